Source: an optimization exercise on an open RTL-to-GDS flow (aim: small area). Production flows keep margins and buffers that such runs may drop.
RTL that was checked went through simulation tests only; none was proved equivalent to the original.
Runs are listed by start time; runs that overlapped did not see each other's results, and the first one shown may already differ from the original design.
The series may have gaps, and a smaller design here may also do less where the tests do not look.
No functional check of the RTL was part of runs 1, 6 to 8, 10 and 11.

==> flow/design.v <==
module spi_slave_interface #(
    parameter integer WIDTH = 16
)(
    input  logic clk,                
    input  logic rst,                
    input  logic sclk,              
    input  logic cs_n,              
    input  logic mosi,              
    output logic miso,              
    output logic wr_en,                             
    output logic [15:0] addr,                       
    output logic signed [WIDTH-1:0] wr_data,        
    input  logic signed [WIDTH-1:0] rd_data         
);
    typedef enum logic [1:0] {
        IDLE,
        SHIFT_IN,
        SHIFT_OUT
    } spi_state_t;
    spi_state_t state, next_state;
    logic [5:0] bit_count;
    logic [31:0] shift_reg;          
    logic [WIDTH-1:0] read_buffer;   
    logic [1:0] sclk_sync;
    logic sclk_rising, sclk_falling;
    always_ff @(posedge clk or posedge rst) begin
        if (rst) begin
            sclk_sync <= 2'b00;
        end else begin
            sclk_sync <= {sclk_sync[0], sclk};
        end
    end
    assign sclk_rising  = (sclk_sync == 2'b01);
    assign sclk_falling = (sclk_sync == 2'b10);
    always_ff @(posedge clk or posedge rst) begin
        if (rst) begin
            state <= IDLE;
        end else begin
            state <= next_state;
        end
    end
    always_comb begin
        next_state = state;
        case (state)
            IDLE: begin
                if (!cs_n) begin
                    next_state = SHIFT_IN;
                end
            end
            SHIFT_IN: begin
                if (bit_count == 6'd32) begin
                    next_state = SHIFT_OUT;
                end
            end
            SHIFT_OUT: begin
                if (cs_n) begin
                    next_state = IDLE;
                end
            end
            default: begin
                next_state = IDLE;
            end
        endcase
    end
    always_ff @(posedge clk or posedge rst) begin
        if (rst) begin
            shift_reg <= 32'd0;
            bit_count <= 6'd0;
        end else if (cs_n) begin
            shift_reg <= 32'd0;
            bit_count <= 6'd0;
        end else if (state == SHIFT_IN) begin
            if (sclk_rising) begin
                shift_reg <= {shift_reg[30:0], mosi};
                bit_count <= bit_count + 1;
            end
        end else if (state != SHIFT_IN) begin
            bit_count <= 6'd0;
        end
    end
    always_ff @(posedge clk or posedge rst) begin
        if (rst) begin
            wr_en   <= 1'b0;
            addr    <= 16'd0;
            wr_data <= '0;
        end else begin
            wr_en <= 1'b0;  
            if (state == SHIFT_IN && bit_count == 6'd32) begin
                addr    <= shift_reg[30:16];
                wr_data <= shift_reg[15:0];
                if (!shift_reg[31]) begin  
                    wr_en <= 1'b1;
                end
            end
        end
    end
    logic rd_pending;
    always_ff @(posedge clk or posedge rst) begin
        if (rst) begin
            rd_pending <= 1'b0;
        end else begin
            rd_pending <= (state == SHIFT_IN && bit_count == 6'd32 && shift_reg[31]);
        end
    end
    always_ff @(posedge clk or posedge rst) begin
        if (rst) begin
            read_buffer <= '0;
        end else begin
            if (rd_pending) begin
                read_buffer <= rd_data;
            end else if (state == SHIFT_OUT && sclk_falling) begin
                read_buffer <= {read_buffer[WIDTH-2:0], 1'b0};
            end
        end
    end
    always_ff @(posedge clk or posedge rst) begin
        if (rst) begin
            miso <= 1'b0;
        end else begin
            if (state == SHIFT_OUT && shift_reg[31]) begin
                miso <= read_buffer[WIDTH-1];
            end else begin
                miso <= 1'b0;
            end
        end
    end
endmodule
module parameter_register_file #(
    parameter integer WIDTH = 16,
    parameter integer NUM_NEURONS_LAYER_1 = 4,
    parameter integer NUM_NEURONS_LAYER_2 = 3
)(
    input  logic clk,
    input  logic rst,
    input  logic wr_en,
    input  logic [15:0] addr,
    input  logic signed [WIDTH-1:0] wr_data,
    output logic signed [WIDTH-1:0] rd_data,
    output logic signed [WIDTH-1:0] threshold,
    output logic signed [WIDTH-1:0] leak,
    output logic signed [WIDTH-1:0] reset_potential,
    output logic signed [WIDTH-1:0] refractory_cycles,
    output logic [NUM_NEURONS_LAYER_1-1:0][NUM_NEURONS_LAYER_2-1:0][WIDTH-1:0] synaptic_weights
);
    logic signed [WIDTH-1:0] threshold_reg, leak_reg, reset_reg, refractory_reg;
    logic [NUM_NEURONS_LAYER_1-1:0][NUM_NEURONS_LAYER_2-1:0][WIDTH-1:0] weight_mem;
    int w_idx, w_i, w_j;
    assign w_idx = addr - 16'h1000;
    assign w_i   = w_idx / NUM_NEURONS_LAYER_2;
    assign w_j   = w_idx % NUM_NEURONS_LAYER_2;
    always_ff @(posedge clk or posedge rst) begin
        if (rst) begin
            threshold_reg   <= 16'd1000;
            leak_reg        <= 16'd10;
            reset_reg       <= 16'd0;
            refractory_reg  <= 16'd10;
            for (int m = 0; m < NUM_NEURONS_LAYER_1; m++) begin
                for (int n = 0; n < NUM_NEURONS_LAYER_2; n++) begin
                    weight_mem[m][n] <= '0;
                end
            end
        end else if (wr_en) begin
            case (addr)
                16'h0000: threshold_reg  <= wr_data;
                16'h0001: leak_reg       <= wr_data;
                16'h0002: reset_reg      <= wr_data;
                16'h0003: refractory_reg <= wr_data;
                default: begin
                    if (addr >= 16'h1000 && addr < 16'h1000 + NUM_NEURONS_LAYER_1 * NUM_NEURONS_LAYER_2) begin
                        weight_mem[w_i][w_j] <= wr_data;
                    end
                end
            endcase
        end
    end
    always_comb begin
        case (addr)
            16'h0000: rd_data = threshold_reg;
            16'h0001: rd_data = leak_reg;
            16'h0002: rd_data = reset_reg;
            16'h0003: rd_data = refractory_reg;
            default: begin
                if (addr >= 16'h1000 && addr < 16'h1000 + NUM_NEURONS_LAYER_1 * NUM_NEURONS_LAYER_2) begin
                    rd_data = weight_mem[w_i][w_j];
                end else begin
                    rd_data = '0;
                end
            end
        endcase
    end
    assign threshold          = threshold_reg;
    assign leak               = leak_reg;
    assign reset_potential    = reset_reg;
    assign refractory_cycles  = refractory_reg;
    assign synaptic_weights   = weight_mem;
endmodule
module lif_neuron #(
    parameter integer WIDTH = 16
)(
    input  logic                      clk,
    input  logic                      rst,
    input  logic signed [WIDTH-1:0]   input_current,
    input  logic signed [WIDTH-1:0]   threshold,
    input  logic signed [WIDTH-1:0]   leak,
    input  logic signed [WIDTH-1:0]   reset_potential,
    input  logic signed [WIDTH-1:0]   refractory_cycles,
    output reg                        spike
);
    localparam signed [WIDTH-1:0] MAX_POTENTIAL = 2**(WIDTH-1) - 1;
    localparam signed [WIDTH-1:0] MIN_POTENTIAL = -(2**(WIDTH-1));
    logic signed [WIDTH-1:0] membrane_potential;
    logic [WIDTH-1:0] refractory_counter;
    logic in_refractory;
    logic signed [WIDTH:0] extended_sum;   
    logic signed [WIDTH-1:0] next_potential;
    logic spike_next;
    always_comb begin
        extended_sum = $signed(membrane_potential) + $signed(input_current) - $signed(leak);
        if (extended_sum > MAX_POTENTIAL)
            next_potential = MAX_POTENTIAL;
        else if (extended_sum < MIN_POTENTIAL)
            next_potential = MIN_POTENTIAL;
        else
            next_potential = extended_sum[WIDTH-1:0];
        spike_next = (!in_refractory && next_potential >= threshold);
    end
    always_ff @(posedge clk or posedge rst) begin
        if (rst) begin
            membrane_potential <= 0;
            spike <= 0;
            refractory_counter <= 0;
            in_refractory <= 0;
        end else begin
            spike <= 0;
            if (in_refractory) begin
                if (refractory_counter == 0)
                    in_refractory <= 0;
                else
                    refractory_counter <= refractory_counter - 1;
            end else begin
                if (spike_next) begin
                    spike <= 1;
                    membrane_potential <= reset_potential;
                    in_refractory <= 1;
                    refractory_counter <= refractory_cycles - 1;
                end else begin
                    membrane_potential <= next_potential;
                end
            end
        end
    end
endmodule
module fully_connected_neural_network #(
    parameter integer WIDTH = 16,
    parameter integer NUM_NEURONS_LAYER_1 = 4,
    parameter integer NUM_NEURONS_LAYER_2 = 3
)(
    input  logic clk,
    input  logic rst,
    input  logic signed [WIDTH-1:0] input_current,
    input  logic signed [WIDTH-1:0] threshold,
    input  logic signed [WIDTH-1:0] leak,
    input  logic signed [WIDTH-1:0] reset_potential,
    input  logic signed [WIDTH-1:0] refractory_cycles,
    input  logic [NUM_NEURONS_LAYER_1-1:0][NUM_NEURONS_LAYER_2-1:0][WIDTH-1:0] synaptic_weights,
    output logic [NUM_NEURONS_LAYER_2-1:0] spikes_layer_2
);
    logic spike_layer_1 [NUM_NEURONS_LAYER_1-1:0];
    logic signed [WIDTH-1:0] input_current_layer_2 [NUM_NEURONS_LAYER_2-1:0];
    logic spike_layer_2_int [NUM_NEURONS_LAYER_2-1:0];
    genvar i;
    generate
        for (i = 0; i < NUM_NEURONS_LAYER_1; i++) begin : layer_1_neurons
            lif_neuron #(
                .WIDTH(WIDTH)
            ) neuron_layer_1 (
                .clk(clk),
                .rst(rst),
                .input_current(input_current),
                .threshold(threshold),
                .leak(leak),
                .reset_potential(reset_potential),
                .refractory_cycles(refractory_cycles),
                .spike(spike_layer_1[i])
            );
        end
    endgenerate
    always_comb begin
        integer j, k;
        for (j = 0; j < NUM_NEURONS_LAYER_2; j++) begin
            input_current_layer_2[j] = 0;
            for (k = 0; k < NUM_NEURONS_LAYER_1; k++) begin
                if (spike_layer_1[k]) begin
                    input_current_layer_2[j] += synaptic_weights[k][j];
                end
            end
        end
    end
    generate
        for (i = 0; i < NUM_NEURONS_LAYER_2; i++) begin : layer_2_neurons
            lif_neuron #(
                .WIDTH(WIDTH)
            ) neuron_layer_2 (
                .clk(clk),
                .rst(rst),
                .input_current(input_current_layer_2[i]),
                .threshold(threshold),
                .leak(leak),
                .reset_potential(reset_potential),
                .refractory_cycles(refractory_cycles),
                .spike(spike_layer_2_int[i])
            );
        end
    endgenerate
    always_ff @(posedge clk or posedge rst) begin
        if (rst) begin
            spikes_layer_2 <= '0;
        end else begin
            for (int s = 0; s < NUM_NEURONS_LAYER_2; s++) begin
                spikes_layer_2[s] <= spike_layer_2_int[s];
            end
        end
    end
endmodule
module top #(
    parameter integer WIDTH = 16,
    parameter integer NUM_NEURONS_LAYER_1 = 4,
    parameter integer NUM_NEURONS_LAYER_2 = 3
)(
    input  logic clk,
    input  logic rst,
    input  logic sclk,
    input  logic cs_n,
    input  logic mosi,
    output logic miso,
    input  logic signed [WIDTH-1:0] input_current,
    output logic [NUM_NEURONS_LAYER_2-1:0] spikes
);
    logic wr_en;
    logic [15:0] addr;
    logic signed [WIDTH-1:0] wr_data;
    logic signed [WIDTH-1:0] rd_data;
    logic signed [WIDTH-1:0] threshold;
    logic signed [WIDTH-1:0] leak;
    logic signed [WIDTH-1:0] reset_potential;
    logic signed [WIDTH-1:0] refractory_cycles;
    logic [NUM_NEURONS_LAYER_1-1:0][NUM_NEURONS_LAYER_2-1:0][WIDTH-1:0] synaptic_weights;
    spi_slave_interface #(
        .WIDTH(WIDTH)
    ) spi_inst (
        .clk(clk),
        .rst(rst),
        .sclk(sclk),
        .cs_n(cs_n),
        .mosi(mosi),
        .miso(miso),
        .wr_en(wr_en),
        .addr(addr),
        .wr_data(wr_data),
        .rd_data(rd_data)
    );
    parameter_register_file #(
        .WIDTH(WIDTH),
        .NUM_NEURONS_LAYER_1(NUM_NEURONS_LAYER_1),
        .NUM_NEURONS_LAYER_2(NUM_NEURONS_LAYER_2)
    ) reg_file (
        .clk(clk),
        .rst(rst),
        .wr_en(wr_en),
        .addr(addr),
        .wr_data(wr_data),
        .rd_data(rd_data),
        .threshold(threshold),
        .leak(leak),
        .reset_potential(reset_potential),
        .refractory_cycles(refractory_cycles),
        .synaptic_weights(synaptic_weights)
    );
    fully_connected_neural_network #(
        .WIDTH(WIDTH),
        .NUM_NEURONS_LAYER_1(NUM_NEURONS_LAYER_1),
        .NUM_NEURONS_LAYER_2(NUM_NEURONS_LAYER_2)
    ) nn_inst (
        .clk(clk),
        .rst(rst),
        .input_current(input_current),
        .threshold(threshold),
        .leak(leak),
        .reset_potential(reset_potential),
        .refractory_cycles(refractory_cycles),
        .synaptic_weights(synaptic_weights),
        .spikes_layer_2(spikes)
    );
endmodule
==> flow/run.sh <==
#!/bin/bash
# synth_recipe.tcl (not shown) runs the flow's synth.tcl, then flattens the netlist and writes it again
# the make line also repeats each setting of config.mk as NAME=value (left out here)
make -C /OpenROAD-flow-scripts/flow DESIGN_CONFIG=/design/flow/config.mk WORK_HOME=/design/flow/orfs CLKGATE_MAP_FILE= SYNTH_SCRIPT=/design/flow/synth_recipe.tcl finish
==> flow/config.mk <==
export PLATFORM = sky130hd
export DESIGN_NAME = top
export DESIGN_NICKNAME = top
export VERILOG_FILES = /design/flow/design.v
export SDC_FILE = /design/flow/constraint.sdc
export NUM_CORES = 4
export LEC_CHECK = 0
export CAP_MARGIN = 20
export CORE_MARGIN = 2
export CORE_UTILIZATION = 40
export SLEW_MARGIN = 20
==> flow/constraint.sdc <==
create_clock -name core_clock -period 14.0 [get_ports {clk}]
set_input_delay 2.8000 -clock core_clock [delete_from_list [all_inputs] [get_ports {clk}]]
set_output_delay 2.8000 -clock core_clock [all_outputs]
set_load 0.01 [all_outputs]
==> results of run 1 <==
-- worst max-delay path, delay by kind of cell, from the launching register on --
family,cells,cell delay [ps]
simple gates,13,3210
compound gates,35,6240
buf+inv,6,880
mux,1,220
xor+xnor,3,480
flops,1,430
fa+ha+maj,6,1640
-- cell families after synthesis --
group	count (synthesis)	synth area share [%]
adder cells (fa/ha/maj)	590	15.9
AO/OA/AOI/OAI	1612	18.9
XOR/XNOR	374	6.34
flip-flops	589	28.3
buffers and inverters	874	6.51
AND/OR/NAND/NOR	1286	12.3
multiplexers	494	11.7
-- through the flow --
| stage | util, % | hold slack (ps) | instance area (sq um) |
|---|---|---|---|
| after floorplan | - | 331 | 52200 |
| after global placement | 42.7 | 335 | 55400 |
| after detailed placement | 42.8 | 343 | 55400 |
| after CTS | 44.7 | 359 | 57900 |
| after global routing | 45.0 | 361 | 58300 |
| final | 45.0 | 354 | 58300 |
-- timing repair --
item | in CTS | in global routing
setup endpoints to repair | 93 | 192
buffers inserted | 0 | 3
pin swaps | 0 | 17
gates cloned | 0 | 1
resized for setup | 3 | 73
-- how the worst min path moves through the flow --
stage | start | end | slack [ps] | depth (start not counted)
after CTS | nn_inst.layer_2_neurons[2].neuron_layer_2.spike | nn_inst.spikes_layer_2[2] | 360 | 0
final | nn_inst.layer_2_neurons[2].neuron_layer_2.spike | nn_inst.spikes_layer_2[2] | 350 | 0
after floorplan | nn_inst.layer_2_neurons[0].neuron_layer_2.spike | nn_inst.spikes_layer_2[0] | 330 | 0
after global routing | nn_inst.layer_2_neurons[2].neuron_layer_2.spike | nn_inst.spikes_layer_2[2] | 360 | 0
after detailed placement | nn_inst.layer_2_neurons[0].neuron_layer_2.spike | nn_inst.spikes_layer_2[0] | 340 | 0
after global placement | nn_inst.layer_2_neurons[2].neuron_layer_2.spike | nn_inst.spikes_layer_2[2] | 340 | 0
-- layer usage --
metal  wire (um)  GRT usage [%]  up-vias
li1            -              -    20628
met1       74300           33.8    20986
met2       66700           35.0     1166
met3        8680           2.81      186
met4        3470           5.95        0
met5           0              0        -
-- cell usage after synthesis (13+ instances only) --
library cell	instances	area share (%)
o21bai_1	138	2.0
a221oi_1	31	0.52
nor4_1	17	0.20
and2_1	72	0.86
xnor2_1	294	4.9
o31ai_1	14	0.20
a21o_1	55	0.79
buf_1	28	0.20
o21ai_0	456	4.4
a21boi_0	23	0.33
xor2_1	78	1.3
and3_1	15	0.18
buf_2	13	0.12
mux4_2	48	2.1
a31oi_1	42	0.50
mux2_4	50	1.4
o22ai_1	87	1.0
nand4_1	35	0.42
mux2_2	218	4.7
or3_1	17	0.20
nor3_1	54	0.52
a32o_1	49	0.94
nor4_4	14	0.57
a21oi_1	522	5.0
nor2b_1	52	0.62
ha_1	467	11
o21a_1	35	0.50
a211oi_1	26	0.37
fa_1	123	4.7
dfrtp_1	579	28
or4_1	13	0.19
nor3b_1	61	0.88
nand3_1	121	1.2
a22o_1	15	0.25
inv_1	582	4.2
o211ai_1	16	0.23
nor2_1	241	1.7
mux2i_1	165	3.2
or2_2	20	0.24
clkbuf_1	232	1.7
nand2_1	475	3.4
nand2b_1	40	0.48
-- area by class of cell --
cell class,count,area (sq um)
fill,12534,71200
multi-input combinational,4357,34500
sequential,589,14800
inverter,586,2200
tap,1742,2180
timing repair buffer,240,2130
clock buffer,106,2130
clock inverter,27,409
==> Flow_metrics.wiki, run 1 <==
{| class="wikitable"
! Metric !! Value
|-
| Number of cells in the design after placement || 7508
|-
| Maximum cell stage delay along the critical path || 650 ps
|-
| Maximum achievable frequency || 75.6 MHz
|-
| Global-route wire length before repair || 240000 um
|-
| Tightest Hold Check Type || register to register
|-
| Top FF cell, synth || dfrtp_1
|-
| Vertical die dimension || between 300 and 400 um
|-
| Count of TritonRoute iterations in the first routing pass || 6
|-
| Reg2reg start || spi_inst.addr[2]
|-
| Signed area change from the synthesized netlist to the final layout || 11.8%
|-
| Setup WS pre-CTS || 26.5 ps
|-
| Largest net degree at the start of global routing || 163
|-
| Most common cell after layout, fill and taps aside || inv_1
|-
| Antenna violations before repair || 2
|-
| Gate count of the mapped netlist || 5819
|-
| PortBufs || 24
|-
| Required time worst endpoint || roughly 15000 ps
|-
| CTS tree || built
|-
| Vias || about 43000
|-
| Global-route usage over all layers || 22.8%
|-
| Startpoint-to-endpoint class of the critical path || register to register
|-
| Post-route clock period utilization || 94.5%
|-
| Worst Setup SP || spi_inst.addr[2]
|-
| R2R Path End || reg_file.weight_mem[30]
|-
| Worst-case clock buffer depth || 3
|-
| Final hold violation count || 0
|-
| Flip-flop count of the largest register after layout || between 150 and 200
|-
| Layout cells sized above 1 || 13.6%
|-
| Number of hold buffers added after CTS || 0
|-
| Post-Synthesis Net Count || 6430
|-
| Avg Cell Area, Syn || 8.96 sq um
|-
| Via count of the first global-routing pass || 41343
|-
| Count of routing violations after the opening detailed-route iteration || 3565
|-
| Crit path capture type || register
|-
| Final weighted congestion in routability-driven placement || 0.898
|-
| Mean routed wirelength per cell || 20.0 um
|-
| Shortest period the worst path allows || 13230 ps
|-
| Total number of yosys warnings || 8
|-
| Count of pins over their slew limit || 0
|-
| Cell Area, Synth || 0.0521 sq mm
|-
| Global-route congestion overflow total || 0
|-
| Status || complete, no violations
|-
| Clock net sink count || between 500 and 600
|-
| Number of inserted diodes || 0
|-
| Worst clock skew on the final layout || between 40 and 50 ps
|-
| Slew at the pin closest to its max-slew limit || approximately 1100 ps
|-
| Detailed-route DRC error count || 0
|-
| Reg with most FFs || reg_file.weight_mem
|-
| Dpl hpwl || around 120000 um
|-
| Die ar. || 0.133 sq mm
|-
| Proportion of synthesized chip area in sequential cells || around 28%
|-
| Sum of routed wire length over all layers || 153000 um
|-
| Number of flops mapped to enable cells by yosys || 0
|-
| Post-route non-filler standard cell count || 7647
|-
| Final setup margin || 774 ps
|-
| Termination of the worst setup path || reg_file.weight_mem[30]
|-
| Later-pin clock latency in the skew report || 660 ps
|-
| Peak fanout along the critical path || 16
|-
| Launching element type of the critical path || register
|-
| Largest registers || reg_file.weight_mem (192), nn_inst.layer_1_neurons.neuron_layer_1.membrane_potential (64), nn_inst.layer_1_neurons.neuron_layer_1.refractory_counter (64)
|-
| Cell Rows || roughly 130
|-
| I/O Pins || 25
|-
| Core region area || 0.129 sq mm
|-
| Number of cells traversed by the worst register-to-register path || 64
|-
| Maximum capacitance violations || 0
|-
| Slowest stage cell on the critical path || or4_4
|-
| Clock-pin slew on the worst setup and hold paths || 50 ps
|-
| Total clock buffers created by CTS || 75
|-
| Number of nets in the layout || 6460
|-
| Die width || 365 um
|-
| Count of state elements after synthesis || 589
|-
| CP Data Arrival Time || 13740 ps
|-
| Clock tree root driver cell || clkbuf_16
|-
| Most Frequent Cell on Critical Path || a21oi_1
|-
| Fraction of registers with async set or reset after synthesis || 100%
|-
| Worst slew slack as a fraction of its limit || 24.5%
|-
| Top library cells by usage in the layout, fill and taps aside || 581 x inv_1, 571 x dfrtp_1, 514 x a21oi_1, 474 x nand2_1, 466 x ha_1
|-
| Htree depth || 3
|-
| Number of antenna-violating nets in the routed design || 0
|-
| Final sum of negative setup slack || 0 ps
|-
| Effective utilization at floorplan || 40.3%
|-
| Count of unique library cells instantiated by Yosys || between 100 and 150
|-
| Setup slack of the most critical reg-to-reg path || 770 ps
|-
| Ratio of routed vias to standard cells || 5.62
|-
| Setup violators final || 0
|}
Power of run 1 is not shown: the default activity estimate is doubtful for this run.
==> run 2, diff against run 1 <==
==> flow/design.v (replaced) <==
module spi_slave_interface (
    input  logic        clk,
    input  logic        rst,
    input  logic        sclk,
    input  logic        cs_n,
    input  logic        mosi,
    output logic        miso,
    output logic        wr_en,
    output logic        rd_pending,
    output logic        addr_valid,    
    output logic [31:0] frame,
    input  logic [15:0] rd_data
);
    localparam logic [1:0] IDLE = 2'd0, SHIFT_IN = 2'd1, SHIFT_OUT = 2'd2;
    logic [1:0]  state;
    logic [5:0]  bit_count;
    logic [31:0] shift_reg;
    logic [15:0] read_buffer;
    logic [1:0]  sclk_sync;
    wire sclk_rising  = (sclk_sync == 2'b01);
    wire sclk_falling = (sclk_sync == 2'b10);
    wire in_shift     = (state == SHIFT_IN);
    wire in_out       = (state == SHIFT_OUT);
    wire decode       = in_shift && bit_count[5];
    assign frame = shift_reg;
    assign addr_valid = in_shift && (bit_count == 6'd16);
    always_ff @(posedge clk or posedge rst) begin
        if (rst) begin
            sclk_sync     <= 2'b00;
            state         <= IDLE;
            bit_count     <= 6'd0;
            shift_reg[31] <= 1'b0;
            wr_en         <= 1'b0;
            rd_pending    <= 1'b0;
            read_buffer   <= 16'd0;
            miso          <= 1'b0;
        end else begin
            sclk_sync <= {sclk_sync[0], sclk};
            case (state)
                IDLE:      if (!cs_n) state <= SHIFT_IN;
                SHIFT_IN:  if (bit_count[5]) state <= SHIFT_OUT;
                SHIFT_OUT: if (cs_n) state <= IDLE;
                default:   state <= IDLE;
            endcase
            if (cs_n || !in_shift)
                bit_count <= 6'd0;
            else if (sclk_rising)
                bit_count <= bit_count + 6'd1;
            if (cs_n)
                shift_reg[31] <= 1'b0;
            else if (in_shift && sclk_rising)
                shift_reg[31] <= shift_reg[30];
            wr_en      <= decode && !shift_reg[31];
            rd_pending <= decode && shift_reg[31];
            if (rd_pending)
                read_buffer <= rd_data;
            else if (in_out && sclk_falling)
                read_buffer <= {read_buffer[14:0], 1'b0};
            miso <= in_out && shift_reg[31] && read_buffer[15];
        end
    end
    always_ff @(posedge clk) begin
        if (!cs_n && in_shift && sclk_rising)
            shift_reg[30:0] <= {shift_reg[29:0], mosi};
    end
endmodule
module parameter_register_file (
    input  logic        clk,
    input  logic        rst,
    input  logic        wr_en,
    input  logic        rd_pending,
    input  logic        addr_valid,
    input  logic [31:0] frame,
    output logic [15:0] rd_data,
    output logic [15:0] threshold,
    output logic [15:0] leak,
    output logic [15:0] reset_potential,
    output logic [15:0] refractory_cycles,
    output logic [2:0][15:0] weight_sum
);
    logic [14:0] a;
    assign a = frame[14:0];
    logic       sel_par, sel_w;
    logic [1:0] sel_i, sel_j;        
    always_ff @(posedge clk)
        if (addr_valid) begin
            sel_par <= (a[14:2] == 13'd0);
            sel_w   <= (a[14:4] == 11'h100) && (a[3:0] < 4'd12);
            sel_i   <= (a[3:0] < 4'd3) ? 2'd0 : (a[3:0] < 4'd6) ? 2'd1 : (a[3:0] < 4'd9) ? 2'd2 : 2'd3;
            sel_j   <= (a[14:2] == 13'd0) ? a[1:0] :
                       (a[3:0] == 4'd0 || a[3:0] == 4'd3 || a[3:0] == 4'd6 || a[3:0] == 4'd9) ? 2'd0 :
                       (a[3:0] == 4'd1 || a[3:0] == 4'd4 || a[3:0] == 4'd7 || a[3:0] == 4'd10) ? 2'd1 : 2'd2;
        end
    wire [15:0] wr_data = frame[15:0];
    always_ff @(posedge clk or posedge rst) begin
        if (rst) begin
            threshold         <= 16'd1000;
            leak              <= 16'd10;
            reset_potential   <= 16'd0;
            refractory_cycles <= 16'd10;
        end else if (wr_en && sel_par) begin
            case (sel_j)
                2'd0: threshold         <= wr_data;
                2'd1: leak              <= wr_data;
                2'd2: reset_potential   <= wr_data;
                2'd3: refractory_cycles <= wr_data;
            endcase
        end
    end
    logic [11:0][15:0] ring;
    logic [1:0] pi, pj;
    logic clearing, pending;
    logic [15:0] hold;
    wire at_sel = (pi == sel_i) && (pj == sel_j);
    wire put = pending && at_sel;
    always_ff @(posedge clk) begin
        for (int k = 0; k < 11; k++) ring[k] <= ring[k+1];
        ring[11] <= clearing ? 16'd0 : put ? hold : ring[0];
        if (wr_en && sel_w)
            hold <= wr_data;
        else if (!pending && at_sel)
            hold <= ring[0];
    end
    always_ff @(posedge clk or posedge rst) begin
        if (rst) begin
            pi <= 2'd0;
            pj <= 2'd0;
            clearing <= 1'b1;
            pending <= 1'b0;
        end else begin
            if (pj == 2'd2) begin
                pj <= 2'd0;
                pi <= pi + 2'd1;
                if (pi == 2'd3) clearing <= 1'b0;
            end else begin
                pj <= pj + 2'd1;
            end
            if (wr_en && sel_w)
                pending <= 1'b1;
            else if (put)
                pending <= 1'b0;
        end
    end
    wire [15:0] wsum_sel = weight_sum[sel_j];
    wire [15:0] wsum_new = wsum_sel + wr_data - hold;
    always_ff @(posedge clk or posedge rst) begin
        if (rst)
            weight_sum <= '0;
        else if (wr_en && sel_w)
            weight_sum[sel_j] <= wsum_new;
    end
    always_comb begin
        rd_data = 16'd0;
        if (sel_w)
            rd_data = hold;
        else if (sel_par)
            case (sel_j)
                2'd0: rd_data = threshold;
                2'd1: rd_data = leak;
                2'd2: rd_data = reset_potential;
                2'd3: rd_data = refractory_cycles;
            endcase
    end
endmodule
module lif_neuron (
    input  logic        clk,
    input  logic        rst,
    input  logic [15:0] input_current,
    input  logic [15:0] nleak,         
    input  logic [15:0] threshold,
    input  logic        tmin,          
    input  logic [15:0] reset_potential,
    input  logic [16:0] refractory_load,
    output logic        spike
);
    logic [15:0] p;
    logic [16:0] count;
    wire inr = |count;
    wire [15:0] s = p ^ input_current ^ nleak;
    wire [16:0] k = {(p & input_current) | (p & nleak) | (input_current & nleak), 1'b0};
    wire [16:0] se = {s[15], s};
    logic [17:0] c;
    logic [16:0] v;
    logic [17:0] g;
    wire [16:0] nt = {threshold[15], ~threshold};
    always_comb begin
        c[0] = 1'b1;
        g[0] = 1'b1;
        for (int b = 0; b < 17; b++) begin
            v[b] = se[b] ^ k[b] ^ c[b];
            c[b+1] = (se[b] & k[b]) | (se[b] & c[b]) | (k[b] & c[b]);
        end
        for (int b = 0; b < 17; b++) begin
            logic vb;
            vb = (b == 16) ? ~v[16] : v[b];
            g[b+1] = (vb & nt[b]) | (vb & g[b]) | (nt[b] & g[b]);
        end
    end
    wire under = v[16] & ~v[15];
    wire over  = ~v[16] & v[15];
    wire fire = g[17] | (under & tmin);
    wire [15:0] np = (under | over) ? {v[16], {15{~v[16]}}} : v[15:0];
    always_ff @(posedge clk or posedge rst) begin
        if (rst) begin
            p     <= 16'd0;
            count <= 17'd0;
            spike <= 1'b0;
        end else begin
            spike <= !inr && fire;
            if (!inr)
                p <= fire ? reset_potential : np;
            count <= ({17{!inr && fire}} & refractory_load) | (count - {16'd0, inr});
        end
    end
endmodule
module fully_connected_neural_network (
    input  logic        clk,
    input  logic        rst,
    input  logic [15:0] input_current,
    input  logic [15:0] threshold,
    input  logic [15:0] leak,
    input  logic [15:0] reset_potential,
    input  logic [15:0] refractory_cycles,
    input  logic [2:0][15:0] weight_sum,
    output logic [2:0]  spikes_layer_2
);
    logic s1;
    logic [2:0] s2;
    wire [16:0] rload = {refractory_cycles == 16'd0, refractory_cycles};
    wire [15:0] nleak = ~leak;
    wire        tmin  = (threshold == 16'h8000);
    lif_neuron n1 (
        .clk(clk), .rst(rst), .input_current(input_current),
        .threshold(threshold), .tmin(tmin), .nleak(nleak), .reset_potential(reset_potential),
        .refractory_load(rload), .spike(s1)
    );
    genvar j;
    generate
        for (j = 0; j < 3; j++) begin : l2
            lif_neuron n2 (
                .clk(clk), .rst(rst), .input_current(weight_sum[j] & {16{s1}}),
                .threshold(threshold), .tmin(tmin), .nleak(nleak), .reset_potential(reset_potential),
                .refractory_load(rload), .spike(s2[j])
            );
        end
    endgenerate
    always_ff @(posedge clk or posedge rst)
        if (rst) spikes_layer_2 <= 3'b0;
        else     spikes_layer_2 <= s2;
endmodule
module top (
    input  logic clk,
    input  logic rst,
    input  logic sclk,
    input  logic cs_n,
    input  logic mosi,
    output logic miso,
    input  logic signed [15:0] input_current,
    output logic [2:0] spikes
);
    logic wr_en, rd_pending, addr_valid;
    logic [31:0] frame;
    logic [15:0] rd_data, threshold, leak, reset_potential, refractory_cycles;
    logic [2:0][15:0] weight_sum;
    spi_slave_interface spi_inst (
        .clk(clk), .rst(rst), .sclk(sclk), .cs_n(cs_n), .mosi(mosi), .miso(miso),
        .wr_en(wr_en), .rd_pending(rd_pending), .addr_valid(addr_valid),
        .frame(frame), .rd_data(rd_data)
    );
    parameter_register_file reg_file (
        .clk(clk), .rst(rst), .wr_en(wr_en), .rd_pending(rd_pending),
        .addr_valid(addr_valid), .frame(frame), .rd_data(rd_data),
        .threshold(threshold), .leak(leak), .reset_potential(reset_potential),
        .refractory_cycles(refractory_cycles), .weight_sum(weight_sum)
    );
    fully_connected_neural_network nn_inst (
        .clk(clk), .rst(rst), .input_current(input_current), .threshold(threshold),
        .leak(leak), .reset_potential(reset_potential), .refractory_cycles(refractory_cycles),
        .weight_sum(weight_sum), .spikes_layer_2(spikes)
    );
endmodule
==> run 2 against run 1 <==
  * Global-route usage decreased by 1.9 points
  * Area after synthesis shrank 52%
  * First-iteration DRC count decreased by 58%
  * Non-clock buffer count fell by 190
  * Cell area is 52% lower
  * Synthesized cell count shrank 60%
  * Count of clock-buffer cells in the layout shrank 27
  * Cell count is 58% lower
  * Hold slack got worse by 32 ps
  * Die area shrank 52%
  * Still clean
  * Critical path depth decreased by 40
==> Flow_metrics.wiki, run 2 <==
{| class="wikitable"
! Metric !! Value
|-
| Worst slew slack as a fraction of its limit || 21.0%
|-
| Top-count cell post-synth || inv_1
|-
| Later-pin clock latency in the skew report || 620 ps
|-
| Reg with most FFs || reg_file.ring
|-
| Flip-flop count of the largest register after layout || about 190
|-
| Largest registers || reg_file.ring (192), nn_inst.l2.n2.count (51)
|-
| Count of pins over their slew limit || 0
|-
| Largest net degree at the start of global routing || 80
|-
| Number of hold buffers added after CTS || 0
|-
| Detailed-route DRC error count || 0
|-
| Global-route congestion overflow total || 0
|-
| Top FF cell, synth || dfrtp_1
|-
| I/O Pins || 25
|-
| CTS tree || built
|-
| Worst-case clock buffer depth || 3
|-
| Htree depth || 2
|-
| Number of nets in the layout || 2548
|-
| Dpl hpwl || 47900 um
|-
| Crit path capture type || register
|-
| Area contributors post-synth || dfrtp_1 28%, dfxtp_1 15%, fa_1 11%, edfxtp_1 6.4%, inv_1 4.5%
|-
| Proportion of synthesized chip area in sequential cells || 50.6%
|-
| Sum of routed wire length over all layers || ~66000 um
|-
| Setup repair after global routing missed its margin || false
|-
| Clock net sink count || ~530
|-
| Number of cells traversed by the worst register-to-register path || 24
|-
| Launching element type of the critical path || input pin
|-
| Total clock buffers created by CTS || 54
|-
| Startpoint-to-endpoint class of the critical path || input pin to register
|-
| Die ar. || between 0.06 and 0.07 sq mm
|-
| Slew at the pin closest to its max-slew limit || 1180 ps
|-
| Antenna violations before repair || 1
|-
| Avg Cell Area, Syn || 10.7 sq um
|-
| Post-cts resize count || 0
|-
| Vertical die dimension || 254 um
|-
| Layout cells sized above 1 || just under 8%
|-
| Worst clock skew on the final layout || 15.9 ps
|-
| Hold path cells || 0
|-
| Status || complete, no violations
|-
| Number of setup buffers added after CTS || 0
|-
| Core region area || between 0.06 and 0.07 sq mm
|-
| Required time worst endpoint || 14490 ps
|-
| Peak fanout along the critical path || 16
|-
| Fraction of registers with async set or reset after synthesis || around 54%
|-
| Count of state elements after synthesis || roughly 530
|-
| Number of flops mapped to enable cells by yosys || 53
|-
| Area occupied by multi-input gates || approximately 0.011 sq mm
|-
| Area occupied by registers || 0.0126 sq mm
|-
| Mean routed wirelength per cell || 20.4 um
|-
| Area leader, netlist || dfrtp_1
|-
| Maximum capacitance violations || 0
|-
| Cell Area, Synth || around 0.025 sq mm
|-
| Number of inserted diodes || 0
|-
| Number of antenna-violating nets in the routed design || 0
|-
| Via count of the first global-routing pass || 17775
|-
| Cell Rows || 91
|-
| Vias || 17316
|-
| Final sum of negative setup slack || 0 ps
|-
| Count of unique library cells instantiated by Yosys || 74
|-
| Signed area change from the synthesized netlist to the final layout || 12.2%
|-
| Shortest period the worst path allows || between 10000 and 15000 ps
|-
| Global-route usage over all layers || 21.0%
|-
| Tightest Hold Check Type || register to register
|-
| Setup violators final || 0
|-
| PortBufs || 24
|-
| Clock tree root driver cell || clkbuf_16
|-
| Post-Synthesis Net Count || 2538
|-
| List of most frequent post-synthesis cells || 301 x inv_1, 276 x dfrtp_1, 234 x nand2_1, 192 x dfxtp_1, 191 x o21ai_0
|-
| Most common cell after layout, fill and taps aside || inv_1
|-
| Top library cells by usage in the layout, fill and taps aside || 300 x inv_1, 276 x dfrtp_1, 234 x nand2_1, 192 x dfxtp_1, 190 x o21ai_0
|-
| Maximum achievable frequency || 83.2 MHz
|-
| Count of routing violations after the opening detailed-route iteration || 1508
|-
| Final weighted congestion in routability-driven placement || ~0.9
|-
| Clock-pin slew on the worst setup and hold paths || roughly 60 ps
|-
| Post-route clock period utilization || 85.8%
|-
| Layout filler cell count || 5747
|-
| Die width || 254 um
|-
| Total number of yosys warnings || 4
|-
| Ratio of routed vias to standard cells || 5.35
|-
| Global-route wire length before repair || 103000 um
|-
| Gate count of the mapped netlist || 2343
|-
| CP Data Arrival Time || 12500 ps
|-
| Final hold violation count || 0
|-
| Count of TritonRoute iterations in the first routing pass || 6
|-
| Effective utilization at floorplan || about two fifths
|-
| Synth top area share || 27.7%
|}
==> run 2: cell count changes after synthesis, moves of 241 or more <==
cell,change
ha_1,-432
a21oi_1,-411
dfrtp_1,-303
inv_1,-281
o21ai_0,-265
nand2_1,-241
==> run 2: kinds of logic (layout without fill, tap and decap cells) <==
family          count (synthesis)  in the layout  synth area share, %
simple gates                  550            550                 10.4
compound gates                532            532                 14.3
flops                         532            532                 50.6
buf+inv                       403            457                 6.17
fa+ha+maj                     176            176                 13.0
xor+xnor                       90             90                 3.16
mux                            60             60                 2.47
==> run 2: final timing paths <==
| kind | start | end | slack (ps) |
|---|---|---|---|
| setup / recovery | input_current[0] | nn_inst.n1.p[12] | 1980 |
| hold / removal | reg_file.ring[56] | reg_file.ring[40] | 320 |
| setup reg to reg | reg_file.leak[1] | nn_inst.n1.p[12] | 3990 |
| hold reg to reg | reg_file.ring[56] | reg_file.ring[40] | 320 |
| max in group asynchronous | rst | nn_inst.l2[0].n2.count[4] | 9580 |
| min in group asynchronous | rst | reg_file.weight_sum[4] | 2650 |
==> run 2: stage by stage <==
step           util, %  instances  setup WS (ps)  hold slack [ps]  cell area (sq um)
2_1_floorplan        -       2343           2750              310              25000
3_3_place_gp      42.3       3130           1290              310              26100
3_5_place_dp      42.3       3133           1190              312              26100
4_1_cts           45.3       3233           1810              324              28000
5_1_grt           45.4       3234           1630              328              28000
6_report          45.4       3234           1980              323              28000
==> run 2: final cells by class <==
class	instances	share of cell area, %
clock buffer	79	5.63
clock inverter	21	0.956
inverter	307	4.14
multi-input combinational	1408	38.8
sequential	532	45.1
tap	837	3.74
timing repair buffer	50	1.70
==> run 2: worst max-delay path, stage by stage <==
cell and delay (ps):
clkdlybuf4s50_1 460, inv_1 50, fa_1 610, fa_1 190, inv_1 60, fa_1 440
fa_1 480, fa_1 470, fa_1 470, fa_1 470, fa_1 460, fa_1 480
fa_1 470, fa_1 490, fa_1 470, fa_1 470, fa_1 420, inv_1 90
fa_1 200, fa_1 450, ha_1 570, nor2_1 990, a21oi_1 80, o311ai_0 360
==> run 2: routing by layer <==
layer | up-vias | global-route usage (%) | share of wire, %
met5 | - | 0 | 0
met4 | 0 | 7.16 | 2.8
met3 | 111 | 3.27 | 6.0
met2 | 542 | 33.3 | 46
met1 | 8748 | 29.3 | 45
li1 | 7915 | - | -
Power of run 2 is not shown: the default activity estimate is doubtful for this run.
==> run 3, diff against run 2 <==
--- a/flow/config.mk
+++ b/flow/config.mk
@@ -8,4 +8,6 @@
 export CAP_MARGIN = 20
 export CORE_MARGIN = 2
-export CORE_UTILIZATION = 40
+export CORE_UTILIZATION = 65
+export CTS_BUF_LIST = sky130_fd_sc_hd__clkbuf_2 sky130_fd_sc_hd__clkbuf_4 sky130_fd_sc_hd__clkbuf_8
+export CTS_CLUSTER_SIZE = 30
 export SLEW_MARGIN = 20
==> run 3 against run 2 <==
  * Still clean
  * Via count increased by 3.2%
  * Core utilization increased by 27 points
  * Hold slack worse by 23 ps
  * Synthesized cell count is the same
  * Cell count is 8.8% lower
  * Count of clock-buffer cells in the layout rose by 53
  * Clock skew grew 39 ps
  * Die area is 38% lower
  * Cell area decreased by 1.9%
  * Maximum frequency grew 1.8%
  * Area after synthesis stayed put
==> Flow_metrics.wiki, run 3 <==
{| class="wikitable"
! Metric !! Value
|-
| Status || complete, no violations
|-
| Most Frequent Cell on Critical Path || fa_1
|-
| Largest net degree at the start of global routing || between 100 and 150
|-
| Clock tree root driver cell || clkbuf_8
|-
| Slowest stage cell on the critical path || o21ai_1
|-
| Clock-pin slew on the worst setup and hold paths || 70 ps
|-
| Number of inserted diodes || 0
|-
| Layout cells sized above 1 || 10.0%
|-
| Final sum of negative setup slack || 0 ps
|-
| Most common cell after layout, fill and taps aside || inv_1
|-
| Maximum cell stage delay along the critical path || 800 ps
|-
| Final weighted congestion in routability-driven placement || 0.952
|-
| Core region area || around 0.038 sq mm
|-
| Tightest Hold Check Type || register to register
|-
| Worst slew slack as a fraction of its limit || 22.2%
|-
| Dpl hpwl || 47100 um
|-
| Top-count cell post-synth || inv_1
|-
| Number of setup buffers added after CTS || 0
|-
| Area contributors post-synth || dfrtp_1 28%, dfxtp_1 15%, fa_1 11%, edfxtp_1 6.4%, inv_1 4.5%
|-
| Vias || 17864
|-
| Largest registers || reg_file.ring (192), nn_inst.l2.n2.count (51)
|-
| Avg Cell Area, Syn || between 10 and 15 sq um
|-
| Count of state elements after synthesis || 532
|-
| Post-Synthesis Net Count || 2538
|-
| Maximum capacitance violations || 0
|-
| Launching element type of the critical path || input pin
|-
| Shortest period the worst path allows || 11810 ps
|-
| Fraction of registers with async set or reset after synthesis || 53.9%
|-
| Area leader, netlist || dfrtp_1
|-
| Count of routing violations after the opening detailed-route iteration || between 1500 and 2000
|-
| Worst clock skew on the final layout || 55.3 ps
|-
| Worst-case clock buffer depth || 3
|-
| I/O Pins || 25
|-
| Number of antenna-violating nets in the routed design || 0
|-
| Flip-flop count of the largest register after layout || 192
|-
| Sum of routed wire length over all layers || ~67000 um
|-
| Peak fanout along the critical path || 18
|-
| Antenna violations before repair || 0
|-
| Final hold violation count || 0
|-
| Slew at the pin closest to its max-slew limit || between 1000 and 1500 ps
|-
| Clock net sink count || 532
|-
| Vertical die dimension || 200 um
|-
| Setup violators final || 0
|-
| Count of pins over their slew limit || 0
|-
| Proportion of synthesized chip area in sequential cells || 50.6%
|-
| Via count of the first global-routing pass || 17586
|-
| Count of TritonRoute iterations in the first routing pass || 8
|-
| Count of unique library cells instantiated by Yosys || 74
|-
| Total number of yosys warnings || 4
|-
| Startpoint-to-endpoint class of the critical path || input pin to register
|-
| Required time worst endpoint || ~14000 ps
|-
| Global-route wire length before repair || ~100000 um
|-
| List of most frequent post-synthesis cells || 301 x inv_1, 276 x dfrtp_1, 234 x nand2_1, 192 x dfxtp_1, 191 x o21ai_0
|-
| Die width || 200 um
|-
| Signed area change from the synthesized netlist to the final layout || 10.1%
|-
| Ratio of routed vias to standard cells || 6.06
|-
| Synth top area share || 27.7%
|-
| Gate count of the mapped netlist || 2343
|-
| Detailed-route DRC error count || 0
|-
| Htree depth || 3
|-
| Mean routed wirelength per cell || 22.6 um
|-
| Post-route clock period utilization || a little over four fifths
|-
| Later-pin clock latency in the skew report || 670 ps
|-
| Reg with most FFs || reg_file.ring
|-
| Top FF cell, synth || dfrtp_1
|-
| Number of hold buffers added after CTS || 0
|-
| Global-route usage over all layers || 34.7%
|-
| Post-cts resize count || 0
|-
| Top library cells by usage in the layout, fill and taps aside || 300 x inv_1, 276 x dfrtp_1, 234 x nand2_1, 192 x dfxtp_1, 190 x o21ai_0
|-
| Setup repair after global routing missed its margin || false
|-
| Number of nets in the layout || 2572
|-
| CP Data Arrival Time || between 10000 and 15000 ps
|-
| Crit path capture type || register
|-
| Die ar. || 0.0400 sq mm
|-
| CTS tree || built
|-
| Effective utilization at floorplan || 66.1%
|-
| Maximum achievable frequency || 84.7 MHz
|-
| PortBufs || 24
|-
| Cell Rows || between 70 and 80
|-
| Number of flops mapped to enable cells by yosys || 53
|-
| Total clock buffers created by CTS || 83
|-
| Cell Area, Synth || 0.0250 sq mm
|-
| Global-route congestion overflow total || 0
|}
## run 3: cell counts after synthesis
No cell type changed its count.
## run 3: cells by family (layout without fill, tap and decap cells)
| family | after synthesis | in the layout | share of synthesized area [%] |
|---|---|---|---|
| AND/OR/NAND/NOR | 550 | 550 | 10.4 |
| AO/OA/AOI/OAI | 532 | 532 | 14.3 |
| flip-flops | 532 | 532 | 50.6 |
| buffers and inverters | 403 | 499 | 6.17 |
| adder cells (fa/ha/maj) | 176 | 176 | 13.0 |
| XOR/XNOR | 90 | 90 | 3.16 |
| multiplexers | 60 | 60 | 2.47 |
## run 3: worst paths after layout
path | startpoint | endpoint | slack (ps) | cells past startpoint
worst min-delay path | reg_file.ring[41] | reg_file.ring[25] | 300 | 0
worst min register to register | reg_file.ring[41] | reg_file.ring[25] | 300 | 0
worst max-delay path | input_current[0] | nn_inst.n1.count[16] | 2190 | 27
worst max register to register | reg_file.leak[1] | nn_inst.n1.count[16] | 4080 | 27
max in group asynchronous | rst | reg_file.weight_sum[20] | 8830 | 4
min in group asynchronous | rst | spi_inst.state[0] | 2760 | 2
## run 3: per-layer routing
metal | track usage [%] | up-vias | wire length [um]
met1 | 48.8 | 8903 | 28000
met5 | 0 | - | 0
li1 | - | 7982 | -
met4 | 15.7 | 0 | 2870
met3 | 7.16 | 152 | 5880
met2 | 52.4 | 827 | 29800
## run 3: through the flow
stage	setup slack, ps	utilization, %	hold slack, ps	area [sq um]	cells
2_1_floorplan	2750	-	310	25000	2343
3_3_place_gp	1540	67.9	311	25700	2802
3_5_place_dp	1410	68.0	312	25700	2803
4_1_cts	2140	72.8	300	27500	2950
5_1_grt	1650	72.8	306	27500	2950
6_report	2190	72.8	299	27500	2950
## run 3: cell type report
class	instances	area, sq um
clock buffers	132	1660
clock inverters	15	143
fillers	2696	10300
inverters	307	1160
multi-input cells	1408	10900
flip-flops and latches	532	12600
well taps	511	639
repair buffers	45	402
## run 3: worst max-delay path: cells and delay by family
kind	cells	cell delay (ps)
adder cells (fa/ha/maj)	15	6510
buffers and inverters	5	840
AO/OA/AOI/OAI	6	2070
AND/OR/NAND/NOR	1	80
Power of run 3 is not shown: the default activity estimate is doubtful for this run.
==> run 4, diff against run 3 <==
==> flow/config.mk (replaced) <==
export PLATFORM = sky130hd
export DESIGN_NAME = top
export DESIGN_NICKNAME = top
export VERILOG_FILES = /design/flow/design.v
export SDC_FILE = /design/flow/constraint.sdc
export NUM_CORES = 4
export LEC_CHECK = 0
export CAP_MARGIN = 20
export CORE_MARGIN = 2
export CORE_UTILIZATION = 40
export CTS_BUF_LIST = sky130_fd_sc_hd__clkbuf_4
export CTS_CLUSTER_SIZE = 20
export SLEW_MARGIN = 20
==> run 4 against run 3 <==
  * Still clean on timing, DRC and antenna
  * Setup slack better by 210 ps
  * Global-route usage down 13 points
  * Core utilization down 27 points
  * Area after synthesis unchanged
  * Clock skew up 14 ps
  * Maximum frequency up 1.8%
  * Via count up 0.31%
  * Cell count up 15%
  * First-iteration DRC count down 8.9%
  * Non-clock buffer count up 4
  * Critical path type unchanged
==> Flow_metrics.wiki, run 4 <==
{| class="wikitable"
! Metric !! Value
|-
| Maximum achievable frequency || roughly 86 MHz
|-
| Antenna violations before repair || 3
|-
| Cell type group with the largest total delay on the critical path || adder cells
|-
| Via count of the first global-routing pass || 18507
|-
| Count of pins over their slew limit || 0
|-
| Number of antenna-violating nets in the routed design || 0
|-
| Post-Synthesis Net Count || 2538
|-
| Final hold violation count || 0
|-
| Worst clock skew on the final layout || 68.9 ps
|-
| Number of nets in the layout || 2633
|-
| Number of setup buffers added after CTS || 0
|-
| Worst path buffer plus inverter count || 4
|-
| Later-pin clock latency in the skew report || 990 ps
|-
| Final sum of negative setup slack || 0 ps
|-
| Count of routing violations after the opening detailed-route iteration || 1526
|-
| Core region area || 0.0617 sq mm
|-
| Gate count of the mapped netlist || 2343
|-
| Global-route usage over all layers || 21.6%
|-
| Setup repair after global routing missed its margin || false
|-
| Top FF cell, synth || dfrtp_1
|-
| Number of flops mapped to enable cells by yosys || 53
|-
| Synth top area share || 27.7%
|-
| Ratio of routed vias to standard cells || roughly 5.3
|-
| Post-cts resize count || 0
|-
| CTS tree || built
|-
| Count of state elements after synthesis || ~530
|-
| Total clock buffers created by CTS || 140
|-
| Effective utilization at floorplan || between 40% and 50%
|-
| Clock-pin slew on the worst setup and hold paths || ~60 ps
|-
| Worst path cell trace || clkdlybuf4s50_1 -> inv_1 -> fa_1 -> fa_1 -> inv_1 -> fa_1 -> fa_1 -> fa_1 -> fa_1 -> fa_1 -> fa_1 -> fa_1 -> fa_1 -> fa_1 -> fa_1 -> fa_1 -> fa_1 -> inv_1 -> fa_1 -> fa_1 -> ha_1 -> nor2_1 -> a21oi_1 -> o311ai_0
|-
| Global-route congestion overflow total || 0
|-
| Maximum cell stage delay along the critical path || ~940 ps
|-
| Clock net sink count || around 530
|-
| Count of unique library cells instantiated by Yosys || 74
|-
| List of most frequent post-synthesis cells || 301 x inv_1, 276 x dfrtp_1, 234 x nand2_1, 192 x dfxtp_1, 191 x o21ai_0
|-
| Layout cells sized above 1 || between 10 and 15%
|-
| Tightest Hold Check Type || register to register
|-
| Proportion of synthesized chip area in sequential cells || 50.6%
|-
| Sum of routed wire length over all layers || about 67000 um
|-
| Shortest period the worst path allows || 11600 ps
|-
| Setup violators final || 0
|-
| CP Data Arrival Time || between 10000 and 15000 ps
|-
| Cell Area, Synth || 0.0250 sq mm
|-
| PortBufs || 24
|-
| Cell Rows || 91
|-
| Slew at the pin closest to its max-slew limit || 1110 ps
|-
| Vertical die dimension || between 200 and 300 um
|-
| Largest registers || reg_file.ring (192), nn_inst.l2.n2.count (51)
|-
| Post-route clock period utilization || 82.9%
|-
| Largest net degree at the start of global routing || 80
|-
| Startpoint-to-endpoint class of the critical path || input pin to register
|-
| Slowest stage cell on the critical path || nor2_1
|-
| Area leader, netlist || dfrtp_1
|-
| Peak fanout along the critical path || 16
|-
| Final weighted congestion in routability-driven placement || 0.904
|-
| Count of TritonRoute iterations in the first routing pass || 6
|-
| Launching element type of the critical path || input pin
|-
| Signed area change from the synthesized netlist to the final layout || 12.0%
|-
| Most common cell after layout, fill and taps aside || inv_1
|-
| Clock tree root driver cell || clkbuf_4
|-
| Status || complete, no violations
|-
| Dpl hpwl || 47900 um
|-
| I/O Pins || 25
|-
| Area contributors post-synth || dfrtp_1 28%, dfxtp_1 15%, fa_1 11%, edfxtp_1 6.4%, inv_1 4.5%
|-
| Mean routed wirelength per cell || 19.8 um
|-
| Htree depth || 4
|-
| Top-count cell post-synth || inv_1
|-
| Fraction of registers with async set or reset after synthesis || 53.9%
|-
| Worst-case clock buffer depth || 3
|-
| Reg with most FFs || reg_file.ring
|-
| Number of hold buffers added after CTS || 0
|-
| Maximum capacitance violations || 0
|-
| Required time worst endpoint || about 15000 ps
|-
| Most Frequent Cell on Critical Path || fa_1
|-
| Vias || 17919
|-
| Flip-flop count of the largest register after layout || between 150 and 200
|-
| Die width || ~250 um
|-
| Crit path capture type || register
|-
| Worst slew slack as a fraction of its limit || 25.8%
|-
| Avg Cell Area, Syn || 10.7 sq um
|-
| Total number of yosys warnings || 4
|-
| Die ar. || 0.0644 sq mm
|-
| Top library cells by usage in the layout, fill and taps aside || 300 x inv_1, 276 x dfrtp_1, 234 x nand2_1, 206 x clkbuf_4, 192 x dfxtp_1
|-
| Global-route wire length before repair || 105000 um
|-
| Worst hold-check slack || 283 ps
|-
| Detailed-route DRC error count || 0
|}
==> run 4: cell types whose count changed in the layout (fill, tap and decap cells not counted), sizes merged <==
cell      change
clkinv       +27
bufinv        -1
clkbuf       +74
inv           +2
buf           +4
diode         +5
clkinvlp      +3
==> run 4: kinds of logic (layout without fill, tap and decap cells) <==
group	count (synthesis)	count (layout)	synth area share, %
multiplexers	60	60	2.47
flip-flops	532	532	50.6
other	0	5	0
XOR/XNOR	90	90	3.16
AND/OR/NAND/NOR	550	550	10.4
adder cells (fa/ha/maj)	176	176	13.0
buffers and inverters	403	608	6.17
AO/OA/AOI/OAI	532	532	14.3
==> run 4: cell type report <==
type                       instances  area, sq um
fill                            5876        33700
sequential                       532        12600
multi-input combinational       1408        10900
clock buffer                     206         1550
inverter                         307         1160
tap                              837         1050
timing repair buffer              49          455
clock inverter                    46          258
antenna                            5         12.5
==> run 4: path summary, 6_finish.rpt <==
kind	from	end	slack (ps)	cells past startpoint
max in group asynchronous	rst	nn_inst.n1.count[11]	9520	4
min in group asynchronous	rst	reg_file.weight_sum[19]	2290	2
hold / removal	reg_file.ring[16]	reg_file.ring[0]	280	0
hold reg to reg	reg_file.ring[16]	reg_file.ring[0]	280	0
setup reg to reg	reg_file.leak[1]	nn_inst.n1.p[13]	4100	24
setup / recovery	input_current[0]	nn_inst.n1.p[13]	2400	24
==> run 4: metrics by stage <==
step	area [sq um]	util [%]	cells	worst slack [ps]
2_1_floorplan	25000	-	2343	2750
3_3_place_gp	26100	42.3	3130	1290
3_5_place_dp	26100	42.3	3133	1190
4_1_cts	27900	45.3	3385	2240
5_1_grt	28000	45.3	3390	2010
6_report	28000	45.3	3390	2400
==> run 4: metal layers <==
layer	up-vias	global-route usage (%)	routed length (um)
li1	8175	-	-
met1	8941	29.1	29800
met2	673	33.4	30800
met3	130	4.75	4520
met4	0	9.51	1990
met5	-	0	0
==> run 4: worst reg2reg max path, cell delays in order (launching register included) <==
cell	delay, ps
dfstp_2	700
inv_1	110
fa_1	450
inv_1	70
fa_1	160
inv_1	60
fa_1	440
fa_1	470
fa_1	480
fa_1	470
fa_1	470
fa_1	460
fa_1	480
fa_1	470
fa_1	490
fa_1	470
fa_1	470
fa_1	420
inv_1	90
fa_1	200
fa_1	450
ha_1	570
nor2_1	940
a21oi_1	70
o311ai_0	330
Power of run 4 is not shown: the default activity estimate is doubtful for this run.
==> run 5, diff against run 4 <==
--- a/flow/config.mk
+++ b/flow/config.mk
@@ -8,6 +8,7 @@
 export CAP_MARGIN = 20
 export CORE_MARGIN = 2
-export CORE_UTILIZATION = 40
-export CTS_BUF_LIST = sky130_fd_sc_hd__clkbuf_4
-export CTS_CLUSTER_SIZE = 20
+export CORE_UTILIZATION = 65
+export CTS_BUF_LIST = sky130_fd_sc_hd__clkbuf_16
+export CTS_CLUSTER_DIAMETER = 120
+export CTS_CLUSTER_SIZE = 25
 export SLEW_MARGIN = 20
==> run 5 against run 4 <==
  * Cell count is 16% lower
  * Critical path depth is 3 higher
  * Die area is 38% lower
  * Non-clock buffer count is 3 lower
  * Global-route usage is 12 points higher
  * Maximum frequency is 2.0% lower
  * Synthesized cell count stayed put
  * Core utilization is 25 points higher
  * Critical path type unchanged
  * Critical endpoint is now nn_inst.n1.count[8]
  * Largest cell class unchanged
==> Flow_metrics.wiki, run 5 <==
{| class="wikitable"
! Metric !! Value
|-
| Layout filler cell count || 2800
|-
| Post-synthesis share of cell area spent on full adders, half adders and majority gates || 13.0%
|-
| Status || complete, no violations
|-
| Setup violators final || 0
|-
| Reg with most FFs || reg_file.ring
|-
| Fraction of registers with async set or reset after synthesis || 53.9%
|-
| Via count of the first global-routing pass || ~17000
|-
| Hold path cells || 0
|-
| Top-count cell post-synth || inv_1
|-
| Worst Hold Launch || reg_file.ring[28]
|-
| Count of pins over their slew limit || 0
|-
| Total number of yosys warnings || 4
|-
| Number of setup buffers added after CTS || 0
|-
| Vertical die dimension || 200 um
|-
| Tightest Hold Check Type || register to register
|-
| Count of unique library cells instantiated by Yosys || 74
|-
| Total length of routed met3 wires || 5780 um
|-
| Most common cell after layout, fill and taps aside || inv_1
|-
| CTS tree || built
|-
| Ratio of routed vias to standard cells || between 6 and 7
|-
| Reg2reg start || reg_file.leak[1]
|-
| Later-pin clock latency in the skew report || a little over 600 ps
|-
| Avg Cell Area, Syn || around 11 sq um
|-
| Layout cells sized above 1 || 5.39%
|-
| Dpl hpwl || 47100 um
|-
| Post-route clock period utilization || 84.6%
|-
| Final hold violation count || 0
|-
| Number of antenna-violating nets in the routed design || 0
|-
| Shortest period the worst path allows || 11840 ps
|-
| Top library cells by usage in the layout, fill and taps aside || 317 x inv_1, 276 x dfrtp_1, 234 x nand2_1, 192 x dfxtp_1, 190 x o21ai_0
|-
| List of most frequent post-synthesis cells || 301 x inv_1, 276 x dfrtp_1, 234 x nand2_1, 192 x dfxtp_1, 191 x o21ai_0
|-
| PortBufs || 24
|-
| Gate count of the mapped netlist || approximately 2300
|-
| Global-route congestion overflow total || 0
|-
| Peak fanout along the critical path || 18
|-
| Vias || 17439
|-
| Met2 routed wirelength || about 30000 um
|-
| Synth top area share || between 20% and 30%
|-
| Worst-case clock buffer depth || 3
|-
| Die width || 200 um
|-
| Proportion of synthesized chip area in sequential cells || 50.6%
|-
| Highest metal layer with signal wires || met4
|-
| Setup repair after global routing missed its margin || false
|-
| Signed area change from the synthesized netlist to the final layout || 5.80%
|-
| Htree depth || 1
|-
| Number of nets in the layout || 2515
|-
| CP Data Arrival Time || roughly 12000 ps
|-
| Worst hold path endpoint || reg_file.ring[12]
|-
| Area leader, netlist || dfrtp_1
|-
| Flip-flop count of the largest register after layout || 192
|-
| Number of inserted diodes || 0
|-
| Synthesized-area fraction occupied by xor and xnor cells || 3.16%
|-
| Clock-pin slew on the worst setup and hold paths || 100 ps
|-
| Count of state elements after synthesis || around 530
|-
| Global-route wire length before repair || 99900 um
|-
| Worst clock skew on the final layout || 30.0 ps
|-
| Mean routed wirelength per cell || 23.0 um
|-
| Worst slew slack as a fraction of its limit || around 24%
|-
| Largest registers || reg_file.ring (192), nn_inst.l2.n2.count (51)
|-
| Antenna violations before repair || 0
|-
| Global-route usage over all layers || 33.8%
|-
| Area contributors post-synth || dfrtp_1 28%, dfxtp_1 15%, fa_1 11%, edfxtp_1 6.4%, inv_1 4.5%
|-
| Top FF cell, synth || dfrtp_1
|-
| Launching element type of the critical path || input pin
|-
| Required time worst endpoint || 14440 ps
|-
| Clock net sink count || 532
|-
| Largest net degree at the start of global routing || roughly 140
|-
| Post-cts resize count || 0
|-
| Number of flops mapped to enable cells by yosys || 53
|-
| Count of TritonRoute iterations in the first routing pass || 9
|-
| Cell Rows || 71
|-
| Maximum capacitance violations || 0
|-
| Die ar. || roughly 0.04 sq mm
|-
| Final sum of negative setup slack || 0 ps
|-
| Effective utilization at floorplan || 66.1%
|-
| Final weighted congestion in routability-driven placement || 0.952
|-
| Crit path capture type || register
|-
| Post-Synthesis Net Count || about 2500
|-
| Clock tree root driver cell || clkbuf_16
|-
| Total clock buffers created by CTS || 25
|-
| I/O Pins || 25
|-
| Met1 Wirelength || 27500 um
|-
| Core region area || 0.0378 sq mm
|-
| Maximum achievable frequency || roughly 84 MHz
|-
| Setup slack of the most critical reg-to-reg path || 4070 ps
|-
| R2R Path End || nn_inst.n1.count[8]
|-
| Count of routing violations after the opening detailed-route iteration || 1675
|-
| Sum of routed wire length over all layers || 65500 um
|-
| Multiplexer area fraction after synthesis || under 10%
|-
| Number of cells traversed by the worst register-to-register path || 27
|-
| Cell Area, Synth || ~0.025 sq mm
|-
| Dominant combinational cell family by area after synthesis || compound AO/OA/AOI/OAI gates
|-
| Slew at the pin closest to its max-slew limit || approximately 1100 ps
|-
| Simple-gate share of the synthesized area || 10.4%
|-
| Synthesized-area fraction occupied by ao, oa, aoi and oai cells || between 10% and 20%
|-
| Detailed-route DRC error count || 0
|-
| Startpoint-to-endpoint class of the critical path || input pin to register
|-
| Number of hold buffers added after CTS || 0
|}
## run 5: logic make-up after synthesis
logic type,Yosys count
AND/OR/NAND/NOR,550
AO/OA/AOI/OAI,532
flip-flops,532
buffers and inverters,403
adder cells (fa/ha/maj),176
XOR/XNOR,90
multiplexers,60
## run 5: layout make-up
class,instances,area [sq um],share of cell area [%]
clock inverters,20,92.6,0.350
repair buffers,46,417,1.58
clock buffers,25,626,2.37
flip-flops and latches,532,12600,47.8
inverters,307,1160,4.39
well taps,511,639,2.42
multi-input cells,1408,10900,41.1
## run 5: critical path, stage by stage
cell,delay (ps)
clkdlybuf4s50_1,450
inv_1,50
fa_1,610
fa_1,200
inv_1,50
fa_1,440
fa_1,460
fa_1,460
fa_1,460
fa_1,460
fa_1,470
fa_1,460
fa_1,460
fa_1,460
fa_1,460
fa_1,460
fa_1,420
inv_1,90
fa_1,220
nor2_1,80
a221o_1,300
a211o_1,270
o32a_1,340
a21o_1,160
buf_4,190
o21ai_1,790
o21ai_0,200
## run 5: metal layers
| metal | global-route usage (%) | vias up |
|---|---|---|
| li1 | - | 7823 |
| met1 | 48.2 | 8736 |
| met2 | 52.3 | 744 |
| met3 | 6.15 | 136 |
| met4 | 12.9 | 0 |
| met5 | 0 | - |
## run 5: worst max path at each step
stage / slack [ps] / to / cells after the start / from
after detailed placement: 1410 / nn_inst.n1.p[12] / 24 / input_current[0]
after CTS: 2080 / nn_inst.n1.p[14] / 24 / input_current[0]
after global placement: 1540 / nn_inst.n1.count[16] / 27 / input_current[0]
after global routing: 1610 / nn_inst.n1.count[3] / 27 / input_current[0]
after floorplan: 2750 / nn_inst.n1.count[11] / 27 / input_current[0]
final: 2160 / nn_inst.n1.count[8] / 27 / input_current[0]
## run 5: stage by stage
step	instances	utilization, %	cell area, sq um	hold WS (ps)	setup slack (ps)
after detailed placement	2803	68.0	25700	312	1410
after global routing	2849	70.0	26400	329	1610
after global placement	2802	67.9	25700	311	1540
after CTS	2848	69.9	26400	320	2080
after floorplan	2343	-	25000	310	2750
final	2849	70.0	26400	316	2160
Power of run 5 is not shown: the default activity estimate is doubtful for this run.
==> run 6, diff against run 5 <==
--- a/flow/design.v
+++ b/flow/design.v
@@ -9,5 +9,5 @@
     output logic        rd_pending,
     output logic        addr_valid,    
-    output logic [31:0] frame,
+    output logic [15:0] frame,
     input  logic [15:0] rd_data
 );
@@ -15,5 +15,6 @@
     logic [1:0]  state;
     logic [5:0]  bit_count;
-    logic [31:0] shift_reg;
+    logic [15:0] shift_reg;
+    logic        rw;           
     logic [15:0] read_buffer;
     logic [1:0]  sclk_sync;
@@ -30,5 +31,5 @@
             state         <= IDLE;
             bit_count     <= 6'd0;
-            shift_reg[31] <= 1'b0;
+            rw          <= 1'b0;
             wr_en         <= 1'b0;
             rd_pending    <= 1'b0;
@@ -48,19 +49,19 @@
                 bit_count <= bit_count + 6'd1;
             if (cs_n)
-                shift_reg[31] <= 1'b0;
-            else if (in_shift && sclk_rising)
-                shift_reg[31] <= shift_reg[30];
-            wr_en      <= decode && !shift_reg[31];
-            rd_pending <= decode && shift_reg[31];
+                rw <= 1'b0;
+            else if (addr_valid)
+                rw <= shift_reg[15];
+            wr_en      <= decode && !rw;
+            rd_pending <= decode && rw;
             if (rd_pending)
                 read_buffer <= rd_data;
             else if (in_out && sclk_falling)
                 read_buffer <= {read_buffer[14:0], 1'b0};
-            miso <= in_out && shift_reg[31] && read_buffer[15];
+            miso <= in_out && rw && read_buffer[15];
         end
     end
     always_ff @(posedge clk) begin
         if (!cs_n && in_shift && sclk_rising)
-            shift_reg[30:0] <= {shift_reg[29:0], mosi};
+            shift_reg <= {shift_reg[14:0], mosi};
     end
 endmodule
@@ -71,5 +72,5 @@
     input  logic        rd_pending,
     input  logic        addr_valid,
-    input  logic [31:0] frame,
+    input  logic [15:0] frame,
     output logic [15:0] rd_data,
     output logic [15:0] threshold,
@@ -260,5 +261,5 @@
 );
     logic wr_en, rd_pending, addr_valid;
-    logic [31:0] frame;
+    logic [15:0] frame;
     logic [15:0] rd_data, threshold, leak, reset_potential, refractory_cycles;
     logic [2:0][15:0] weight_sum;
==> flow/flow/run.sh (new file) <==
#!/bin/bash
# Own flow: the standard ORFS flow, except that synthesis maps the
# combinational logic with an area-oriented ABC script (flow/abc_area.script
# in place of ORFS's abc_speed.script). Synthesis itself is the standard one
# (synth_recipe.tcl: -nofsm -noshare, flattened, renamed), so the registers,
# their names and cell types are unchanged; every step after synthesis is
# standard.sh's own.
set -euo pipefail
W=$(pwd)

# a copy of ORFS's scripts with the ABC script swapped
rm -rf "$W/scripts_area"
mkdir -p "$W/scripts_area"
cp -r "$FLOW_HOME/scripts/." "$W/scripts_area/"
cp "$W/flow/abc_area.script" "$W/scripts_area/abc_speed.script"

# synthesis (make reads SCRIPTS_DIR from the environment)
SCRIPTS_DIR="$W/scripts_area" bash "$W/standard.sh" synth > "$W/synth.log" 2>&1

# floorplan to final layout, the standard way, from that netlist
bash "$W/standard.sh" finish > "$W/layout.log" 2>&1

test -f "$W/out/final.def"
==> flow/flow/abc_area.script (new file) <==
&get -n
&st
&syn2
&dch -f
&nf -p -a -R 1000
&st
&syn2
&dch -f
&nf -p -a -R 1000
&st
&dch -f
&nf -p -a -R 1000
&put
topo
stime -c
==> flow/standard.sh (new file) <==
#!/bin/bash
# synth_recipe.tcl (not shown) runs the flow's synth.tcl, then flattens the netlist and writes it again
# the make line also repeats each setting of config.mk as NAME=value (left out here)
make -C /OpenROAD-flow-scripts/flow DESIGN_CONFIG=/design/flow/config.mk WORK_HOME=/design/flow/orfs CLKGATE_MAP_FILE= SYNTH_SCRIPT=/design/flow/synth_recipe.tcl "${@:-finish}"
--- a/flow/config.mk
+++ b/flow/config.mk
@@ -8,7 +8,4 @@
 export CAP_MARGIN = 20
 export CORE_MARGIN = 2
-export CORE_UTILIZATION = 65
-export CTS_BUF_LIST = sky130_fd_sc_hd__clkbuf_16
-export CTS_CLUSTER_DIAMETER = 120
-export CTS_CLUSTER_SIZE = 25
+export CORE_UTILIZATION = 40
 export SLEW_MARGIN = 20
removed: flow/run.sh
==> run 6 against run 5 <==
  * Still clean
  * Count of clock-buffer cells in the layout grew 48
  * Sequential cell count fell by 15
  * Hold slack about the same
  * Non-clock buffer count rose by 4
  * Core utilization decreased by 24 points
==> Flow_metrics.wiki, run 6 <==
{| class="wikitable"
! Metric !! Value
|-
| Post-route non-filler standard cell count || 3109
|-
| Via count of the first global-routing pass || 17390
|-
| Slew at the pin closest to its max-slew limit || 1120 ps
|-
| Reg2reg start || reg_file.leak[1]
|-
| Global-route usage over all layers || 21.5%
|-
| R2R Path End || nn_inst.n1.p[6]
|-
| Dpl hpwl || about 45000 um
|-
| Count of pins over their slew limit || 0
|-
| Tightest Hold Check Type || register to register
|-
| Most Frequent Cell on Critical Path || fa_1
|-
| Worst-case clock buffer depth || 3
|-
| Top library cells by usage in the layout, fill and taps aside || 331 x nand2_1, 282 x clkinv_1, 276 x dfrtp_1, 192 x dfxtp_1, 191 x o21ai_0
|-
| Number of flops mapped to enable cells by yosys || 38
|-
| Total number of yosys warnings || 4
|-
| Clock net sink count || 517
|-
| Number of hold buffers added after CTS || 0
|-
| Area leader, netlist || dfrtp_1
|-
| Top-count cell post-synth || nand2_1
|-
| Global-route congestion overflow total || 0
|-
| Setup repair after global routing missed its margin || false
|-
| CP Data Arrival Time || 12330 ps
|-
| Most common cell after layout, fill and taps aside || nand2_1
|-
| Setup slack of the most critical reg-to-reg path || 4220 ps
|-
| Detailed-route DRC error count || 0
|-
| Final hold violation count || 0
|-
| Count of unique library cells instantiated by Yosys || 53
|-
| Required time worst endpoint || 14440 ps
|-
| Core region area || 0.0576 sq mm
|-
| Number of cells traversed by the worst register-to-register path || 29
|-
| Die ar. || 0.0600 sq mm
|-
| Die width || 245 um
|-
| PortBufs || 24
|-
| Top FF cell, synth || dfrtp_1
|-
| Crit path capture type || register
|-
| List of most frequent post-synthesis cells || 331 x nand2_1, 283 x clkinv_1, 276 x dfrtp_1, 192 x dfxtp_1, 192 x o21ai_0
|-
| Worst clock skew on the final layout || 50.9 ps
|-
| Proportion of synthesized chip area in sequential cells || roughly 52%
|-
| Final weighted congestion in routability-driven placement || ~0.9
|-
| Global-route wire length before repair || 99300 um
|-
| Avg Cell Area, Syn || around 11 sq um
|-
| Hold path cells || 0
|-
| Mean routed wirelength per cell || 20.3 um
|-
| Fraction of registers with async set or reset after synthesis || 55.5%
|-
| Largest registers || reg_file.ring (192), nn_inst.l2.n2.count (51)
|-
| Number of antenna-violating nets in the routed design || 0
|-
| Number of setup buffers added after CTS || 0
|-
| Htree depth || 2
|-
| Number of nets in the layout || 2491
|-
| Reg with most FFs || reg_file.ring
|-
| Clock-pin slew on the worst setup and hold paths || ~60 ps
|-
| Maximum achievable frequency || 84.1 MHz
|-
| Worst slew slack as a fraction of its limit || 25.3%
|-
| Worst hold path endpoint || reg_file.ring[111]
|-
| Maximum capacitance violations || 0
|-
| Post-cts resize count || 0
|-
| Signed area change from the synthesized netlist to the final layout || 14.6%
|-
| CTS tree || built
|-
| Post-Synthesis Net Count || around 2400
|-
| Number of cells in the design after placement || between 3000 and 4000
|-
| Final sum of negative setup slack || 0 ps
|-
| Launching element type of the critical path || input pin
|-
| Count of TritonRoute iterations in the first routing pass || 5
|-
| Setup violators final || 0
|-
| Cell Rows || ~90
|-
| Flip-flop count of the largest register after layout || 192
|-
| Layout cells sized above 1 || between 6 and 7%
|-
| Vertical die dimension || 245 um
|-
| Area contributors post-synth || dfrtp_1 30%, dfxtp_1 17%, fa_1 12%, nand2_1 5.4%, edfxtp_1 4.9%
|-
| Ratio of routed vias to standard cells || roughly 5.4
|-
| Slowest stage cell on the critical path || fa_1
|-
| Largest net degree at the start of global routing || 79
|-
| Count of routing violations after the opening detailed-route iteration || 1385
|-
| Total clock buffers created by CTS || 54
|-
| Maximum cell stage delay along the critical path || about 620 ps
|-
| Status || complete, no violations
|-
| Startpoint-to-endpoint class of the critical path || input pin to register
|-
| Synth top area share || 29.7%
|-
| Gate count of the mapped netlist || 2190
|-
| Worst hold-check slack || around 320 ps
|-
| Cell Area, Synth || 0.0232 sq mm
|-
| Peak fanout along the critical path || 20
|-
| Sum of routed wire length over all layers || 63000 um
|-
| Worst Hold Launch || reg_file.ring[127]
|-
| Shortest period the worst path allows || 11890 ps
|-
| Vias || 16899
|-
| Clock tree root driver cell || clkbuf_16
|-
| Effective utilization at floorplan || 40.3%
|-
| I/O Pins || 25
|-
| Count of state elements after synthesis || 517
|-
| Antenna violations before repair || 0
|-
| Post-route clock period utilization || 84.9%
|-
| Later-pin clock latency in the skew report || 630 ps
|}
## run 6: cell count changes after synthesis, sizes merged, moves of 17 or more
| cell | before | now |
|---|---|---|
| nor2 | 132 | 69 |
| nand2 | 234 | 331 |
| clkinv | 1 | 283 |
| clkbuf | 83 | 0 |
| inv | 306 | 0 |
| a221oi | 36 | 7 |
| xor2 | 29 | 10 |
| mux2i | 48 | 17 |
| o22ai | 6 | 73 |
| a222oi | 18 | 1 |
| a21oi | 111 | 152 |
| a211oi | 24 | 5 |
| nor2b | 32 | 15 |
| o211ai | 27 | 5 |
## run 6: critical path, delay by kind of cell
kind            cells  cell delay [ps]
xor+xnor            2              410
compound gates      5             1030
buf+inv             6             1280
fa+ha+maj          16             6790
## run 6: routing by layer
| layer | vias up | track usage [%] | part of all wire [%] |
|---|---|---|---|
| met5 | - | 0 | 0 |
| met3 | 121 | 3.56 | 6.9 |
| met2 | 592 | 33.9 | 45 |
| met4 | 0 | 8.64 | 3.9 |
| li1 | 7722 | - | - |
| met1 | 8464 | 29.5 | 44 |
## run 6: cell type report
class / instances / area, sq um
fillers: 5339 / 31000
flip-flops and latches: 517 / 12200
multi-input cells: 1390 / 10000
clock buffers: 73 / 1620
inverters: 283 / 1070
well taps: 765 / 957
repair buffers: 50 / 439
clock inverters: 29 / 329
diodes: 2 / 5.00
## run 6: stage by stage
stage / setup slack [ps] / util (%) / instance area (sq um)
floorplan: 1670 / - / 23200
global placement: 1600 / 42.8 / 24700
detailed placement: 1410 / 42.8 / 24700
CTS: 2080 / 46.2 / 26600
global route: 1630 / 46.2 / 26600
finish: 2110 / 46.2 / 26600
## run 6: worst max path at each step
stage                                start             endpoint  slack (ps)  depth (start not counted)
after floorplan           input_current[0]      nn_inst.n1.p[0]        1670                         26
after global placement    input_current[0]  nn_inst.n1.count[5]        1600                         28
after detailed placement  input_current[0]  nn_inst.n1.count[7]        1410                         28
after CTS                 input_current[0]  nn_inst.n1.count[7]        2080                         28
after global routing      input_current[0]      nn_inst.n1.p[6]        1630                         29
final                     input_current[0]      nn_inst.n1.p[6]        2110                         29
## run 6: cells by family after synthesis
group | Yosys count | synth area share, %
AOI/OAI and AO/OA | 581 | 15.3
xor gates and xnor gates | 59 | 2.23
adders and majority gates | 179 | 14.1
buffers and inverters | 283 | 4.57
DFF | 517 | 52.5
muxes | 22 | 0.975
and+or+nand+nor | 549 | 10.4
Power of run 6 is not shown: the default activity estimate is doubtful for this run.
==> run 7, diff against run 6 <==
--- a/flow/config.mk
+++ b/flow/config.mk
@@ -8,4 +8,7 @@
 export CAP_MARGIN = 20
 export CORE_MARGIN = 2
-export CORE_UTILIZATION = 40
+export CORE_UTILIZATION = 65
+export CTS_BUF_LIST = sky130_fd_sc_hd__clkbuf_16
+export CTS_CLUSTER_DIAMETER = 120
+export CTS_CLUSTER_SIZE = 25
 export SLEW_MARGIN = 20
==> run 7 against run 6 <==
  * Still clean on timing, DRC and antenna
  * Global-route usage up 12 points
  * Critical path depth is 2 lower
  * Register-to-register slack improved by 70 ps
  * Count of clock-buffer cells in the layout is 48 lower
  * Hold slack better by 5.1 ps
  * Sequential cell count did not move
  * Critical path type unchanged
==> Flow_metrics.wiki, run 7 <==
{| class="wikitable"
! Metric !! Value
|-
| R2R Path End || nn_inst.n1.p[7]
|-
| Setup slack of the most critical reg-to-reg path || 4290 ps
|-
| Die width || slightly below 200 um
|-
| Via count of the first global-routing pass || 16837
|-
| Ratio of routed vias to standard cells || 6.19
|-
| Count of state elements after synthesis || ~520
|-
| Termination of the worst setup path || nn_inst.n1.p[7]
|-
| Top FF cell, synth || dfrtp_1
|-
| Number of setup buffers added after CTS || 0
|-
| Reg with most FFs || reg_file.ring
|-
| Cell Area, Synth || 0.0232 sq mm
|-
| Post-route non-filler standard cell count || 2742
|-
| Total clock buffers created by CTS || 24
|-
| Effective utilization at floorplan || roughly two thirds
|-
| Slew at the pin closest to its max-slew limit || about 1100 ps
|-
| Clock-pin slew on the worst setup and hold paths || 110 ps
|-
| Shortest period the worst path allows || around 12000 ps
|-
| Core region area || between 0.03 and 0.04 sq mm
|-
| Count of TritonRoute iterations in the first routing pass || 6
|-
| Worst hold-check slack || 322 ps
|-
| Fraction of registers with async set or reset after synthesis || 55.5%
|-
| Largest net degree at the start of global routing || 168
|-
| Htree depth || 1
|-
| CP Data Arrival Time || about 12000 ps
|-
| Vertical die dimension || 193 um
|-
| Startpoint-to-endpoint class of the critical path || input pin to register
|-
| Simple-gate share of the synthesized area || 10.4%
|-
| Top-count cell post-synth || nand2_1
|-
| Worst slew slack as a fraction of its limit || between 20% and 30%
|-
| Global-route wire length before repair || 94400 um
|-
| PortBufs || 24
|-
| List of most frequent post-synthesis cells || 331 x nand2_1, 283 x clkinv_1, 276 x dfrtp_1, 192 x dfxtp_1, 192 x o21ai_0
|-
| Reg2reg start || reg_file.leak[1]
|-
| Dominant combinational cell family by area after synthesis || compound AO/OA/AOI/OAI gates
|-
| Detailed-route DRC error count || 0
|-
| Required time worst endpoint || 14490 ps
|-
| Synthesized-area fraction occupied by xor and xnor cells || 2.23%
|-
| Launching element type of the critical path || input pin
|-
| Synthesized-area fraction occupied by ao, oa, aoi and oai cells || between 15 and 20%
|-
| Final setup margin || 2180 ps
|-
| CTS tree || built
|-
| Later-pin clock latency in the skew report || 570 ps
|-
| Maximum capacitance violations || 0
|-
| Global-route congestion overflow total || 0
|-
| Area leader, netlist || dfrtp_1
|-
| Number of nets in the layout || 2459
|-
| Mean routed wirelength per cell || 22.1 um
|-
| Die ar. || 0.0373 sq mm
|-
| Antenna violations before repair || 2
|-
| Clock net sink count || between 500 and 600
|-
| Final sum of negative setup slack || 0 ps
|-
| Sum of routed wire length over all layers || approximately 61000 um
|-
| Count of routing violations after the opening detailed-route iteration || roughly 1400
|-
| Final weighted congestion in routability-driven placement || 0.925
|-
| Worst Setup SP || input_current[0]
|-
| Area contributors post-synth || dfrtp_1 30%, dfxtp_1 17%, fa_1 12%, nand2_1 5.4%, edfxtp_1 4.9%
|-
| Number of cells traversed by the worst register-to-register path || 27
|-
| I/O Pins || 25
|-
| Count of unique library cells instantiated by Yosys || between 50 and 60
|-
| Synth top area share || 29.7%
|-
| Worst clock skew on the final layout || 21.1 ps
|-
| Post-Synthesis Net Count || 2385
|-
| Signed area change from the synthesized netlist to the final layout || 7.62%
|-
| Worst-case clock buffer depth || 3
|-
| Setup repair after global routing missed its margin || false
|-
| Final hold violation count || 0
|-
| Avg Cell Area, Syn || 10.6 sq um
|-
| Crit path capture type || register
|-
| Peak fanout along the critical path || 16
|-
| Number of antenna-violating nets in the routed design || 0
|-
| Top library cells by usage in the layout, fill and taps aside || 330 x nand2_1, 282 x clkinv_1, 276 x dfrtp_1, 192 x dfxtp_1, 191 x o21ai_0
|-
| Gate count of the mapped netlist || 2190
|-
| Vias || 16967
|-
| Dpl hpwl || 42400 um
|-
| Post-synthesis share of cell area spent on full adders, half adders and majority gates || between 10% and 20%
|-
| Status || complete, no violations
|-
| Number of cells in the design after placement || 2697
|-
| Number of flops mapped to enable cells by yosys || 38
|-
| Setup violators final || 0
|-
| Number of hold buffers added after CTS || 0
|-
| Tightest Hold Check Type || register to register
|-
| Total number of yosys warnings || 4
|-
| Proportion of synthesized chip area in sequential cells || between 50% and 60%
|-
| Post-cts resize count || 0
|-
| Multiplexer area fraction after synthesis || 0.975%
|-
| Clock tree root driver cell || clkbuf_16
|-
| Number of inserted diodes || 0
|-
| Global-route usage over all layers || 33.4%
|-
| Setup WS pre-CTS || roughly 1400 ps
|-
| Layout cells sized above 1 || 3.24%
|-
| Flip-flop count of the largest register after layout || around 190
|-
| Cell Rows || 69
|-
| Largest registers || reg_file.ring (192), nn_inst.l2.n2.count (51)
|-
| Most common cell after layout, fill and taps aside || nand2_1
|-
| Maximum achievable frequency || 84.6 MHz
|-
| Post-route clock period utilization || 84.4%
|-
| Count of pins over their slew limit || 0
|}
## run 7: cell count changes in the layout (fill, tap and decap cells not counted), sizes merged
cell and change:
buf -2, bufinv -4, clkbuf -48, clkinv -20
clkinvlp -1, diode -2, inv +14
## run 7: final cells by class
class | instances | area, sq um
well taps | 461 | 577
clock inverters | 18 | 72.6
multi-input cells | 1390 | 10000
flip-flops and latches | 517 | 12200
inverters | 283 | 1070
clock buffers | 25 | 626
fillers | 2626 | 10400
repair buffers | 48 | 433
## run 7: worst min path at each step
stage / cells past startpoint / end / from
global placement: 0 / reg_file.ring[13] / reg_file.ring[29]
detailed placement: 0 / reg_file.ring[161] / reg_file.ring[177]
global route: 0 / reg_file.ring[100] / reg_file.ring[116]
CTS: 0 / reg_file.ring[9] / reg_file.ring[25]
finish: 0 / reg_file.ring[100] / reg_file.ring[116]
floorplan: 0 / reg_file.ring[0] / reg_file.ring[16]
## run 7: cells by family (layout without fill, tap and decap cells)
family | Yosys count | after routing
compound gates | 581 | 581
xor+xnor | 59 | 59
fa+ha+maj | 179 | 179
buf+inv | 283 | 374
flops | 517 | 517
mux | 22 | 22
simple gates | 549 | 549
## run 7: critical path, cell delays in order
cell and delay, ps:
clkdlybuf4s50_1 490, clkinv_1 90, fa_1 620, fa_1 200, clkinv_1 90, fa_1 450, fa_1 470, fa_1 470
fa_1 480, fa_1 460, fa_1 460, fa_1 470, fa_1 460, fa_1 470, fa_1 470, fa_1 460
fa_1 430, clkinv_1 70, fa_1 190, fa_1 190, xor2_1 170, xnor2_1 220, ha_1 500, o21ai_0 610
buf_4 300, a21oi_1 60, o22ai_1 150
## run 7: through the flow
| stage | utilization [%] | cell area [sq um] |
|---|---|---|
| after detailed placement | 68.5 | 24300 |
| after floorplan | - | 23200 |
| final | 70.6 | 25000 |
| after global placement | 68.5 | 24300 |
| after global routing | 70.6 | 25000 |
| after CTS | 70.5 | 25000 |
## run 7: per-layer routing
layer	routed length [um]	GRT usage, %	part of all wire, %
met4	2230	11.6	3.7
met1	25100	46.8	41
met2	28400	53.7	47
met5	25	0	0.041
met3	4950	5.16	8.1
Power of run 7 is not shown: the default activity estimate is doubtful for this run.
==> run 8, diff against run 7 <==
--- a/flow/config.mk
+++ b/flow/config.mk
@@ -10,5 +10,5 @@
 export CORE_UTILIZATION = 65
 export CTS_BUF_LIST = sky130_fd_sc_hd__clkbuf_16
-export CTS_CLUSTER_DIAMETER = 120
-export CTS_CLUSTER_SIZE = 25
+export CTS_CLUSTER_DIAMETER = 100
+export CTS_CLUSTER_SIZE = 20
 export SLEW_MARGIN = 20
==> run 8 against run 7 <==
  * Still clean on timing, DRC and antenna
  * Via count shrank 0.18%
  * First-iteration DRC count grew 0.14%
  * Wire length grew 0.41%
  * Critical path depth is the same
  * Sequential share of layout area shrank 0.23 points
  * Synthesized cell count is the same
  * Non-clock buffer count is the same
  * Maximum frequency is essentially flat
  * Clock skew grew 10 ps
  * Critical path type unchanged
==> Flow_metrics.wiki, run 8 <==
{| class="wikitable"
! Metric !! Value
|-
| Number of inserted diodes || 0
|-
| Post-route clock period utilization || 84.3%
|-
| Area leader, netlist || dfrtp_1
|-
| Top library cells by usage in the layout, fill and taps aside || 330 x nand2_1, 282 x clkinv_1, 276 x dfrtp_1, 192 x dfxtp_1, 191 x o21ai_0
|-
| Worst slew slack as a fraction of its limit || approximately 29%
|-
| Count of TritonRoute iterations in the first routing pass || 8
|-
| Final hold violation count || 0
|-
| PortBufs || 24
|-
| Total clock buffers created by CTS || 29
|-
| Maximum achievable frequency || 84.7 MHz
|-
| Area contributors post-synth || dfrtp_1 30%, dfxtp_1 17%, fa_1 12%, nand2_1 5.4%, edfxtp_1 4.9%
|-
| Vertical die dimension || 193 um
|-
| List of most frequent post-synthesis cells || 331 x nand2_1, 283 x clkinv_1, 276 x dfrtp_1, 192 x dfxtp_1, 192 x o21ai_0
|-
| Slew at the pin closest to its max-slew limit || 1070 ps
|-
| Global-route wire length before repair || ~95000 um
|-
| Required time worst endpoint || around 15000 ps
|-
| Count of unique library cells instantiated by Yosys || 53
|-
| Worst-case clock buffer depth || 3
|-
| Worst clock skew on the final layout || 31.1 ps
|-
| Peak fanout along the critical path || 16
|-
| Launching element type of the critical path || input pin
|-
| Die width || 193 um
|-
| Setup repair after global routing missed its margin || false
|-
| Htree depth || 1
|-
| Effective utilization at floorplan || 65.6%
|-
| Most Frequent Cell on Critical Path || fa_1
|-
| Core region area || ~0.035 sq mm
|-
| Synth top area share || just under 30%
|-
| Flip-flop count of the largest register after layout || around 190
|-
| Antenna violations before repair || 2
|-
| Gate count of the mapped netlist || 2190
|-
| Startpoint-to-endpoint class of the critical path || input pin to register
|-
| Post-route non-filler standard cell count || 2751
|-
| Count of pins over their slew limit || 0
|-
| Number of nets in the layout || 2464
|-
| Cell Rows || 69
|-
| Reg with most FFs || reg_file.ring
|-
| Later-pin clock latency in the skew report || 600 ps
|-
| Fraction of registers with async set or reset after synthesis || 55.5%
|-
| Final sum of negative setup slack || 0 ps
|-
| I/O Pins || 25
|-
| Via count of the first global-routing pass || 16938
|-
| Maximum capacitance violations || 0
|-
| Count of routing violations after the opening detailed-route iteration || 1388
|-
| Largest net degree at the start of global routing || 168
|-
| Clock net sink count || 517
|-
| Post-Synthesis Net Count || 2385
|-
| Largest registers || reg_file.ring (192), nn_inst.l2.n2.count (51)
|-
| CP Data Arrival Time || 12310 ps
|-
| Number of flops mapped to enable cells by yosys || 38
|-
| Dpl hpwl || 42400 um
|-
| Sum of routed wire length over all layers || 61000 um
|-
| Count of state elements after synthesis || 517
|-
| Number of hold buffers added after CTS || 0
|-
| Number of antenna-violating nets in the routed design || 0
|-
| Cell Area, Synth || 0.0232 sq mm
|-
| Post-cts resize count || 0
|-
| Top-count cell post-synth || nand2_1
|-
| Area occupied by registers || 0.0122 sq mm
|-
| CTS tree || built
|-
| Number of cells in the design after placement || 2697
|-
| Total number of yosys warnings || 4
|-
| Clock tree root driver cell || clkbuf_16
|-
| Proportion of synthesized chip area in sequential cells || a little over half
|-
| Avg Cell Area, Syn || ~11 sq um
|-
| Global-route usage over all layers || around a third
|-
| Detailed-route DRC error count || 0
|-
| Clock-pin slew on the worst setup and hold paths || 100 ps
|-
| Tightest Hold Check Type || register to register
|-
| Final weighted congestion in routability-driven placement || between 0.9 and 1
|-
| Number of setup buffers added after CTS || 0
|-
| Ratio of routed vias to standard cells || 6.16
|-
| Signed area change from the synthesized netlist to the final layout || 8.14%
|-
| Area occupied by multi-input gates || 0.0100 sq mm
|-
| Layout cells sized above 1 || between 3 and 4%
|-
| Layout filler cell count || 2614
|-
| Setup violators final || 0
|-
| Top FF cell, synth || dfrtp_1
|-
| Mean routed wirelength per cell || 22.2 um
|-
| Global-route congestion overflow total || 0
|-
| Worst hold-check slack || 317 ps
|-
| Slowest stage cell on the critical path || fa_1
|-
| Shortest period the worst path allows || about 12000 ps
|-
| Crit path capture type || register
|-
| Status || complete, no violations
|-
| Vias || 16937
|-
| Die ar. || 0.0373 sq mm
|-
| Maximum cell stage delay along the critical path || 620 ps
|-
| Most common cell after layout, fill and taps aside || nand2_1
|}
[run 8: changes by cell type in the layout (fill, tap and decap cells not counted)]
cell and delta:
clkinv_2 +1, inv_1 +4, clkbuf_16 +4
[run 8: cells by family (layout without fill, tap and decap cells)]
logic type	Yosys count	after routing	share of synthesized area (%)
simple gates	549	549	10.4
fa+ha+maj	179	179	14.1
xor+xnor	59	59	2.23
mux	22	22	0.975
flops	517	517	52.5
buf+inv	283	383	4.57
compound gates	581	581	15.3
[run 8: path summary, 6_finish.rpt]
path / from / to / slack [ps] / cells past startpoint
worst min-delay path: reg_file.ring[142] / reg_file.ring[126] / 320 / 0
min in group asynchronous: rst / spi_inst.bit_count[4] / 2790 / 2
max in group asynchronous: rst / reg_file.leak[5] / 9760 / 3
worst min register to register: reg_file.ring[142] / reg_file.ring[126] / 320 / 0
worst max-delay path: input_current[0] / nn_inst.n1.p[7] / 2190 / 27
worst max register to register: reg_file.leak[1] / nn_inst.n1.p[7] / 4260 / 27
[run 8: critical path: cells and delay by family]
| kind | cells | cell delay (ps) |
|---|---|---|
| adders and majority gates | 17 | 7260 |
| buffers and inverters | 5 | 1030 |
| AOI/OAI and AO/OA | 3 | 820 |
| xor gates and xnor gates | 2 | 390 |
[run 8: through the flow]
stage               utilization, %  setup slack, ps  cell area, sq um
global route                  70.9             1800             25100
finish                        70.9             2190             25100
global placement              68.5             1600             24300
floorplan                        -             1670             23200
CTS                           70.9             2060             25100
detailed placement            68.5             1440             24300
[run 8: cell type report]
| type | count | area share (%) |
|---|---|---|
| clock buffer | 29 | 2.89 |
| clock inverter | 23 | 0.369 |
| inverter | 283 | 4.26 |
| multi-input combinational | 1390 | 40.0 |
| sequential | 517 | 48.5 |
| tap | 461 | 2.30 |
| timing repair buffer | 48 | 1.72 |
[run 8: layer usage]
layer	up-vias	share of wire [%]	wire length (um)	track usage, %
li1	7654	-	-	-
met1	8431	41	25100	46.9
met2	686	47	28800	54.4
met3	162	8.0	4850	5.48
met4	4	3.7	2250	11.4
met5	-	0.048	29	0
Power of run 8 is not shown: the default activity estimate is doubtful for this run.
==> run 9, diff against run 8 <==
--- a/flow/design.v
+++ b/flow/design.v
@@ -74,6 +74,6 @@
     input  logic [15:0] frame,
     output logic [15:0] rd_data,
-    output logic [15:0] threshold,
-    output logic [15:0] leak,
+    output logic [15:0] nthreshold,      
+    output logic [15:0] nleak,           
     output logic [15:0] reset_potential,
     output logic [15:0] refractory_cycles,
@@ -96,12 +96,12 @@
     always_ff @(posedge clk or posedge rst) begin
         if (rst) begin
-            threshold         <= 16'd1000;
-            leak              <= 16'd10;
+            nthreshold        <= 16'd1000 ^ 16'h7fff;
+            nleak             <= ~16'd10;
             reset_potential   <= 16'd0;
             refractory_cycles <= 16'd10;
         end else if (wr_en && sel_par) begin
             case (sel_j)
-                2'd0: threshold         <= wr_data;
-                2'd1: leak              <= wr_data;
+                2'd0: nthreshold        <= wr_data ^ 16'h7fff;
+                2'd1: nleak             <= ~wr_data;
                 2'd2: reset_potential   <= wr_data;
                 2'd3: refractory_cycles <= wr_data;
@@ -157,6 +157,6 @@
         else if (sel_par)
             case (sel_j)
-                2'd0: rd_data = threshold;
-                2'd1: rd_data = leak;
+                2'd0: rd_data = nthreshold ^ 16'h7fff;
+                2'd1: rd_data = ~nleak;
                 2'd2: rd_data = reset_potential;
                 2'd3: rd_data = refractory_cycles;
@@ -169,5 +169,5 @@
     input  logic [15:0] input_current,
     input  logic [15:0] nleak,         
-    input  logic [15:0] threshold,
+    input  logic [15:0] nthreshold,    
     input  logic        tmin,          
     input  logic [15:0] reset_potential,
@@ -184,5 +184,5 @@
     logic [16:0] v;
     logic [17:0] g;
-    wire [16:0] nt = {threshold[15], ~threshold};
+    wire [16:0] nt = {nthreshold[15], nthreshold[15] ^ 1'b1, nthreshold[14:0]};
     always_comb begin
         c[0] = 1'b1;
@@ -219,6 +219,6 @@
     input  logic        rst,
     input  logic [15:0] input_current,
-    input  logic [15:0] threshold,
-    input  logic [15:0] leak,
+    input  logic [15:0] nthreshold,
+    input  logic [15:0] nleak,
     input  logic [15:0] reset_potential,
     input  logic [15:0] refractory_cycles,
@@ -229,9 +229,8 @@
     logic [2:0] s2;
     wire [16:0] rload = {refractory_cycles == 16'd0, refractory_cycles};
-    wire [15:0] nleak = ~leak;
-    wire        tmin  = (threshold == 16'h8000);
+    wire        tmin  = &nthreshold;     
     lif_neuron n1 (
         .clk(clk), .rst(rst), .input_current(input_current),
-        .threshold(threshold), .tmin(tmin), .nleak(nleak), .reset_potential(reset_potential),
+        .nthreshold(nthreshold), .tmin(tmin), .nleak(nleak), .reset_potential(reset_potential),
         .refractory_load(rload), .spike(s1)
     );
@@ -241,5 +240,5 @@
             lif_neuron n2 (
                 .clk(clk), .rst(rst), .input_current(weight_sum[j] & {16{s1}}),
-                .threshold(threshold), .tmin(tmin), .nleak(nleak), .reset_potential(reset_potential),
+                .nthreshold(nthreshold), .tmin(tmin), .nleak(nleak), .reset_potential(reset_potential),
                 .refractory_load(rload), .spike(s2[j])
             );
@@ -262,5 +261,5 @@
     logic wr_en, rd_pending, addr_valid;
     logic [15:0] frame;
-    logic [15:0] rd_data, threshold, leak, reset_potential, refractory_cycles;
+    logic [15:0] rd_data, nthreshold, nleak, reset_potential, refractory_cycles;
     logic [2:0][15:0] weight_sum;
     spi_slave_interface spi_inst (
@@ -272,10 +271,10 @@
         .clk(clk), .rst(rst), .wr_en(wr_en), .rd_pending(rd_pending),
         .addr_valid(addr_valid), .frame(frame), .rd_data(rd_data),
-        .threshold(threshold), .leak(leak), .reset_potential(reset_potential),
+        .nthreshold(nthreshold), .nleak(nleak), .reset_potential(reset_potential),
         .refractory_cycles(refractory_cycles), .weight_sum(weight_sum)
     );
     fully_connected_neural_network nn_inst (
-        .clk(clk), .rst(rst), .input_current(input_current), .threshold(threshold),
-        .leak(leak), .reset_potential(reset_potential), .refractory_cycles(refractory_cycles),
+        .clk(clk), .rst(rst), .input_current(input_current), .nthreshold(nthreshold),
+        .nleak(nleak), .reset_potential(reset_potential), .refractory_cycles(refractory_cycles),
         .weight_sum(weight_sum), .spikes_layer_2(spikes)
     );
==> run 9 against run 8 <==
  * Still clean on timing, DRC and antenna
  * Cell area is 1.5% lower
  * Synthesized cell count is 4.8% lower
  * Sequential share of layout area is 0.80 points higher
  * Maximum frequency is 0.53% higher
  * Global-route usage is 1.9 points lower
  * Count of clock-buffer cells in the layout stayed put
  * Area after synthesis is 1.6% lower
  * Cell count is 4.0% lower
  * Via count is 3.8% lower
  * Critical path type unchanged
  * Critical endpoint is now nn_inst.n1.count[3]
==> Flow_metrics.wiki, run 9 <==
{| class="wikitable"
! Metric !! Value
|-
| Status || complete, no violations
|-
| Maximum achievable frequency || 85.1 MHz
|-
| Startpoint-to-endpoint class of the critical path || input pin to register
|-
| Count of state elements after synthesis || 517
|-
| Worst path buffer plus inverter count || 4
|-
| Largest net degree at the start of global routing || 165
|-
| Final cell utilization of the core || between 70 and 80%
|-
| Hold path cells || 0
|-
| Reg2reg start || reg_file.nleak[1]
|-
| I/O Pins || 25
|-
| Cell Area, Synth || roughly 0.023 sq mm
|-
| Final sum of negative setup slack || 0 ps
|-
| Synthesized-area fraction occupied by ao, oa, aoi and oai cells || between 15 and 20%
|-
| Post-cts resize count || 0
|-
| Core region area || 0.0345 sq mm
|-
| Die width || 192 um
|-
| Crit path capture type || register
|-
| Cell type group with the largest total delay on the critical path || adder cells
|-
| Vias || ~16000
|-
| Peak fanout along the critical path || 17
|-
| Multiplexer area fraction after synthesis || 0.942%
|-
| Maximum capacitance violations || 0
|-
| Signed area change from the synthesized netlist to the final layout || 8.28%
|-
| Effective utilization at floorplan || 66.2%
|-
| Worst slew slack as a fraction of its limit || 27.8%
|-
| Number of cells in the design after placement || 2589
|-
| Tightest Hold Check Type || register to register
|-
| Avg Cell Area, Syn || 11.0 sq um
|-
| Launching element type of the critical path || input pin
|-
| Number of setup buffers added after CTS || 0
|-
| Setup repair after global routing missed its margin || false
|-
| Clock-pin slew on the worst setup and hold paths || 90 ps
|-
| Area leader, netlist || dfrtp_1
|-
| Most common cell after layout, fill and taps aside || nand2_1
|-
| Largest registers || reg_file.ring (192), nn_inst.l2.n2.count (51)
|-
| List of most frequent post-synthesis cells || 332 x nand2_1, 261 x dfrtp_1, 229 x o21ai_0, 192 x dfxtp_1, 166 x a21oi_1
|-
| Post-Synthesis Net Count || 2280
|-
| Mean routed wirelength per cell || approximately 21 um
|-
| Reg with most FFs || reg_file.ring
|-
| CTS tree || built
|-
| Global-route congestion overflow total || 0
|-
| Worst Hold Launch || reg_file.ring[39]
|-
| Slew at the pin closest to its max-slew limit || 1080 ps
|-
| PortBufs || 24
|-
| Sum of routed wire length over all layers || 56300 um
|-
| Htree depth || 1
|-
| Count of routing violations after the opening detailed-route iteration || 1460
|-
| Top FF cell, synth || dfrtp_1
|-
| Total clock buffers created by CTS || 29
|-
| Worst clock skew on the final layout || 19.8 ps
|-
| Number of hold buffers added after CTS || 0
|-
| Number of cells traversed by the worst register-to-register path || 27
|-
| Final hold violation count || 0
|-
| Worst hold-check slack || 314 ps
|-
| Maximum cell stage delay along the critical path || 850 ps
|-
| Layout cells sized above 1 || 4.26%
|-
| Total number of yosys warnings || 4
|-
| Count of pins over their slew limit || 0
|-
| Die ar. || around 0.037 sq mm
|-
| Later-pin clock latency in the skew report || 590 ps
|-
| Worst Setup SP || input_current[1]
|-
| Number of nets in the layout || 2360
|-
| Antenna violations before repair || 0
|-
| Ratio of routed vias to standard cells || 6.17
|-
| Post-route non-filler standard cell count || 2640
|-
| Proportion of synthesized chip area in sequential cells || 53.4%
|-
| Global-route wire length before repair || about 89000 um
|-
| CP Data Arrival Time || 12260 ps
|-
| Via count of the first global-routing pass || 16217
|-
| Shortest period the worst path allows || between 10000 and 15000 ps
|-
| Number of flops mapped to enable cells by yosys || 38
|-
| Vertical die dimension || 192 um
|-
| Count of unique library cells instantiated by Yosys || approximately 50
|-
| Slowest stage cell on the critical path || nor2_1
|-
| Synthesized-area fraction occupied by xor and xnor cells || 2.34%
|-
| Final weighted congestion in routability-driven placement || ~0.9
|-
| Detailed-route DRC error count || 0
|-
| Flip-flop count of the largest register after layout || 192
|-
| Global-route usage over all layers || 31.7%
|-
| Post-synthesis share of cell area spent on full adders, half adders and majority gates || 14.1%
|-
| Most Frequent Cell on Critical Path || fa_1
|-
| Setup violators final || 0
|-
| Fraction of registers with async set or reset after synthesis || 55.5%
|-
| Clock tree root driver cell || clkbuf_16
|-
| Worst-case clock buffer depth || 3
|-
| Number of antenna-violating nets in the routed design || 0
|-
| Cell Rows || 68
|-
| Top-count cell post-synth || nand2_1
|-
| Top library cells by usage in the layout, fill and taps aside || 332 x nand2_1, 260 x dfrtp_1, 228 x o21ai_0, 192 x dfxtp_1, 166 x a21oi_1
|-
| Count of TritonRoute iterations in the first routing pass || 6
|-
| Area contributors post-synth || dfrtp_1 29%, dfxtp_1 17%, fa_1 12%, nand2_1 5.5%, o21ai_0 5.0%
|-
| Synth top area share || ~29%
|-
| Simple-gate share of the synthesized area || 11.5%
|-
| Dominant combinational cell family by area after synthesis || compound AO/OA/AOI/OAI gates
|-
| Instance count on the critical path || 28
|-
| Clock net sink count || 517
|-
| Gate count of the mapped netlist || 2085
|-
| Post-route clock period utilization || roughly 84%
|-
| Dpl hpwl || 40900 um
|-
| Required time worst endpoint || 14520 ps
|-
| Number of inserted diodes || 0
|}
-- run 9: cell count changes after synthesis, moves of 8 or more --
cell	previous run	this run
dfstp_2	11	26
o22ai_1	73	33
dfrtp_1	276	261
and2_0	12	43
o21ai_0	192	229
nor4_1	24	16
a21oi_1	152	166
clkinv_1	283	137
-- run 9: worst reg2reg max path, stage by stage (launching register included) --
cell      delay [ps]
dfrtp_1          540
clkinv_1         260
fa_1             580
fa_1             190
clkinv_1          90
fa_1             460
fa_1             470
fa_1             470
fa_1             470
fa_1             460
fa_1             460
fa_1             460
fa_1             460
fa_1             480
fa_1             460
fa_1             460
fa_1             430
clkinv_1          70
fa_1             200
fa_1             190
xor2_1           170
xnor2_1          220
ha_1             210
a21oi_1           50
a21boi_1         210
nor2_1           850
a22oi_1          210
nand2_1          110
-- run 9: final cells by class --
cell class | count | area (sq um)
Sequential cell | 517 | 12200
Multi-Input combinational cell | 1431 | 10200
Timing Repair Buffer | 49 | 438
Tap cell | 455 | 569
Fill cell | 2509 | 9800
Inverter | 137 | 522
Clock inverter | 22 | 88.8
Clock buffer | 29 | 726
-- run 9: path summary, 6_finish.rpt --
path	end	slack (ps)
hold / removal	reg_file.ring[23]	310
setup reg to reg	nn_inst.n1.count[3]	4210
min in group asynchronous	nn_inst.n1.p[15]	2740
max in group asynchronous	spi_inst.read_buffer[11]	9860
hold reg to reg	reg_file.ring[23]	310
setup / recovery	nn_inst.n1.count[3]	2260
-- run 9: metal layers --
| metal | global-route usage [%] | vias up | share of wire [%] |
|---|---|---|---|
| met2 | 49.5 | 654 | 46 |
| met4 | 7.51 | 0 | 2.1 |
| met1 | 46.6 | 8118 | 43 |
| li1 | - | 7440 | - |
| met3 | 5.75 | 81 | 9.3 |
| met5 | 0 | - | 0 |
-- run 9: metrics by stage --
step	area (sq um)	worst slack [ps]
5_1_grt	24700	1810
2_1_floorplan	22900	1820
3_3_place_gp	23900	1780
6_report	24700	2260
3_5_place_dp	23900	1640
4_1_cts	24700	2220
-- run 9: cell families (layout without fill, tap and decap cells) --
group                      count (synthesis)  after routing
DFF                                      517            517
AOI/OAI and AO/OA                        590            590
and+or+nand+nor                          585            585
muxes                                     21             21
buffers and inverters                    137            237
xor gates and xnor gates                  61             61
adders and majority gates                174            174
Power of run 9 is not shown: the default activity estimate is doubtful for this run.
==> run 10, diff against run 9 <==
--- a/flow/design.v
+++ b/flow/design.v
@@ -109,16 +109,30 @@
         end
     end
-    logic [11:0][15:0] ring;
+    wire [15:0] wsum_sel = weight_sum[sel_j];
+    logic [8:0][15:0] ring;
     logic [1:0] pi, pj;
     logic clearing, pending;
+    logic acc_go, acc_on, negate;
     logic [15:0] hold;
+    wire last   = (pi == 2'd2) && (pj == 2'd2);
+    wire i3     = (sel_i == 2'd3);
     wire at_sel = (pi == sel_i) && (pj == sel_j);
-    wire put = pending && at_sel;
+    wire put    = pending && at_sel;
+    wire upd    = wr_en && sel_w;
+    wire acc_start = acc_go && !acc_on && last;
+    wire acc_take  = acc_on && (pj == sel_j);
+    wire [15:0] f_a = (upd || acc_start) ? wsum_sel : 16'd0;
+    wire [15:0] f_b = upd ? wr_data : acc_take ? ring[0] : 16'd0;
+    wire [15:0] f_c = acc_start ? 16'd0 : hold;
+    wire [15:0] f   = f_a + f_b - f_c;
     always_ff @(posedge clk) begin
-        for (int k = 0; k < 11; k++) ring[k] <= ring[k+1];
-        ring[11] <= clearing ? 16'd0 : put ? hold : ring[0];
-        if (wr_en && sel_w)
+        for (int k = 0; k < 8; k++) ring[k] <= ring[k+1];
+        ring[8] <= clearing ? 16'd0 : put ? hold : ring[0];
+        if (upd && !i3)
             hold <= wr_data;
-        else if (!pending && at_sel)
+        else if (i3) begin
+            if (acc_start || acc_take || negate)
+                hold <= f;
+        end else if (!pending && at_sel)
             hold <= ring[0];
     end
@@ -129,25 +143,32 @@
             clearing <= 1'b1;
             pending <= 1'b0;
+            acc_go <= 1'b0;
+            acc_on <= 1'b0;
+            negate <= 1'b0;
         end else begin
             if (pj == 2'd2) begin
                 pj <= 2'd0;
-                pi <= pi + 2'd1;
-                if (pi == 2'd3) clearing <= 1'b0;
+                pi <= (pi == 2'd2) ? 2'd0 : pi + 2'd1;
+                if (pi == 2'd2) clearing <= 1'b0;
             end else begin
                 pj <= pj + 2'd1;
             end
-            if (wr_en && sel_w)
+            if (upd && !i3)
                 pending <= 1'b1;
             else if (put)
                 pending <= 1'b0;
-        end
-    end
-    wire [15:0] wsum_sel = weight_sum[sel_j];
-    wire [15:0] wsum_new = wsum_sel + wr_data - hold;
+            acc_go <= addr_valid || (acc_go && !acc_start);
+            if (acc_start)
+                acc_on <= 1'b1;
+            else if (last)
+                acc_on <= 1'b0;
+            negate <= acc_take;
+        end
+    end
     always_ff @(posedge clk or posedge rst) begin
         if (rst)
             weight_sum <= '0;
-        else if (wr_en && sel_w)
-            weight_sum[sel_j] <= wsum_new;
+        else if (upd)
+            weight_sum[sel_j] <= f;
     end
     always_comb begin
==> flow/flow/run.sh (replaced) <==
#!/bin/bash
# Own flow: the standard ORFS flow with three changes that only affect
# how the cells are chosen:
#  - synthesis maps the combinational logic with an area-oriented ABC script
#    (flow/abc_area.script in place of ORFS's abc_speed.script). Synthesis is
#    otherwise the standard one (synth_recipe.tcl: -nofsm -noshare, flattened,
#    renamed), so the registers, their names and cell types are unchanged;
#  - every input and output port still gets its own buffer, but a buf_1;
#  - clock tree: clkbuf_16 sink clusters of at most 20 flip-flops, without
#    dummy loads.
# Every step after synthesis is standard.sh's own.
set -euo pipefail
W=$(pwd)

# a copy of ORFS's scripts with the ABC script swapped
rm -rf "$W/scripts_area"
mkdir -p "$W/scripts_area"
cp -r "$FLOW_HOME/scripts/." "$W/scripts_area/"
cp "$W/flow/abc_area.script" "$W/scripts_area/abc_speed.script"

# synthesis (make reads SCRIPTS_DIR from the environment)
SCRIPTS_DIR="$W/scripts_area" bash "$W/standard.sh" synth > "$W/synth.log" 2>&1

# floorplan to final layout, the standard way, from that netlist
bash "$W/standard.sh" \
  "BUFFER_PORTS_ARGS=-buffer_cell sky130_fd_sc_hd__buf_1" \
  "CTS_ARGS=-sink_clustering_enable -repair_clock_nets -sink_clustering_size 20 -sink_clustering_max_diameter 100 -buf_list sky130_fd_sc_hd__clkbuf_16 -dont_use_dummy_load" \
  finish > "$W/layout.log" 2>&1

test -f "$W/out/final.def"
==> run 10 against run 9 <==
  * Core utilization shrank 0.60 points
  * Critical endpoint is now nn_inst.n1.p[11]
  * Clock skew is 14 ps higher
  * Cell count is 1.3% lower
  * Still clean
  * Synthesized cell count down 0.43%
==> Flow_metrics.wiki, run 10 <==
{| class="wikitable"
! Metric !! Value
|-
| Status || complete, no violations
|-
| Layout cells sized above 1 || 4.22%
|-
| Die ar. || 0.0358 sq mm
|-
| Maximum achievable frequency || 88.2 MHz
|-
| Hold path cells || 0
|-
| Fraction of registers with async set or reset after synthesis || 61.4%
|-
| Number of antenna-violating nets in the routed design || 0
|-
| Proportion of synthesized chip area in sequential cells || slightly above 50%
|-
| Detailed-route DRC error count || 0
|-
| Number of inserted diodes || 0
|-
| Tightest Hold Check Type || register to register
|-
| Effective utilization at floorplan || 66.3%
|-
| Setup repair after global routing missed its margin || false
|-
| Cell Area, Synth || 0.0223 sq mm
|-
| Worst Hold Launch || reg_file.ring[47]
|-
| Dpl hpwl || ~42000 um
|-
| Cell Rows || between 60 and 70
|-
| Setup WS pre-CTS || 2060 ps
|-
| Area occupied by multi-input gates || between 0.01 and 0.015 sq mm
|-
| Setup slack of the most critical reg-to-reg path || 4220 ps
|-
| Number of cells traversed by the worst register-to-register path || 29
|-
| CTS tree || built
|-
| Post-Synthesis Net Count || 2270
|-
| CP Data Arrival Time || around 12000 ps
|-
| Antenna violations before repair || 2
|-
| Count of routing violations after the opening detailed-route iteration || 1456
|-
| Later-pin clock latency in the skew report || 560 ps
|-
| Final sum of negative setup slack || 0 ps
|-
| Count of unique library cells instantiated by Yosys || 48
|-
| Reg2reg start || reg_file.nleak[1]
|-
| Number of nets in the layout || ~2400
|-
| Final hold violation count || 0
|-
| Total number of yosys warnings || 4
|-
| Largest net degree at the start of global routing || 134
|-
| Number of flops mapped to enable cells by yosys || 38
|-
| Core region area || 0.0336 sq mm
|-
| Shortest period the worst path allows || between 10000 and 15000 ps
|-
| Vertical die dimension || 189 um
|-
| Global-route congestion overflow total || 0
|-
| Startpoint-to-endpoint class of the critical path || input pin to register
|-
| Worst slew slack as a fraction of its limit || 23.8%
|-
| Via count of the first global-routing pass || 16866
|-
| Crit path capture type || register
|-
| Die width || between 150 and 200 um
|-
| Signed area change from the synthesized netlist to the final layout || 7.13%
|-
| Worst hold path endpoint || reg_file.ring[31]
|-
| Global-route wire length before repair || roughly 93000 um
|-
| Count of pins over their slew limit || 0
|-
| Required time worst endpoint || 14450 ps
|-
| Final setup margin || 2660 ps
|-
| I/O Pins || 25
|-
| Setup violators final || 0
|-
| Slowest stage cell on the critical path || fa_1
|-
| Cell type group with the largest total delay on the critical path || adder cells
|-
| Final std cell area, no fill || 0.0239 sq mm
|-
| Sum of routed wire length over all layers || roughly 57000 um
|-
| Worst clock skew on the final layout || roughly 34 ps
|-
| Total clock buffers created by CTS || 27
|-
| Slew at the pin closest to its max-slew limit || 1140 ps
|-
| Most Frequent Cell on Critical Path || fa_1
|-
| Area contributors post-synth || dfrtp_1 30%, dfxtp_1 13%, fa_1 12%, nand2_1 5.9%, edfxtp_1 5.1%
|-
| Worst-case clock buffer depth || 3
|-
| Top library cells by usage in the layout, fill and taps aside || 351 x nand2_1, 264 x dfrtp_1, 209 x o21ai_0, 159 x a21oi_1, 144 x dfxtp_1
|-
| PortBufs || 24
|-
| Reg with most FFs || reg_file.ring
|-
| Flip-flop count of the largest register after layout || 144
|-
| Maximum cell stage delay along the critical path || 560 ps
|-
| Ratio of routed vias to standard cells || 6.38
|-
| Largest registers || reg_file.ring (144), nn_inst.l2.n2.count (51)
|-
| Post-cts resize count || 0
|-
| Clock-pin slew on the worst setup and hold paths || approximately 90 ps
|-
| Worst Setup SP || input_current[1]
|-
| Number of hold buffers added after CTS || 0
|-
| Htree depth || 1
|-
| Count of TritonRoute iterations in the first routing pass || 7
|-
| Maximum capacitance violations || 0
|-
| Clock net sink count || roughly 470
|-
| Peak fanout along the critical path || 19
|-
| Worst path buffer plus inverter count || 7
|-
| Area leader, netlist || dfrtp_1
|-
| Launching element type of the critical path || input pin
|-
| Final weighted congestion in routability-driven placement || 0.920
|-
| Post-route clock period utilization || 81.0%
|-
| Avg Cell Area, Syn || between 10 and 15 sq um
|-
| Global-route usage over all layers || approximately a third
|-
| Mean routed wirelength per cell || about 22 um
|-
| R2R Path End || nn_inst.n1.p[11]
|-
| Top-count cell post-synth || nand2_1
|-
| Layout filler cell count || 2480
|-
| List of most frequent post-synthesis cells || 351 x nand2_1, 264 x dfrtp_1, 210 x o21ai_0, 159 x a21oi_1, 144 x dfxtp_1
|-
| Gate count of the mapped netlist || 2076
|-
| Post-placement cell area || between 0.02 and 0.025 sq mm
|-
| Synth top area share || between 20% and 30%
|-
| Area occupied by registers || 0.0113 sq mm
|-
| Clock tree root driver cell || clkbuf_16
|-
| Top FF cell, synth || dfrtp_1
|-
| Number of setup buffers added after CTS || 0
|-
| Most common cell after layout, fill and taps aside || nand2_1
|-
| Vias || 16629
|-
| Count of state elements after synthesis || 472
|}
run 10: changes by cell type after synthesis, sizes merged, moves of 5 or more:
cell    before  now
a21oi      166  159
a22oi       24   36
a31oi        5   20
clkinv     137  105
dfxtp      192  144
mux2         4   28
nand2      332  351
nor2        69  104
nor2b       21   14
nor3        15   20
o21ai      229  210
or4          5    0
xnor2       49   44
run 10: area by class of cell:
type                    count  share of cell area, %
well taps                 448                   2.35
flip-flops and latches    472                   47.4
clock buffers              27                   2.83
repair buffers             54                   1.35
inverters                 105                   1.68
multi-input cells        1499                   44.4
run 10: kinds of logic after synthesis:
kind of cell	Yosys count	synth area share (%)
fa+ha+maj	173	14.4
simple gates	634	12.5
buf+inv	105	1.77
xor+xnor	60	2.36
flops	472	50.8
mux	45	2.18
compound gates	587	16.0
run 10: worst max-delay path by stage:
stage                        to  slack, ps  cells past startpoint
3_3_place_gp   nn_inst.n1.p[14]       2250                     30
5_1_grt         nn_inst.n1.p[1]       2180                     30
2_1_floorplan  nn_inst.n1.p[14]       1570                     27
6_report       nn_inst.n1.p[11]       2660                     30
4_1_cts        nn_inst.n1.p[11]       2690                     30
3_5_place_dp   nn_inst.n1.p[11]       2060                     30
run 10: through the flow:
step	utilization, %	std cells	hold slack, ps
2_1_floorplan	-	2076	310
3_3_place_gp	69.0	2578	310
3_5_place_dp	69.0	2578	312
4_1_cts	71.0	2605	314
5_1_grt	71.0	2605	317
6_report	71.0	2605	311
run 10: routing by layer:
layer | GRT usage, % | wire length [um] | vias to the layer above
met5 | 0 | 11 | -
met4 | 10.7 | 2150 | 2
met3 | 6.01 | 5190 | 132
met2 | 51.5 | 25800 | 715
met1 | 48.0 | 24300 | 8304
li1 | - | - | 7476
Power of run 10 is not shown: the default activity estimate is doubtful for this run.
==> run 11, diff against run 10 <==
==> flow/flow/run.sh (replaced) <==
#!/bin/bash
# Own flow: the standard ORFS flow, except that synthesis maps the
# combinational logic with an area-oriented ABC script (flow/abc_area.script
# in place of ORFS's abc_speed.script). Synthesis itself is the standard one
# (synth_recipe.tcl: -nofsm -noshare, flattened, renamed), so the registers,
# their names and cell types are unchanged; every step after synthesis is
# standard.sh's own.
set -euo pipefail
W=$(pwd)

# a copy of ORFS's scripts with the ABC script swapped
rm -rf "$W/scripts_area"
mkdir -p "$W/scripts_area"
cp -r "$FLOW_HOME/scripts/." "$W/scripts_area/"
cp "$W/flow/abc_area.script" "$W/scripts_area/abc_speed.script"

# synthesis (make reads SCRIPTS_DIR from the environment)
SCRIPTS_DIR="$W/scripts_area" bash "$W/standard.sh" synth > "$W/synth.log" 2>&1

# floorplan to final layout, the standard way, from that netlist
bash "$W/standard.sh" finish > "$W/layout.log" 2>&1

test -f "$W/out/final.def"
==> run 11 against run 10 <==
  * Sequential share of layout area shrank 0.51 points
  * Critical path depth decreased by 1
  * Count of clock-buffer cells in the layout unchanged
  * Register-to-register slack improved by 150 ps
  * Hold slack improved by 10 ps
  * Non-clock buffer count grew 1
  * Synthesized cell count is the same
  * Critical endpoint is now nn_inst.n1.count[8]
  * Highest routed layer unchanged
==> Flow_metrics.wiki, run 11 <==
{| class="wikitable"
! Metric !! Value
|-
| Status || complete, no violations
|-
| Clock-pin slew on the worst setup and hold paths || 90 ps
|-
| Reg2reg start || reg_file.nleak[1]
|-
| Post-Synthesis Net Count || 2270
|-
| Htree depth || 1
|-
| Synth top area share || 29.6%
|-
| Global-route wire length before repair || 94100 um
|-
| Hold path cells || 0
|-
| Worst-case clock buffer depth || 3
|-
| I/O Pins || 25
|-
| Crit path capture type || register
|-
| Vertical die dimension || about 190 um
|-
| Reg with most FFs || reg_file.ring
|-
| Count of state elements after synthesis || 472
|-
| Setup slack of the most critical reg-to-reg path || approximately 4400 ps
|-
| Number of cells traversed by the worst register-to-register path || 28
|-
| Antenna violations before repair || 1
|-
| Vias || 16812
|-
| Post-route clock period utilization || just over 80%
|-
| Area contributors post-synth || dfrtp_1 30%, dfxtp_1 13%, fa_1 12%, nand2_1 5.9%, edfxtp_1 5.1%
|-
| Final weighted congestion in routability-driven placement || between 0.9 and 1
|-
| Total number of yosys warnings || 4
|-
| Required time worst endpoint || about 14000 ps
|-
| Proportion of synthesized chip area in sequential cells || 50.8%
|-
| Top library cells by usage in the layout, fill and taps aside || 351 x nand2_1, 264 x dfrtp_1, 209 x o21ai_0, 159 x a21oi_1, 144 x dfxtp_1
|-
| Cell Rows || 67
|-
| Count of TritonRoute iterations in the first routing pass || 6
|-
| Most common cell after layout, fill and taps aside || nand2_1
|-
| Largest net degree at the start of global routing || 115
|-
| Fraction of registers with async set or reset after synthesis || 61.4%
|-
| Clock net sink count || between 400 and 500
|-
| Worst Hold Launch || reg_file.ring[62]
|-
| Area leader, netlist || dfrtp_1
|-
| Number of setup buffers added after CTS || 0
|-
| Peak fanout along the critical path || 19
|-
| Maximum capacitance violations || 0
|-
| Dpl hpwl || 42000 um
|-
| CTS tree || built
|-
| List of most frequent post-synthesis cells || 351 x nand2_1, 264 x dfrtp_1, 210 x o21ai_0, 159 x a21oi_1, 144 x dfxtp_1
|-
| Number of antenna-violating nets in the routed design || 0
|-
| CP Data Arrival Time || approximately 12000 ps
|-
| Worst hold path endpoint || reg_file.ring[46]
|-
| Mean routed wirelength per cell || 22.3 um
|-
| Count of pins over their slew limit || 0
|-
| Worst clock skew on the final layout || 17.3 ps
|-
| Number of nets in the layout || 2354
|-
| Setup violators final || 0
|-
| Shortest period the worst path allows || 11570 ps
|-
| Signed area change from the synthesized netlist to the final layout || 8.30%
|-
| Sum of routed wire length over all layers || 58500 um
|-
| Layout cells sized above 1 || 4.40%
|-
| Slowest stage cell on the critical path || fa_1
|-
| Final sum of negative setup slack || 0 ps
|-
| Top-count cell post-synth || nand2_1
|-
| Clock tree root driver cell || clkbuf_16
|-
| Post-cts resize count || 0
|-
| Maximum cell stage delay along the critical path || 560 ps
|-
| Avg Cell Area, Syn || about 11 sq um
|-
| Final hold violation count || 0
|-
| Number of flops mapped to enable cells by yosys || 38
|-
| R2R Path End || nn_inst.n1.count[8]
|-
| Gate count of the mapped netlist || 2076
|-
| Effective utilization at floorplan || 66.3%
|-
| Launching element type of the critical path || input pin
|-
| Top FF cell, synth || dfrtp_1
|-
| PortBufs || 24
|-
| Layout filler cell count || 2502
|-
| Startpoint-to-endpoint class of the critical path || input pin to register
|-
| Maximum achievable frequency || 86.4 MHz
|-
| Setup repair after global routing missed its margin || false
|-
| Largest registers || reg_file.ring (144), nn_inst.l2.n2.count (51)
|-
| Later-pin clock latency in the skew report || ~590 ps
|-
| Core region area || 0.0336 sq mm
|-
| Most Frequent Cell on Critical Path || fa_1
|-
| Slew at the pin closest to its max-slew limit || 1020 ps
|-
| Worst slew slack as a fraction of its limit || 32.1%
|-
| Die ar. || 0.0358 sq mm
|-
| Number of hold buffers added after CTS || 0
|-
| Number of inserted diodes || 0
|-
| Flip-flop count of the largest register after layout || 144
|-
| Detailed-route DRC error count || 0
|-
| Via count of the first global-routing pass || 17061
|-
| Tightest Hold Check Type || register to register
|-
| Total clock buffers created by CTS || 27
|-
| Count of routing violations after the opening detailed-route iteration || 1425
|-
| Ratio of routed vias to standard cells || 6.40
|-
| Die width || 189 um
|-
| Count of unique library cells instantiated by Yosys || 48
|-
| Cell Area, Synth || approximately 0.022 sq mm
|-
| Global-route congestion overflow total || 0
|-
| Global-route usage over all layers || 33.6%
|}
## run 11: changes by cell type in the layout (fill, tap and decap cells not counted), moves of 2 or more
cell             previous run  this run
inv_1                       0        20
buf_4                      28        31
buf_1                      24         0
clkdlybuf4s50_1             0        24
buf_6                       2         0
## run 11: how the worst max path moves through the flow
stage | startpoint | endpoint | slack (ps) | cells after the start
2_1_floorplan | input_current[1] | nn_inst.n1.p[14] | 1570 | 27
3_3_place_gp | input_current[1] | nn_inst.n1.count[8] | 1730 | 29
3_5_place_dp | input_current[1] | nn_inst.n1.count[8] | 1610 | 29
4_1_cts | input_current[1] | nn_inst.n1.count[8] | 2190 | 29
5_1_grt | input_current[1] | nn_inst.n1.count[8] | 1930 | 29
6_report | input_current[1] | nn_inst.n1.count[8] | 2430 | 29
## run 11: final cells by class
| cell class | instances | area, sq um | share of cell area (%) |
|---|---|---|---|
| Clock buffer | 27 | 676 | 2.80 |
| Clock inverter | 22 | 104 | 0.430 |
| Sequential cell | 472 | 11300 | 46.9 |
| Multi-Input combinational cell | 1499 | 10600 | 44.0 |
| Tap cell | 448 | 561 | 2.32 |
| Inverter | 105 | 402 | 1.66 |
| Timing Repair Buffer | 55 | 473 | 1.96 |
## run 11: critical path, delay by kind of cell
kind / cells / cell delay (ps)
xor+xnor: 2 / 380
compound gates: 3 / 670
buf+inv: 6 / 1170
fa+ha+maj: 17 / 6860
simple gates: 1 / 180
## run 11: cell families (layout without fill, tap and decap cells)
logic type	after synthesis	count (layout)	share of synthesized area, %
simple gates	634	634	12.5
compound gates	587	587	16.0
flops	472	472	50.8
fa+ha+maj	173	173	14.4
buf+inv	105	209	1.77
xor+xnor	60	60	2.36
mux	45	45	2.18
## run 11: metrics by stage
stage | hold slack, ps | cells | utilization [%] | worst slack [ps] | area, sq um
floorplan | 310 | 2076 | - | 1570 | 22300
CTS | 321 | 2628 | 71.7 | 2190 | 24100
finish | 321 | 2628 | 71.8 | 2430 | 24100
detailed placement | 312 | 2579 | 69.4 | 1610 | 23300
global placement | 311 | 2579 | 69.4 | 1730 | 23300
global route | 325 | 2628 | 71.8 | 1930 | 24100
## run 11: per-layer routing
layer  vias to the layer above  track usage [%]  part of all wire [%]
li1                       7510                -                     -
met3                       135             6.15                   8.8
met1                      8355             48.2                    42
met2                       810             51.8                    45
met5                         -                0                 0.021
met4                         2             12.7                   4.1
Power of run 11 is not shown: the default activity estimate is doubtful for this run.
==> run 12, diff against run 11 <==
--- a/flow/design.v
+++ b/flow/design.v
@@ -12,40 +12,40 @@
     input  logic [15:0] rd_data
 );
-    localparam logic [1:0] IDLE = 2'd0, SHIFT_IN = 2'd1, SHIFT_OUT = 2'd2;
-    logic [1:0]  state;
-    logic [5:0]  bit_count;
+    localparam logic [5:0] SHIFT_OUT = 6'd33, IDLE = 6'd34;
+    logic [5:0]  state;
     logic [15:0] shift_reg;
     logic        rw;           
     logic [15:0] read_buffer;
+    logic        rb_loaded;    
     logic [1:0]  sclk_sync;
     wire sclk_rising  = (sclk_sync == 2'b01);
     wire sclk_falling = (sclk_sync == 2'b10);
-    wire in_shift     = (state == SHIFT_IN);
-    wire in_out       = (state == SHIFT_OUT);
-    wire decode       = in_shift && bit_count[5];
+    wire decode       = state[5] && (state[1:0] == 2'd0);
+    wire in_shift     = !state[5] || decode;
+    wire in_out       = state[5] && state[0];
     assign frame = shift_reg;
-    assign addr_valid = in_shift && (bit_count == 6'd16);
+    assign addr_valid = (state == 6'd16);
     always_ff @(posedge clk or posedge rst) begin
         if (rst) begin
-            sclk_sync     <= 2'b00;
-            state         <= IDLE;
-            bit_count     <= 6'd0;
-            rw          <= 1'b0;
-            wr_en         <= 1'b0;
-            rd_pending    <= 1'b0;
-            read_buffer   <= 16'd0;
-            miso          <= 1'b0;
+            sclk_sync  <= 2'b00;
+            state      <= IDLE;
+            rw         <= 1'b0;
+            wr_en      <= 1'b0;
+            rd_pending <= 1'b0;
+            rb_loaded  <= 1'b0;
+            miso       <= 1'b0;
         end else begin
             sclk_sync <= {sclk_sync[0], sclk};
-            case (state)
-                IDLE:      if (!cs_n) state <= SHIFT_IN;
-                SHIFT_IN:  if (bit_count[5]) state <= SHIFT_OUT;
-                SHIFT_OUT: if (cs_n) state <= IDLE;
-                default:   state <= IDLE;
-            endcase
-            if (cs_n || !in_shift)
-                bit_count <= 6'd0;
+            if (state[5]) begin
+                if (decode)
+                    state <= SHIFT_OUT;
+                else if (cs_n)
+                    state <= IDLE;
+                else if (state[1])
+                    state <= 6'd0;
+            end else if (cs_n)
+                state <= 6'd0;
             else if (sclk_rising)
-                bit_count <= bit_count + 6'd1;
+                state <= state + 6'd1;
             if (cs_n)
                 rw <= 1'b0;
@@ -55,11 +55,15 @@
             rd_pending <= decode && rw;
             if (rd_pending)
-                read_buffer <= rd_data;
-            else if (in_out && sclk_falling)
-                read_buffer <= {read_buffer[14:0], 1'b0};
-            miso <= in_out && rw && read_buffer[15];
+                rb_loaded <= 1'b1;
+            miso <= in_out && rw && rb_loaded && read_buffer[15];
         end
     end
     always_ff @(posedge clk) begin
+        if (rd_pending)
+            read_buffer <= rd_data;
+        else if (in_out && sclk_falling)
+            read_buffer <= {read_buffer[14:0], 1'b0};
+    end
+    always_ff @(posedge clk) begin
         if (!cs_n && in_shift && sclk_rising)
             shift_reg <= {shift_reg[14:0], mosi};
==> flow/flow/run.sh (replaced) <==
#!/bin/bash
# Own flow: the standard ORFS flow with three changes that only affect
# how the cells are chosen:
#  - synthesis maps the combinational logic with an area-oriented ABC script
#    (flow/abc_area.script in place of ORFS's abc_speed.script). Synthesis is
#    otherwise the standard one (synth_recipe.tcl: -nofsm -noshare, flattened,
#    renamed), so the registers, their names and cell types are unchanged;
#  - every input and output port still gets its own buffer, but a buf_1;
#  - clock tree: clkbuf_16 sink clusters of at most 20 flip-flops, without
#    dummy loads.
# Every step after synthesis is standard.sh's own.
set -euo pipefail
W=$(pwd)

# a copy of ORFS's scripts with the ABC script swapped
rm -rf "$W/scripts_area"
mkdir -p "$W/scripts_area"
cp -r "$FLOW_HOME/scripts/." "$W/scripts_area/"
cp "$W/flow/abc_area.script" "$W/scripts_area/abc_speed.script"

# synthesis (make reads SCRIPTS_DIR from the environment)
SCRIPTS_DIR="$W/scripts_area" bash "$W/standard.sh" synth > "$W/synth.log" 2>&1

# floorplan to final layout, the standard way, from that netlist
bash "$W/standard.sh" \
  "BUFFER_PORTS_ARGS=-buffer_cell sky130_fd_sc_hd__buf_1" \
  "CTS_ARGS=-sink_clustering_enable -repair_clock_nets -sink_clustering_size 20 -sink_clustering_max_diameter 100 -buf_list sky130_fd_sc_hd__clkbuf_16 -dont_use_dummy_load" \
  finish > "$W/layout.log" 2>&1

test -f "$W/out/final.def"
==> run 12 against run 11 <==
  * Hold slack lost 19 ps
  * Cell count shrank 1.4%
  * Sequential share of layout area grew 0.90 points
  * Setup slack lost 100 ps
  * Sequential cell count shrank 1
  * Non-clock buffer count shrank 4
  * Core utilization shrank 0.99 points
  * Register-to-register slack lost 430 ps
  * Via count shrank 1.2%
  * Die area shrank 0.23%
==> Flow_metrics.wiki, run 12 <==
{| class="wikitable"
! Metric !! Value
|-
| Status || complete, no violations
|-
| Count of TritonRoute iterations in the first routing pass || 5
|-
| Cell Area, Synth || 0.0222 sq mm
|-
| Cell Rows || 67
|-
| Slew at the pin closest to its max-slew limit || 1120 ps
|-
| CP Data Arrival Time || 12170 ps
|-
| Synth top area share || 27.6%
|-
| Startpoint-to-endpoint class of the critical path || input pin to register
|-
| Layout cells sized above 1 || 4.20%
|-
| Avg Cell Area, Syn || 10.8 sq um
|-
| Htree depth || 1
|-
| Worst Setup SP || input_current[1]
|-
| Number of cells traversed by the worst register-to-register path || 27
|-
| Largest net degree at the start of global routing || about 140
|-
| Post-route clock period utilization || 83.4%
|-
| Area leader, netlist || dfrtp_1
|-
| Final std cell area, no fill || 0.0238 sq mm
|-
| Global-route usage over all layers || 33.1%
|-
| Number of setup buffers added after CTS || 0
|-
| Count of routing violations after the opening detailed-route iteration || 1648
|-
| Number of hold buffers added after CTS || 0
|-
| Number of flops mapped to enable cells by yosys || 54
|-
| Maximum achievable frequency || 85.7 MHz
|-
| Worst slew slack as a fraction of its limit || between 20% and 30%
|-
| Setup repair after global routing missed its margin || false
|-
| Ratio of routed vias to standard cells || around 6.4
|-
| Maximum capacitance violations || 0
|-
| Worst-case clock buffer depth || 3
|-
| Final hold violation count || 0
|-
| Post-placement cell area || 0.0231 sq mm
|-
| Number of nets in the layout || 2339
|-
| Flip-flop count of the largest register after layout || 144
|-
| Vias || around 17000
|-
| PortBufs || 24
|-
| Signed area change from the synthesized netlist to the final layout || 7.07%
|-
| Proportion of synthesized chip area in sequential cells || 51.1%
|-
| Reg2reg start || reg_file.nleak[1]
|-
| Launching element type of the critical path || input pin
|-
| Effective utilization at floorplan || roughly 66%
|-
| Post-cts resize count || 0
|-
| Core region area || 0.0336 sq mm
|-
| CTS tree || built
|-
| Fraction of registers with async set or reset after synthesis || 58.0%
|-
| Top library cells by usage in the layout, fill and taps aside || 342 x nand2_1, 245 x dfrtp_1, 221 x o21ai_0, 144 x dfxtp_1, 140 x a21oi_1
|-
| Clock tree root driver cell || clkbuf_16
|-
| Tightest Hold Check Type || register to register
|-
| Vertical die dimension || around 190 um
|-
| Top FF cell, synth || dfrtp_1
|-
| Count of pins over their slew limit || 0
|-
| Reg with most FFs || reg_file.ring
|-
| Later-pin clock latency in the skew report || 590 ps
|-
| Worst clock skew on the final layout || 47.1 ps
|-
| Detailed-route DRC error count || 0
|-
| Largest registers || reg_file.ring (144), nn_inst.l2.n2.count (51)
|-
| Setup slack of the most critical reg-to-reg path || slightly below 4000 ps
|-
| Clock net sink count || roughly 470
|-
| Antenna violations before repair || 0
|-
| Count of unique library cells instantiated by Yosys || 52
|-
| Clock-pin slew on the worst setup and hold paths || 90 ps
|-
| Die width || 189 um
|-
| Setup violators final || 0
|-
| Shortest period the worst path allows || 11670 ps
|-
| Sum of routed wire length over all layers || 57700 um
|-
| Post-Synthesis Net Count || about 2300
|-
| Final weighted congestion in routability-driven placement || between 0.9 and 1
|-
| Termination of the worst setup path || nn_inst.n1.count[8]
|-
| Total number of yosys warnings || 4
|-
| Top-count cell post-synth || nand2_1
|-
| Worst hold-check slack || slightly above 300 ps
|-
| Die ar. || 0.0357 sq mm
|-
| Crit path capture type || register
|-
| Peak fanout along the critical path || 20
|-
| Final cell utilization of the core || 70.8%
|-
| Most common cell after layout, fill and taps aside || nand2_1
|-
| List of most frequent post-synthesis cells || 343 x nand2_1, 245 x dfrtp_1, 222 x o21ai_0, 144 x dfxtp_1, 140 x a21oi_1
|-
| Area contributors post-synth || dfrtp_1 28%, dfxtp_1 13%, fa_1 13%, edfxtp_1 7.3%, nand2_1 5.8%
|-
| Global-route wire length before repair || 92400 um
|-
| Total clock buffers created by CTS || 27
|-
| Mean routed wirelength per cell || 22.3 um
|-
| Via count of the first global-routing pass || 16648
|-
| Final sum of negative setup slack || 0 ps
|-
| Required time worst endpoint || between 10000 and 15000 ps
|-
| Global-route congestion overflow total || 0
|-
| Dpl hpwl || 41800 um
|-
| Gate count of the mapped netlist || 2065
|-
| Count of state elements after synthesis || roughly 470
|-
| Number of antenna-violating nets in the routed design || 0
|-
| I/O Pins || 25
|-
| R2R Path End || nn_inst.n1.count[8]
|}
-- run 12: layer usage --
metal  track usage (%)  vias up  share of wire [%]
met5                 0        -                  0
met2              51.3      789                 45
met1              48.2     8292                 42
met4              11.7        0                3.6
met3              5.15      132                9.3
li1                  -     7401                  -
-- run 12: kinds of logic after synthesis --
| group | after synthesis | synth area share (%) |
|---|---|---|
| AO/OA/AOI/OAI | 575 | 15.6 |
| XOR/XNOR | 62 | 2.44 |
| adder cells (fa/ha/maj) | 173 | 14.4 |
| buffers and inverters | 104 | 1.76 |
| flip-flops | 471 | 51.1 |
| multiplexers | 45 | 2.18 |
| AND/OR/NAND/NOR | 635 | 12.5 |
-- run 12: worst min path at each step --
stage | endpoint | from | slack (ps) | cells past startpoint
3_3_place_gp | reg_file.ring[14] | reg_file.ring[30] | 310 | 0
6_report | reg_file.ring[9] | reg_file.ring[25] | 300 | 0
2_1_floorplan | reg_file.ring[0] | reg_file.ring[16] | 310 | 0
5_1_grt | reg_file.ring[9] | reg_file.ring[25] | 300 | 0
3_5_place_dp | reg_file.ring[68] | reg_file.ring[84] | 310 | 0
4_1_cts | reg_file.ring[9] | reg_file.ring[25] | 300 | 0
-- run 12: layout make-up --
cell class / instances / area (sq um)
timing repair buffer: 51 / 300
clock buffer: 27 / 676
multi-input combinational: 1490 / 10500
antenna: 1 / 2.50
sequential: 471 / 11400
tap: 448 / 561
inverter: 104 / 398
fill: 2501 / 9810
-- run 12: through the flow --
stage	setup WS [ps]	instances
after CTS	2330	2589
final	2330	2592
after floorplan	2520	2065
after global placement	1970	2562
after global routing	1950	2591
after detailed placement	1700	2562
-- run 12: critical path: stages --
cell and delay (ps):
buf_1 80, clkinv_1 100, fa_1 560, fa_1 190, clkinv_1 100, fa_1 470
fa_1 470, fa_1 470, fa_1 470, fa_1 480, fa_1 470, fa_1 470
fa_1 460, fa_1 480, fa_1 470, fa_1 460, fa_1 430, clkinv_1 70
fa_1 200, fa_1 190, xor2_1 160, xnor2_1 220, ha_1 220, a21oi_1 60
o21a_1 350, nor2_1 940, a22oi_1 220, o21ai_0 130
Power of run 12 is not shown: the default activity estimate is doubtful for this run.
==> run 13, diff against run 12 <==
--- a/flow/flow/run.sh
+++ b/flow/flow/run.sh
@@ -25,5 +25,5 @@
 bash "$W/standard.sh" \
   "BUFFER_PORTS_ARGS=-buffer_cell sky130_fd_sc_hd__buf_1" \
-  "CTS_ARGS=-sink_clustering_enable -repair_clock_nets -sink_clustering_size 20 -sink_clustering_max_diameter 100 -buf_list sky130_fd_sc_hd__clkbuf_16 -dont_use_dummy_load" \
+  "CTS_ARGS=-sink_clustering_enable -repair_clock_nets -sink_clustering_size 24 -sink_clustering_max_diameter 110 -buf_list sky130_fd_sc_hd__clkbuf_16 -dont_use_dummy_load" \
   finish > "$W/layout.log" 2>&1
 
==> run 13 against run 12 <==
  * First-iteration DRC count up 1.9%
  * Area after synthesis unchanged
  * Clock skew up 12 ps
  * Sequential cell count unchanged
  * Sequential share of layout area up 0.22 points
  * Core utilization down 0.32 points
  * Highest routed layer unchanged
  * Global-route usage about the same
  * Setup slack worse by 27 ps
  * Register-to-register slack worse by 40 ps
  * Die area unchanged
==> Flow_metrics.wiki, run 13 <==
{| class="wikitable"
! Metric !! Value
|-
| Cell Area, Synth || roughly 0.022 sq mm
|-
| Post-Synthesis Net Count || 2259
|-
| Count of routing violations after the opening detailed-route iteration || 1679
|-
| Largest registers || reg_file.ring (144), nn_inst.l2.n2.count (51)
|-
| List of most frequent post-synthesis cells || 343 x nand2_1, 245 x dfrtp_1, 222 x o21ai_0, 144 x dfxtp_1, 140 x a21oi_1
|-
| Proportion of synthesized chip area in sequential cells || 51.1%
|-
| Top-count cell post-synth || nand2_1
|-
| Worst-case clock buffer depth || 3
|-
| Vertical die dimension || 189 um
|-
| Multiplexer area fraction after synthesis || under 10%
|-
| Slew at the pin closest to its max-slew limit || 1150 ps
|-
| Count of TritonRoute iterations in the first routing pass || 6
|-
| Top FF cell, synth || dfrtp_1
|-
| Required time worst endpoint || between 10000 and 15000 ps
|-
| Slowest stage cell on the critical path || nor2_1
|-
| Status || complete, no violations
|-
| Worst clock skew on the final layout || 58.9 ps
|-
| Crit path capture type || register
|-
| Shortest period the worst path allows || 11700 ps
|-
| PortBufs || 24
|-
| Global-route congestion overflow total || 0
|-
| Launching element type of the critical path || input pin
|-
| CP Data Arrival Time || roughly 12000 ps
|-
| Total clock buffers created by CTS || 23
|-
| Die ar. || around 0.036 sq mm
|-
| Reg with most FFs || reg_file.ring
|-
| Later-pin clock latency in the skew report || 580 ps
|-
| Cell Rows || 67
|-
| Core region area || 0.0336 sq mm
|-
| Number of hold buffers added after CTS || 0
|-
| Cell type group with the largest total delay on the critical path || adder cells
|-
| Area contributors post-synth || dfrtp_1 28%, dfxtp_1 13%, fa_1 13%, edfxtp_1 7.3%, nand2_1 5.8%
|-
| Vias || 16585
|-
| Maximum cell stage delay along the critical path || 930 ps
|-
| Worst path buffer plus inverter count || 4
|-
| Avg Cell Area, Syn || 10.8 sq um
|-
| Most common cell after layout, fill and taps aside || nand2_1
|-
| Worst slew slack as a fraction of its limit || between 20 and 25%
|-
| Top library cells by usage in the layout, fill and taps aside || 342 x nand2_1, 245 x dfrtp_1, 221 x o21ai_0, 144 x dfxtp_1, 140 x a21oi_1
|-
| Clock tree root driver cell || clkbuf_16
|-
| Number of inserted diodes || 0
|-
| Number of setup buffers added after CTS || 0
|-
| Area leader, netlist || dfrtp_1
|-
| CTS tree || built
|-
| Post-route clock period utilization || 83.6%
|-
| Post-cts resize count || 0
|-
| Mean routed wirelength per cell || 22.3 um
|-
| Effective utilization at floorplan || 66.1%
|-
| Ratio of routed vias to standard cells || 6.41
|-
| Count of unique library cells instantiated by Yosys || 52
|-
| Final sum of negative setup slack || 0 ps
|-
| Maximum achievable frequency || 85.5 MHz
|-
| Layout cells sized above 1 || under 10%
|-
| Fraction of registers with async set or reset after synthesis || 58.0%
|-
| Global-route wire length before repair || between 90000 and 100000 um
|-
| I/O Pins || 25
|-
| Number of antenna-violating nets in the routed design || 0
|-
| Sum of routed wire length over all layers || roughly 58000 um
|-
| Total number of yosys warnings || 4
|-
| Setup repair after global routing missed its margin || false
|-
| Clock net sink count || between 400 and 500
|-
| Number of flops mapped to enable cells by yosys || 54
|-
| Flip-flop count of the largest register after layout || 144
|-
| Synthesized-area fraction occupied by xor and xnor cells || ~2.4%
|-
| Dominant combinational cell family by area after synthesis || compound AO/OA/AOI/OAI gates
|-
| Tightest Hold Check Type || register to register
|-
| Number of nets in the layout || 2334
|-
| Largest net degree at the start of global routing || 135
|-
| Via count of the first global-routing pass || between 15000 and 20000
|-
| Antenna violations before repair || 0
|-
| Simple-gate share of the synthesized area || 12.5%
|-
| Detailed-route DRC error count || 0
|-
| Signed area change from the synthesized netlist to the final layout || 6.58%
|-
| Die width || 189 um
|-
| Final weighted congestion in routability-driven placement || 0.921
|-
| Dpl hpwl || between 40000 and 50000 um
|-
| Peak fanout along the critical path || 20
|-
| Gate count of the mapped netlist || 2065
|-
| Htree depth || 1
|-
| Synthesized-area fraction occupied by ao, oa, aoi and oai cells || 15.6%
|-
| Clock-pin slew on the worst setup and hold paths || approximately 100 ps
|-
| Maximum capacitance violations || 0
|-
| Count of pins over their slew limit || 0
|-
| Post-synthesis share of cell area spent on full adders, half adders and majority gates || 14.4%
|-
| Count of state elements after synthesis || approximately 470
|-
| Most Frequent Cell on Critical Path || fa_1
|-
| Synth top area share || 27.6%
|-
| Startpoint-to-endpoint class of the critical path || input pin to register
|-
| Global-route usage over all layers || 33.1%
|-
| Setup violators final || 0
|-
| Final hold violation count || 0
|}
## run 13: cell counts after synthesis
Identical to the previous run, type by type.
## run 13: layout make-up
cell class | instances | area [sq um]
fillers | 2508 | 9920
clock buffers | 23 | 576
multi-input cells | 1490 | 10500
well taps | 448 | 561
flip-flops and latches | 471 | 11400
repair buffers | 50 | 293
inverters | 104 | 398
## run 13: through the flow
step	setup slack (ps)	std cells	hold WS [ps]	utilization, %	cell area, sq um
after global routing	1910	2586	321	70.5	23700
after CTS	2280	2585	316	70.4	23700
after floorplan	2520	2065	310	-	22200
after detailed placement	1700	2562	312	68.7	23100
final	2300	2586	312	70.5	23700
after global placement	1970	2562	311	68.7	23100
## run 13: worst register-to-register path, cell delays in order, from the launching register on
cell and delay (ps):
dfrtp_1 540, clkinv_1 280, fa_1 580, fa_1 190
clkinv_1 110, fa_1 470, fa_1 470, fa_1 470
fa_1 470, fa_1 480, fa_1 470, fa_1 470
fa_1 460, fa_1 480, fa_1 470, fa_1 460
fa_1 430, clkinv_1 70, fa_1 200, fa_1 190
xor2_1 160, xnor2_1 220, ha_1 220, a21oi_1 60
o21a_1 340, nor2_1 930, a22oi_1 220, o21ai_0 130
## run 13: worst paths after layout
check | startpoint | endpoint | slack (ps) | cells after the start
setup / recovery | input_current[1] | nn_inst.n1.count[8] | 2300 | 28
hold / removal | reg_file.ring[63] | reg_file.ring[47] | 310 | 0
setup reg to reg | reg_file.nleak[1] | nn_inst.n1.count[8] | 3900 | 27
hold reg to reg | reg_file.ring[63] | reg_file.ring[47] | 310 | 0
max in group asynchronous | rst | nn_inst.l2[2].n2.p[2] | 9250 | 4
min in group asynchronous | rst | spi_inst.rd_pending | 2360 | 2
## run 13: cell families (layout without fill, tap and decap cells)
logic type	count (synthesis)	count (layout)
xor gates and xnor gates	62	62
buffers and inverters	104	177
and+or+nand+nor	635	635
muxes	45	45
AOI/OAI and AO/OA	575	575
DFF	471	471
adders and majority gates	173	173
## run 13: per-layer routing
| metal | vias to the layer above | GRT usage, % | routed length [um] |
|---|---|---|---|
| met5 | - | 0 | 0 |
| met4 | 0 | 12.7 | 2440 |
| met3 | 134 | 5.60 | 4910 |
| met2 | 740 | 51.0 | 26000 |
| met1 | 8310 | 47.7 | 24400 |
| li1 | 7401 | - | - |
Power of run 13 is not shown: the default activity estimate is doubtful for this run.
==> run 14, diff against run 13 <==
--- a/flow/flow/run.sh
+++ b/flow/flow/run.sh
@@ -25,5 +25,5 @@
 bash "$W/standard.sh" \
   "BUFFER_PORTS_ARGS=-buffer_cell sky130_fd_sc_hd__buf_1" \
-  "CTS_ARGS=-sink_clustering_enable -repair_clock_nets -sink_clustering_size 24 -sink_clustering_max_diameter 110 -buf_list sky130_fd_sc_hd__clkbuf_16 -dont_use_dummy_load" \
+  "CTS_ARGS=-sink_clustering_enable -repair_clock_nets -sink_clustering_size 20 -sink_clustering_max_diameter 100 -buf_list sky130_fd_sc_hd__clkbuf_16 -dont_use_dummy_load" \
   finish > "$W/layout.log" 2>&1
 
--- a/flow/config.mk
+++ b/flow/config.mk
@@ -8,7 +8,4 @@
 export CAP_MARGIN = 20
 export CORE_MARGIN = 2
-export CORE_UTILIZATION = 65
-export CTS_BUF_LIST = sky130_fd_sc_hd__clkbuf_16
-export CTS_CLUSTER_DIAMETER = 100
-export CTS_CLUSTER_SIZE = 20
+export CORE_UTILIZATION = 75
 export SLEW_MARGIN = 20
==> run 14 against run 13 <==
  * Die area is 13% lower
  * Clock skew is 27 ps lower
  * Global-route usage is 5.5 points higher
  * Still clean on timing, DRC and antenna
  * Sequential cell count stayed put
  * Critical endpoint is now nn_inst.n1.count[14]
==> Flow_metrics.wiki, run 14 <==
{| class="wikitable"
! Metric !! Value
|-
| Clock-pin slew on the worst setup and hold paths || 90 ps
|-
| Shortest period the worst path allows || roughly 12000 ps
|-
| CTS tree || built
|-
| Worst clock skew on the final layout || about 32 ps
|-
| Area leader, netlist || dfrtp_1
|-
| Final hold violation count || 0
|-
| Number of nets in the layout || 2336
|-
| Setup violators final || 0
|-
| I/O Pins || 25
|-
| Gate count of the mapped netlist || 2065
|-
| Proportion of synthesized chip area in sequential cells || 51.1%
|-
| Required time worst endpoint || about 14000 ps
|-
| Count of pins over their slew limit || 0
|-
| Maximum capacitance violations || 0
|-
| Layout cells sized above 1 || 3.97%
|-
| Synthesized-area fraction occupied by xor and xnor cells || 2.44%
|-
| Die width || 176 um
|-
| Final weighted congestion in routability-driven placement || about 0.91
|-
| Synth top area share || between 20 and 30%
|-
| Top-count cell post-synth || nand2_1
|-
| Antenna violations before repair || 0
|-
| Clock net sink count || approximately 470
|-
| Largest net degree at the start of global routing || 127
|-
| Core region area || 0.0294 sq mm
|-
| Global-route usage over all layers || 38.6%
|-
| Post-Synthesis Net Count || ~2300
|-
| Post-cts resize count || 0
|-
| Setup slack of the most critical reg-to-reg path || between 4000 and 5000 ps
|-
| Htree depth || 1
|-
| Peak fanout along the critical path || 20
|-
| Effective utilization at floorplan || 75.6%
|-
| Count of state elements after synthesis || about 470
|-
| Sum of routed wire length over all layers || 58600 um
|-
| Top library cells by usage in the layout, fill and taps aside || 343 x nand2_1, 245 x dfrtp_1, 221 x o21ai_0, 144 x dfxtp_1, 140 x a21oi_1
|-
| Reg with most FFs || reg_file.ring
|-
| Die ar. || 0.0310 sq mm
|-
| Synthesized-area fraction occupied by ao, oa, aoi and oai cells || between 10% and 20%
|-
| Number of flops mapped to enable cells by yosys || 54
|-
| Launching element type of the critical path || input pin
|-
| Vias || 17244
|-
| Count of routing violations after the opening detailed-route iteration || 2312
|-
| Count of unique library cells instantiated by Yosys || between 50 and 60
|-
| Mean routed wirelength per cell || 23.1 um
|-
| Most common cell after layout, fill and taps aside || nand2_1
|-
| Final sum of negative setup slack || 0 ps
|-
| Multiplexer area fraction after synthesis || 2.18%
|-
| Dpl hpwl || 41100 um
|-
| Setup repair after global routing missed its margin || false
|-
| Slew at the pin closest to its max-slew limit || 1100 ps
|-
| Global-route congestion overflow total || 0
|-
| List of most frequent post-synthesis cells || 343 x nand2_1, 245 x dfrtp_1, 222 x o21ai_0, 144 x dfxtp_1, 140 x a21oi_1
|-
| Startpoint-to-endpoint class of the critical path || input pin to register
|-
| Flip-flop count of the largest register after layout || roughly 140
|-
| Post-route clock period utilization || 82.5%
|-
| Count of TritonRoute iterations in the first routing pass || 6
|-
| PortBufs || 24
|-
| Total clock buffers created by CTS || 27
|-
| Cell Area, Synth || 0.0222 sq mm
|-
| Vertical die dimension || ~180 um
|-
| Via count of the first global-routing pass || roughly 17000
|-
| Ratio of routed vias to standard cells || 6.82
|-
| Cell Rows || 63
|-
| Simple-gate share of the synthesized area || between 10% and 20%
|-
| Signed area change from the synthesized netlist to the final layout || 6.57%
|-
| Largest registers || reg_file.ring (144), nn_inst.l2.n2.count (51)
|-
| Number of antenna-violating nets in the routed design || 0
|-
| Clock tree root driver cell || clkbuf_16
|-
| Detailed-route DRC error count || 0
|-
| Dominant combinational cell family by area after synthesis || compound AO/OA/AOI/OAI gates
|-
| Number of inserted diodes || 0
|-
| Tightest Hold Check Type || register to register
|-
| Maximum achievable frequency || just under 90 MHz
|-
| Area contributors post-synth || dfrtp_1 28%, dfxtp_1 13%, fa_1 13%, edfxtp_1 7.3%, nand2_1 5.8%
|-
| Number of setup buffers added after CTS || 0
|-
| Fraction of registers with async set or reset after synthesis || between 50% and 60%
|-
| Top FF cell, synth || dfrtp_1
|-
| Layout filler cell count || 1695
|-
| Crit path capture type || register
|-
| Worst slew slack as a fraction of its limit || 26.0%
|-
| CP Data Arrival Time || 12040 ps
|-
| Worst-case clock buffer depth || 3
|-
| Post-synthesis share of cell area spent on full adders, half adders and majority gates || 14.4%
|-
| Global-route wire length before repair || 93100 um
|-
| Total number of yosys warnings || 4
|-
| Number of hold buffers added after CTS || 0
|-
| Avg Cell Area, Syn || 10.8 sq um
|-
| Status || complete, no violations
|-
| Later-pin clock latency in the skew report || 560 ps
|}
[run 14: cell counts after synthesis]
Identical to the previous run, type by type.
[run 14: through the flow]
| step | instances | setup WS [ps] | utilization [%] | hold slack [ps] | cell area, sq um |
|---|---|---|---|---|---|
| global placement | 2503 | 2040 | 78.3 | 312 | 23000 |
| CTS | 2530 | 2420 | 80.6 | 306 | 23700 |
| global route | 2530 | 1960 | 80.6 | 309 | 23700 |
| floorplan | 2065 | 2520 | - | 310 | 22200 |
| detailed placement | 2503 | 1870 | 78.3 | 312 | 23000 |
| finish | 2530 | 2450 | 80.6 | 299 | 23700 |
[run 14: worst max-delay path: stages]
cell and delay [ps]:
buf_1 80, clkinv_1 80, fa_1 550, fa_1 180, clkinv_1 80, fa_1 460
fa_1 470, fa_1 480, fa_1 460, fa_1 470, fa_1 460, fa_1 470
fa_1 470, fa_1 470, fa_1 470, fa_1 460, fa_1 430, clkinv_1 70
fa_1 190, fa_1 190, xor2_1 80, xnor2_1 340, ha_1 230, a21oi_1 60
o21a_1 340, nor2_1 870, a22oi_1 200, o21ai_0 130
[run 14: worst paths after layout]
path | startpoint | to | cells after the start
max | input_current[1] | nn_inst.n1.count[14] | 28
min in group asynchronous | rst | spi_inst.state[0] | 2
min | reg_file.ring[126] | reg_file.ring[110] | 0
min reg2reg | reg_file.ring[126] | reg_file.ring[110] | 0
max in group asynchronous | rst | nn_inst.l2[2].n2.p[2] | 4
max reg2reg | reg_file.nleak[1] | nn_inst.n1.count[14] | 27
[run 14: cell type report]
| cell class | count | area [sq um] | share of cell area, % |
|---|---|---|---|
| Tap cell | 390 | 488 | 2.06 |
| Sequential cell | 471 | 11400 | 48.0 |
| Inverter | 104 | 398 | 1.68 |
| Clock buffer | 27 | 676 | 2.85 |
| Timing Repair Buffer | 48 | 270 | 1.14 |
| Multi-Input combinational cell | 1490 | 10500 | 44.3 |
[run 14: logic make-up after synthesis]
kind of cell,count (synthesis)
DFF,471
muxes,45
and+or+nand+nor,635
adders and majority gates,173
AOI/OAI and AO/OA,575
buffers and inverters,104
xor gates and xnor gates,62
[run 14: metal layers]
| metal | part of all wire [%] | up-vias | routed length [um] | GRT usage (%) |
|---|---|---|---|---|
| met5 | 0 | - | 0 | 0 |
| met4 | 4.9 | 0 | 2860 | 15.0 |
| met3 | 11 | 225 | 6190 | 7.39 |
| met2 | 46 | 1119 | 26700 | 60.4 |
| li1 | - | 7393 | - | - |
| met1 | 39 | 8507 | 22800 | 54.5 |
Power of run 14 is not shown: the default activity estimate is doubtful for this run.
==> run 15, diff against run 14 <==
--- a/flow/flow/run.sh
+++ b/flow/flow/run.sh
@@ -25,5 +25,5 @@
 bash "$W/standard.sh" \
   "BUFFER_PORTS_ARGS=-buffer_cell sky130_fd_sc_hd__buf_1" \
-  "CTS_ARGS=-sink_clustering_enable -repair_clock_nets -sink_clustering_size 20 -sink_clustering_max_diameter 100 -buf_list sky130_fd_sc_hd__clkbuf_16 -dont_use_dummy_load" \
+  "CTS_ARGS=-sink_clustering_enable -repair_clock_nets -sink_clustering_size 24 -sink_clustering_max_diameter 110 -buf_list sky130_fd_sc_hd__clkbuf_16 -dont_use_dummy_load" \
   finish > "$W/layout.log" 2>&1
 
--- a/flow/config.mk
+++ b/flow/config.mk
@@ -6,6 +6,6 @@
 export NUM_CORES = 4
 export LEC_CHECK = 0
-export CAP_MARGIN = 20
+export CAP_MARGIN = 5
 export CORE_MARGIN = 2
 export CORE_UTILIZATION = 75
-export SLEW_MARGIN = 20
+export SLEW_MARGIN = 5
==> run 15 against run 14 <==
  * Critical path depth unchanged
  * Die area unchanged
  * Wire length down 0.57%
  * Sequential cell count unchanged
  * Setup slack better by 19 ps
  * Area after synthesis unchanged
  * Cell count down 0.16%
  * Cell area down 0.44%
==> Flow_metrics.wiki, run 15 <==
{| class="wikitable"
! Metric !! Value
|-
| Tightest Hold Check Type || register to register
|-
| Post-Synthesis Net Count || 2259
|-
| Vertical die dimension || 176 um
|-
| Avg Cell Area, Syn || 10.8 sq um
|-
| Core region area || roughly 0.03 sq mm
|-
| Fraction of registers with async set or reset after synthesis || 58.0%
|-
| CP Data Arrival Time || between 10000 and 15000 ps
|-
| Number of inserted diodes || 0
|-
| Vias || 17101
|-
| Flip-flop count of the largest register after layout || 144
|-
| Total number of yosys warnings || 4
|-
| Post-cts resize count || 0
|-
| Most common cell after layout, fill and taps aside || nand2_1
|-
| Number of cells traversed by the worst register-to-register path || 27
|-
| Final hold violation count || 0
|-
| Proportion of synthesized chip area in sequential cells || 51.1%
|-
| Slowest stage cell on the critical path || nor2_1
|-
| Sum of routed wire length over all layers || approximately 58000 um
|-
| I/O Pins || 25
|-
| Layout cells sized above 1 || 3.70%
|-
| Worst Hold Launch || reg_file.ring[111]
|-
| Reg2reg start || reg_file.nleak[1]
|-
| Maximum achievable frequency || around 87 MHz
|-
| Largest registers || reg_file.ring (144), nn_inst.l2.n2.count (51)
|-
| Ratio of routed vias to standard cells || 6.77
|-
| Final weighted congestion in routability-driven placement || 0.910
|-
| Maximum capacitance violations || 0
|-
| Count of TritonRoute iterations in the first routing pass || 8
|-
| Clock-pin slew on the worst setup and hold paths || about 90 ps
|-
| Number of hold buffers added after CTS || 0
|-
| Setup slack of the most critical reg-to-reg path || 4080 ps
|-
| Top library cells by usage in the layout, fill and taps aside || 343 x nand2_1, 245 x dfrtp_1, 221 x o21ai_0, 144 x dfxtp_1, 140 x a21oi_1
|-
| Final sum of negative setup slack || 0 ps
|-
| Area leader, netlist || dfrtp_1
|-
| Effective utilization at floorplan || between 70% and 80%
|-
| Worst slew slack as a fraction of its limit || 11.2%
|-
| Number of setup buffers added after CTS || 0
|-
| Termination of the worst setup path || nn_inst.n1.count[8]
|-
| Crit path capture type || register
|-
| Synth top area share || 27.6%
|-
| Antenna violations before repair || 0
|-
| Setup violators final || 0
|-
| Largest net degree at the start of global routing || around 130
|-
| Final std cell area, no fill || 0.0236 sq mm
|-
| Later-pin clock latency in the skew report || 550 ps
|-
| Count of pins over their slew limit || 0
|-
| Post-placement cell area || approximately 0.023 sq mm
|-
| Count of state elements after synthesis || ~470
|-
| PortBufs || 24
|-
| Worst clock skew on the final layout || ~29 ps
|-
| Die width || 176 um
|-
| CTS tree || built
|-
| Shortest period the worst path allows || 11530 ps
|-
| List of most frequent post-synthesis cells || 343 x nand2_1, 245 x dfrtp_1, 222 x o21ai_0, 144 x dfxtp_1, 140 x a21oi_1
|-
| Cell Rows || 63
|-
| Maximum cell stage delay along the critical path || 880 ps
|-
| Count of routing violations after the opening detailed-route iteration || 2179
|-
| Top-count cell post-synth || nand2_1
|-
| Number of flops mapped to enable cells by yosys || 54
|-
| Clock tree root driver cell || clkbuf_16
|-
| Number of nets in the layout || 2332
|-
| Total clock buffers created by CTS || 23
|-
| Dpl hpwl || 41100 um
|-
| R2R Path End || nn_inst.n1.count[8]
|-
| Top FF cell, synth || dfrtp_1
|-
| Required time worst endpoint || between 10000 and 15000 ps
|-
| Slew at the pin closest to its max-slew limit || 1330 ps
|-
| Global-route wire length before repair || a little over 90000 um
|-
| Most Frequent Cell on Critical Path || fa_1
|-
| Signed area change from the synthesized netlist to the final layout || 6.10%
|-
| Reg with most FFs || reg_file.ring
|-
| Gate count of the mapped netlist || 2065
|-
| Post-route clock period utilization || 82.4%
|-
| Htree depth || 1
|-
| Launching element type of the critical path || input pin
|-
| Setup repair after global routing missed its margin || false
|-
| Global-route usage over all layers || a little under two fifths
|-
| Startpoint-to-endpoint class of the critical path || input pin to register
|-
| Count of unique library cells instantiated by Yosys || 52
|-
| Number of antenna-violating nets in the routed design || 0
|-
| Cell Area, Synth || 0.0222 sq mm
|-
| Die ar. || 0.0310 sq mm
|-
| Clock net sink count || 471
|-
| Status || complete, no violations
|-
| Peak fanout along the critical path || 20
|-
| Mean routed wirelength per cell || 23.1 um
|-
| Detailed-route DRC error count || 0
|-
| Global-route congestion overflow total || 0
|-
| Via count of the first global-routing pass || 16818
|-
| Worst-case clock buffer depth || 3
|-
| Worst Setup SP || input_current[1]
|-
| Area contributors post-synth || dfrtp_1 28%, dfxtp_1 13%, fa_1 13%, edfxtp_1 7.3%, nand2_1 5.8%
|}
-- run 15: how the worst min path moves through the flow --
stage	to	slack [ps]	depth (start not counted)
final	reg_file.ring[95]	300	0
after global routing	reg_file.ring[95]	300	0
after CTS	reg_file.ring[95]	300	0
after detailed placement	reg_file.ring[114]	310	0
after global placement	reg_file.ring[4]	310	0
after floorplan	reg_file.ring[0]	310	0
-- run 15: cell families after synthesis --
group / after synthesis / share of synthesized area (%)
DFF: 471 / 51.1
AOI/OAI and AO/OA: 575 / 15.6
muxes: 45 / 2.18
buffers and inverters: 104 / 1.76
and+or+nand+nor: 635 / 12.5
adders and majority gates: 173 / 14.4
xor gates and xnor gates: 62 / 2.44
-- run 15: critical path, delay by kind of cell --
| family | cells | cell delay (ps) |
|---|---|---|
| adders and majority gates | 17 | 6850 |
| and+or+nand+nor | 1 | 880 |
| AOI/OAI and AO/OA | 4 | 740 |
| xor gates and xnor gates | 2 | 400 |
| buffers and inverters | 4 | 310 |
-- run 15: cell type report --
type	instances	area, sq um
sequential	471	11400
fill	1718	5810
multi-input combinational	1490	10500
inverter	104	398
clock buffer	23	576
timing repair buffer	48	270
tap	390	488
-- run 15: per-stage QoR --
step	worst slack, ps	utilization [%]	hold WS (ps)	std cells
global placement	2040	78.3	312	2503
CTS	2410	80.2	301	2526
global route	1950	80.2	297	2526
floorplan	2520	-	310	2065
finish	2470	80.2	300	2526
detailed placement	1870	78.3	312	2503
-- run 15: layer usage --
metal / share of wire, % / global-route usage [%]
met5: 0 / 0
met1: 39 / 54.4
met4: 4.0 / 13.5
met2: 46 / 59.6
met3: 11 / 7.49
Power of run 15 is not shown: the default activity estimate is doubtful for this run.
==> run 16, diff against run 15 <==
--- a/flow/config.mk
+++ b/flow/config.mk
@@ -6,6 +6,6 @@
 export NUM_CORES = 4
 export LEC_CHECK = 0
-export CAP_MARGIN = 5
+export CAP_MARGIN = 20
 export CORE_MARGIN = 2
 export CORE_UTILIZATION = 75
-export SLEW_MARGIN = 5
+export SLEW_MARGIN = 20
==> run 16 against run 15 <==
  * Area after synthesis is the same
  * Highest routed layer unchanged
  * Critical path type unchanged
  * Still clean on timing, DRC and antenna
  * Via count is 0.58% higher
  * Die area unchanged
  * First-iteration DRC count rose by 2.6%
  * Critical endpoint unchanged
  * Core utilization about the same
  * Setup slack lost 24 ps
  * Hold slack barely moved
==> Flow_metrics.wiki, run 16 <==
{| class="wikitable"
! Metric !! Value
|-
| Count of state elements after synthesis || 471
|-
| Global-route wire length before repair || 92000 um
|-
| Most Frequent Cell on Critical Path || fa_1
|-
| Number of inserted diodes || 0
|-
| Crit path capture type || register
|-
| Shortest period the worst path allows || 11560 ps
|-
| Post-route clock period utilization || 82.6%
|-
| Core region area || 0.0294 sq mm
|-
| Cell Area, Synth || 0.0222 sq mm
|-
| Global-route usage over all layers || 38.2%
|-
| Maximum cell stage delay along the critical path || 880 ps
|-
| Most common cell after layout, fill and taps aside || nand2_1
|-
| Signed area change from the synthesized netlist to the final layout || 6.12%
|-
| Final weighted congestion in routability-driven placement || approximately 0.91
|-
| Setup repair after global routing missed its margin || false
|-
| Worst slew slack as a fraction of its limit || 25.5%
|-
| Launching element type of the critical path || input pin
|-
| Status || complete, no violations
|-
| Setup violators final || 0
|-
| Number of setup buffers added after CTS || 0
|-
| Effective utilization at floorplan || 75.6%
|-
| Dpl hpwl || about 41000 um
|-
| Number of antenna-violating nets in the routed design || 0
|-
| Final sum of negative setup slack || 0 ps
|-
| I/O Pins || 25
|-
| Slew at the pin closest to its max-slew limit || 1110 ps
|-
| Clock tree root driver cell || clkbuf_16
|-
| Avg Cell Area, Syn || around 11 sq um
|-
| Vias || 17200
|-
| Gate count of the mapped netlist || 2065
|-
| Count of unique library cells instantiated by Yosys || 52
|-
| Die ar. || 0.0310 sq mm
|-
| Cell Rows || 63
|-
| Slowest stage cell on the critical path || nor2_1
|-
| Startpoint-to-endpoint class of the critical path || input pin to register
|-
| Required time worst endpoint || 14480 ps
|-
| Final cell utilization of the core || about four fifths
|-
| Top library cells by usage in the layout, fill and taps aside || 343 x nand2_1, 245 x dfrtp_1, 221 x o21ai_0, 144 x dfxtp_1, 140 x a21oi_1
|-
| Post-route non-filler standard cell count || 2526
|-
| Peak fanout along the critical path || 20
|-
| CTS tree || built
|-
| Count of routing violations after the opening detailed-route iteration || roughly 2200
|-
| Tightest Hold Check Type || register to register
|-
| Ratio of routed vias to standard cells || 6.81
|-
| Maximum achievable frequency || 86.5 MHz
|-
| Later-pin clock latency in the skew report || 550 ps
|-
| Die width || approximately 180 um
|-
| Synth top area share || 27.6%
|-
| Total number of yosys warnings || 4
|-
| Number of hold buffers added after CTS || 0
|-
| Top-count cell post-synth || nand2_1
|-
| Count of pins over their slew limit || 0
|-
| Mean routed wirelength per cell || 23.1 um
|-
| Largest net degree at the start of global routing || 127
|-
| Htree depth || 1
|-
| Setup slack of the most critical reg-to-reg path || 4060 ps
|-
| Number of cells in the design after placement || 2503
|-
| Total clock buffers created by CTS || 23
|-
| Final hold violation count || 0
|-
| Via count of the first global-routing pass || 16818
|-
| Clock-pin slew on the worst setup and hold paths || about 90 ps
|-
| Vertical die dimension || 176 um
|-
| Number of nets in the layout || 2332
|-
| Worst clock skew on the final layout || between 30 and 40 ps
|-
| Sum of routed wire length over all layers || about 58000 um
|-
| Count of TritonRoute iterations in the first routing pass || 6
|-
| Area contributors post-synth || dfrtp_1 28%, dfxtp_1 13%, fa_1 13%, edfxtp_1 7.3%, nand2_1 5.8%
|-
| Worst-case clock buffer depth || 3
|-
| Antenna violations before repair || 0
|-
| Top FF cell, synth || dfrtp_1
|-
| List of most frequent post-synthesis cells || 343 x nand2_1, 245 x dfrtp_1, 222 x o21ai_0, 144 x dfxtp_1, 140 x a21oi_1
|-
| Area leader, netlist || dfrtp_1
|-
| Proportion of synthesized chip area in sequential cells || between 50% and 60%
|-
| Number of flops mapped to enable cells by yosys || 54
|-
| Cell type group with the largest total delay on the critical path || adder cells
|-
| Global-route congestion overflow total || 0
|-
| Detailed-route DRC error count || 0
|-
| Post-Synthesis Net Count || 2259
|-
| Reg with most FFs || reg_file.ring
|-
| Layout cells sized above 1 || 3.79%
|-
| PortBufs || 24
|-
| Maximum capacitance violations || 0
|-
| Flip-flop count of the largest register after layout || 144
|-
| Clock net sink count || ~470
|-
| Largest registers || reg_file.ring (144), nn_inst.l2.n2.count (51)
|-
| Worst path buffer plus inverter count || 4
|-
| Post-cts resize count || 0
|-
| Fraction of registers with async set or reset after synthesis || 58.0%
|-
| CP Data Arrival Time || 12040 ps
|}
[run 16: cell counts after synthesis]
No cell type changed its count.
[run 16: kinds of logic (layout without fill, tap and decap cells)]
kind of cell	after synthesis	after routing	share of synthesized area, %
flops	471	471	51.1
xor+xnor	62	62	2.44
compound gates	575	575	15.6
simple gates	635	635	12.5
buf+inv	104	175	1.76
mux	45	45	2.18
fa+ha+maj	173	173	14.4
[run 16: final timing paths]
kind	from	endpoint	cells after the start
setup / recovery	input_current[1]	nn_inst.n1.count[8]	28
hold / removal	reg_file.ring[111]	reg_file.ring[95]	0
setup reg to reg	reg_file.nleak[1]	nn_inst.n1.count[8]	27
hold reg to reg	reg_file.ring[111]	reg_file.ring[95]	0
max in group asynchronous	rst	nn_inst.l2[2].n2.p[2]	4
min in group asynchronous	rst	spi_inst.state[0]	2
[run 16: routing by layer]
| metal | track usage (%) | wire length, um |
|---|---|---|
| met3 | 7.49 | 6350 |
| met4 | 13.5 | 2510 |
| met2 | 59.6 | 26600 |
| met5 | 0 | 0 |
| met1 | 54.4 | 22800 |
[run 16: final cells by class]
class,instances,area (sq um)
Tap cell,390,488
Inverter,104,398
Multi-Input combinational cell,1490,10500
Timing Repair Buffer,48,270
Fill cell,1717,5810
Sequential cell,471,11400
Clock buffer,23,576
[run 16: metrics by stage]
step,hold slack (ps),worst slack [ps],area (sq um)
finish,300,2440,23600
detailed placement,312,1870,23000
global placement,312,2040,23000
floorplan,310,2520,22200
global route,297,1950,23600
CTS,301,2410,23600
Power of run 16 is not shown: the default activity estimate is doubtful for this run.
==> run 17, diff against run 16 <==
--- a/flow/flow/run.sh
+++ b/flow/flow/run.sh
@@ -7,5 +7,5 @@
 #    renamed), so the registers, their names and cell types are unchanged;
 #  - every input and output port still gets its own buffer, but a buf_1;
-#  - clock tree: clkbuf_16 sink clusters of at most 20 flip-flops, without
+#  - clock tree: clkbuf_16 sink clusters of at most 24 flip-flops, without
 #    dummy loads.
 # Every step after synthesis is standard.sh's own.
==> run 17 against run 16 <==
  * Via count did not move
  * Sequential share of layout area stayed put
  * Wire length is the same
  * Critical endpoint unchanged
  * Hold slack unchanged
  * Non-clock buffer count did not move
==> Flow_metrics.wiki, run 17 <==
{| class="wikitable"
! Metric !! Value
|-
| Status || complete, no violations
|-
| Cell Rows || 63
|-
| Number of flops mapped to enable cells by yosys || 54
|-
| Number of inserted diodes || 0
|-
| Effective utilization at floorplan || 75.6%
|-
| Synth top area share || between 20% and 30%
|-
| Worst-case clock buffer depth || 3
|-
| Top FF cell, synth || dfrtp_1
|-
| Final setup margin || 2440 ps
|-
| I/O Pins || 25
|-
| Reg with most FFs || reg_file.ring
|-
| PortBufs || 24
|-
| Count of TritonRoute iterations in the first routing pass || 6
|-
| Total number of yosys warnings || 4
|-
| Fraction of registers with async set or reset after synthesis || 58.0%
|-
| Clock tree root driver cell || clkbuf_16
|-
| Later-pin clock latency in the skew report || 550 ps
|-
| Number of nets in the layout || 2332
|-
| Total length of routed met3 wires || 6350 um
|-
| Shortest period the worst path allows || 11560 ps
|-
| Largest net degree at the start of global routing || around 130
|-
| Flip-flop count of the largest register after layout || 144
|-
| Clock net sink count || 471
|-
| List of most frequent post-synthesis cells || 343 x nand2_1, 245 x dfrtp_1, 222 x o21ai_0, 144 x dfxtp_1, 140 x a21oi_1
|-
| Dpl hpwl || around 41000 um
|-
| Worst hold-check slack || 300 ps
|-
| Vertical die dimension || 176 um
|-
| Htree depth || 1
|-
| Proportion of synthesized chip area in sequential cells || 51.1%
|-
| Setup slack of the most critical reg-to-reg path || 4060 ps
|-
| Worst clock skew on the final layout || between 30 and 40 ps
|-
| Largest registers || reg_file.ring (144), nn_inst.l2.n2.count (51)
|-
| Total clock buffers created by CTS || 23
|-
| Area leader, netlist || dfrtp_1
|-
| Number of hold buffers added after CTS || 0
|-
| Signed area change from the synthesized netlist to the final layout || 6.12%
|-
| Die ar. || 0.0310 sq mm
|-
| Hold path cells || 0
|-
| Post-cts resize count || 0
|-
| Layout cells sized above 1 || around 3.8%
|-
| Final weighted congestion in routability-driven placement || 0.910
|-
| Clock-pin slew on the worst setup and hold paths || 90 ps
|-
| Post-placement cell area || 0.0230 sq mm
|-
| Met1 Wirelength || 22800 um
|-
| Antenna violations before repair || 0
|-
| Final hold violation count || 0
|-
| Launching element type of the critical path || input pin
|-
| Count of state elements after synthesis || ~470
|-
| Global-route wire length before repair || 92000 um
|-
| Post-Synthesis Net Count || between 2000 and 2500
|-
| Tightest Hold Check Type || register to register
|-
| Met2 routed wirelength || 26600 um
|-
| Required time worst endpoint || between 10000 and 15000 ps
|-
| Avg Cell Area, Syn || 10.8 sq um
|-
| Most common cell after layout, fill and taps aside || nand2_1
|-
| Count of pins over their slew limit || 0
|-
| Worst slew slack as a fraction of its limit || approximately a quarter
|-
| Maximum capacitance violations || 0
|-
| Top library cells by usage in the layout, fill and taps aside || 343 x nand2_1, 245 x dfrtp_1, 221 x o21ai_0, 144 x dfxtp_1, 140 x a21oi_1
|-
| Detailed-route DRC error count || 0
|-
| Count of routing violations after the opening detailed-route iteration || 2236
|-
| Setup violators final || 0
|-
| Post-route clock period utilization || 82.6%
|-
| Number of antenna-violating nets in the routed design || 0
|-
| Mean routed wirelength per cell || 23.1 um
|-
| Global-route usage over all layers || 38.2%
|-
| Vias || 17200
|-
| Peak fanout along the critical path || 20
|-
| Final std cell area, no fill || 0.0236 sq mm
|-
| Core region area || 0.0294 sq mm
|-
| Top-count cell post-synth || nand2_1
|-
| Worst Hold Launch || reg_file.ring[111]
|-
| Die width || 176 um
|-
| Ratio of routed vias to standard cells || 6.81
|-
| Reg2reg start || reg_file.nleak[1]
|-
| Worst hold path endpoint || reg_file.ring[95]
|-
| Crit path capture type || register
|-
| Maximum achievable frequency || approximately 87 MHz
|-
| CP Data Arrival Time || 12040 ps
|-
| Final sum of negative setup slack || 0 ps
|-
| Number of setup buffers added after CTS || 0
|-
| Sum of routed wire length over all layers || 58200 um
|-
| Cell Area, Synth || 0.0222 sq mm
|-
| Area contributors post-synth || dfrtp_1 28%, dfxtp_1 13%, fa_1 13%, edfxtp_1 7.3%, nand2_1 5.8%
|-
| Startpoint-to-endpoint class of the critical path || input pin to register
|-
| Slew at the pin closest to its max-slew limit || about 1100 ps
|-
| Global-route congestion overflow total || 0
|-
| Setup WS pre-CTS || 1870 ps
|-
| Via count of the first global-routing pass || 16818
|-
| Gate count of the mapped netlist || slightly above 2000
|-
| CTS tree || built
|-
| Count of unique library cells instantiated by Yosys || 52
|-
| Setup repair after global routing missed its margin || false
|-
| R2R Path End || nn_inst.n1.count[8]
|-
| Number of cells traversed by the worst register-to-register path || 27
|-
| Highest metal layer with signal wires || met4
|}
-- run 17: layer usage --
metal  vias up  global-route usage, %
met5         -                      0
met4         0                   13.5
met3       206                   7.49
met2      1145                   59.6
met1      8446                   54.4
li1       7403                      -
-- run 17: logic make-up after synthesis --
group / synth area share [%]
AND/OR/NAND/NOR: 12.5
buffers and inverters: 1.76
flip-flops: 51.1
AO/OA/AOI/OAI: 15.6
adder cells (fa/ha/maj): 14.4
XOR/XNOR: 2.44
multiplexers: 2.18
-- run 17: area by class of cell --
type / count / area [sq um]
sequential: 471 / 11400
timing repair buffer: 48 / 270
clock buffer: 23 / 576
inverter: 104 / 398
multi-input combinational: 1490 / 10500
tap: 390 / 488
fill: 1717 / 5810
-- run 17: metrics by stage --
stage / cells / util [%]
floorplan: 2065 / -
global placement: 2503 / 78.3
detailed placement: 2503 / 78.3
CTS: 2526 / 80.2
global route: 2526 / 80.3
finish: 2526 / 80.3
-- run 17: worst max-delay path by stage --
stage	start	endpoint	slack [ps]	cells past startpoint
floorplan	input_current[1]	nn_inst.n1.p[0]	2520	25
global placement	input_current[1]	nn_inst.n1.count[14]	2040	28
detailed placement	input_current[1]	nn_inst.n1.count[14]	1870	28
CTS	input_current[1]	nn_inst.n1.count[8]	2410	28
global route	input_current[1]	nn_inst.n1.count[8]	1950	28
finish	input_current[1]	nn_inst.n1.count[8]	2440	28
-- run 17: critical path, stage by stage --
cell and delay, ps:
buf_1 80, clkinv_1 80, fa_1 550, fa_1 180, clkinv_1 80, fa_1 460
fa_1 460, fa_1 480, fa_1 460, fa_1 460, fa_1 460, fa_1 460
fa_1 460, fa_1 470, fa_1 470, fa_1 460, fa_1 430, clkinv_1 70
fa_1 190, fa_1 190, xor2_1 80, xnor2_1 330, ha_1 230, a21oi_1 60
o21a_1 350, nor2_1 880, a22oi_1 220, o21ai_0 120
Power of run 17 is not shown: the default activity estimate is doubtful for this run.
==> run 18, diff against run 17 <==
--- a/flow/config.mk
+++ b/flow/config.mk
@@ -8,4 +8,4 @@
 export CAP_MARGIN = 20
 export CORE_MARGIN = 2
-export CORE_UTILIZATION = 75
+export CORE_UTILIZATION = 85
 export SLEW_MARGIN = 20
==> run 18 against run 17 <==
  * First-iteration DRC count grew 54%
  * Wire length is 14% higher
  * Sequential share of layout area rose by 0.17 points
  * Hold slack gained 0.87 ps
  * Count of clock-buffer cells in the layout unchanged
  * Via count increased by 8.5%
  * Core utilization increased by 11 points
  * Area after synthesis did not move
  * Global-route usage grew 11 points
  * Die area shrank 12%
  * Critical endpoint is now nn_inst.n1.count[14]
  * Highest routed layer unchanged
==> Flow_metrics.wiki, run 18 <==
{| class="wikitable"
! Metric !! Value
|-
| Count of state elements after synthesis || approximately 470
|-
| Number of flops mapped to enable cells by yosys || between 50 and 60
|-
| Count of unique library cells instantiated by Yosys || 52
|-
| Post-route clock period utilization || 84.5%
|-
| Die ar. || approximately 0.027 sq mm
|-
| Top FF cell, synth || dfrtp_1
|-
| CTS tree || built
|-
| Gate count of the mapped netlist || 2065
|-
| Clock tree root driver cell || clkbuf_16
|-
| Crit path capture type || register
|-
| Clock net sink count || ~470
|-
| Ratio of routed vias to standard cells || 7.55
|-
| Largest registers || reg_file.ring (144), nn_inst.l2.n2.count (51)
|-
| Detailed-route DRC error count || 0
|-
| Avg Cell Area, Syn || 10.8 sq um
|-
| Cell Area, Synth || about 0.022 sq mm
|-
| Setup repair after global routing missed its margin || false
|-
| Worst slew slack as a fraction of its limit || 19.1%
|-
| Fraction of registers with async set or reset after synthesis || between 50% and 60%
|-
| Mean routed wirelength per cell || between 20 and 30 um
|-
| Total clock buffers created by CTS || 23
|-
| Post-cts resize count || 0
|-
| Shortest period the worst path allows || roughly 12000 ps
|-
| Sum of routed wire length over all layers || 66300 um
|-
| Clock-pin slew on the worst setup and hold paths || 100 ps
|-
| Startpoint-to-endpoint class of the critical path || input pin to register
|-
| Most common cell after layout, fill and taps aside || nand2_1
|-
| Effective utilization at floorplan || 86.1%
|-
| Number of antenna-violating nets in the routed design || 0
|-
| Cell Rows || around 60
|-
| Global-route congestion overflow total || 0
|-
| Number of hold buffers added after CTS || 0
|-
| Synth top area share || roughly 28%
|-
| Dpl hpwl || roughly 44000 um
|-
| Core region area || approximately 0.026 sq mm
|-
| Tightest Hold Check Type || register to register
|-
| Area leader, netlist || dfrtp_1
|-
| Slew at the pin closest to its max-slew limit || around 1200 ps
|-
| Flip-flop count of the largest register after layout || 144
|-
| Vertical die dimension || 166 um
|-
| Final weighted congestion in routability-driven placement || 1.03
|-
| Htree depth || 1
|-
| Signed area change from the synthesized netlist to the final layout || 5.76%
|-
| Later-pin clock latency in the skew report || 590 ps
|-
| Count of TritonRoute iterations in the first routing pass || 10
|-
| Vias || around 19000
|-
| Global-route usage over all layers || 49.3%
|-
| Required time worst endpoint || 14460 ps
|-
| CP Data Arrival Time || 12290 ps
|-
| Total number of yosys warnings || 4
|-
| Top-count cell post-synth || nand2_1
|-
| Count of pins over their slew limit || 0
|-
| Antenna violations before repair || 1
|-
| Launching element type of the critical path || input pin
|-
| Global-route wire length before repair || 106000 um
|-
| Die width || 166 um
|-
| Final hold violation count || 0
|-
| I/O Pins || 25
|-
| Peak fanout along the critical path || 20
|-
| Maximum achievable frequency || about 85 MHz
|-
| PortBufs || 24
|-
| Area contributors post-synth || dfrtp_1 28%, dfxtp_1 13%, fa_1 13%, edfxtp_1 7.3%, nand2_1 5.8%
|-
| Worst-case clock buffer depth || 3
|-
| Layout filler cell count || 966
|-
| Count of routing violations after the opening detailed-route iteration || 3444
|-
| Worst clock skew on the final layout || 58.9 ps
|-
| Top library cells by usage in the layout, fill and taps aside || 342 x nand2_1, 244 x dfrtp_1, 221 x o21ai_0, 144 x dfxtp_1, 140 x a21oi_1
|-
| Post-Synthesis Net Count || 2259
|-
| Via count of the first global-routing pass || 19301
|-
| Final std cell area, no fill || 0.0235 sq mm
|-
| Proportion of synthesized chip area in sequential cells || 51.1%
|-
| Final sum of negative setup slack || 0 ps
|-
| Status || complete, no violations
|-
| Number of nets in the layout || 2329
|-
| Post-placement cell area || between 0.02 and 0.025 sq mm
|-
| Number of setup buffers added after CTS || 0
|-
| Maximum capacitance violations || 0
|-
| Largest net degree at the start of global routing || between 100 and 150
|-
| Reg with most FFs || reg_file.ring
|-
| Setup violators final || 0
|-
| List of most frequent post-synthesis cells || 343 x nand2_1, 245 x dfrtp_1, 222 x o21ai_0, 144 x dfxtp_1, 140 x a21oi_1
|-
| Layout cells sized above 1 || under 10%
|}
==> run 18: worst max-delay path: stages <==
cell	delay [ps]
buf_1	70
clkinv_1	80
fa_1	560
fa_1	190
clkinv_1	90
fa_1	450
fa_1	470
fa_1	460
fa_1	460
fa_1	460
fa_1	460
fa_1	470
fa_1	460
fa_1	480
fa_1	490
fa_1	470
fa_1	440
clkinv_1	80
fa_1	200
fa_1	450
o21ai_0	360
o21ai_0	210
o21a_1	430
nor2_1	870
a22oi_1	200
o21ai_0	120
==> run 18: final timing paths <==
check                                   from                           end  slack (ps)  cells after the start
max in group asynchronous                rst  reg_file.reset_potential[11]        9200                      4
setup / recovery            input_current[1]          nn_inst.n1.count[14]        2180                     26
setup reg to reg           reg_file.nleak[1]          nn_inst.n1.count[14]        3800                     25
hold / removal             reg_file.ring[62]             reg_file.ring[46]         300                      0
hold reg to reg            reg_file.ring[62]             reg_file.ring[46]         300                      0
min in group asynchronous                rst                 spi_inst.miso        2440                      2
==> run 18: layout make-up <==
type	count	area [sq um]	area share, %
Timing Repair Buffer	45	248	1.05
Multi-Input combinational cell	1490	10500	44.6
Clock buffer	23	576	2.45
Sequential cell	471	11400	48.4
Tap cell	335	419	1.78
Inverter	104	398	1.69
Antenna cell	2	5.00	0.0213
==> run 18: per-stage QoR <==
step	setup slack [ps]	std cells	util [%]	hold WS, ps
4_1_cts	2210	2468	90.9	309
2_1_floorplan	2520	2065	-	310
5_1_grt	1770	2469	91.0	309
6_report	2180	2470	91.0	301
3_5_place_dp	1750	2445	88.7	312
3_3_place_gp	2080	2445	88.7	312
==> run 18: cells by family after synthesis <==
| logic type | Yosys count | synth area share, % |
|---|---|---|
| flops | 471 | 51.1 |
| mux | 45 | 2.18 |
| compound gates | 575 | 15.6 |
| simple gates | 635 | 12.5 |
| fa+ha+maj | 173 | 14.4 |
| xor+xnor | 62 | 2.44 |
| buf+inv | 104 | 1.76 |
==> run 18: metal layers <==
metal	track usage, %	part of all wire [%]
met3	15.0	15
met1	62.6	32
met5	0	0
met2	76.7	45
met4	28.2	7.7
Power of run 18 is not shown: the default activity estimate is doubtful for this run.
==> run 19, diff against run 18 <==
--- a/flow/design.v
+++ b/flow/design.v
@@ -7,4 +7,5 @@
     output logic        miso,
     output logic        wr_en,
+    output logic        wr_next,       
     output logic        rd_pending,
     output logic        addr_valid,    
@@ -25,4 +26,5 @@
     wire in_out       = state[5] && state[0];
     assign frame = shift_reg;
+    assign wr_next = decode && !rw;
     assign addr_valid = (state == 6'd16);
     always_ff @(posedge clk or posedge rst) begin
@@ -52,5 +54,5 @@
             else if (addr_valid)
                 rw <= shift_reg[15];
-            wr_en      <= decode && !rw;
+            wr_en      <= wr_next;
             rd_pending <= decode && rw;
             if (rd_pending)
@@ -74,4 +76,5 @@
     input  logic        rst,
     input  logic        wr_en,
+    input  logic        wr_next,         
     input  logic        rd_pending,
     input  logic        addr_valid,
@@ -117,5 +120,5 @@
     logic [1:0] pi, pj;
     logic clearing, pending;
-    logic acc_go, acc_on, negate;
+    logic acc_go, acc_on;
     logic [15:0] hold;
     wire last   = (pi == 2'd2) && (pj == 2'd2);
@@ -123,11 +126,11 @@
     wire at_sel = (pi == sel_i) && (pj == sel_j);
     wire put    = pending && at_sel;
-    wire upd    = wr_en && sel_w;
+    wire upd    = wr_en && sel_w;        
+    wire pre    = wr_next && sel_w;      
     wire acc_start = acc_go && !acc_on && last;
     wire acc_take  = acc_on && (pj == sel_j);
-    wire [15:0] f_a = (upd || acc_start) ? wsum_sel : 16'd0;
-    wire [15:0] f_b = upd ? wr_data : acc_take ? ring[0] : 16'd0;
-    wire [15:0] f_c = acc_start ? 16'd0 : hold;
-    wire [15:0] f   = f_a + f_b - f_c;
+    wire [15:0] f_a = (upd || acc_start) ? wsum_sel : hold;
+    wire [15:0] f_c = pre ? wr_data : upd ? hold : acc_take ? ring[0] : 16'd0;
+    wire [15:0] f   = f_a - f_c;
     always_ff @(posedge clk) begin
         for (int k = 0; k < 8; k++) ring[k] <= ring[k+1];
@@ -135,8 +138,7 @@
         if (upd && !i3)
             hold <= wr_data;
-        else if (i3) begin
-            if (acc_start || acc_take || negate)
-                hold <= f;
-        end else if (!pending && at_sel)
+        else if (pre || (i3 && (acc_start || acc_take)))
+            hold <= f;
+        else if (!i3 && !pending && at_sel)
             hold <= ring[0];
     end
@@ -149,5 +151,4 @@
             acc_go <= 1'b0;
             acc_on <= 1'b0;
-            negate <= 1'b0;
         end else begin
             if (pj == 2'd2) begin
@@ -167,5 +168,4 @@
             else if (last)
                 acc_on <= 1'b0;
-            negate <= acc_take;
         end
     end
@@ -284,5 +284,5 @@
     output logic [2:0] spikes
 );
-    logic wr_en, rd_pending, addr_valid;
+    logic wr_en, wr_next, rd_pending, addr_valid;
     logic [15:0] frame;
     logic [15:0] rd_data, nthreshold, nleak, reset_potential, refractory_cycles;
@@ -290,9 +290,9 @@
     spi_slave_interface spi_inst (
         .clk(clk), .rst(rst), .sclk(sclk), .cs_n(cs_n), .mosi(mosi), .miso(miso),
-        .wr_en(wr_en), .rd_pending(rd_pending), .addr_valid(addr_valid),
+        .wr_en(wr_en), .wr_next(wr_next), .rd_pending(rd_pending), .addr_valid(addr_valid),
         .frame(frame), .rd_data(rd_data)
     );
     parameter_register_file reg_file (
-        .clk(clk), .rst(rst), .wr_en(wr_en), .rd_pending(rd_pending),
+        .clk(clk), .rst(rst), .wr_en(wr_en), .wr_next(wr_next), .rd_pending(rd_pending),
         .addr_valid(addr_valid), .frame(frame), .rd_data(rd_data),
         .nthreshold(nthreshold), .nleak(nleak), .reset_potential(reset_potential),
--- a/flow/config.mk
+++ b/flow/config.mk
@@ -8,4 +8,4 @@
 export CAP_MARGIN = 20
 export CORE_MARGIN = 2
-export CORE_UTILIZATION = 85
+export CORE_UTILIZATION = 75
 export SLEW_MARGIN = 20
==> run 19 against run 18 <==
  * Critical path type unchanged
  * Setup slack better by 240 ps
  * Critical path depth increased by 2
  * Via count shrank 6.7%
  * Sequential cell count shrank 1
  * First-iteration DRC count decreased by 28%
  * Cell count grew 2.1%
  * Still clean on timing, DRC and antenna
  * Synthesized cell count barely moved
  * Area after synthesis fell by 0.67%
  * Maximum frequency rose by 2.1%
  * Die area rose by 12%
  * Highest routed layer is now met5
  * Global-route usage shrank 8.9 points
  * Cell area hardly changed
==> Flow_metrics.wiki, run 19 <==
{| class="wikitable"
! Metric !! Value
|-
| Status || complete, no violations
|-
| Vertical die dimension || around 180 um
|-
| Proportion of synthesized chip area in sequential cells || between 50% and 60%
|-
| Top-count cell post-synth || nand2_1
|-
| Met1 Resource Use GR || 55.3%
|-
| Later-pin clock latency in the skew report || 580 ps
|-
| Number of cells traversed by the worst register-to-register path || 27
|-
| Slew at the pin closest to its max-slew limit || 1090 ps
|-
| Global Route met2 Usage || 62.4%
|-
| Reg with most FFs || reg_file.ring
|-
| Signed area change from the synthesized netlist to the final layout || 6.41%
|-
| Number of inserted diodes || 0
|-
| Vias || 17406
|-
| Clock net sink count || 470
|-
| CP Data Arrival Time || 12000 ps
|-
| Layout cells sized above 1 || 4.16%
|-
| Global-route wire length before repair || 96200 um
|-
| Peak fanout along the critical path || 15
|-
| Global routing usage on met3 || around 8.3%
|-
| PortBufs || 24
|-
| Setup slack of the most critical reg-to-reg path || 4060 ps
|-
| Fraction of registers with async set or reset after synthesis || 57.9%
|-
| Number of hold buffers added after CTS || 0
|-
| Post-cts resize count || 0
|-
| Worst clock skew on the final layout || 50.2 ps
|-
| Count of TritonRoute iterations in the first routing pass || 6
|-
| Detailed-route DRC error count || 0
|-
| Post-route clock period utilization || between 80% and 90%
|-
| Largest net degree at the start of global routing || 146
|-
| Required time worst endpoint || ~14000 ps
|-
| List of most frequent post-synthesis cells || 337 x nand2_1, 244 x dfrtp_1, 231 x o21ai_0, 144 x dfxtp_1, 141 x a21oi_1
|-
| Antenna violations before repair || 2
|-
| Number of nets in the layout || 2320
|-
| Reg2reg start || reg_file.nleak[1]
|-
| Area contributors post-synth || dfrtp_1 28%, dfxtp_1 13%, fa_1 11%, edfxtp_1 7.3%, nand2_1 5.7%
|-
| Launching element type of the critical path || input pin
|-
| Clock-pin slew on the worst setup and hold paths || between 100 and 150 ps
|-
| Worst path buffer plus inverter count || 5
|-
| I/O Pins || 25
|-
| Cell type group with the largest total delay on the critical path || adder cells
|-
| Termination of the worst setup path || nn_inst.n1.p[11]
|-
| Final sum of negative setup slack || 0 ps
|-
| Die width || 176 um
|-
| Tightest Hold Check Type || register to register
|-
| Core region area || 0.0289 sq mm
|-
| Final weighted congestion in routability-driven placement || 0.954
|-
| Setup repair after global routing missed its margin || false
|-
| Worst slew slack as a fraction of its limit || 27.0%
|-
| Most common cell after layout, fill and taps aside || nand2_1
|-
| Setup WS pre-CTS || 1920 ps
|-
| Effective utilization at floorplan || between 70% and 80%
|-
| Sum of routed wire length over all layers || 61000 um
|-
| Die ar. || 0.0308 sq mm
|-
| Maximum cell stage delay along the critical path || roughly 800 ps
|-
| Flip-flop count of the largest register after layout || 144
|-
| Cell Area, Synth || 0.0221 sq mm
|-
| Busiest layer in global routing || met2
|-
| Count of state elements after synthesis || 470
|-
| Maximum capacitance violations || 0
|-
| Count of pins over their slew limit || 0
|-
| Instance count on the critical path || 28
|-
| Worst Setup SP || input_current[1]
|-
| Layout filler cell count || around 1700
|-
| Most Frequent Cell on Critical Path || fa_1
|-
| Global-route usage over all layers || 40.4%
|-
| Synth top area share || between 20% and 30%
|-
| Number of setup buffers added after CTS || 0
|-
| Count of unique library cells instantiated by Yosys || 48
|-
| Post-Synthesis Net Count || approximately 2200
|-
| Clock tree root driver cell || clkbuf_16
|-
| Htree depth || 1
|-
| Total number of yosys warnings || 4
|-
| Ratio of routed vias to standard cells || ~7
|-
| Top library cells by usage in the layout, fill and taps aside || 337 x nand2_1, 244 x dfrtp_1, 230 x o21ai_0, 144 x dfxtp_1, 141 x a21oi_1
|-
| Count of routing violations after the opening detailed-route iteration || 2479
|-
| Final setup margin || ~2400 ps
|-
| Global-route congestion overflow total || 0
|-
| Via count of the first global-routing pass || roughly 17000
|-
| Shortest period the worst path allows || 11580 ps
|-
| Area leader, netlist || dfrtp_1
|-
| Avg Cell Area, Syn || ~11 sq um
|-
| Number of antenna-violating nets in the routed design || 0
|-
| Total clock buffers created by CTS || 23
|-
| Dpl hpwl || between 40000 and 50000 um
|-
| Cell Rows || 62
|-
| Startpoint-to-endpoint class of the critical path || input pin to register
|-
| Top FF cell, synth || dfrtp_1
|-
| Largest registers || reg_file.ring (144), nn_inst.l2.n2.count (51)
|-
| Worst-case clock buffer depth || 3
|-
| Gate count of the mapped netlist || 2063
|-
| Final cell utilization of the core || 81.4%
|-
| Crit path capture type || register
|-
| Number of flops mapped to enable cells by yosys || 54
|-
| Setup violators final || 0
|-
| Worst hold-check slack || 308 ps
|-
| Maximum achievable frequency || about 86 MHz
|-
| Final hold violation count || 0
|-
| R2R Path End || nn_inst.n1.p[11]
|-
| Mean routed wirelength per cell || 24.2 um
|-
| Slowest stage cell on the critical path || a221oi_1
|-
| CTS tree || built
|}
run 19: cell count changes in the layout (fill, tap and decap cells not counted), moves of 7 or more:
cell     delta
nor2_1     -10
or3_1       +7
o21ai_0     +9
buf_4       +8
fa_1       -14
a221o_1    +14
run 19: final cells by class:
| type | count | area (sq um) | area share, % |
|---|---|---|---|
| clock buffer | 23 | 576 | 2.45 |
| timing repair buffer | 53 | 308 | 1.31 |
| tap | 384 | 480 | 2.04 |
| multi-input combinational | 1494 | 10400 | 44.3 |
| inverter | 99 | 384 | 1.63 |
| sequential | 470 | 11300 | 48.3 |
run 19: per-layer routing:
metal,part of all wire [%],vias to the layer above
li1,-,7470
met1,37,8414
met2,45,1247
met3,12,273
met4,6.2,2
met5,0.021,-
run 19: worst min-delay path by stage:
stage                                   from                  to  slack, ps  cells after the start
final                      reg_file.ring[74]   reg_file.ring[58]        310                      0
after global routing       reg_file.ring[74]   reg_file.ring[58]        310                      0
after CTS                  reg_file.ring[74]   reg_file.ring[58]        310                      0
after detailed placement  reg_file.ring[133]  reg_file.ring[117]        310                      0
after global placement     reg_file.ring[93]   reg_file.ring[77]        310                      0
after floorplan            reg_file.ring[16]    reg_file.ring[0]        310                      0
run 19: logic make-up after synthesis:
family / after synthesis / share of synthesized area [%]
adders and majority gates: 158 / 13.2
buffers and inverters: 99 / 1.68
AOI/OAI and AO/OA: 593 / 16.3
and+or+nand+nor: 633 / 12.6
xor gates and xnor gates: 64 / 2.54
DFF: 470 / 51.4
muxes: 46 / 2.24
run 19: worst reg2reg max path: stages, from the launching register on:
cell,delay (ps)
dfrtp_1,510
clkinv_1,250
fa_1,570
fa_1,180
clkinv_1,80
fa_1,450
fa_1,480
fa_1,480
fa_1,470
fa_1,460
fa_1,460
fa_1,470
fa_1,460
fa_1,460
fa_1,470
fa_1,460
fa_1,430
clkinv_1,70
fa_1,200
fa_1,190
xor2_1,80
xnor2_1,340
o21ai_0,160
a221oi_1,810
o21ai_0,240
buf_4,260
a21oi_1,180
o21ai_0,150
run 19: per-stage QoR:
stage | instances | cell area [sq um]
after CTS | 2523 | 23500
final | 2523 | 23500
after global placement | 2500 | 22900
after floorplan | 2063 | 22100
after detailed placement | 2500 | 22900
after global routing | 2523 | 23500
Power of run 19 is not shown: the default activity estimate is doubtful for this run.

==> what the ideal ports hide <==
The flow's constraints put no driver on any port. The routed layouts listed below were extracted and timed again, unchanged, in two steps. Step 1: set_driving_cell puts a clkbuf_16 on clk and a buf_2 on each other input, an assumption about the parent block. Step 2, shift: input delay + t, output delay - t, t = (earliest + latest rising clock arrival at the registers) / 2. This alone moves slack from input paths to output paths. a / b / c = ideal / step 1 / step 2; a / b = the first two.
run	shift t [ns]	setup slack, ns	pins driven straight from the clock port
run 1	0.705	0.774 / 0.774 / 0.774	1
run 2	0.667	1.984 / 2.006 / 1.339	1
run 3	0.695	2.191 / 2.217 / 1.523	1
run 4	1.004	2.398 / 2.418 / 1.415	1
run 5	0.640	2.160 / 2.188 / 1.548	1
run 6	0.667	2.108 / 2.140 / 1.473	1
run 7	0.611	2.184 / 2.206 / 1.594	1
run 8	0.640	2.193 / 2.217 / 1.577	1
run 9	0.625	2.256 / 2.281 / 1.656	1
run 10	0.603	2.664 / 2.693 / 2.090	1
run 11	0.641	2.431 / 2.462 / 1.820	1
run 12	0.615	2.328 / 2.354 / 1.739	1
run 13	0.609	2.301 / 2.327 / 1.718	1
run 14	0.605	2.448 / 2.480 / 1.874	1
run 15	0.593	2.467 / 2.500 / 1.906	1
run 16	0.594	2.442 / 2.475 / 1.881	1
run 17	0.594	2.442 / 2.475 / 1.881	1
run 18	0.611	2.176 / 2.208 / 1.596	1
run 19	0.607	2.417 / 2.449 / 1.841	1
After both steps every run listed still meets setup and hold. For run 4, which loses most, drivers alone change the setup slack by +0.020 ns; drivers and shift together by -0.983 ns.
